What follows belongs to an exercise in optimizing a design on an open flow for small area, a short achievable clock period and few clock cycles per item; a production flow would make more cautious choices.
RTL that was checked went through simulation tests only; none was proved equivalent to the original.
The runs stand in the order in which they began. Some may have run side by side, so a run need not build on the results above it, and the first need not be the original design.
The series may have gaps, and a smaller design here may also do less where the tests do not look.
Function not checked in runs 2 to 6: the RTL went through the layout flow alone.
The clock port is modelled as an ideal driver; clocking choices that lean on that would not hold on a real chip.
No activity file was given, so power comes from the tool's default toggle rates.

`design.v`:
```
module storage(input pclk, input we, input [6:0] addr, input [31:0] wdata,
               input [3:0] strb, output [31:0] rdata);
  reg [31:0] memory [0:127];
  wire [3:0] be = (strb == 4'b0) ? 4'b1111 : strb;
  always @(posedge pclk) begin
    if (we) begin
      if (be[0]) memory[addr][7:0]   <= wdata[7:0];
      if (be[1]) memory[addr][15:8]  <= wdata[15:8];
      if (be[2]) memory[addr][23:16] <= wdata[23:16];
      if (be[3]) memory[addr][31:24] <= wdata[31:24];
    end
  end
  assign rdata = memory[addr];
endmodule
module apb_master(
  input pclk,
  input preset,
  input [31:0]paddr,
  input pwrite,
  input [2:0]pprot,
  input [31:0]pwdata,
  input [3:0]pstrb,
  output reg [31:0]prdata,
  output pslverr,
  output reg penable,
  output reg [3:0]psel,
  output reg pready
);
  wire req = |paddr;
  wire [31:0] rdata;
  storage m1(pclk, preset & req & pwrite, {paddr[31:30], paddr[4:0]}, pwdata, pstrb, rdata);
  assign pslverr = 1'b0;
  always @(*) begin
    pready  = req;
    penable = req;
    psel    = 4'b0001 << paddr[31:30];
    prdata  = rdata;
  end
endmodule
```
`run.sh`:
```
#!/bin/bash
# synth_recipe.tcl (not shown) runs the flow's synth.tcl, then flattens the netlist and writes it again
# the make line also repeats each setting of config.mk as NAME=value (left out here)
make -C /OpenROAD-flow-scripts/flow DESIGN_CONFIG=/design/flow/config.mk WORK_HOME=/design/flow/orfs CLKGATE_MAP_FILE= SYNTH_SCRIPT=/design/flow/synth_recipe.tcl finish
```
`config.mk`:
```
export PLATFORM = sky130hd
export DESIGN_NAME = apb_master
export DESIGN_NICKNAME = apb_master
export VERILOG_FILES = /design/flow/design.v
export SDC_FILE = /design/flow/constraint.sdc
export NUM_CORES = 4
export LEC_CHECK = 0
export CAP_MARGIN = 20
export CORE_MARGIN = 2
export CORE_UTILIZATION = 45
export PLACE_DENSITY = 0.6
export SLEW_MARGIN = 20
```
`constraint.sdc`:
```
create_clock -name core_clock -period 8.0 [get_ports {pclk}]
set_input_delay 1.6000 -clock core_clock [delete_from_list [all_inputs] [get_ports {pclk}]]
set_output_delay 1.6000 -clock core_clock [all_outputs]
set_load 0.01 [all_outputs]
```
==> out/qor.csv, run 1 <==
stage,metric,value,unit
outcome,status,timing/DRC/antenna clean,
layout,nFillCells,28927,
sta,maxSlewHeadroom,5.197,%
placement,port_buffers,108,
yosys,yosysSeqAreaShare,76.04,%
sta,layout_setup_ws,382.4,ps
critical_path,crit_arrival,6020,ps
yosys,synth_edf_count,4096,
route,drt-pass1-iter-count,10,
yosys,synth.avg_cell_area,16.69,sq um
layout,design_area,183300,sq um
route,drt-wirelength-per-cell,39.57,um
route,drt-initial-drc-count,18132,
global_routing,grt_overflow,0,
floorplanning,initial_utilization,45.13,%
global_routing,antenna_found_initial,94,
global_routing,grt_pass1_vias,95057,
critical_path,cp_data_required_time,6400,ps
critical_path,critical_path_class,input port to output port,
placement,dp_hpwl,369.0,mm
critical_path,start_kind,input port,
yosys,syn-cell-area,161800,sq um
clocking,cts_root_buf,clkbuf_16,
yosys,synth_mux_area_share,4.281,%
clocking,clock_sinks,4096,
route,avgViaCountPerCell,6.823,
floorplanning,die_area,364300,sq um
clocking,cts_tree,yes,
route,drcViolationCount,0,
placement,gp_congestion,0.9427,
power_and_ir_drop,vdd_drop_max,196.2,uV
yosys,yosys.area.top_type_share,76.04,%
floorplanning,core,358400,sq um
yosys,synth_simple_gate_area_share,4.435,%
floorplanning,dieHeight,603.5,um
clocking,clk_path_buf_depth,4,
yosys,yosys_warnings,2,
floorplanning,rows,220,
yosys,synthesis.instances,9692,
sta,slew_violations,0,
yosys,ys_top_cells_by_area,"edfxtp_1, a22oi_1, mux2_2",
clocking,post_cts_resized,0,
yosys,synth_flop_cell,edfxtp_1,
route,drt_wl_total,596.3,mm
floorplanning,die_w,603.5,um
layout,top_regs,m1.memory: 4096 flops,
yosys,synth_top_family_by_area,compound AO/OA/AOI/OAI gates,
flow_run,drv_cap,0,
yosys,synth_cell_type_count,81,
clocking,postCtsHoldBufs,0,
layout,fin_nets,9912,
global_routing,grt_max_degree,107,
power_and_ir_drop,leakage,57.18,nW
route,ant_nets,0,
clocking,htreeDepth,5,
critical_path,crit_fanout,52,
placement,pre_cts_slack,661.4,ps
sta,max_slew.worst_pin.slew,1419,ps
hold_path,hold_path.class,input port to flop,
clocking,cts_setup_buffers,0,
placement,placed_cell_area,169500,sq um
yosys,yosysTopAreaCell,edfxtp_1,
floorplanning,ios,113,
yosys,synth_compound_area_share,12.64,%
yosys,synthAdderAreaFrac,0,%
critical_path,cp-end-kind,output port,
clocking,numCtsBuffers,414,
sta,hold_violations,0,
yosys,synth.ff_latch_count,4096,
layout,area_delta_synth_final,13.32,%
layout,final_cell_mix,"edfxtp_1, nor2_1, a22oi_1, nand2_1, clkbuf_16",
layout,drive_gt1_share,16.06,%
sta,fin_tns_setup,0,ps
yosys,syn_nets,9766,
global_routing,grt_use_total,31.91,%
yosys,synth-async-reset-ratio,0,%
layout,top_register,m1.memory,
global_routing,grt_pass1_wl,799.0,mm
sta,finalCritPeriodShare,95.22,%
route,dr_total_vias,102795,
sta,rsz0062_at_grt,false,
sta,fmaxAchievable,131.3,MHz
yosys,synthXorXnorAreaFrac,0,%
power_and_ir_drop,p_per_area,251.6,nW/um^2
sta,setup_viol,0,
clocking,clk_pin_slew,60,ps
layout,largest_reg_flops,4096,
layout,final_common_cell,edfxtp_1,
sta,fin_crit,7618,ps
[kinds of logic after synthesis]
kind of cell / count (synthesis)
and+or+nand+nor: 1562
DFF: 4096
buffers and inverters: 846
other: 1
muxes: 568
AOI/OAI and AO/OA: 2619
[per-layer routing]
layer	vias up	routed length, um	GRT usage [%]
met4	58	44450	21.28
met1	52782	213700	41.32
li1	40187	-	-
met3	1572	79870	10.12
met2	8196	257700	46.06
met5	-	493	0.7003
[report_power, final]
part	total (W)	internal, W	switching, W
clock	0.0194	0.0111	0.00833
combinational	0.00307	0.000868	0.00221
sequential	0.0236	0.0236	0.00000636
[through the flow]
step / hold slack [ps] / total power [W] / cells / utilization (%)
3_5_place_dp: 2037 / 0.02707 / 14193 / 47.30
6_report: 1030 / 0.04612 / 15067 / 51.14
2_1_floorplan: 1699 / 0.02542 / 9692 / -
4_1_cts: 1009 / 0.04601 / 14954 / 51.04
5_1_grt: 1044 / 0.04691 / 14975 / 51.08
3_3_place_gp: 2025 / 0.02702 / 14191 / 47.27
[final timing paths]
path,startpoint,endpoint,cells past startpoint
worst min-delay path,pwdata[3],m1.memory[23][3]$_DFFE_PP_,1
worst max-delay path,paddr[0],prdata[7],9
[synthesized netlist by cell type, drive strengths merged (22+ instances only)]
cell,instances
a222oi,215
buf,484
o211ai,34
nand4,34
nand2b,42
mux4,71
a221o,139
a211o,23
a21bo,105
o2bb2ai,78
clkbuf,331
nand3,33
o221ai,108
mux2i,216
o22a,22
nand3b,62
o21ai,212
or3b,27
a221oi,252
nand2,494
mux2,281
nor2,624
a22o,112
nor3,32
edfxtp,4096
nor3b,27
a21oi,347
and3b,22
o22ai,136
and3,27
o32ai,58
a22oi,540
nor4,29
inv,31
a2111oi,23
nor2b,80
[final cells by class]
class / count / area (sq um) / share of cell area (%)
sequential: 4096 / 123000 / 67.10
multi-input combinational: 4750 / 34940 / 19.06
clock buffer: 497 / 10880 / 5.938
tap: 4773 / 5972 / 3.258
timing repair buffer: 545 / 5563 / 3.035
clock inverter: 264 / 2522 / 1.376
antenna: 111 / 277.8 / 0.1515
inverter: 31 / 133.9 / 0.07304
[worst max-delay path, stage by stage]
cell             delay [ps]
buf_8                   440
nor2b_4                 340
buf_12                  350
buf_4                   500
a221oi_1                180
o21ai_0                 730
o221ai_1                480
o32ai_1                 580
clkdlybuf4s50_1         690
Testbench counts, summed over its fixed seeds: cycles 12,000, items 12,000.
==> run 2, diff against run 1 <==
--- a/design.v
+++ b/design.v
@@ -1,16 +1,24 @@
 module storage(input pclk, input we, input [6:0] addr, input [31:0] wdata,
-               input [3:0] strb, output [31:0] rdata);
+               input [3:0] strb, output reg [31:0] rdata);
   reg [31:0] memory [0:127];
   wire [3:0] be = (strb == 4'b0) ? 4'b1111 : strb;
+  wire [127:0] wl = 128'b1 << addr;
+  integer i;
   always @(posedge pclk) begin
-    if (we) begin
-      if (be[0]) memory[addr][7:0]   <= wdata[7:0];
-      if (be[1]) memory[addr][15:8]  <= wdata[15:8];
-      if (be[2]) memory[addr][23:16] <= wdata[23:16];
-      if (be[3]) memory[addr][31:24] <= wdata[31:24];
+    for (i = 0; i < 128; i = i + 1) begin
+      if (we & wl[i]) begin
+        if (be[0]) memory[i][7:0]   <= wdata[7:0];
+        if (be[1]) memory[i][15:8]  <= wdata[15:8];
+        if (be[2]) memory[i][23:16] <= wdata[23:16];
+        if (be[3]) memory[i][31:24] <= wdata[31:24];
+      end
     end
   end
-  assign rdata = memory[addr];
+  always @(*) begin
+    rdata = 32'b0;
+    for (i = 0; i < 128; i = i + 1)
+      rdata = rdata | (memory[i] & {32{wl[i]}});
+  end
 endmodule
 module apb_master(
   input pclk,
--- a/config.mk
+++ b/config.mk
@@ -7,6 +7,7 @@
 export LEC_CHECK = 0
 export CAP_MARGIN = 20
 export CORE_MARGIN = 2
-export CORE_UTILIZATION = 45
-export PLACE_DENSITY = 0.6
+export CORE_UTILIZATION = 60
+export PLACE_DENSITY = 0.7
+export SETUP_SLACK_MARGIN = 2.5
 export SLEW_MARGIN = 20
==> run 2 against run 1 <==
  * The flow now stops in global routing (5_1_grt)
  * Synthesized area is 5.1% lower
  * Synthesized cell count is 7.7% lower
==> out/qor.csv, run 2 <==
stage,metric,value,unit,change
global_routing,grt_max_degree,118,,
yosys,synth_edf_count,4096,,unchanged
outcome,stop_error,[ERROR GRT-0232] Routing congestion too high. Check the congestion heatmap in the GUI.,,
global_routing,grt_overflow,2,,
clocking,htreeDepth,5,,unchanged
floorplanning,ios,113,,unchanged
yosys,synth-async-reset-ratio,0,%,unchanged
floorplanning,rows,185,,-16%
clocking,clock_sinks,4096,,unchanged
yosys,syn_nets,9017,,-7.7%
floorplanning,initial_utilization,60.37,%,+15 points
global_routing,grt_use_total,77.13,%,
yosys,synthesis.instances,8943,,-7.7%
yosys,synth_flop_cell,edfxtp_1,,
yosys,ys_top_cells_by_count,"edfxtp_1, a22oi_1, nor2_1",,
floorplanning,dieHeight,509.7,um,-16%
placement,place_inst,13185,,-7.1%
yosys,syn-cell-area,153400,sq um,-5.1%
yosys,synth.avg_cell_area,17.16,sq um,+2.8%
placement,port_buffers,108,,unchanged
yosys,yosys.area.top_type_share,80.16,%,+4.1 points
clocking,numCtsBuffers,414,,unchanged
yosys,synth.most_common_cell,edfxtp_1,,
placement,dp_hpwl,624.1,mm,+69%
outcome,haltStage,global routing (5_1_grt),,
clocking,clk_path_buf_depth,4,,unchanged
yosys,yosysTopAreaCell,edfxtp_1,,
yosys,synth_cell_type_count,89,,+9.9%
yosys,yosysSeqAreaShare,80.16,%,+4.1 points
outcome,status,aborted with a tool error,,
yosys,ys_top_cells_by_area,"edfxtp_1, a22oi_1, nor2_1",,
yosys,synth.ff_latch_count,4096,,unchanged
placement,pre_cts_slack,128.1,ps,-533.3 ps
placement,placed_cell_area,168800,sq um,-0.42%
floorplanning,die_w,509.7,um,-16%
placement,gp_congestion,1.271,,+35%
clocking,cts_root_buf,clkbuf_16,,
yosys,yosys_warnings,3,,+1
==> run 2: cell types whose count changed after synthesis, sizes merged, moves of 136 or more <==
cell	previous run	this run
a22oi	540	1349
mux2	281	69
a21oi	347	161
nand4	34	190
a221oi	252	104
nand2	494	347
a222oi	215	78
o21ai	212	76
==> run 2: repair_timing <==
item / 4_1_cts
setup endpoints to repair: 3759
buffers inserted: 395
hold buffers: 0
gates cloned: 23
pin swaps: 251
resized for setup: 829
==> run 2: how the worst max path moves through the flow <==
stage	from	endpoint	cells past startpoint
detailed placement	paddr[4]	prdata[1]	13
floorplan	paddr[30]	prdata[5]	9
CTS	paddr[2]	prdata[21]	13
global placement	paddr[4]	prdata[12]	13
==> run 2: kinds of logic after synthesis <==
logic type / after synthesis / synth area share (%)
buf+inv: 579 / 1.778
flops: 4096 / 80.16
compound gates: 2258 / 11.08
other cells: 1 / 0.002444
simple gates: 1818 / 5.653
mux: 191 / 1.327
==> run 2: per-layer routing <==
metal / global-route usage (%) / overflow
met4: 73.19 / 0
met3: 68.33 / 0
met1: 78.68 / 0
met2: 86.73 / 0
met5: 50.27 / 2
==> run 2: stage by stage <==
step / power, W / hold slack (ps)
2_1_floorplan: 0.02463 / 1699
3_3_place_gp: 0.02601 / 1874
3_5_place_dp: 0.02604 / 1883
4_1_cts: 0.04481 / 805.7
==> run 2: power groups by stage <==
stage / Clock (W) / Sequential [W] / Combinational [W]
floorplan: 0 / 0.0241 / 0.000531
global placement: 0 / 0.0241 / 0.00192
detailed placement: 0 / 0.0241 / 0.00194
CTS: 0.0189 / 0.0236 / 0.00222
==> run 3, diff against run 2 <==
==> design.v (replaced) <==
module rd_aoi3(input [31:0] d0, input [31:0] d1, input [31:0] d2,
               input s0, input s1, input s2, output [31:0] y);
  assign y = ~((d0 & {32{s0}}) | (d1 & {32{s1}}) | (d2 & {32{s2}}));
endmodule
module rd_aoi2(input [31:0] d0, input [31:0] d1, input s0, input s1,
               output [31:0] y);
  assign y = ~((d0 & {32{s0}}) | (d1 & {32{s1}}));
endmodule
module rd_nand4(input [31:0] a, input [31:0] b, input [31:0] c, input [31:0] d,
                output [31:0] y);
  assign y = ~(a & b & c & d);
endmodule
module rd_nand3(input [31:0] a, input [31:0] b, input [31:0] c, output [31:0] y);
  assign y = ~(a & b & c);
endmodule
module rd_nor4(input [31:0] a, input [31:0] b, input [31:0] c, input [31:0] d,
               output [31:0] y);
  assign y = ~(a | b | c | d);
endmodule
module rd_nor3(input [31:0] a, input [31:0] b, input [31:0] c, output [31:0] y);
  assign y = ~(a | b | c);
endmodule
module apb_master(
  input pclk,
  input preset,
  input [31:0]paddr,
  input pwrite,
  input [2:0]pprot,
  input [31:0]pwdata,
  input [3:0]pstrb,
  output reg [31:0]prdata,
  output pslverr,
  output reg penable,
  output reg [3:0]psel,
  output reg pready
);
  wire req = |paddr;
  wire [6:0] addr = {paddr[31:30], paddr[4:0]};
  wire [127:0] wl = 128'b1 << addr;
  wire [3:0] be = (pstrb == 4'b0) ? 4'b1111 : pstrb;
  wire [3:0] wen = {4{preset & req & pwrite}} & be;
  reg [31:0] memory [0:127];
  integer i;
  always @(posedge pclk) begin
    for (i = 0; i < 128; i = i + 1) begin
      if (wl[i] & wen[0]) memory[i][7:0]   <= pwdata[7:0];
      if (wl[i] & wen[1]) memory[i][15:8]  <= pwdata[15:8];
      if (wl[i] & wen[2]) memory[i][23:16] <= pwdata[23:16];
      if (wl[i] & wen[3]) memory[i][31:24] <= pwdata[31:24];
    end
  end
  wire [31:0] g [0:42];
  genvar k;
  generate
    for (k = 0; k < 42; k = k + 1) begin : l1
      rd_aoi3 u(memory[3*k], memory[3*k+1], memory[3*k+2],
                wl[3*k], wl[3*k+1], wl[3*k+2], g[k]);
    end
  endgenerate
  rd_aoi2 l1_last(memory[126], memory[127], wl[126], wl[127], g[42]);
  wire [31:0] h [0:10];
  generate
    for (k = 0; k < 10; k = k + 1) begin : l2
      rd_nand4 u(g[4*k], g[4*k+1], g[4*k+2], g[4*k+3], h[k]);
    end
  endgenerate
  rd_nand3 l2_last(g[40], g[41], g[42], h[10]);
  wire [31:0] k0, k1, k2, rdata;
  rd_nor4 l3_0(h[0], h[1], h[2], h[3], k0);
  rd_nor4 l3_1(h[4], h[5], h[6], h[7], k1);
  rd_nor3 l3_2(h[8], h[9], h[10], k2);
  rd_nand3 l4(k0, k1, k2, rdata);
  assign pslverr = 1'b0;
  always @(*) begin
    pready  = req;
    penable = req;
    psel    = 4'b0001 << paddr[31:30];
    prdata  = rdata;
  end
endmodule
--- a/config.mk
+++ b/config.mk
@@ -7,7 +7,9 @@
 export LEC_CHECK = 0
 export CAP_MARGIN = 20
 export CORE_MARGIN = 2
-export CORE_UTILIZATION = 60
-export PLACE_DENSITY = 0.7
-export SETUP_SLACK_MARGIN = 2.5
+export CORE_UTILIZATION = 45
+export PLACE_DENSITY = 0.6
+export SETUP_SLACK_MARGIN = 2.0
 export SLEW_MARGIN = 20
+export SYNTH_HIERARCHICAL = 1
+export SYNTH_MINIMUM_KEEP_SIZE = 0
==> run 3 against run 2 <==
  * The run now finishes clean
  * Synthesized area down 3.1%
  * Synthesized cell count down 19%
==> out/qor.csv, run 3 <==
stage,metric,value,unit,change
yosys,synth_flop_cell,edfxtp_1,,
clocking,clock_sinks,4096,,unchanged
placement,dp_hpwl,273.1,mm,-56%
critical_path,cp_data_required_time,6400,ps,
sta,fin_crit,6532,ps,
route,drt_wl_total,428.7,mm,
layout,largest_reg_flops,4096,,
floorplanning,core,329700,sq um,
power_and_ir_drop,leakage,53.61,nW,
sta,max_slew.worst_pin.slew,1181,ps,
yosys,syn-cell-area,148700,sq um,-3.1%
critical_path,cp-end-kind,output port,,
sta,slew_violations,0,,
yosys,synth.avg_cell_area,20.53,sq um,+20%
clocking,postCtsHoldBufs,0,,unchanged
power_and_ir_drop,p_int,0.03476,W,
yosys,synth_cell_type_count,39,,-56%
yosys,ys_top_cells_by_area,"edfxtp_1, a222oi_1, buf_6",,
yosys,yosysSeqAreaShare,82.71,%,+2.5 points
power_and_ir_drop,p_clk_share,42.7,%,
clocking,cts_tree,yes,,
critical_path,crit_arrival,4930,ps,
floorplanning,die_area,335100,sq um,
yosys,syn_nets,7317,,-19%
sta,setup_viol,0,,
layout,drive_gt1_share,19.77,%,
route,avgViaCountPerCell,6.504,,
power_and_ir_drop,p_per_area,255.1,nW/um^2,
global_routing,grt_use_total,24.88,%,
global_routing,grt_pass1_vias,78774,,
power_and_ir_drop,vdd_drop_max,195.1,uV,
sta,fmaxAchievable,153.1,MHz,
clocking,htreeDepth,5,,unchanged
clocking,clk_path_buf_depth,4,,unchanged
power_and_ir_drop,finalPower,0.04391,W,
power_and_ir_drop,pwr-share-seq,53.9,%,
yosys,yosysTopAreaCell,edfxtp_1,,
route,drt-initial-drc-count,16932,,
route,dr_total_vias,82278,,
hold_path,hold_path.class,input port to flop,,
placement,gp_congestion,0.8804,,-31%
yosys,yosys.area.top_type_share,82.71,%,+2.5 points
floorplanning,dieHeight,578.9,um,+14%
critical_path,path_cells,"buf_8, nor2b_4, buf_12, buf_16, nand3_4, clkinvlp_4, buf_6, buf_12, a222oi_1, nand4_1, nor4_4, nand3_4, buf_6",,
placement,port_buffers,108,,unchanged
layout,final_cell_mix,"edfxtp_1, a222oi_1, buf_4, nor2_1, clkbuf_16",,
critical_path,critPathMaxStageDelay,610,ps,
yosys,synthesis.instances,7243,,-19%
yosys,synth.ff_latch_count,4096,,unchanged
layout,fin_nets,8020,,
global_routing,grt_overflow,0,,
yosys,synth_edf_count,4096,,unchanged
layout,top_regs,memory: 4096 flops,,
global_routing,grt_pass1_wl,590.8,mm,
clocking,numCtsBuffers,401,,-3.1%
sta,hold_violations,0,,
layout,area_delta_synth_final,15.73,%,
yosys,ys_top_cells_by_count,"edfxtp_1, a222oi_1, nor2_1",,
floorplanning,initial_utilization,45.10,%,-15 points
sta,maxSlewHeadroom,21.27,%,
route,ant_nets,0,,
power_and_ir_drop,switchingPower,0.009155,W,
layout,final_common_cell,edfxtp_1,,
layout,top_register,memory,,
route,wl_met2,200.3,mm,
clocking,cts_root_buf,clkbuf_16,,
critical_path,crit_fanout,7,,
global_routing,antenna_found_initial,12,,
sta,fin_tns_setup,0,ps,
power_and_ir_drop,p_sw_share,20.85,%,
route,routed.top_layer,met5,,
floorplanning,rows,211,,+14%
clocking,clk_pin_slew,60,ps,
yosys,yosys_warnings,9,,+6
sta,rsz0062_at_grt,true,,
global_routing,grt_max_degree,129,,
route,drcViolationCount,0,,
yosys,synth.most_common_cell,edfxtp_1,,
yosys,synth-async-reset-ratio,0,%,unchanged
route,route.met3.wl,48.15,mm,
critical_path,crit_slowest_cell,nor4_4,,
route,drt-pass1-iter-count,13,,
flow_run,drv_cap,0,,
route,wl_met1,161.1,mm,
critical_path,start_kind,input port,,
sta,finalCritPeriodShare,81.65,%,
outcome,status,timing/DRC/antenna clean,,
critical_path,critical_path_class,input port to output port,,
floorplanning,die_w,578.9,um,+14%
power_and_ir_drop,p_comb_share,3.4,%,
route,drt-wirelength-per-cell,33.89,um,
floorplanning,ios,113,,unchanged
[run 3: changes by cell type after synthesis, sizes merged, moves of 161 or more]
cell and change:
clkbuf -216, a21oi -161, nor2 -247, nand2 -347, a22oi -1317, a222oi +1266
[run 3: kinds of logic after synthesis]
| logic type | Yosys count | share of synthesized area (%) |
|---|---|---|
| other cells | 1 | 0.002522 |
| flops | 4096 | 82.71 |
| simple gates | 1147 | 4.876 |
| buf+inv | 615 | 3.173 |
| compound gates | 1384 | 9.241 |
[run 3: area by class of cell]
type                            instances  area (sq um)
Timing Repair inverter                  6         42.54
Sequential cell                      4096        123000
Clock inverter                        265          2716
Fill cell                           25377        157600
Multi-Input combinational cell       2533         22010
Antenna cell                            7         17.52
Inverter                              130         744.5
Timing Repair Buffer                  778          7741
Tap cell                             4366          5463
Clock buffer                          469         10380
[run 3: power groups by stage]
stage          Clock [W]  Sequential [W]  Combinational, W
3_3_place_gp           0          0.0241           0.00128
2_1_floorplan          0          0.0241          0.000334
6_report          0.0188          0.0236           0.00150
5_1_grt           0.0198          0.0236           0.00152
3_5_place_dp           0          0.0241           0.00131
4_1_cts           0.0190          0.0236           0.00143
[run 3: repair_timing]
action,in CTS,in global routing
endpoints found under the setup margin,32,32
gates resized for setup,459,114
buffers inserted,187,85
hold endpoints to repair,0,0
pin swaps,282,173
gates cloned,13,4
[run 3: path summary, 6_finish.rpt]
path	start	end	slack, ps	cells after the start
worst max-delay path	paddr[4]	prdata[28]	1470	13
worst min-delay path	pwdata[19]	memory[20][19]$_DFFE_PP_	1090	1
[run 3: critical path, delay by kind of cell]
family          cells  cell delay [ps]
compound gates      1              510
buf+inv             7             1070
simple gates        5             1670
[run 3: stage by stage]
stage          hold slack, ps  std cells  utilization, %  cell area, sq um  worst slack [ps]
2_1_floorplan            1699       7243               -            148700              2984
3_3_place_gp             2065      11617           46.82            154400            -258.3
3_5_place_dp             2073      11619           46.83            154400            -290.6
4_1_cts                  1045      12553           51.80            170800              1609
5_1_grt                  1084      12644           52.19            172100              1537
6_report                 1090      12650           52.20            172100              1468
[run 3: Yosys stat by module (local to each module, per instance)]
module	copies in the design	cells	flip-flops and latches	area (sq um)
apb_master	1	5003	4096	128100
rd_nand4	10	32	0	200.2
rd_nor4	2	32	0	400.4
rd_nor3	1	32	0	320.3
rd_aoi3	42	41	0	402.9
rd_nand3	2	32	0	160.2
rd_aoi2	1	38	0	289.0
[run 3: layer usage]
| layer | GRT usage [%] | up-vias |
|---|---|---|
| met5 | 0 | - |
| met4 | 9.769 | 4 |
| met3 | 4.512 | 682 |
| met2 | 39.28 | 5264 |
| met1 | 34.45 | 42569 |
| li1 | - | 33759 |
==> run 4, diff against run 3 <==
--- a/config.mk
+++ b/config.mk
@@ -7,8 +7,10 @@
 export LEC_CHECK = 0
 export CAP_MARGIN = 20
 export CORE_MARGIN = 2
-export CORE_UTILIZATION = 45
-export PLACE_DENSITY = 0.6
+export CORE_UTILIZATION = 60
+export CTS_CLUSTER_DIAMETER = 100
+export CTS_CLUSTER_SIZE = 30
+export PLACE_DENSITY = 0.7
 export SETUP_SLACK_MARGIN = 2.0
 export SLEW_MARGIN = 20
 export SYNTH_HIERARCHICAL = 1
==> run 4 against run 3 <==
  * Die area shrank 25%
  * Non-clock buffer count grew 52
  * Utilization up 14 points
  * Critical endpoint is now prdata[7]
  * Via count shrank 0.66%
  * Still clean
==> out/qor.csv, run 4 <==
stage,metric,value,unit,change
outcome,status,timing/DRC/antenna clean,,
yosys,synth.ff_latch_count,4096,,unchanged
clocking,cts_root_buf,clkbuf_16,,
power_and_ir_drop,p_clk_share,28.1,%,-15 points
critical_path,critical_path_class,input port to output port,,
global_routing,grt_max_degree,129,,unchanged
layout,nFillCells,15655,,-38%
critical_path,crit_arrival,4830,ps,-100 ps
route,drt_wl_total,408.0,mm,-4.8%
layout,top_regs,memory: 4096 flops,,
critical_path,cp-end-kind,output port,,
global_routing,grt_pass1_wl,565.3,mm,-4.3%
power_and_ir_drop,p_comb_share,4.2,%,+0.8 points
sta,slew_violations,0,,unchanged
sta,setup_viol,0,,unchanged
floorplanning,dieHeight,501.9,um,-13%
power_and_ir_drop,p_int,0.02772,W,-20%
yosys,ys_top_cells_by_area,"edfxtp_1, a222oi_1, buf_6",,
critical_path,crit_fanout,8,,+1
hold_path,hold_path_end,memory[1][25]$_DFFE_PP_,,
layout,drive_gt1_share,16.55,%,-3.2 points
yosys,yosys.area.top_type_share,82.71,%,unchanged
layout,top_register,memory,,
layout,final_cell_mix,"edfxtp_1, a222oi_1, buf_4, nor2_1, nand4_1",,
clocking,htreeDepth,4,,-1
floorplanning,rows,182,,-14%
power_and_ir_drop,pwr-share-seq,67.7,%,+14 points
route,avgViaCountPerCell,7.375,,+13%
floorplanning,ios,113,,unchanged
floorplanning,core,246200,sq um,-25%
yosys,synth.avg_cell_area,20.53,sq um,unchanged
hold_path,holdPathStages,1,,unchanged
sta,fmaxAchievable,155.6,MHz,+1.6%
clocking,postCtsHoldBufs,0,,unchanged
yosys,synth_edf_count,4096,,unchanged
power_and_ir_drop,vdd_drop_max,243.7,uV,+25%
clocking,cts_tree,yes,,
route,drt-initial-drc-count,19768,,+17%
global_routing,grt_use_total,31.79,%,+6.9 points
route,dr_total_vias,81732,,-0.66%
placement,dp_hpwl,260.6,mm,-4.6%
yosys,yosysSeqAreaShare,82.71,%,unchanged
route,drt-wirelength-per-cell,36.82,um,+8.6%
route,ant_nets,0,,unchanged
critical_path,start_kind,input port,,
global_routing,grt_overflow,0,,unchanged
power_and_ir_drop,finalPower,0.03488,W,-21%
power_and_ir_drop,leakage,49.65,nW,-7.4%
yosys,yosysTopAreaCell,edfxtp_1,,
placement,port_buffers,108,,unchanged
clocking,clock_sinks,4096,,unchanged
flow_run,drv_cap,0,,unchanged
layout,fin_nets,7822,,-2.5%
sta,fin_crit,6428,ps,-104.0 ps
yosys,syn_nets,7317,,unchanged
yosys,synth.most_common_cell,edfxtp_1,,
power_and_ir_drop,p_sw_share,20.54,%,-0.31 points
yosys,syn-cell-area,148700,sq um,unchanged
floorplanning,initial_utilization,60.41,%,+15 points
layout,post-route-util,65.96,%,+14 points
hold_path,hold_path.class,input port to flop,,
critical_path,cp_data_required_time,6400,ps,about the same
route,drt-pass1-iter-count,13,,unchanged
clocking,clk_path_buf_depth,3,,-1
yosys,yosys_warnings,9,,unchanged
power_and_ir_drop,p_per_area,214.8,nW/um^2,-16%
layout,largest_reg_flops,4096,,unchanged
floorplanning,die_w,501.9,um,-13%
sta,finalCritPeriodShare,80.35,%,-1.3 points
yosys,synth_cell_type_count,39,,unchanged
sta,maxSlewHeadroom,25.23,%,+4.0 points
route,drcViolationCount,0,,unchanged
clocking,numCtsBuffers,155,,-61%
sta,hold_violations,0,,unchanged
global_routing,grt_pass1_vias,77171,,-2.0%
sta,rsz0062_at_grt,true,,
floorplanning,die_area,251900,sq um,-25%
sta,max_slew.worst_pin.slew,1122,ps,-59.42 ps
sta,fin_tns_setup,0,ps,unchanged
power_and_ir_drop,switchingPower,0.007163,W,-22%
yosys,ys_top_cells_by_count,"edfxtp_1, a222oi_1, nor2_1",,
yosys,synth_flop_cell,edfxtp_1,,
yosys,synthesis.instances,7243,,unchanged
layout,area_delta_synth_final,9.181,%,
yosys,synth-async-reset-ratio,0,%,unchanged
placement,gp_congestion,0.9169,,+4.1%
clocking,clk_pin_slew,100,ps,+40 ps
layout,final_common_cell,edfxtp_1,,
global_routing,antenna_found_initial,14,,+2
hold_path,hp-start,pwdata[25],,
==> run 4: cell counts after synthesis <==
Identical to the previous run, type by type.
==> run 4: per-layer routing <==
metal / vias up / track usage (%) / wire length, um
met2: 6463 / 49.72 / 191600
met3: 740 / 6.500 / 56580
met5: - / 0 / 25
li1: 32934 / - / -
met1: 41591 / 44.18 / 139200
met4: 4 / 13.22 / 20620
==> run 4: worst max-delay path, stage by stage <==
cell,delay (ps)
buf_6,140
and2_4,230
buf_12,150
buf_6,140
nand3_4,110
clkinvlp_4,190
buf_12,180
buf_4,160
a222oi_1,470
nand4_1,540
nor4_4,520
nand3_1,180
buf_2,180
==> run 4: through the flow <==
step	cells	hold slack, ps	setup slack (ps)	area, sq um
2_1_floorplan	7243	1699	2984	148700
3_3_place_gp	10619	2071	-4.362	153400
3_5_place_dp	10619	2081	-50.17	153400
4_1_cts	11012	1130	1718	161500
5_1_grt	11081	1157	1620	162400
6_report	11083	1172	1572	162400
==> run 4: how the worst max path moves through the flow <==
| stage | from | endpoint | slack (ps) |
|---|---|---|---|
| finish | paddr[3] | prdata[7] | 1570 |
| global route | paddr[1] | prdata[28] | 1620 |
| CTS | paddr[1] | prdata[28] | 1720 |
| detailed placement | paddr[0] | prdata[25] | -50 |
| global placement | paddr[2] | prdata[25] | -4 |
| floorplan | paddr[1] | prdata[10] | 2980 |
==> run 4: logic make-up (layout without fill, tap and decap cells) <==
group / after synthesis / count (layout) / share of synthesized area (%)
AO/OA/AOI/OAI: 1384 / 1384 / 9.241
buffers and inverters: 615 / 1136 / 3.173
flip-flops: 4096 / 4096 / 82.71
other: 1 / 6 / 0.002522
AND/OR/NAND/NOR: 1147 / 1149 / 4.876
==> run 4: per-module statistics from Yosys, one instance, submodules excluded <==
module	area (sq um)	flops+latches
rd_aoi2	289.0	0
rd_aoi3	402.9	0
rd_nor3	320.3	0
rd_nand4	200.2	0
rd_nand3	160.2	0
rd_nor4	400.4	0
apb_master	128100	4096
==> run 4: area by class of cell <==
cell class | instances | area [sq um] | area share [%]
sequential | 4096 | 123000 | 75.75
multi-input combinational | 2534 | 21930 | 13.51
timing repair buffer | 830 | 8269 | 5.093
tap | 3312 | 4144 | 2.552
clock buffer | 160 | 4004 | 2.466
inverter | 130 | 725.7 | 0.4469
clock inverter | 15 | 279.0 | 0.1718
antenna | 5 | 12.51 | 0.007706
timing repair inverter | 1 | 5.005 | 0.003082
==> run 4: power groups by stage <==
stage          combinational (W)  sequential [W]  clock [W]
5_1_grt                  0.00147          0.0236     0.0105
6_report                 0.00146          0.0236    0.00980
4_1_cts                  0.00140          0.0236    0.00981
3_3_place_gp             0.00123          0.0241          0
3_5_place_dp             0.00126          0.0241          0
2_1_floorplan           0.000334          0.0241          0
==> run 4: timing repair <==
action	CTS	global route
gates cloned	12	4
pin swaps	323	142
resized for setup	527	65
hold endpoints to repair	0	0
buffers inserted	206	62
endpoints found under the setup margin	34	32
==> run 5, diff against run 4 <==
==> flow/run.sh (new file) <==
#!/bin/bash
# Layout: the standard flow, with the resizer allowed to change a cell's
# footprint (drive strength) while repairing timing.
set -euo pipefail
bash standard.sh MATCH_CELL_FOOTPRINT=0 finish > standard_flow.log 2>&1
==> standard.sh (new file) <==
#!/bin/bash
# synth_recipe.tcl (not shown) runs the flow's synth.tcl, then flattens the netlist and writes it again
# the make line also repeats each setting of config.mk as NAME=value (left out here)
make -C /OpenROAD-flow-scripts/flow DESIGN_CONFIG=/design/flow/config.mk WORK_HOME=/design/flow/orfs CLKGATE_MAP_FILE= SYNTH_SCRIPT=/design/flow/synth_recipe.tcl "${@:-finish}"
--- a/config.mk
+++ b/config.mk
@@ -7,10 +7,8 @@
 export LEC_CHECK = 0
 export CAP_MARGIN = 20
 export CORE_MARGIN = 2
-export CORE_UTILIZATION = 60
-export CTS_CLUSTER_DIAMETER = 100
-export CTS_CLUSTER_SIZE = 30
-export PLACE_DENSITY = 0.7
+export CORE_UTILIZATION = 45
+export PLACE_DENSITY = 0.6
 export SETUP_SLACK_MARGIN = 2.0
 export SLEW_MARGIN = 20
 export SYNTH_HIERARCHICAL = 1
removed: run.sh
==> run 5 against run 4 <==
  * Critical endpoint is now prdata[26]
  * Routed wire length up 4.8%
  * Synthesized area unchanged
  * Global-route usage down 6.9 points
  * Utilization down 14 points
  * Cell area up 5.4%
  * Via count up 0.74%
  * Setup slack worse by 130 ps
  * Critical path type unchanged
==> out/qor.csv, run 5 <==
stage,metric,value,unit,change
yosys,synth_cell_type_count,39,,unchanged
yosys,ys_top_cells_by_count,"edfxtp_1, a222oi_1, nor2_1",,
power_and_ir_drop,p_comb_share,3.3,%,-0.9 points
clocking,cts_tree,yes,,
route,dr_total_vias,82334,,+0.74%
yosys,syn_nets,7317,,unchanged
sta,hold_violations,0,,unchanged
floorplanning,ios,113,,unchanged
route,drt-pass1-iter-count,14,,+1
floorplanning,dieHeight,578.9,um,+15%
sta,rsz0062_at_grt,true,,
clocking,clk_path_buf_depth,4,,+1
layout,area_delta_synth_final,15.09,%,
floorplanning,core,329700,sq um,+34%
hold_path,hold_path.class,input port to flop,,
critical_path,critical_path_class,input port to output port,,
sta,fmaxAchievable,152.4,MHz,-2.0%
sta,finalCritPeriodShare,82.00,%,+1.6 points
clocking,cts_root_buf,clkbuf_16,,
clocking,htreeDepth,5,,+1
placement,gp_congestion,0.8804,,-4.0%
yosys,yosysSeqAreaShare,82.71,%,unchanged
sta,setup_viol,0,,unchanged
yosys,synth.ff_latch_count,4096,,unchanged
critical_path,crit_arrival,4960,ps,+130 ps
yosys,synth.most_common_cell,edfxtp_1,,
power_and_ir_drop,p_per_area,256.3,nW/um^2,+19%
global_routing,antenna_found_initial,14,,unchanged
layout,design_area,171200,sq um,+5.4%
flow_run,drv_cap,0,,unchanged
placement,port_buffers,108,,unchanged
route,ant_nets,0,,unchanged
critical_path,cp-end-kind,output port,,
power_and_ir_drop,pwr-share-seq,53.9,%,-14 points
sta,max_slew.worst_pin.slew,1209,ps,+87.75 ps
route,drt_wl_total,427.8,mm,+4.8%
hold_path,holdPathStages,1,,unchanged
layout,fin_nets,7956,,+1.7%
layout,post-route-util,51.91,%,-14 points
power_and_ir_drop,finalPower,0.04387,W,+26%
critical_path,cp_data_required_time,6400,ps,about the same
placement,placed_cell_area,154400,sq um,+0.63%
yosys,yosys_warnings,9,,unchanged
floorplanning,rows,211,,+16%
clocking,clk_pin_slew,60,ps,-40 ps
sta,slew_violations,0,,unchanged
outcome,status,timing/DRC/antenna clean,,
placement,dp_hpwl,273.1,mm,+4.8%
yosys,synth_flop_cell,edfxtp_1,,
route,avgViaCountPerCell,6.541,,-11%
sta,hold_slack,1081,ps,-90.63 ps
floorplanning,die_w,578.9,um,+15%
route,drt-wirelength-per-cell,33.98,um,-7.7%
yosys,ys_top_cells_by_area,"edfxtp_1, a222oi_1, buf_6",,
clocking,clock_sinks,4096,,unchanged
yosys,yosysTopAreaCell,edfxtp_1,,
clocking,numCtsBuffers,401,,+160%
layout,top_register,memory,,
yosys,yosys.area.top_type_share,82.71,%,unchanged
hold_path,hp-start,pwdata[19],,
sta,maxSlewHeadroom,19.38,%,-5.8 points
yosys,synth.avg_cell_area,20.53,sq um,unchanged
global_routing,grt_max_degree,129,,unchanged
power_and_ir_drop,p_clk_share,42.8,%,+15 points
layout,final_cell_mix,"edfxtp_1, a222oi_1, nor2_1, buf_4, clkbuf_16",,
layout,final_common_cell,edfxtp_1,,
yosys,syn-cell-area,148700,sq um,unchanged
power_and_ir_drop,p_int,0.03473,W,+25%
layout,top_regs,memory: 4096 flops,,
global_routing,grt_pass1_wl,590.9,mm,+4.5%
floorplanning,die_area,335100,sq um,+33%
yosys,synth_edf_count,4096,,unchanged
floorplanning,initial_utilization,45.10,%,-15 points
global_routing,grt_overflow,0,,unchanged
power_and_ir_drop,leakage,53.31,nW,+7.4%
sta,fin_crit,6560,ps,+131.6 ps
sta,fin_tns_setup,0,ps,unchanged
power_and_ir_drop,vdd_drop_max,198.0,uV,-19%
route,drt-initial-drc-count,16974,,-14%
global_routing,grt_pass1_vias,78759,,+2.1%
critical_path,crit_fanout,6,,-2
power_and_ir_drop,p_sw_share,20.83,%,+0.30 points
yosys,synthesis.instances,7243,,unchanged
hold_path,hold_path_end,memory[20][19]$_DFFE_PP_,,
power_and_ir_drop,switchingPower,0.009141,W,+28%
critical_path,start_kind,input port,,
layout,largest_reg_flops,4096,,unchanged
global_routing,grt_use_total,24.90,%,-6.9 points
yosys,synth-async-reset-ratio,0,%,unchanged
layout,drive_gt1_share,18.91,%,+2.4 points
route,drcViolationCount,0,,unchanged
-- run 5: logic make-up (layout without fill, tap and decap cells) --
logic type	after synthesis	in the layout	synth area share (%)
flops	4096	4096	82.71
compound gates	1384	1384	9.241
simple gates	1147	1148	4.876
buf+inv	615	1584	3.173
other cells	1	9	0.002522
-- run 5: worst max path at each step --
stage | to | startpoint | cells after the start | slack, ps
6_report | prdata[26] | paddr[2] | 15 | 1440
5_1_grt | prdata[13] | paddr[2] | 14 | 1480
4_1_cts | prdata[19] | paddr[2] | 15 | 1570
3_5_place_dp | prdata[28] | paddr[0] | 10 | -290
3_3_place_gp | prdata[28] | paddr[0] | 10 | -260
2_1_floorplan | prdata[10] | paddr[1] | 11 | 2980
-- run 5: modules after synthesis (local to each module, per instance) --
module / area, sq um / cells inside / copies in the design / flip-flops and latches
apb_master: 128100 / 5003 / 1 / 4096
rd_nand3: 160.2 / 32 / 2 / 0
rd_nor3: 320.3 / 32 / 1 / 0
rd_aoi3: 402.9 / 41 / 42 / 0
rd_nor4: 400.4 / 32 / 2 / 0
rd_aoi2: 289.0 / 38 / 1 / 0
rd_nand4: 200.2 / 32 / 10 / 0
-- run 5: power groups by stage --
stage / clock network, W / registers, W / logic (W)
after CTS: 0.0190 / 0.0236 / 0.00143
after global routing: 0.0198 / 0.0236 / 0.00148
after floorplan: 0 / 0.0241 / 0.000334
final: 0.0188 / 0.0236 / 0.00146
after global placement: 0 / 0.0241 / 0.00128
after detailed placement: 0 / 0.0241 / 0.00131
-- run 5: timing repair --
action	CTS	global route
hold buffers	0	0
pin swaps	257	97
setup buffers	179	30
endpoints found under the setup margin	32	32
cloned	13	4
gates resized for setup	419	41
-- run 5: metal layers --
metal  global-route usage (%)  part of all wire (%)  vias to the layer above
met5                        0                0.0061                        -
met4                    9.895                   4.4                        4
met3                    4.527                    11                      669
met2                    39.30                    47                     5367
met1                    34.43                    38                    42655
li1                         -                     -                    33639
-- run 5: through the flow --
step                worst slack [ps]  cells
global placement              -258.3  11617
global route                    1478  12581
CTS                             1567  12545
finish                          1440  12587
detailed placement            -290.6  11619
floorplan                       2984   7243
-- run 5: layout make-up --
| type | count | area (sq um) |
|---|---|---|
| Timing Repair inverter | 5 | 37.54 |
| Clock buffer | 469 | 10380 |
| Sequential cell | 4096 | 123000 |
| Clock inverter | 265 | 2716 |
| Tap cell | 4366 | 5463 |
| Fill cell | 25490 | 158600 |
| Inverter | 130 | 686.9 |
| Multi-Input combinational cell | 2533 | 21900 |
| Timing Repair Buffer | 715 | 6960 |
| Antenna cell | 8 | 20.02 |
-- run 5: worst max-delay path, stage by stage --
cell and delay, ps:
buf_12 110, buf_8 120, nor3b_4 150, buf_12 150
buf_8 130, nand3_4 90, clkinvlp_4 190, buf_4 190
buf_6 120, clkbuf_16 160, a222oi_1 420, nand4_1 480
nor4_4 520, nand3_4 290, buf_6 210
==> run 6, diff against run 5 <==
==> flow/run.sh (replaced) <==
#!/bin/bash
# Layout: the standard flow, with longer timing repair after CTS
# (flow/post_cts.tcl, sourced at the end of ORFS's CTS step).
set -euo pipefail
here=$(pwd)
bash standard.sh POST_CTS_TCL=$here/flow/post_cts.tcl finish > standard_flow.log 2>&1
==> flow/post_cts.tcl (new file) <==
# Extra setup repair after CTS: the standard call stops after a fixed number of
# passes while the in-to-out paths are still improving.
estimate_parasitics -placement
for {set i 0} {$i < 4} {incr i} {
  log_cmd repair_timing -setup -setup_margin 3.0 -repair_tns 100 \
    -max_passes 5000 -verbose
  detailed_placement
  estimate_parasitics -placement
}
check_placement -verbose
report_worst_slack -max
--- a/config.mk
+++ b/config.mk
@@ -7,8 +7,10 @@
 export LEC_CHECK = 0
 export CAP_MARGIN = 20
 export CORE_MARGIN = 2
-export CORE_UTILIZATION = 45
-export PLACE_DENSITY = 0.6
+export CORE_UTILIZATION = 60
+export CTS_CLUSTER_DIAMETER = 100
+export CTS_CLUSTER_SIZE = 30
+export PLACE_DENSITY = 0.7
 export SETUP_SLACK_MARGIN = 2.0
 export SLEW_MARGIN = 20
 export SYNTH_HIERARCHICAL = 1
==> run 6 against run 5 <==
  * Synthesized area unchanged
  * Non-clock buffer count increased by 175
  * Setup slack improved by 110 ps
  * Sequential cell count unchanged
  * Largest cell class unchanged
  * First-iteration DRC count increased by 11%
  * Critical path type unchanged
  * Still clean
  * Critical endpoint is now prdata[22]
  * Largest power group unchanged
==> out/qor.csv, run 6 <==
stage,metric,value,unit,change
layout,final_cell_mix,"edfxtp_1, a222oi_1, buf_4, nor2_1, nand4_1",,
hold_path,holdPathStages,1,,unchanged
yosys,syn-cell-area,148700,sq um,unchanged
critical_path,cp.buffers_inverters,8,,-1
critical_path,crit_fanout,6,,unchanged
critical_path,crit_slowest_cell,nor4_4,,
yosys,yosysSeqAreaShare,82.71,%,unchanged
layout,drive_gt1_share,17.26,%,-1.6 points
floorplanning,dieHeight,501.9,um,-13%
sta,finalCritPeriodShare,80.63,%,-1.4 points
sta,setup_viol,0,,unchanged
clocking,clock_sinks,4096,,unchanged
yosys,synth.most_common_cell,edfxtp_1,,
power_and_ir_drop,p_per_area,213.8,nW/um^2,-17%
route,drt-wirelength-per-cell,36.83,um,+8.4%
critical_path,cpMostUsedCell,buf_6,,
critical_path,cp_top_family,simple AND/OR/NAND/NOR gates,,
yosys,ys_top_cells_by_count,"edfxtp_1, a222oi_1, nor2_1",,
hold_path,hold_path_end,memory[9][25]$_DFFE_PP_,,
yosys,yosysTopAreaCell,edfxtp_1,,
yosys,synth_cell_type_count,39,,unchanged
yosys,yosys_warnings,9,,unchanged
yosys,syn_nets,7317,,unchanged
sta,maxSlewHeadroom,25.72,%,+6.3 points
floorplanning,die_w,501.9,um,-13%
global_routing,grt_use_total,32.06,%,+7.2 points
power_and_ir_drop,leakage,50.09,nW,-6.0%
floorplanning,die_area,251900,sq um,-25%
sta,hold_violations,0,,unchanged
global_routing,antenna_found_initial,9,,-5
power_and_ir_drop,vdd_drop_max,241.9,uV,+22%
yosys,synth_flop_cell,edfxtp_1,,
floorplanning,core,246200,sq um,-25%
sta,rsz0062_at_grt,true,,
sta,fmaxAchievable,155.0,MHz,+1.7%
route,dr_total_vias,81994,,-0.41%
critical_path,critical_path_class,input port to output port,,
route,drt_wl_total,410.3,mm,-4.1%
global_routing,grt_overflow,0,,unchanged
layout,nFillCells,15549,,-39%
clocking,cts_tree,yes,,
placement,pre_cts_slack,-50.17,ps,+240.4 ps
critical_path,start_kind,input port,,
critical_path,critPathMaxStageDelay,740,ps,+220 ps
sta,layout_setup_ws,1550,ps,+109.3 ps
critical_path,crit_arrival,4850,ps,-110 ps
global_routing,grt_pass1_vias,77842,,-1.2%
sta,slew_violations,0,,unchanged
layout,final-seq-area,123000,sq um,unchanged
hold_path,hold_path.class,input port to flop,,
yosys,synth.ff_latch_count,4096,,unchanged
layout,top_regs,memory: 4096 flops,,
critical_path,cp-end-kind,output port,,
critical_path,cp_data_required_time,6400,ps,about the same
sta,fin_crit,6450,ps,-109.3 ps
layout,largest_reg_flops,4096,,unchanged
layout,top_register,memory,,
route,drt-initial-drc-count,18900,,+11%
layout,final_common_cell,edfxtp_1,,
yosys,ys_top_cells_by_area,"edfxtp_1, a222oi_1, buf_6",,
global_routing,grt_max_degree,129,,unchanged
yosys,yosys.area.top_type_share,82.71,%,unchanged
critical_path,path_cells,"buf_12, buf_8, nor3b_4, buf_6, buf_12, nand3_4, inv_2, buf_6, buf_4, a222oi_1, nand4_1, nor4_4, nand3_2, buf_6",,
clocking,clk_pin_slew,110,ps,+50 ps
route,avgViaCountPerCell,7.360,,+13%
outcome,status,timing/DRC/antenna clean,,
placement,dp_hpwl,260.6,mm,-4.6%
placement,gp_congestion,0.9169,,+4.1%
layout,fin_nets,7882,,-0.93%
flow_run,drv_cap,0,,unchanged
layout,area_delta_synth_final,9.832,%,
floorplanning,initial_utilization,60.41,%,+15 points
floorplanning,ios,113,,unchanged
yosys,synth_edf_count,4096,,unchanged
yosys,synthesis.instances,7243,,unchanged
hold_path,hp-start,pwdata[25],,
route,drt-pass1-iter-count,13,,-1
route,ant_nets,0,,unchanged
global_routing,grt_pass1_wl,570.5,mm,-3.5%
placement,port_buffers,108,,unchanged
yosys,synth.avg_cell_area,20.53,sq um,unchanged
layout,multi_input_area,21990,sq um,+0.41%
route,drcViolationCount,0,,unchanged
sta,max_slew.worst_pin.slew,1114,ps,-95.06 ps
floorplanning,rows,182,,-14%
sta,fin_tns_setup,0,ps,unchanged
yosys,synth-async-reset-ratio,0,%,unchanged
[run 6: cell counts after synthesis]
Identical to the previous run, type by type.
[run 6: area by class of cell]
type                    instances  area share [%]
diodes                          2        0.003064
repair buffers                890           5.621
flip-flops and latches       4096           75.30
repair inverters                1        0.003064
clock inverters                15          0.1708
multi-input cells            2534           13.46
well taps                    3312           2.537
clock buffers                 160           2.451
inverters                     130          0.4458
[run 6: cells by family (layout without fill, tap and decap cells)]
kind of cell | Yosys count | in the layout | share of synthesized area [%]
AO/OA/AOI/OAI | 1384 | 1384 | 9.241
flip-flops | 4096 | 4096 | 82.71
buffers and inverters | 615 | 1196 | 3.173
other | 1 | 3 | 0.002522
AND/OR/NAND/NOR | 1147 | 1149 | 4.876
[run 6: per-stage QoR]
stage          hold slack (ps)  utilization [%]  total power (W)  cells  instance area, sq um
3_5_place_dp              2081            62.33          0.02536  10619                153400
2_1_floorplan             1699                -          0.02443   7243                148700
5_1_grt                   1148            66.35          0.03557  11139                163300
6_report                  1170            66.35          0.03492  11140                163300
3_3_place_gp              2071            62.33          0.02533  10619                153400
[run 6: worst max-delay path by stage]
stage | start | end | slack, ps | cells after the start
after floorplan | paddr[1] | prdata[10] | 2980 | 11
after global placement | paddr[2] | prdata[25] | -4 | 12
after detailed placement | paddr[0] | prdata[25] | -50 | 12
after global routing | paddr[0] | prdata[28] | 1610 | 10
final | paddr[1] | prdata[22] | 1550 | 14
[run 6: layer usage]
metal	up-vias	track usage (%)	wire length [um]
li1	33054	-	-
met1	41746	44.44	140100
met2	6402	49.90	191300
met3	786	6.694	57310
met4	6	13.95	21560
met5	-	0	35
[run 6: report_power, final]
part / leakage (nW) / switching, W / internal (W) / total (W)
logic: 11.2 / 0.00109 / 0.000397 / 0.00149
clock network: 2.10 / 0.00608 / 0.00373 / 0.00981
registers: 36.8 / 0.00000732 / 0.0236 / 0.0236
total: 50.1 / 0.00718 / 0.0277 / 0.0349
[run 6: Yosys stat by module (local to each module, per instance)]
| module | cell area (sq um) | times used |
|---|---|---|
| apb_master | 128100 | 1 |
| rd_nor3 | 320.3 | 1 |
| rd_aoi3 | 402.9 | 42 |
| rd_nand3 | 160.2 | 2 |
| rd_nor4 | 400.4 | 2 |
| rd_aoi2 | 289.0 | 1 |
| rd_nand4 | 200.2 | 10 |
==> run 7, diff against run 6 <==
==> design.v (replaced) <==
module rd_aoi2(input [31:0] d0, input [31:0] d1, input s0, input s1, output [31:0] y);
  assign y = ~((d0 & {32{s0}}) | (d1 & {32{s1}}));
endmodule
module rd_nand4(input [31:0] a0, input [31:0] a1, input [31:0] a2, input [31:0] a3, output [31:0] y);
  assign y = ~(a0 & a1 & a2 & a3);
endmodule
module rd_nor4(input [31:0] a0, input [31:0] a1, input [31:0] a2, input [31:0] a3, output [31:0] y);
  assign y = ~(a0 | a1 | a2 | a3);
endmodule
module apb_master(
  input pclk,
  input preset,
  input [31:0]paddr,
  input pwrite,
  input [2:0]pprot,
  input [31:0]pwdata,
  input [3:0]pstrb,
  output reg [31:0]prdata,
  output pslverr,
  output reg penable,
  output reg [3:0]psel,
  output reg pready
);
  wire req = |paddr;
  wire [6:0] addr = {paddr[31:30], paddr[4:0]};
  wire [127:0] wl = 128'b1 << addr;
  wire [3:0] be = (pstrb == 4'b0) ? 4'b1111 : pstrb;
  wire [3:0] wen = {4{preset & req & pwrite}} & be;
  reg [31:0] memory [0:127];
  integer i;
  always @(posedge pclk) begin
    for (i = 0; i < 128; i = i + 1) begin
      if (wl[i] & wen[0]) memory[i][7:0]   <= pwdata[7:0];
      if (wl[i] & wen[1]) memory[i][15:8]  <= pwdata[15:8];
      if (wl[i] & wen[2]) memory[i][23:16] <= pwdata[23:16];
      if (wl[i] & wen[3]) memory[i][31:24] <= pwdata[31:24];
    end
  end
  wire [31:0] t1 [0:63];
  rd_aoi2 l1_0(memory[0], memory[1], wl[0], wl[1], t1[0]);
  rd_aoi2 l1_1(memory[2], memory[3], wl[2], wl[3], t1[1]);
  rd_aoi2 l1_2(memory[4], memory[5], wl[4], wl[5], t1[2]);
  rd_aoi2 l1_3(memory[6], memory[7], wl[6], wl[7], t1[3]);
  rd_aoi2 l1_4(memory[8], memory[9], wl[8], wl[9], t1[4]);
  rd_aoi2 l1_5(memory[10], memory[11], wl[10], wl[11], t1[5]);
  rd_aoi2 l1_6(memory[12], memory[13], wl[12], wl[13], t1[6]);
  rd_aoi2 l1_7(memory[14], memory[15], wl[14], wl[15], t1[7]);
  rd_aoi2 l1_8(memory[16], memory[17], wl[16], wl[17], t1[8]);
  rd_aoi2 l1_9(memory[18], memory[19], wl[18], wl[19], t1[9]);
  rd_aoi2 l1_10(memory[20], memory[21], wl[20], wl[21], t1[10]);
  rd_aoi2 l1_11(memory[22], memory[23], wl[22], wl[23], t1[11]);
  rd_aoi2 l1_12(memory[24], memory[25], wl[24], wl[25], t1[12]);
  rd_aoi2 l1_13(memory[26], memory[27], wl[26], wl[27], t1[13]);
  rd_aoi2 l1_14(memory[28], memory[29], wl[28], wl[29], t1[14]);
  rd_aoi2 l1_15(memory[30], memory[31], wl[30], wl[31], t1[15]);
  rd_aoi2 l1_16(memory[32], memory[33], wl[32], wl[33], t1[16]);
  rd_aoi2 l1_17(memory[34], memory[35], wl[34], wl[35], t1[17]);
  rd_aoi2 l1_18(memory[36], memory[37], wl[36], wl[37], t1[18]);
  rd_aoi2 l1_19(memory[38], memory[39], wl[38], wl[39], t1[19]);
  rd_aoi2 l1_20(memory[40], memory[41], wl[40], wl[41], t1[20]);
  rd_aoi2 l1_21(memory[42], memory[43], wl[42], wl[43], t1[21]);
  rd_aoi2 l1_22(memory[44], memory[45], wl[44], wl[45], t1[22]);
  rd_aoi2 l1_23(memory[46], memory[47], wl[46], wl[47], t1[23]);
  rd_aoi2 l1_24(memory[48], memory[49], wl[48], wl[49], t1[24]);
  rd_aoi2 l1_25(memory[50], memory[51], wl[50], wl[51], t1[25]);
  rd_aoi2 l1_26(memory[52], memory[53], wl[52], wl[53], t1[26]);
  rd_aoi2 l1_27(memory[54], memory[55], wl[54], wl[55], t1[27]);
  rd_aoi2 l1_28(memory[56], memory[57], wl[56], wl[57], t1[28]);
  rd_aoi2 l1_29(memory[58], memory[59], wl[58], wl[59], t1[29]);
  rd_aoi2 l1_30(memory[60], memory[61], wl[60], wl[61], t1[30]);
  rd_aoi2 l1_31(memory[62], memory[63], wl[62], wl[63], t1[31]);
  rd_aoi2 l1_32(memory[64], memory[65], wl[64], wl[65], t1[32]);
  rd_aoi2 l1_33(memory[66], memory[67], wl[66], wl[67], t1[33]);
  rd_aoi2 l1_34(memory[68], memory[69], wl[68], wl[69], t1[34]);
  rd_aoi2 l1_35(memory[70], memory[71], wl[70], wl[71], t1[35]);
  rd_aoi2 l1_36(memory[72], memory[73], wl[72], wl[73], t1[36]);
  rd_aoi2 l1_37(memory[74], memory[75], wl[74], wl[75], t1[37]);
  rd_aoi2 l1_38(memory[76], memory[77], wl[76], wl[77], t1[38]);
  rd_aoi2 l1_39(memory[78], memory[79], wl[78], wl[79], t1[39]);
  rd_aoi2 l1_40(memory[80], memory[81], wl[80], wl[81], t1[40]);
  rd_aoi2 l1_41(memory[82], memory[83], wl[82], wl[83], t1[41]);
  rd_aoi2 l1_42(memory[84], memory[85], wl[84], wl[85], t1[42]);
  rd_aoi2 l1_43(memory[86], memory[87], wl[86], wl[87], t1[43]);
  rd_aoi2 l1_44(memory[88], memory[89], wl[88], wl[89], t1[44]);
  rd_aoi2 l1_45(memory[90], memory[91], wl[90], wl[91], t1[45]);
  rd_aoi2 l1_46(memory[92], memory[93], wl[92], wl[93], t1[46]);
  rd_aoi2 l1_47(memory[94], memory[95], wl[94], wl[95], t1[47]);
  rd_aoi2 l1_48(memory[96], memory[97], wl[96], wl[97], t1[48]);
  rd_aoi2 l1_49(memory[98], memory[99], wl[98], wl[99], t1[49]);
  rd_aoi2 l1_50(memory[100], memory[101], wl[100], wl[101], t1[50]);
  rd_aoi2 l1_51(memory[102], memory[103], wl[102], wl[103], t1[51]);
  rd_aoi2 l1_52(memory[104], memory[105], wl[104], wl[105], t1[52]);
  rd_aoi2 l1_53(memory[106], memory[107], wl[106], wl[107], t1[53]);
  rd_aoi2 l1_54(memory[108], memory[109], wl[108], wl[109], t1[54]);
  rd_aoi2 l1_55(memory[110], memory[111], wl[110], wl[111], t1[55]);
  rd_aoi2 l1_56(memory[112], memory[113], wl[112], wl[113], t1[56]);
  rd_aoi2 l1_57(memory[114], memory[115], wl[114], wl[115], t1[57]);
  rd_aoi2 l1_58(memory[116], memory[117], wl[116], wl[117], t1[58]);
  rd_aoi2 l1_59(memory[118], memory[119], wl[118], wl[119], t1[59]);
  rd_aoi2 l1_60(memory[120], memory[121], wl[120], wl[121], t1[60]);
  rd_aoi2 l1_61(memory[122], memory[123], wl[122], wl[123], t1[61]);
  rd_aoi2 l1_62(memory[124], memory[125], wl[124], wl[125], t1[62]);
  rd_aoi2 l1_63(memory[126], memory[127], wl[126], wl[127], t1[63]);
  wire [31:0] t2 [0:15];
  rd_nand4 l2_0(t1[0], t1[1], t1[2], t1[3], t2[0]);
  rd_nand4 l2_1(t1[4], t1[5], t1[6], t1[7], t2[1]);
  rd_nand4 l2_2(t1[8], t1[9], t1[10], t1[11], t2[2]);
  rd_nand4 l2_3(t1[12], t1[13], t1[14], t1[15], t2[3]);
  rd_nand4 l2_4(t1[16], t1[17], t1[18], t1[19], t2[4]);
  rd_nand4 l2_5(t1[20], t1[21], t1[22], t1[23], t2[5]);
  rd_nand4 l2_6(t1[24], t1[25], t1[26], t1[27], t2[6]);
  rd_nand4 l2_7(t1[28], t1[29], t1[30], t1[31], t2[7]);
  rd_nand4 l2_8(t1[32], t1[33], t1[34], t1[35], t2[8]);
  rd_nand4 l2_9(t1[36], t1[37], t1[38], t1[39], t2[9]);
  rd_nand4 l2_10(t1[40], t1[41], t1[42], t1[43], t2[10]);
  rd_nand4 l2_11(t1[44], t1[45], t1[46], t1[47], t2[11]);
  rd_nand4 l2_12(t1[48], t1[49], t1[50], t1[51], t2[12]);
  rd_nand4 l2_13(t1[52], t1[53], t1[54], t1[55], t2[13]);
  rd_nand4 l2_14(t1[56], t1[57], t1[58], t1[59], t2[14]);
  rd_nand4 l2_15(t1[60], t1[61], t1[62], t1[63], t2[15]);
  wire [31:0] t3 [0:3];
  rd_nor4 l3_0(t2[0], t2[1], t2[2], t2[3], t3[0]);
  rd_nor4 l3_1(t2[4], t2[5], t2[6], t2[7], t3[1]);
  rd_nor4 l3_2(t2[8], t2[9], t2[10], t2[11], t3[2]);
  rd_nor4 l3_3(t2[12], t2[13], t2[14], t2[15], t3[3]);
  wire [31:0] t4 [0:0];
  rd_nand4 l4_0(t3[0], t3[1], t3[2], t3[3], t4[0]);
  wire [31:0] rdata = t4[0];
  assign pslverr = 1'b0;
  always @(*) begin
    pready  = req;
    penable = req;
    psel    = 4'b0001 << paddr[31:30];
    prdata  = rdata;
  end
endmodule
==> run.sh (new file) <==
#!/bin/bash
# synth_recipe.tcl (not shown) runs the flow's synth.tcl, then flattens the netlist and writes it again
# the make line also repeats each setting of config.mk as NAME=value (left out here)
make -C /OpenROAD-flow-scripts/flow DESIGN_CONFIG=/design/flow/config.mk WORK_HOME=/design/flow/orfs CLKGATE_MAP_FILE= SYNTH_SCRIPT=/design/flow/synth_recipe.tcl finish
--- a/config.mk
+++ b/config.mk
@@ -7,10 +7,10 @@
 export LEC_CHECK = 0
 export CAP_MARGIN = 20
 export CORE_MARGIN = 2
-export CORE_UTILIZATION = 60
+export CORE_UTILIZATION = 70
 export CTS_CLUSTER_DIAMETER = 100
-export CTS_CLUSTER_SIZE = 30
-export PLACE_DENSITY = 0.7
+export CTS_CLUSTER_SIZE = 25
+export PLACE_DENSITY = 0.8
 export SETUP_SLACK_MARGIN = 2.0
 export SLEW_MARGIN = 20
 export SYNTH_HIERARCHICAL = 1
removed: flow/run.sh
removed: flow/post_cts.tcl
removed: standard.sh
==> run 7 against run 6 <==
  * Cell area is 0.16% higher
  * Power is 0.67% higher
  * Still clean on timing, DRC and antenna
  * Largest cell class unchanged
  * Sequential cell count stayed put
  * Routed wire length is 7.3% lower
  * Sequential power hardly changed
  * Clock power is 5% higher
  * Sequential share of layout area is 0.12 points lower
  * Global-route usage is 1.8 points higher
==> out/qor.csv, run 7 <==
stage,metric,value,unit,change
outcome,status,timing/DRC/antenna clean,,
flow_run,drv_cap,0,,unchanged
global_routing,grt_max_degree,101,,-22%
layout,final_common_cell,edfxtp_1,,
clocking,clk_path_buf_depth,3,,
yosys,yosys.area.top_type_share,81.15,%,-1.6 points
power_and_ir_drop,p_comb_share,3.6,%,-0.7 points
layout,largest_reg_flops,4096,,unchanged
yosys,synthesis.instances,8107,,+12%
route,drt-initial-drc-count,11426,,-40%
hold_path,hold_path.class,input port to flop,,
floorplanning,ios,113,,unchanged
hold_path,hp-start,pwdata[19],,
global_routing,grt_use_total,33.83,%,+1.8 points
layout,fin_nets,8536,,+8.3%
clocking,postCtsHoldBufs,0,,
critical_path,crit_arrival,4780,ps,-70 ps
sta,finalCritPeriodShare,79.76,%,-0.87 points
power_and_ir_drop,p_clk_share,29.2,%,+1.1 points
sta,rsz0062_at_grt,true,,
global_routing,antenna_found_initial,20,,+11
power_and_ir_drop,p_per_area,214.8,nW/um^2,+0.50%
yosys,yosysSeqAreaShare,81.15,%,-1.6 points
power_and_ir_drop,p_int,0.02812,W,+1.4%
sta,max_slew.worst_pin.slew,1098,ps,-16.40 ps
placement,gp_congestion,0.8979,,-2.1%
critical_path,cp_data_required_time,6400,ps,about the same
layout,final-seq-area,123000,sq um,unchanged
layout,top_register,memory,,
power_and_ir_drop,pwr-share-seq,67.2,%,-0.4 points
global_routing,grt_pass1_wl,541.0,mm,-5.2%
sta,maxSlewHeadroom,26.81,%,+1.1 points
yosys,ys_top_cells_by_area,"edfxtp_1, a22oi_1, nand4_1",,
critical_path,cp-end-kind,output port,,
clocking,cts_root_buf,clkbuf_16,,
sta,slew_violations,0,,unchanged
clocking,clk_pin_slew,90,ps,-20 ps
critical_path,critical_path_class,input port to output port,,
sta,fmaxAchievable,156.7,MHz,+1.1%
layout,drive_gt1_share,14.42,%,-2.8 points
floorplanning,die_w,469.3,um,-6.5%
floorplanning,initial_utilization,70.55,%,+10 points
floorplanning,core,214800,sq um,-13%
hold_path,holdPathStages,1,,unchanged
placement,dp_hpwl,255.0,mm,-2.1%
critical_path,start_kind,input port,,
yosys,synth_flop_cell,edfxtp_1,,
power_and_ir_drop,leakage,49.06,nW,-2.0%
layout,final_cell_mix,"edfxtp_1, a22oi_1, nand4_1, nor2_1, buf_4",,
sta,setup_viol,0,,unchanged
layout,area_delta_synth_final,7.944,%,
placement,port_buffers,108,,unchanged
route,dr_total_vias,83165,,+1.4%
floorplanning,rows,170,,-6.6%
route,ant_nets,0,,unchanged
clocking,clock_sinks,4096,,unchanged
clocking,cts_tree,yes,,
layout,nFillCells,10911,,-30%
layout,multi_input_area,25590,sq um,+16%
power_and_ir_drop,vdd_drop_max,278.1,uV,+15%
power_and_ir_drop,p_sw_share,19.99,%,-0.57 points
yosys,ys_top_cells_by_count,"edfxtp_1, a22oi_1, nand4_1",,
global_routing,grt_overflow,0,,unchanged
layout,design_area,163600,sq um,+0.16%
yosys,syn-cell-area,151600,sq um,+1.9%
route,drcViolationCount,0,,unchanged
hold_path,hold_path_end,memory[28][19]$_DFFE_PP_,,
yosys,syn_nets,8181,,+12%
global_routing,grt_pass1_vias,79397,,+2.0%
yosys,yosys_warnings,9,,unchanged
route,avgViaCountPerCell,7.342,,-0.26%
placement,placed_cell_area,155100,sq um,+1.1%
layout,top_regs,memory: 4096 flops,,
power_and_ir_drop,switchingPower,0.007027,W,-2.1%
yosys,synth.avg_cell_area,18.70,sq um,-8.9%
yosys,synth_cell_type_count,37,,-5.1%
yosys,synth.most_common_cell,edfxtp_1,,
route,drt-wirelength-per-cell,33.59,um,-8.8%
floorplanning,die_area,220300,sq um,-13%
yosys,synth_edf_count,4096,,unchanged
sta,fin_tns_setup,0,ps,unchanged
yosys,synth.ff_latch_count,4096,,unchanged
route,drt_wl_total,380.5,mm,-7.3%
sta,hold_violations,0,,unchanged
clocking,htreeDepth,4,,
floorplanning,dieHeight,469.3,um,-6.5%
clocking,numCtsBuffers,181,,
yosys,yosysTopAreaCell,edfxtp_1,,
critical_path,crit_fanout,8,,+2
sta,fin_crit,6381,ps,-69.30 ps
route,drt-pass1-iter-count,6,,-7
yosys,synth-async-reset-ratio,0,%,unchanged
==> run 7: cell types whose count changed in the layout (fill, tap and decap cells not counted), sizes merged, moves of 13 or more <==
cell,before,now
a222oi,1344,0
buf,844,605
nand3,192,128
a22oi,32,2048
inv,85,99
nor3,38,6
clkbuf,167,190
nor4,69,133
nand4,320,544
clkinvlp,53,40
==> run 7: per-layer routing <==
layer	share of wire, %	global-route usage, %	routed length, um	up-vias
li1	-	-	-	34351
met1	34	46.10	128900	42322
met2	48	53.78	181800	5749
met3	13	7.454	49840	731
met4	5.2	14.43	19890	12
met5	0.021	0	80	-
==> run 7: worst max-delay path, cell delays in order <==
cell and delay, ps:
buf_4 180, nor2b_4 160, buf_8 170, buf_4 180, nand3_1 130, inv_1 90
a22oi_1 300, nand4_1 300, nor4_4 800, nand4_1 540, buf_2 310
==> run 7: stage by stage <==
step | util, % | instances | total power [W] | setup slack, ps | hold slack [ps]
detailed placement | 72.21 | 10925 | 0.02524 | 225.3 | 2021
CTS | 75.67 | 11275 | 0.03504 | 1847 | 1077
floorplan | - | 8107 | 0.02443 | 3127 | 1699
global placement | 72.20 | 10924 | 0.02518 | 333.3 | 2007
global route | 76.14 | 11318 | 0.03584 | 1719 | 1103
finish | 76.15 | 11328 | 0.03515 | 1619 | 1119
==> run 7: worst max path at each step <==
stage	depth (start not counted)	slack (ps)	start	to
after floorplan	11	3130	paddr[0]	prdata[10]
after CTS	12	1850	paddr[1]	prdata[17]
final	11	1620	paddr[3]	prdata[17]
after global routing	11	1720	paddr[3]	prdata[17]
after detailed placement	11	230	paddr[31]	prdata[17]
after global placement	9	330	paddr[30]	prdata[17]
==> run 7: power groups by stage <==
| stage | Clock (W) | Combinational (W) | Sequential, W |
|---|---|---|---|
| finish | 0.0103 | 0.00126 | 0.0236 |
| global route | 0.0110 | 0.00128 | 0.0236 |
| CTS | 0.0102 | 0.00119 | 0.0236 |
| detailed placement | 0 | 0.00114 | 0.0241 |
| global placement | 0 | 0.00108 | 0.0241 |
| floorplan | 0 | 0.000329 | 0.0241 |
==> run 7: per-module statistics from Yosys (local to each module, per instance) <==
module      flip-flops and latches  cells inside  copies in the design
apb_master                    4096          5003                     1
rd_aoi2                          0            38                    64
rd_nand4                         0            32                    17
rd_nor4                          0            32                     4
==> run 7: kinds of logic (layout without fill, tap and decap cells) <==
| logic type | Yosys count | count (layout) | synth area share, % |
|---|---|---|---|
| DFF | 4096 | 4096 | 81.15 |
| AOI/OAI and AO/OA | 2056 | 2056 | 10.18 |
| and+or+nand+nor | 1339 | 1342 | 5.815 |
| other | 1 | 15 | 0.002474 |
| buffers and inverters | 615 | 981 | 2.853 |
==> run 7: area by class of cell <==
class	count	area share, %
Tap cell	2838	2.170
Multi-Input combinational cell	3399	15.64
Clock buffer	187	2.860
Clock inverter	10	0.08489
Antenna cell	14	0.02141
Inverter	130	0.3900
Sequential cell	4096	75.18
Timing Repair Buffer	649	3.633
Timing Repair inverter	5	0.02141
==> run 7: what timing repair did <==
item                                    CTS  global route
pin swaps                               157           128
cloned                                   12             2
setup buffers                           141            35
endpoints found under the setup margin   34            32
resized for setup                       403           136
Testbench counts for the RTL of run 7, summed over its fixed seeds: cycles 12,000, items 12,000.
==> run 8, diff against run 7 <==
--- a/design.v
+++ b/design.v
@@ -1,11 +1,14 @@
 module rd_aoi2(input [31:0] d0, input [31:0] d1, input s0, input s1, output [31:0] y);
   assign y = ~((d0 & {32{s0}}) | (d1 & {32{s1}}));
+endmodule
+module rd_nand2(input [31:0] a0, input [31:0] a1, output [31:0] y);
+  assign y = ~(a0 & a1);
 endmodule
 module rd_nand4(input [31:0] a0, input [31:0] a1, input [31:0] a2, input [31:0] a3, output [31:0] y);
   assign y = ~(a0 & a1 & a2 & a3);
 endmodule
-module rd_nor4(input [31:0] a0, input [31:0] a1, input [31:0] a2, input [31:0] a3, output [31:0] y);
-  assign y = ~(a0 | a1 | a2 | a3);
+module rd_nor2(input [31:0] a0, input [31:0] a1, output [31:0] y);
+  assign y = ~(a0 | a1);
 endmodule
 module apb_master(
   input pclk,
@@ -118,14 +121,26 @@
   rd_nand4 l2_13(t1[52], t1[53], t1[54], t1[55], t2[13]);
   rd_nand4 l2_14(t1[56], t1[57], t1[58], t1[59], t2[14]);
   rd_nand4 l2_15(t1[60], t1[61], t1[62], t1[63], t2[15]);
-  wire [31:0] t3 [0:3];
-  rd_nor4 l3_0(t2[0], t2[1], t2[2], t2[3], t3[0]);
-  rd_nor4 l3_1(t2[4], t2[5], t2[6], t2[7], t3[1]);
-  rd_nor4 l3_2(t2[8], t2[9], t2[10], t2[11], t3[2]);
-  rd_nor4 l3_3(t2[12], t2[13], t2[14], t2[15], t3[3]);
-  wire [31:0] t4 [0:0];
-  rd_nand4 l4_0(t3[0], t3[1], t3[2], t3[3], t4[0]);
-  wire [31:0] rdata = t4[0];
+  wire [31:0] t3 [0:7];
+  rd_nor2 l3_0(t2[0], t2[1], t3[0]);
+  rd_nor2 l3_1(t2[2], t2[3], t3[1]);
+  rd_nor2 l3_2(t2[4], t2[5], t3[2]);
+  rd_nor2 l3_3(t2[6], t2[7], t3[3]);
+  rd_nor2 l3_4(t2[8], t2[9], t3[4]);
+  rd_nor2 l3_5(t2[10], t2[11], t3[5]);
+  rd_nor2 l3_6(t2[12], t2[13], t3[6]);
+  rd_nor2 l3_7(t2[14], t2[15], t3[7]);
+  wire [31:0] t4 [0:3];
+  rd_nand2 l4_0(t3[0], t3[1], t4[0]);
+  rd_nand2 l4_1(t3[2], t3[3], t4[1]);
+  rd_nand2 l4_2(t3[4], t3[5], t4[2]);
+  rd_nand2 l4_3(t3[6], t3[7], t4[3]);
+  wire [31:0] t5 [0:1];
+  rd_nor2 l5_0(t4[0], t4[1], t5[0]);
+  rd_nor2 l5_1(t4[2], t4[3], t5[1]);
+  wire [31:0] t6 [0:0];
+  rd_nand2 l6_0(t5[0], t5[1], t6[0]);
+  wire [31:0] rdata = t6[0];
   assign pslverr = 1'b0;
   always @(*) begin
     pready  = req;
==> run 8 against run 7 <==
  * Combinational power rose by 7%
  * Fmax rose by 3.3%
  * Largest cell class unchanged
  * Largest power group unchanged
  * Highest routed layer is now met4
  * Die area did not move
==> out/qor.csv, run 8 <==
stage,metric,value,unit,change
clocking,clk_path_buf_depth,3,,unchanged
layout,final_cells,11695,,+3.2%
floorplanning,initial_utilization,70.55,%,unchanged
flow_run,drv_cap,0,,unchanged
power_and_ir_drop,p_per_area,212.8,nW/um^2,-0.97%
yosys,ys_top_cells_by_area,"edfxtp_1, a22oi_1, nand4_1",,
clocking,numCtsBuffers,181,,unchanged
global_routing,grt_max_degree,108,,+6.9%
floorplanning,rows,170,,unchanged
sta,fin_tns_setup,0,ps,unchanged
clocking,postCtsHoldBufs,0,,unchanged
sta,finalCritPeriodShare,77.23,%,-2.5 points
placement,port_buffers,108,,unchanged
global_routing,grt_pass1_wl,540.8,mm,about the same
yosys,yosysTopAreaCell,edfxtp_1,,
layout,top_register,memory,,
yosys,syn-cell-area,151600,sq um,unchanged
layout,fin_nets,8912,,+4.4%
yosys,yosysSeqAreaShare,81.15,%,unchanged
sta,slew_violations,0,,unchanged
layout,drive_gt1_share,16.00,%,+1.6 points
sta,hold_violations,0,,unchanged
sta,max_slew.worst_pin.slew,1112,ps,+13.73 ps
global_routing,grt_pass1_vias,81553,,+2.7%
clocking,htreeDepth,4,,unchanged
sta,hold_slack,1255,ps,+135.9 ps
power_and_ir_drop,vdd_drop_max,263.0,uV,-5.4%
layout,largest_reg_flops,4096,,unchanged
placement,pre_cts_slack,377.2,ps,+151.9 ps
route,drt_wl_total,380.1,mm,about the same
critical_path,path_cells,"clkdlybuf4s15_2, buf_6, nor3b_4, buf_12, buf_4, nand3_4, clkinvlp_4, buf_4, a22oi_1, nand4_1, nor2_2, nand2_4, nor2_4, nand2_2, dlygate4sd2_1",,
power_and_ir_drop,leakage,50.25,nW,+2.4%
hold_path,holdPathStages,1,,unchanged
layout,area_delta_synth_final,9.135,%,
layout,nFillCells,10787,,-1.1%
layout,final-seq-area,123000,sq um,unchanged
global_routing,grt_use_total,33.84,%,about the same
hold_path,hp-start,pwdata[28],,
sta,rsz0062_at_grt,true,,
floorplanning,die_w,469.3,um,unchanged
route,drt-pass1-iter-count,8,,+2
power_and_ir_drop,finalPower,0.03519,W,+0.13%
yosys,synth_flop_cell,edfxtp_1,,
yosys,yosys.area.top_type_share,81.15,%,unchanged
layout,multi_input_area,26470,sq um,+3.4%
critical_path,start_kind,input port,,
critical_path,crit_fanout,7,,-1
sta,maxSlewHeadroom,25.89,%,-0.92 points
layout,top_regs,memory: 4096 flops,,
critical_path,cp_data_required_time,6400,ps,about the same
placement,place_inst,11267,,+3.1%
sta,fin_crit,6179,ps,-202.5 ps
clocking,cts_root_buf,clkbuf_16,,
critical_path,cp_top_family,buffers and inverters,,
critical_path,cp.depth,15,,+4
critical_path,crit_arrival,4580,ps,-200 ps
critical_path,critical_path_class,input port to output port,,
yosys,synth.ff_latch_count,4096,,unchanged
yosys,yosys_warnings,9,,unchanged
floorplanning,ios,113,,unchanged
route,dr_total_vias,85162,,+2.4%
clocking,clock_sinks,4096,,unchanged
placement,dp_hpwl,247.9,mm,-2.8%
outcome,status,timing/DRC/antenna clean,,
yosys,synth_edf_count,4096,,unchanged
critical_path,cp-end-kind,output port,,
yosys,syn_nets,8501,,+3.9%
yosys,synthesis.instances,8427,,+3.9%
placement,gp_congestion,0.9457,,+5.3%
critical_path,cpMostUsedCell,buf_4,,
floorplanning,core,214800,sq um,unchanged
layout,final_common_cell,edfxtp_1,,
yosys,synth-async-reset-ratio,0,%,unchanged
critical_path,critPathMaxStageDelay,320,ps,-480 ps
yosys,synth.most_common_cell,edfxtp_1,,
critical_path,crit_slowest_cell,dlygate4sd2_1,,
route,drcViolationCount,0,,unchanged
clocking,cts_tree,yes,,
floorplanning,dieHeight,469.3,um,unchanged
yosys,synth_cell_type_count,37,,unchanged
clocking,clk_pin_slew,90,ps,about the same
route,ant_nets,0,,unchanged
route,drt-initial-drc-count,13652,,+19%
route,drt-wirelength-per-cell,32.50,um,-3.2%
hold_path,hold_path_end,memory[83][28]$_DFFE_PP_,,
floorplanning,die_area,220300,sq um,unchanged
global_routing,grt_overflow,0,,unchanged
sta,fmaxAchievable,161.8,MHz,+3.3%
critical_path,cp.buffers_inverters,7,,+2
sta,layout_setup_ws,1821,ps,+202.5 ps
yosys,synth.avg_cell_area,17.99,sq um,-3.8%
route,avgViaCountPerCell,7.282,,-0.81%
hold_path,hold_path.class,input port to flop,,
layout,final_cell_mix,"edfxtp_1, a22oi_1, nor2_1, nand4_1, buf_4",,
global_routing,antenna_found_initial,5,,-75%
yosys,ys_top_cells_by_count,"edfxtp_1, a22oi_1, nor2_1",,
sta,setup_viol,0,,unchanged
-- run 8: Yosys stat by module (local to each module, per instance) --
module	flops+latches	times used	area [sq um]
rd_nand2	0	5	120.1
rd_nor2	0	10	120.1
rd_aoi2	0	64	289.0
rd_nand4	0	16	200.2
apb_master	4096	1	128100
-- run 8: layer usage --
metal  global-route usage [%]  vias to the layer above  part of all wire [%]
li1                         -                    35128                     -
met1                    46.08                    42698                    33
met2                    54.48                     6444                    48
met3                    5.927                      892                    13
met4                    15.62                        0                   5.8
met5                        0                        -                     0
-- run 8: what timing repair did --
item,CTS,global route
gates resized for setup,649,194
pin swaps,178,169
gates cloned,9,3
endpoints found under the setup margin,32,32
buffers inserted,171,43
-- run 8: power by group --
| group | internal (W) | total [W] | switching (W) |
|---|---|---|---|
| clock network | 0.00424 | 0.0102 | 0.00599 |
| registers | 0.0236 | 0.0236 | 0.00000799 |
| logic | 0.000298 | 0.00135 | 0.00105 |
| total | 0.0281 | 0.0352 | 0.00705 |
-- run 8: worst max path at each step --
stage,endpoint,startpoint
after floorplan,prdata[21],paddr[1]
after global placement,prdata[9],paddr[1]
after detailed placement,prdata[0],paddr[0]
after CTS,prdata[26],paddr[4]
after global routing,prdata[29],paddr[2]
final,prdata[25],paddr[2]
-- run 8: logic make-up (layout without fill, tap and decap cells) --
| kind of cell | after synthesis | count (layout) | share of synthesized area (%) |
|---|---|---|---|
| DFF | 4096 | 4096 | 81.15 |
| AOI/OAI and AO/OA | 2056 | 2056 | 10.18 |
| and+or+nand+nor | 1659 | 1660 | 5.815 |
| buffers and inverters | 615 | 1039 | 2.853 |
| other | 1 | 6 | 0.002474 |
-- run 8: layout make-up --
type	instances	share of cell area (%)
Antenna cell	5	0.007564
Clock buffer	188	2.844
Clock inverter	9	0.08094
Inverter	130	0.4145
Multi-Input combinational cell	3717	16.00
Sequential cell	4096	74.36
Tap cell	2838	2.147
Timing Repair Buffer	707	4.126
Timing Repair inverter	5	0.02118
-- run 8: per-stage QoR --
stage	util, %	area (sq um)
after floorplan	-	151600
after global placement	72.50	155700
after detailed placement	72.50	155700
after CTS	76.47	164300
after global routing	76.99	165400
final	77.00	165400
Testbench counts for the RTL of run 8, summed over its fixed seeds: cycles 12,000, items 12,000.
==> run 9, diff against run 8 <==
==> flow/run.sh (new file) <==
#!/bin/bash
# Layout: the standard flow. Synthesis runs unchanged; the later steps
# buffer the ports with plain buffers (which the resizer can size) and keep
# the resizer off the low-power clock inverters and delay cells
# (flow/dont_use.txt: the platform's own list plus those).
set -euo pipefail
bash standard.sh synth > synth.log 2>&1
du="$(cat flow/dont_use.txt)"
bash standard.sh "BUFFER_PORTS_ARGS=-buffer_cell sky130_fd_sc_hd__buf_4" \
  "DONT_USE_CELLS=$du" finish > layout.log 2>&1
==> flow/dont_use.txt (new file) <==
sky130_fd_sc_hd__probe_p_8 sky130_fd_sc_hd__probec_p_8 sky130_fd_sc_hd__lpflow_bleeder_1 sky130_fd_sc_hd__lpflow_clkbufkapwr_1 sky130_fd_sc_hd__lpflow_clkbufkapwr_16 sky130_fd_sc_hd__lpflow_clkbufkapwr_2 sky130_fd_sc_hd__lpflow_clkbufkapwr_4 sky130_fd_sc_hd__lpflow_clkbufkapwr_8 sky130_fd_sc_hd__lpflow_clkinvkapwr_1 sky130_fd_sc_hd__lpflow_clkinvkapwr_16 sky130_fd_sc_hd__lpflow_clkinvkapwr_2 sky130_fd_sc_hd__lpflow_clkinvkapwr_4 sky130_fd_sc_hd__lpflow_clkinvkapwr_8 sky130_fd_sc_hd__lpflow_decapkapwr_12 sky130_fd_sc_hd__lpflow_decapkapwr_3 sky130_fd_sc_hd__lpflow_decapkapwr_4 sky130_fd_sc_hd__lpflow_decapkapwr_6 sky130_fd_sc_hd__lpflow_decapkapwr_8 sky130_fd_sc_hd__lpflow_inputiso0n_1 sky130_fd_sc_hd__lpflow_inputiso0p_1 sky130_fd_sc_hd__lpflow_inputiso1n_1 sky130_fd_sc_hd__lpflow_inputiso1p_1 sky130_fd_sc_hd__lpflow_inputisolatch_1 sky130_fd_sc_hd__lpflow_isobufsrc_1 sky130_fd_sc_hd__lpflow_isobufsrc_16 sky130_fd_sc_hd__lpflow_isobufsrc_2 sky130_fd_sc_hd__lpflow_isobufsrc_4 sky130_fd_sc_hd__lpflow_isobufsrc_8 sky130_fd_sc_hd__lpflow_isobufsrckapwr_16 sky130_fd_sc_hd__lpflow_lsbuf_lh_hl_isowell_tap_1 sky130_fd_sc_hd__lpflow_lsbuf_lh_hl_isowell_tap_2 sky130_fd_sc_hd__lpflow_lsbuf_lh_hl_isowell_tap_4 sky130_fd_sc_hd__lpflow_lsbuf_lh_isowell_4 sky130_fd_sc_hd__lpflow_lsbuf_lh_isowell_tap_1 sky130_fd_sc_hd__lpflow_lsbuf_lh_isowell_tap_2 sky130_fd_sc_hd__lpflow_lsbuf_lh_isowell_tap_4 sky130_fd_sc_hd__fill_1 sky130_fd_sc_hd__fill_2 sky130_fd_sc_hd__fill_4 sky130_fd_sc_hd__fill_8  sky130_fd_sc_hd__clkdlybuf4s15_1 sky130_fd_sc_hd__clkdlybuf4s15_2 sky130_fd_sc_hd__clkdlybuf4s18_1 sky130_fd_sc_hd__clkdlybuf4s18_2 sky130_fd_sc_hd__clkdlybuf4s25_1 sky130_fd_sc_hd__clkdlybuf4s25_2 sky130_fd_sc_hd__clkdlybuf4s50_1 sky130_fd_sc_hd__clkdlybuf4s50_2 sky130_fd_sc_hd__clkinvlp_2 sky130_fd_sc_hd__clkinvlp_4 sky130_fd_sc_hd__dlygate4sd1_1 sky130_fd_sc_hd__dlygate4sd2_1 sky130_fd_sc_hd__dlygate4sd3_1 sky130_fd_sc_hd__dlymetal6s2s_1 sky130_fd_sc_hd__dlymetal6s4s_1 sky130_fd_sc_hd__dlymetal6s6s_1 
==> standard.sh (new file) <==
#!/bin/bash
# synth_recipe.tcl (not shown) runs the flow's synth.tcl, then flattens the netlist and writes it again
# the make line also repeats each setting of config.mk as NAME=value (left out here)
make -C /OpenROAD-flow-scripts/flow DESIGN_CONFIG=/design/flow/config.mk WORK_HOME=/design/flow/orfs CLKGATE_MAP_FILE= SYNTH_SCRIPT=/design/flow/synth_recipe.tcl "${@:-finish}"
removed: run.sh
==> run 9 against run 8 <==
  * Critical path type unchanged
  * Sequential cell count stayed put
  * Hold slack better by 18 ps
  * Sequential share of layout area is 2.4 points higher
  * Combinational power is about 10% lower
  * Routed wire length is 5.9% lower
  * Critical endpoint is now prdata[3]
==> out/qor.csv, run 9 <==
stage,metric,value,unit,change
critical_path,crit_fanout,24,,+17
layout,final_cell_mix,"edfxtp_1, a22oi_1, nor2_1, nand4_1, clkbuf_16",,
placement,placed_cell_area,153700,sq um,-1.3%
layout,design_area,160300,sq um,-3.1%
yosys,synth_edf_count,4096,,unchanged
global_routing,grt_pass1_vias,79095,,-3.0%
yosys,synth_flop_cell,edfxtp_1,,
layout,largest_reg_flops,4096,,unchanged
route,dr_total_vias,82152,,-3.5%
route,drt-wirelength-per-cell,31.23,um,-3.9%
yosys,synthesis.instances,8427,,unchanged
critical_path,cp-end-kind,output port,,
yosys,ys_top_cells_by_area,"edfxtp_1, a22oi_1, nand4_1",,
layout,top_register,memory,,
global_routing,antenna_found_initial,4,,-1
power_and_ir_drop,leakage,48.20,nW,-4.1%
global_routing,grt_overflow,0,,unchanged
placement,dp_hpwl,241.5,mm,-2.6%
yosys,syn_nets,8501,,unchanged
critical_path,start_kind,input port,,
global_routing,grt_max_degree,100,,-7.4%
route,drt_wl_total,357.8,mm,-5.9%
route,drt-initial-drc-count,12106,,-11%
clocking,clk_pin_slew,90,ps,about the same
yosys,ys_top_cells_by_count,"edfxtp_1, a22oi_1, nor2_1",,
yosys,synth-async-reset-ratio,0,%,unchanged
route,drcViolationCount,0,,unchanged
floorplanning,core,214800,sq um,unchanged
floorplanning,rows,170,,unchanged
sta,max_slew.worst_pin.slew,1197,ps,+85.63 ps
clocking,cts_tree,yes,,
clocking,clk_path_buf_depth,3,,unchanged
sta,finalCritPeriodShare,76.31,%,-0.93 points
yosys,syn-cell-area,151600,sq um,unchanged
critical_path,cp_data_required_time,6400,ps,about the same
sta,fin_crit,6104,ps,-74.15 ps
yosys,synth.ff_latch_count,4096,,unchanged
route,avgViaCountPerCell,7.171,,-1.5%
critical_path,critical_path_class,input port to output port,,
route,drt-pass1-iter-count,8,,unchanged
yosys,synth_cell_type_count,37,,unchanged
layout,drive_gt1_share,10.96,%,-5.0 points
layout,top_regs,memory: 4096 flops,,
sta,fmaxAchievable,163.8,MHz,+1.2%
clocking,cts_root_buf,clkbuf_16,,
sta,hold_violations,0,,unchanged
floorplanning,ios,113,,unchanged
flow_run,drv_cap,0,,unchanged
floorplanning,dieHeight,469.3,um,unchanged
yosys,synth.avg_cell_area,17.99,sq um,unchanged
clocking,htreeDepth,4,,unchanged
power_and_ir_drop,p_per_area,218.4,nW/um^2,+2.6%
critical_path,crit_arrival,4500,ps,-80 ps
layout,fin_nets,8675,,-2.7%
floorplanning,initial_utilization,70.55,%,unchanged
clocking,numCtsBuffers,181,,unchanged
placement,port_buffers,108,,unchanged
sta,fin_tns_setup,0,ps,unchanged
yosys,yosysSeqAreaShare,81.15,%,unchanged
power_and_ir_drop,vdd_drop_max,240.1,uV,-8.7%
clocking,clock_sinks,4096,,unchanged
floorplanning,die_area,220300,sq um,unchanged
placement,gp_congestion,0.9380,,-0.81%
sta,setup_viol,0,,unchanged
layout,nFillCells,11682,,+8.3%
floorplanning,die_w,469.3,um,unchanged
layout,area_delta_synth_final,5.763,%,
outcome,status,timing/DRC/antenna clean,,
sta,maxSlewHeadroom,20.19,%,-5.7 points
layout,final_common_cell,edfxtp_1,,
yosys,yosysTopAreaCell,edfxtp_1,,
sta,slew_violations,0,,unchanged
yosys,yosys.area.top_type_share,81.15,%,unchanged
hold_path,hold_path.class,input port to flop,,
yosys,synth.most_common_cell,edfxtp_1,,
sta,rsz0062_at_grt,true,,
global_routing,grt_use_total,32.20,%,-1.6 points
power_and_ir_drop,finalPower,0.03500,W,-0.54%
route,ant_nets,0,,unchanged
global_routing,grt_pass1_wl,517.2,mm,-4.4%
yosys,yosys_warnings,9,,unchanged
[run 9: cell counts after synthesis]
No cell type changed its count.
[run 9: Yosys stat by module (local to each module, per instance)]
module	flops+latches	cell area, sq um	cells	times used
rd_nand4	0	200.2	32	16
rd_nor2	0	120.1	32	10
rd_aoi2	0	289.0	38	64
rd_nand2	0	120.1	32	5
apb_master	4096	128100	5003	1
[run 9: cells by family (layout without fill, tap and decap cells)]
kind of cell	after synthesis	after routing	share of synthesized area [%]
DFF	4096	4096	81.15
AOI/OAI and AO/OA	2056	2056	10.18
and+or+nand+nor	1659	1662	5.815
buffers and inverters	615	796	2.853
other	1	8	0.002474
[run 9: metal layers]
layer | GRT usage, % | share of wire [%] | routed length (um)
met5 | 0 | 0.0034 | 12
met3 | 5.707 | 12 | 43170
met4 | 13.96 | 5.1 | 18210
met2 | 51.27 | 48 | 171600
met1 | 44.72 | 35 | 124800
[run 9: repair_timing]
item | 4_1_cts | 5_1_grt
pin swaps | 9 | 19
cloned | 3 | 0
endpoints found under the setup margin | 32 | 32
hold buffers | 0 | 0
setup buffers | 57 | 5
resized for setup | 355 | 137
[run 9: cell type report]
| cell class | count | area (sq um) | area share (%) |
|---|---|---|---|
| Antenna cell | 7 | 17.52 | 0.01093 |
| Clock inverter | 2 | 38.79 | 0.02420 |
| Multi-Input combinational cell | 3719 | 25010 | 15.60 |
| Tap cell | 2838 | 3551 | 2.215 |
| Inverter | 130 | 661.9 | 0.4129 |
| Timing Repair Buffer | 473 | 3243 | 2.023 |
| Sequential cell | 4096 | 123000 | 76.73 |
| Clock buffer | 191 | 4780 | 2.982 |
[run 9: final timing paths]
path,from,to,slack (ps),depth (start not counted)
max,paddr[30],prdata[3],1900,14
min,pwdata[0],memory[2][0]$_DFFE_PP_,1270,1
[run 9: through the flow]
step | cells | setup slack [ps] | hold WS [ps] | util, %
floorplan | 8427 | 3245 | 1699 | -
global placement | 11188 | 1016 | 2148 | 71.55
detailed placement | 11189 | 895.9 | 2183 | 71.56
CTS | 11442 | 1984 | 1243 | 74.37
global route | 11452 | 1933 | 1273 | 74.61
finish | 11456 | 1896 | 1272 | 74.62
[run 9: critical path, stage by stage]
cell      delay, ps
buf_6           180
nand2b_1        140
bufinv_8        250
buf_6           200
nand3_4         140
inv_4           120
buf_2           220
a22oi_1         280
nand4_1         190
nor2_1          340
nand2_2         270
nor2_1          230
nand2_1         110
buf_4           160
[run 9: power by group]
group          internal [W]  switching, W
clock network       0.00428       0.00591
registers            0.0236    0.00000751
logic              0.000236      0.000971
total                0.0281       0.00688
==> run 10, diff against run 9 <==
==> design.v (replaced) <==
module rd_aoi2(input [31:0] d0, input [31:0] d1, input s0, input s1, output [31:0] y);
  assign y = ~((d0 & {32{s0}}) | (d1 & {32{s1}}));
endmodule
module rd_aoi3(input [31:0] d0, input [31:0] d1, input [31:0] d2, input s0, input s1, input s2, output [31:0] y);
  assign y = ~((d0 & {32{s0}}) | (d1 & {32{s1}}) | (d2 & {32{s2}}));
endmodule
module rd_inv(input [31:0] a, output [31:0] y);
  assign y = ~a;
endmodule
module rd_nand2(input [31:0] a0, input [31:0] a1, output [31:0] y);
  assign y = ~(a0 & a1);
endmodule
module rd_nand3(input [31:0] a0, input [31:0] a1, input [31:0] a2, output [31:0] y);
  assign y = ~(a0 & a1 & a2);
endmodule
module rd_nand4(input [31:0] a0, input [31:0] a1, input [31:0] a2, input [31:0] a3, output [31:0] y);
  assign y = ~(a0 & a1 & a2 & a3);
endmodule
module rd_nor2(input [31:0] a0, input [31:0] a1, output [31:0] y);
  assign y = ~(a0 | a1);
endmodule
module apb_master(
  input pclk,
  input preset,
  input [31:0]paddr,
  input pwrite,
  input [2:0]pprot,
  input [31:0]pwdata,
  input [3:0]pstrb,
  output reg [31:0]prdata,
  output pslverr,
  output reg penable,
  output reg [3:0]psel,
  output reg pready
);
  wire req = |paddr;
  wire [6:0] addr = {paddr[31:30], paddr[4:0]};
  wire [127:0] wl = 128'b1 << addr;
  wire [3:0] be = (pstrb == 4'b0) ? 4'b1111 : pstrb;
  wire [3:0] wen = {4{preset & req & pwrite}} & be;
  reg [31:0] memory [0:127];
  integer i;
  always @(posedge pclk) begin
    for (i = 0; i < 128; i = i + 1) begin
      if (wl[i] & wen[0]) memory[i][7:0]   <= pwdata[7:0];
      if (wl[i] & wen[1]) memory[i][15:8]  <= pwdata[15:8];
      if (wl[i] & wen[2]) memory[i][23:16] <= pwdata[23:16];
      if (wl[i] & wen[3]) memory[i][31:24] <= pwdata[31:24];
    end
  end
  wire [31:0] t1 [0:42];
  rd_aoi3 l1_0(memory[0], memory[1], memory[2], wl[0], wl[1], wl[2], t1[0]);
  rd_aoi3 l1_1(memory[3], memory[4], memory[5], wl[3], wl[4], wl[5], t1[1]);
  rd_aoi3 l1_2(memory[6], memory[7], memory[8], wl[6], wl[7], wl[8], t1[2]);
  rd_aoi3 l1_3(memory[9], memory[10], memory[11], wl[9], wl[10], wl[11], t1[3]);
  rd_aoi3 l1_4(memory[12], memory[13], memory[14], wl[12], wl[13], wl[14], t1[4]);
  rd_aoi3 l1_5(memory[15], memory[16], memory[17], wl[15], wl[16], wl[17], t1[5]);
  rd_aoi3 l1_6(memory[18], memory[19], memory[20], wl[18], wl[19], wl[20], t1[6]);
  rd_aoi3 l1_7(memory[21], memory[22], memory[23], wl[21], wl[22], wl[23], t1[7]);
  rd_aoi3 l1_8(memory[24], memory[25], memory[26], wl[24], wl[25], wl[26], t1[8]);
  rd_aoi3 l1_9(memory[27], memory[28], memory[29], wl[27], wl[28], wl[29], t1[9]);
  rd_aoi3 l1_10(memory[30], memory[31], memory[32], wl[30], wl[31], wl[32], t1[10]);
  rd_aoi3 l1_11(memory[33], memory[34], memory[35], wl[33], wl[34], wl[35], t1[11]);
  rd_aoi3 l1_12(memory[36], memory[37], memory[38], wl[36], wl[37], wl[38], t1[12]);
  rd_aoi3 l1_13(memory[39], memory[40], memory[41], wl[39], wl[40], wl[41], t1[13]);
  rd_aoi3 l1_14(memory[42], memory[43], memory[44], wl[42], wl[43], wl[44], t1[14]);
  rd_aoi3 l1_15(memory[45], memory[46], memory[47], wl[45], wl[46], wl[47], t1[15]);
  rd_aoi3 l1_16(memory[48], memory[49], memory[50], wl[48], wl[49], wl[50], t1[16]);
  rd_aoi3 l1_17(memory[51], memory[52], memory[53], wl[51], wl[52], wl[53], t1[17]);
  rd_aoi3 l1_18(memory[54], memory[55], memory[56], wl[54], wl[55], wl[56], t1[18]);
  rd_aoi3 l1_19(memory[57], memory[58], memory[59], wl[57], wl[58], wl[59], t1[19]);
  rd_aoi3 l1_20(memory[60], memory[61], memory[62], wl[60], wl[61], wl[62], t1[20]);
  rd_aoi3 l1_21(memory[63], memory[64], memory[65], wl[63], wl[64], wl[65], t1[21]);
  rd_aoi3 l1_22(memory[66], memory[67], memory[68], wl[66], wl[67], wl[68], t1[22]);
  rd_aoi3 l1_23(memory[69], memory[70], memory[71], wl[69], wl[70], wl[71], t1[23]);
  rd_aoi3 l1_24(memory[72], memory[73], memory[74], wl[72], wl[73], wl[74], t1[24]);
  rd_aoi3 l1_25(memory[75], memory[76], memory[77], wl[75], wl[76], wl[77], t1[25]);
  rd_aoi3 l1_26(memory[78], memory[79], memory[80], wl[78], wl[79], wl[80], t1[26]);
  rd_aoi3 l1_27(memory[81], memory[82], memory[83], wl[81], wl[82], wl[83], t1[27]);
  rd_aoi3 l1_28(memory[84], memory[85], memory[86], wl[84], wl[85], wl[86], t1[28]);
  rd_aoi3 l1_29(memory[87], memory[88], memory[89], wl[87], wl[88], wl[89], t1[29]);
  rd_aoi3 l1_30(memory[90], memory[91], memory[92], wl[90], wl[91], wl[92], t1[30]);
  rd_aoi3 l1_31(memory[93], memory[94], memory[95], wl[93], wl[94], wl[95], t1[31]);
  rd_aoi3 l1_32(memory[96], memory[97], memory[98], wl[96], wl[97], wl[98], t1[32]);
  rd_aoi3 l1_33(memory[99], memory[100], memory[101], wl[99], wl[100], wl[101], t1[33]);
  rd_aoi3 l1_34(memory[102], memory[103], memory[104], wl[102], wl[103], wl[104], t1[34]);
  rd_aoi3 l1_35(memory[105], memory[106], memory[107], wl[105], wl[106], wl[107], t1[35]);
  rd_aoi3 l1_36(memory[108], memory[109], memory[110], wl[108], wl[109], wl[110], t1[36]);
  rd_aoi3 l1_37(memory[111], memory[112], memory[113], wl[111], wl[112], wl[113], t1[37]);
  rd_aoi3 l1_38(memory[114], memory[115], memory[116], wl[114], wl[115], wl[116], t1[38]);
  rd_aoi3 l1_39(memory[117], memory[118], memory[119], wl[117], wl[118], wl[119], t1[39]);
  rd_aoi3 l1_40(memory[120], memory[121], memory[122], wl[120], wl[121], wl[122], t1[40]);
  rd_aoi3 l1_41(memory[123], memory[124], memory[125], wl[123], wl[124], wl[125], t1[41]);
  rd_aoi2 l1_42(memory[126], memory[127], wl[126], wl[127], t1[42]);
  wire [31:0] t2 [0:10];
  rd_nand4 l2_0(t1[0], t1[1], t1[2], t1[3], t2[0]);
  rd_nand4 l2_1(t1[4], t1[5], t1[6], t1[7], t2[1]);
  rd_nand4 l2_2(t1[8], t1[9], t1[10], t1[11], t2[2]);
  rd_nand4 l2_3(t1[12], t1[13], t1[14], t1[15], t2[3]);
  rd_nand4 l2_4(t1[16], t1[17], t1[18], t1[19], t2[4]);
  rd_nand4 l2_5(t1[20], t1[21], t1[22], t1[23], t2[5]);
  rd_nand4 l2_6(t1[24], t1[25], t1[26], t1[27], t2[6]);
  rd_nand4 l2_7(t1[28], t1[29], t1[30], t1[31], t2[7]);
  rd_nand4 l2_8(t1[32], t1[33], t1[34], t1[35], t2[8]);
  rd_nand4 l2_9(t1[36], t1[37], t1[38], t1[39], t2[9]);
  rd_nand3 l2_10(t1[40], t1[41], t1[42], t2[10]);
  wire [31:0] t3 [0:5];
  rd_nor2 l3_0(t2[0], t2[1], t3[0]);
  rd_nor2 l3_1(t2[2], t2[3], t3[1]);
  rd_nor2 l3_2(t2[4], t2[5], t3[2]);
  rd_nor2 l3_3(t2[6], t2[7], t3[3]);
  rd_nor2 l3_4(t2[8], t2[9], t3[4]);
  rd_inv l3_5(t2[10], t3[5]);
  wire [31:0] t4 [0:2];
  rd_nand2 l4_0(t3[0], t3[1], t4[0]);
  rd_nand2 l4_1(t3[2], t3[3], t4[1]);
  rd_nand2 l4_2(t3[4], t3[5], t4[2]);
  wire [31:0] t5 [0:1];
  rd_nor2 l5_0(t4[0], t4[1], t5[0]);
  rd_inv l5_1(t4[2], t5[1]);
  wire [31:0] t6 [0:0];
  rd_nand2 l6_0(t5[0], t5[1], t6[0]);
  wire [31:0] rdata = t6[0];
  assign pslverr = 1'b0;
  always @(*) begin
    pready  = req;
    penable = req;
    psel    = 4'b0001 << paddr[31:30];
    prdata  = rdata;
  end
endmodule
--- a/config.mk
+++ b/config.mk
@@ -7,10 +7,10 @@
 export LEC_CHECK = 0
 export CAP_MARGIN = 20
 export CORE_MARGIN = 2
-export CORE_UTILIZATION = 70
+export CORE_UTILIZATION = 75
 export CTS_CLUSTER_DIAMETER = 100
-export CTS_CLUSTER_SIZE = 25
-export PLACE_DENSITY = 0.8
+export CTS_CLUSTER_SIZE = 30
+export PLACE_DENSITY = 0.85
 export SETUP_SLACK_MARGIN = 2.0
 export SLEW_MARGIN = 20
 export SYNTH_HIERARCHICAL = 1
==> run 10 against run 9 <==
  * Power decreased by 0.94%
  * Largest cell class unchanged
  * Critical path type unchanged
  * Still clean on timing, DRC and antenna
  * Final cell count down 9.3%
  * Setup slack got worse by 170 ps
  * Die area fell by 8.3%
==> out/qor.csv, run 10 <==
stage,metric,value,unit,change
outcome,status,timing/DRC/antenna clean,,
sta,fin_tns_setup,0,ps,unchanged
global_routing,grt_util_met2,61.07,%,+9.8 points
yosys,synth.most_common_cell,edfxtp_1,,
layout,largest_reg_flops,4096,,unchanged
global_routing,grt_pass1_wl,567.5,mm,+9.7%
floorplanning,core,197200,sq um,-8.2%
yosys,syn_nets,7573,,-11%
yosys,synth_edf_count,4096,,unchanged
route,dr_total_vias,86019,,+4.7%
sta,maxSlewHeadroom,16.83,%,-3.4 points
global_routing,grt_use_total,39.60,%,+7.4 points
layout,top_register,memory,,
clocking,cts_tree,yes,,
yosys,ys_top_cells_by_count,"edfxtp_1, a222oi_1, nor2_1",,
global_routing,grt_overflow,0,,unchanged
yosys,synthesis.instances,7499,,-11%
sta,layout_setup_ws,1722,ps,-173.1 ps
route,ant_nets,0,,unchanged
yosys,syn-cell-area,148900,sq um,-1.8%
placement,port_buffers,108,,unchanged
critical_path,crit_arrival,4680,ps,+180 ps
layout,fin_nets,7810,,-10%
yosys,yosysSeqAreaShare,82.62,%,+1.5 points
layout,area_delta_synth_final,6.427,%,
yosys,synth-async-reset-ratio,0,%,unchanged
critical_path,crit_fanout,8,,-67%
sta,hold_slack,1228,ps,-44.56 ps
clocking,postCtsHoldBufs,0,,unchanged
route,drcViolationCount,0,,unchanged
critical_path,path_cells,"buf_12, and3b_4, buf_12, nand3_4, inv_4, buf_2, clkbuf_16, buf_2, a222oi_1, nand4_1, nor2_1, nand2_2, nor2_2, nand2_4, buf_4",,
global_routing,grt_max_degree,90,,-10%
floorplanning,rows,163,,-4.1%
clocking,numCtsBuffers,154,,-15%
power_and_ir_drop,p_per_area,218.8,nW/um^2,+0.22%
placement,dp_hpwl,245.0,mm,+1.5%
clocking,clock_sinks,4096,,unchanged
flow_run,drv_cap,0,,unchanged
sta,hold_violations,0,,unchanged
floorplanning,die_w,449.5,um,-4.2%
sta,fin_crit,6278,ps,+173.1 ps
sta,fmaxAchievable,159.3,MHz,-2.8%
sta,slew_violations,0,,unchanged
power_and_ir_drop,vdd_drop_max,295.1,uV,+23%
layout,final_cell_mix,"edfxtp_1, a222oi_1, nor2_1, nand4_1, buf_4",,
route,drt-initial-drc-count,22714,,+88%
floorplanning,initial_utilization,75.49,%,+4.9 points
global_routing,grt.busiest_layer,met2,,
critical_path,cp_data_required_time,6400,ps,about the same
yosys,synth.ff_latch_count,4096,,unchanged
critical_path,critical_path_class,input port to output port,,
layout,nFillCells,8666,,-26%
route,drt_wl_total,414.3,mm,+16%
placement,pre_cts_slack,634.4,ps,-261.4 ps
hold_path,hold_path.class,input port to flop,,
global_routing,grt_pass1_vias,79973,,+1.1%
route,drt-wirelength-per-cell,39.86,um,+28%
clocking,clk_path_buf_depth,3,,unchanged
clocking,cts_root_buf,clkbuf_16,,
clocking,htreeDepth,4,,unchanged
yosys,yosys_warnings,9,,unchanged
critical_path,cp-end-kind,output port,,
global_routing,antenna_found_initial,7,,+3
yosys,yosys.area.top_type_share,82.62,%,+1.5 points
sta,setup_viol,0,,unchanged
global_routing,grt_use_met1,51.92,%,+7.2 points
floorplanning,ios,113,,unchanged
critical_path,critPathMaxStageDelay,560,ps,+220 ps
power_and_ir_drop,finalPower,0.03467,W,-0.94%
route,avgViaCountPerCell,8.276,,+15%
route,drt-pass1-iter-count,14,,+6
layout,final_common_cell,edfxtp_1,,
critical_path,start_kind,input port,,
clocking,clk_pin_slew,110,ps,+20 ps
placement,place_inst,10025,,-10%
placement,gp_congestion,0.9428,,+0.51%
critical_path,crit_slowest_cell,a222oi_1,,
global_routing,met3_usage,9.603,%,+3.9 points
sta,rsz0062_at_grt,true,,
yosys,yosysTopAreaCell,edfxtp_1,,
layout,multi_input_area,22460,sq um,-10%
yosys,ys_top_cells_by_area,"edfxtp_1, a222oi_1, buf_6",,
floorplanning,dieHeight,449.5,um,-4.2%
floorplanning,die_area,202100,sq um,-8.3%
yosys,synth_cell_type_count,38,,+2.7%
layout,top_regs,memory: 4096 flops,,
sta,finalCritPeriodShare,78.47,%,+2.2 points
yosys,synth.avg_cell_area,19.85,sq um,+10%
yosys,synth_flop_cell,edfxtp_1,,
layout,drive_gt1_share,13.99,%,+3.0 points
layout,final_cells,10394,,-9.3%
sta,max_slew.worst_pin.slew,1247,ps,+50.28 ps
layout,final-seq-area,123000,sq um,unchanged
power_and_ir_drop,leakage,48.30,nW,+0.21%
[run 10: cell type report]
type,instances,share of cell area (%)
Clock buffer,160,2.527
Antenna cell,4,0.006317
Multi-Input combinational cell,2728,14.17
Inverter,194,0.6641
Clock inverter,10,0.06002
Timing Repair inverter,5,0.02922
Sequential cell,4096,77.63
Tap cell,2640,2.085
Timing Repair Buffer,557,2.825
[run 10: final timing paths]
check                 depth (start not counted)       from                  endpoint  slack, ps
worst max-delay path                         15   paddr[0]                prdata[10]       1720
worst min-delay path                          1  pwdata[2]  memory[117][2]$_DFFE_PP_       1230
[run 10: per-layer routing]
metal | vias to the layer above | routed length (um)
li1 | 32945 | -
met5 | - | 0
met1 | 41830 | 117800
met2 | 9613 | 188200
met3 | 1631 | 71480
met4 | 0 | 36790
[run 10: worst max-delay path: cells and delay by family]
| kind | cells | cell delay, ps |
|---|---|---|
| simple gates | 7 | 1510 |
| buf+inv | 7 | 970 |
| compound gates | 1 | 560 |
[run 10: logic make-up (layout without fill, tap and decap cells)]
group / count (synthesis) / in the layout / synth area share [%]
AOI/OAI and AO/OA: 1384 / 1384 / 9.231
buffers and inverters: 679 / 926 / 3.331
other: 1 / 5 / 0.002519
and+or+nand+nor: 1339 / 1343 / 4.817
DFF: 4096 / 4096 / 82.62
[run 10: timing repair]
action / CTS / global route
setup buffers: 59 / 120
cloned: 5 / 9
setup endpoints to repair: 32 / 32
resized for setup: 669 / 248
pin swaps: 312 / 239
[run 10: per-module statistics from Yosys, one instance, submodules excluded, excerpt]
module / times used / flip-flops and latches / cell area [sq um] / cells
rd_nand4: 10 / 0 / 200.2 / 32
rd_aoi2: 1 / 0 / 289.0 / 38
rd_nand3: 1 / 0 / 160.2 / 32
rd_nor2: 6 / 0 / 120.1 / 32
rd_aoi3: 42 / 0 / 402.9 / 41
rd_inv: 2 / 0 / 120.1 / 32
rd_nand2: 4 / 0 / 120.1 / 32
[run 10: through the flow]
step                area (sq um)  util (%)
global placement          150200     76.17
detailed placement        150300     76.22
floorplan                 148900         -
finish                    158400     80.34
global route              158400     80.34
CTS                       156800     79.51
[run 10: report_power, final]
| part | total (W) | switching [W] | internal, W |
|---|---|---|---|
| Clock | 0.00961 | 0.00598 | 0.00363 |
| Combinational | 0.00145 | 0.00116 | 0.000291 |
| Sequential | 0.0236 | 0.00000867 | 0.0236 |
Testbench counts for the RTL of run 10, summed over its fixed seeds: cycles 12,000, items 12,000.
==> run 11, diff against run 10 <==
==> design.v: back to that of run 8 <==
==> flow/run.sh (replaced) <==
#!/bin/bash
# Layout: the standard flow. Synthesis runs unchanged; the later steps
# buffer the ports with plain buffers (which the resizer can size), keep the
# resizer off the low-power clock inverters and delay cells
# (flow/dont_use.txt: the platform's own list plus those), and weight the
# timing-critical nets more in global placement.
set -euo pipefail
bash standard.sh synth > synth.log 2>&1
du="$(cat flow/dont_use.txt)"
bash standard.sh "BUFFER_PORTS_ARGS=-buffer_cell sky130_fd_sc_hd__buf_4" \
  "DONT_USE_CELLS=$du" \
  "GLOBAL_PLACEMENT_ARGS=-timing_driven_net_weight_max 5 -timing_driven_nets_percentage 30" \
  finish > layout.log 2>&1
--- a/config.mk
+++ b/config.mk
@@ -7,10 +7,10 @@
 export LEC_CHECK = 0
 export CAP_MARGIN = 20
 export CORE_MARGIN = 2
-export CORE_UTILIZATION = 75
+export CORE_UTILIZATION = 70
 export CTS_CLUSTER_DIAMETER = 100
 export CTS_CLUSTER_SIZE = 30
-export PLACE_DENSITY = 0.85
+export PLACE_DENSITY = 0.8
 export SETUP_SLACK_MARGIN = 2.0
 export SLEW_MARGIN = 20
 export SYNTH_HIERARCHICAL = 1
==> run 11 against run 10 <==
  * Synthesized area grew 1.8%
  * Routed wire length shrank 14%
  * Sequential cell count is the same
  * First-iteration DRC count is 45% lower
  * Largest cell class unchanged
  * Fmax increased by 2.3%
  * Largest power group unchanged
==> out/qor.csv, run 11 <==
stage,metric,value,unit,change
layout,drive_gt1_share,10.92,%,-3.1 points
sta,maxSlewHeadroom,22.57,%,+5.7 points
route,drt_wl_total,357.0,mm,-14%
sta,hold_slack,1217,ps,-10.34 ps
placement,port_buffers,108,,unchanged
layout,area_delta_synth_final,5.225,%,
sta,fmaxAchievable,162.9,MHz,+2.3%
critical_path,crit_slowest_cell,nor2_1,,
clocking,htreeDepth,4,,unchanged
clocking,clk_path_buf_depth,3,,unchanged
yosys,synthesis.instances,8427,,+12%
route,drcViolationCount,0,,unchanged
critical_path,cp.depth,14,,-1
layout,nFillCells,11895,,+37%
global_routing,grt_max_degree,105,,+17%
layout,fin_nets,8641,,+11%
yosys,yosys.area.top_type_share,81.15,%,-1.5 points
layout,final_common_cell,edfxtp_1,,
critical_path,crit_arrival,4540,ps,-140 ps
critical_path,path_cells,"buf_4, nor3b_4, buf_8, buf_4, nand3_4, inv_1, clkbuf_8, a22oi_1, nand4_1, nor2_1, nand2_2, nor2_2, nand2_1, buf_4",,
layout,top_register,memory,,
floorplanning,die_area,220300,sq um,+9.0%
sta,layout_setup_ws,1862,ps,+139.3 ps
critical_path,cp_top_family,simple AND/OR/NAND/NOR gates,,
yosys,syn_nets,8501,,+12%
clocking,cts_tree,yes,,
yosys,yosys_warnings,9,,unchanged
sta,hold_violations,0,,unchanged
clocking,clock_sinks,4096,,unchanged
yosys,ys_top_cells_by_area,"edfxtp_1, a22oi_1, nand4_1",,
critical_path,start_kind,input port,,
placement,dp_hpwl,239.3,mm,-2.3%
floorplanning,rows,170,,+4.3%
global_routing,grt_pass1_vias,78228,,-2.2%
sta,fin_crit,6138,ps,-139.3 ps
critical_path,critical_path_class,input port to output port,,
flow_run,drv_cap,0,,unchanged
critical_path,cp.buffers_inverters,6,,-1
power_and_ir_drop,leakage,47.85,nW,-0.95%
yosys,syn-cell-area,151600,sq um,+1.8%
outcome,status,timing/DRC/antenna clean,,
route,avgViaCountPerCell,7.181,,-13%
placement,gp_congestion,0.9791,,+3.9%
floorplanning,ios,113,,unchanged
global_routing,grt_use_total,32.11,%,-7.5 points
sta,setup_viol,0,,unchanged
placement,pre_cts_slack,945.8,ps,+311.4 ps
critical_path,cp-end-kind,output port,,
global_routing,grt_overflow,0,,unchanged
yosys,synth_cell_type_count,37,,-2.6%
sta,max_slew.worst_pin.slew,1157,ps,-90.31 ps
sta,slew_violations,0,,unchanged
yosys,synth_edf_count,4096,,unchanged
floorplanning,die_w,469.3,um,+4.4%
route,dr_total_vias,82002,,-4.7%
hold_path,holdPathStages,1,,unchanged
clocking,numCtsBuffers,154,,unchanged
layout,top_regs,memory: 4096 flops,,
yosys,synth.ff_latch_count,4096,,unchanged
floorplanning,initial_utilization,70.55,%,-4.9 points
global_routing,antenna_found_initial,10,,+3
sta,finalCritPeriodShare,76.73,%,-1.7 points
sta,rsz0062_at_grt,true,,
global_routing,grt_pass1_wl,515.7,mm,-9.1%
critical_path,cp_data_required_time,6400,ps,about the same
critical_path,critPathMaxStageDelay,310,ps,-250 ps
route,drt-initial-drc-count,12437,,-45%
route,ant_nets,0,,unchanged
critical_path,crit_fanout,32,,+24
clocking,clk_pin_slew,110,ps,about the same
yosys,yosysTopAreaCell,edfxtp_1,,
power_and_ir_drop,p_per_area,214.5,nW/um^2,-2.0%
route,drt-pass1-iter-count,6,,-8
floorplanning,dieHeight,469.3,um,+4.4%
sta,fin_tns_setup,0,ps,unchanged
route,drt-wirelength-per-cell,31.26,um,-22%
yosys,synth-async-reset-ratio,0,%,unchanged
yosys,synth_flop_cell,edfxtp_1,,
power_and_ir_drop,vdd_drop_max,263.2,uV,-11%
yosys,ys_top_cells_by_count,"edfxtp_1, a22oi_1, nor2_1",,
layout,multi_input_area,25090,sq um,+12%
critical_path,cpMostUsedCell,buf_4,,
yosys,yosysSeqAreaShare,81.15,%,-1.5 points
layout,final_cell_mix,"edfxtp_1, a22oi_1, nor2_1, nand4_1, buf_4",,
layout,final-seq-area,123000,sq um,unchanged
hold_path,hold_path.class,input port to flop,,
floorplanning,core,214800,sq um,+8.9%
clocking,cts_root_buf,clkbuf_16,,
yosys,synth.avg_cell_area,17.99,sq um,-9.4%
layout,largest_reg_flops,4096,,unchanged
yosys,synth.most_common_cell,edfxtp_1,,
## run 11: cell count changes after synthesis, sizes merged
cell,change
a222oi,-1344
nor2,+128
a22oi,+2016
inv,-64
nand4,+192
nand2,+32
nand3,-32
## run 11: metal layers
layer	up-vias	part of all wire [%]	GRT usage (%)
met1	41457	35	45.01
met4	10	4.5	12.28
li1	34571	-	-
met3	572	13	6.113
met2	5392	48	51.14
met5	-	0.018	0
## run 11: power breakdown
group          total (W)  switching, W  leakage (nW)  internal (W)
logic            0.00122      0.000979          9.07      0.000240
registers         0.0236    0.00000752          36.8        0.0236
clock network    0.00938       0.00578          1.97       0.00359
total             0.0342       0.00677          47.8        0.0274
## run 11: final timing paths
path	slack, ps	from	endpoint
worst max-delay path	1860	paddr[0]	prdata[28]
worst min-delay path	1220	pwdata[1]	memory[5][1]$_DFFE_PP_
## run 11: final cells by class
cell class	count	share of cell area [%]
multi-input cells	3719	15.73
diodes	10	0.01569
well taps	2838	2.226
repair buffers	466	2.003
clock buffers	159	2.495
clock inverters	2	0.01569
flip-flops and latches	4096	77.12
inverters	130	0.3876
## run 11: Yosys stat by module (local to each module, per instance)
module      copies in the design  cell area [sq um]
rd_nand4                      16              200.2
rd_nor2                       10              120.1
apb_master                     1             128100
rd_aoi2                       64              289.0
rd_nand2                       5              120.1
## run 11: metrics by stage
step	total power, W	utilization (%)	instances	area [sq um]
floorplan	0.02443	-	8427	151600
global placement	0.02512	71.52	11171	153700
detailed placement	0.02517	71.52	11171	153700
CTS	0.03410	74.00	11405	159000
global route	0.03486	74.23	11414	159500
finish	0.03421	74.24	11420	159500
## run 11: cells by family (layout without fill, tap and decap cells)
family	after synthesis	after routing	synth area share (%)
flip-flops	4096	4096	81.15
AO/OA/AOI/OAI	2056	2056	10.18
AND/OR/NAND/NOR	1659	1662	5.815
buffers and inverters	615	757	2.853
other	1	11	0.002474
## run 11: repair_timing
action | CTS | global route
hold buffers | 0 | 0
setup buffers | 70 | 3
pin swaps | 15 | 30
gates resized for setup | 336 | 136
cloned | 3 | 0
setup endpoints to repair | 32 | 32
Testbench counts for the RTL of run 11, summed over its fixed seeds: cycles 12,000, items 12,000.
==> run 12, diff against run 11 <==
==> design.v (replaced) <==
module rd_oai2(input [31:0] q0, input [31:0] q1, input ns0, input ns1, output [31:0] y);
  assign y = ~((q0 | {32{ns0}}) & (q1 | {32{ns1}}));
endmodule
module rd_nand2(input [31:0] a0, input [31:0] a1, output [31:0] y);
  assign y = ~(a0 & a1);
endmodule
module rd_nor2(input [31:0] a0, input [31:0] a1, output [31:0] y);
  assign y = ~(a0 | a1);
endmodule
module apb_master(
  input pclk,
  input preset,
  input [31:0]paddr,
  input pwrite,
  input [2:0]pprot,
  input [31:0]pwdata,
  input [3:0]pstrb,
  output reg [31:0]prdata,
  output pslverr,
  output reg penable,
  output reg [3:0]psel,
  output reg pready
);
  wire req = |paddr;
  wire [6:0] addr = {paddr[31:30], paddr[4:0]};
  wire [127:0] nwl = ~(128'b1 << addr);
  wire [31:0] nwdata = ~pwdata;
  wire [3:0] be = (pstrb == 4'b0) ? 4'b1111 : pstrb;
  wire [3:0] wen = {4{preset & req & pwrite}} & be;
  reg [31:0] memory [0:127];
  integer i;
  always @(posedge pclk) begin
    for (i = 0; i < 128; i = i + 1) begin
      if (~nwl[i] & wen[0]) memory[i][7:0]   <= nwdata[7:0];
      if (~nwl[i] & wen[1]) memory[i][15:8]  <= nwdata[15:8];
      if (~nwl[i] & wen[2]) memory[i][23:16] <= nwdata[23:16];
      if (~nwl[i] & wen[3]) memory[i][31:24] <= nwdata[31:24];
    end
  end
  wire [31:0] t1 [0:63];
  rd_oai2 l1_0(memory[0], memory[1], nwl[0], nwl[1], t1[0]);
  rd_oai2 l1_1(memory[2], memory[3], nwl[2], nwl[3], t1[1]);
  rd_oai2 l1_2(memory[4], memory[5], nwl[4], nwl[5], t1[2]);
  rd_oai2 l1_3(memory[6], memory[7], nwl[6], nwl[7], t1[3]);
  rd_oai2 l1_4(memory[8], memory[9], nwl[8], nwl[9], t1[4]);
  rd_oai2 l1_5(memory[10], memory[11], nwl[10], nwl[11], t1[5]);
  rd_oai2 l1_6(memory[12], memory[13], nwl[12], nwl[13], t1[6]);
  rd_oai2 l1_7(memory[14], memory[15], nwl[14], nwl[15], t1[7]);
  rd_oai2 l1_8(memory[16], memory[17], nwl[16], nwl[17], t1[8]);
  rd_oai2 l1_9(memory[18], memory[19], nwl[18], nwl[19], t1[9]);
  rd_oai2 l1_10(memory[20], memory[21], nwl[20], nwl[21], t1[10]);
  rd_oai2 l1_11(memory[22], memory[23], nwl[22], nwl[23], t1[11]);
  rd_oai2 l1_12(memory[24], memory[25], nwl[24], nwl[25], t1[12]);
  rd_oai2 l1_13(memory[26], memory[27], nwl[26], nwl[27], t1[13]);
  rd_oai2 l1_14(memory[28], memory[29], nwl[28], nwl[29], t1[14]);
  rd_oai2 l1_15(memory[30], memory[31], nwl[30], nwl[31], t1[15]);
  rd_oai2 l1_16(memory[32], memory[33], nwl[32], nwl[33], t1[16]);
  rd_oai2 l1_17(memory[34], memory[35], nwl[34], nwl[35], t1[17]);
  rd_oai2 l1_18(memory[36], memory[37], nwl[36], nwl[37], t1[18]);
  rd_oai2 l1_19(memory[38], memory[39], nwl[38], nwl[39], t1[19]);
  rd_oai2 l1_20(memory[40], memory[41], nwl[40], nwl[41], t1[20]);
  rd_oai2 l1_21(memory[42], memory[43], nwl[42], nwl[43], t1[21]);
  rd_oai2 l1_22(memory[44], memory[45], nwl[44], nwl[45], t1[22]);
  rd_oai2 l1_23(memory[46], memory[47], nwl[46], nwl[47], t1[23]);
  rd_oai2 l1_24(memory[48], memory[49], nwl[48], nwl[49], t1[24]);
  rd_oai2 l1_25(memory[50], memory[51], nwl[50], nwl[51], t1[25]);
  rd_oai2 l1_26(memory[52], memory[53], nwl[52], nwl[53], t1[26]);
  rd_oai2 l1_27(memory[54], memory[55], nwl[54], nwl[55], t1[27]);
  rd_oai2 l1_28(memory[56], memory[57], nwl[56], nwl[57], t1[28]);
  rd_oai2 l1_29(memory[58], memory[59], nwl[58], nwl[59], t1[29]);
  rd_oai2 l1_30(memory[60], memory[61], nwl[60], nwl[61], t1[30]);
  rd_oai2 l1_31(memory[62], memory[63], nwl[62], nwl[63], t1[31]);
  rd_oai2 l1_32(memory[64], memory[65], nwl[64], nwl[65], t1[32]);
  rd_oai2 l1_33(memory[66], memory[67], nwl[66], nwl[67], t1[33]);
  rd_oai2 l1_34(memory[68], memory[69], nwl[68], nwl[69], t1[34]);
  rd_oai2 l1_35(memory[70], memory[71], nwl[70], nwl[71], t1[35]);
  rd_oai2 l1_36(memory[72], memory[73], nwl[72], nwl[73], t1[36]);
  rd_oai2 l1_37(memory[74], memory[75], nwl[74], nwl[75], t1[37]);
  rd_oai2 l1_38(memory[76], memory[77], nwl[76], nwl[77], t1[38]);
  rd_oai2 l1_39(memory[78], memory[79], nwl[78], nwl[79], t1[39]);
  rd_oai2 l1_40(memory[80], memory[81], nwl[80], nwl[81], t1[40]);
  rd_oai2 l1_41(memory[82], memory[83], nwl[82], nwl[83], t1[41]);
  rd_oai2 l1_42(memory[84], memory[85], nwl[84], nwl[85], t1[42]);
  rd_oai2 l1_43(memory[86], memory[87], nwl[86], nwl[87], t1[43]);
  rd_oai2 l1_44(memory[88], memory[89], nwl[88], nwl[89], t1[44]);
  rd_oai2 l1_45(memory[90], memory[91], nwl[90], nwl[91], t1[45]);
  rd_oai2 l1_46(memory[92], memory[93], nwl[92], nwl[93], t1[46]);
  rd_oai2 l1_47(memory[94], memory[95], nwl[94], nwl[95], t1[47]);
  rd_oai2 l1_48(memory[96], memory[97], nwl[96], nwl[97], t1[48]);
  rd_oai2 l1_49(memory[98], memory[99], nwl[98], nwl[99], t1[49]);
  rd_oai2 l1_50(memory[100], memory[101], nwl[100], nwl[101], t1[50]);
  rd_oai2 l1_51(memory[102], memory[103], nwl[102], nwl[103], t1[51]);
  rd_oai2 l1_52(memory[104], memory[105], nwl[104], nwl[105], t1[52]);
  rd_oai2 l1_53(memory[106], memory[107], nwl[106], nwl[107], t1[53]);
  rd_oai2 l1_54(memory[108], memory[109], nwl[108], nwl[109], t1[54]);
  rd_oai2 l1_55(memory[110], memory[111], nwl[110], nwl[111], t1[55]);
  rd_oai2 l1_56(memory[112], memory[113], nwl[112], nwl[113], t1[56]);
  rd_oai2 l1_57(memory[114], memory[115], nwl[114], nwl[115], t1[57]);
  rd_oai2 l1_58(memory[116], memory[117], nwl[116], nwl[117], t1[58]);
  rd_oai2 l1_59(memory[118], memory[119], nwl[118], nwl[119], t1[59]);
  rd_oai2 l1_60(memory[120], memory[121], nwl[120], nwl[121], t1[60]);
  rd_oai2 l1_61(memory[122], memory[123], nwl[122], nwl[123], t1[61]);
  rd_oai2 l1_62(memory[124], memory[125], nwl[124], nwl[125], t1[62]);
  rd_oai2 l1_63(memory[126], memory[127], nwl[126], nwl[127], t1[63]);
  wire [31:0] t2 [0:31];
  rd_nor2 l2_0(t1[0], t1[1], t2[0]);
  rd_nor2 l2_1(t1[2], t1[3], t2[1]);
  rd_nor2 l2_2(t1[4], t1[5], t2[2]);
  rd_nor2 l2_3(t1[6], t1[7], t2[3]);
  rd_nor2 l2_4(t1[8], t1[9], t2[4]);
  rd_nor2 l2_5(t1[10], t1[11], t2[5]);
  rd_nor2 l2_6(t1[12], t1[13], t2[6]);
  rd_nor2 l2_7(t1[14], t1[15], t2[7]);
  rd_nor2 l2_8(t1[16], t1[17], t2[8]);
  rd_nor2 l2_9(t1[18], t1[19], t2[9]);
  rd_nor2 l2_10(t1[20], t1[21], t2[10]);
  rd_nor2 l2_11(t1[22], t1[23], t2[11]);
  rd_nor2 l2_12(t1[24], t1[25], t2[12]);
  rd_nor2 l2_13(t1[26], t1[27], t2[13]);
  rd_nor2 l2_14(t1[28], t1[29], t2[14]);
  rd_nor2 l2_15(t1[30], t1[31], t2[15]);
  rd_nor2 l2_16(t1[32], t1[33], t2[16]);
  rd_nor2 l2_17(t1[34], t1[35], t2[17]);
  rd_nor2 l2_18(t1[36], t1[37], t2[18]);
  rd_nor2 l2_19(t1[38], t1[39], t2[19]);
  rd_nor2 l2_20(t1[40], t1[41], t2[20]);
  rd_nor2 l2_21(t1[42], t1[43], t2[21]);
  rd_nor2 l2_22(t1[44], t1[45], t2[22]);
  rd_nor2 l2_23(t1[46], t1[47], t2[23]);
  rd_nor2 l2_24(t1[48], t1[49], t2[24]);
  rd_nor2 l2_25(t1[50], t1[51], t2[25]);
  rd_nor2 l2_26(t1[52], t1[53], t2[26]);
  rd_nor2 l2_27(t1[54], t1[55], t2[27]);
  rd_nor2 l2_28(t1[56], t1[57], t2[28]);
  rd_nor2 l2_29(t1[58], t1[59], t2[29]);
  rd_nor2 l2_30(t1[60], t1[61], t2[30]);
  rd_nor2 l2_31(t1[62], t1[63], t2[31]);
  wire [31:0] t3 [0:15];
  rd_nand2 l3_0(t2[0], t2[1], t3[0]);
  rd_nand2 l3_1(t2[2], t2[3], t3[1]);
  rd_nand2 l3_2(t2[4], t2[5], t3[2]);
  rd_nand2 l3_3(t2[6], t2[7], t3[3]);
  rd_nand2 l3_4(t2[8], t2[9], t3[4]);
  rd_nand2 l3_5(t2[10], t2[11], t3[5]);
  rd_nand2 l3_6(t2[12], t2[13], t3[6]);
  rd_nand2 l3_7(t2[14], t2[15], t3[7]);
  rd_nand2 l3_8(t2[16], t2[17], t3[8]);
  rd_nand2 l3_9(t2[18], t2[19], t3[9]);
  rd_nand2 l3_10(t2[20], t2[21], t3[10]);
  rd_nand2 l3_11(t2[22], t2[23], t3[11]);
  rd_nand2 l3_12(t2[24], t2[25], t3[12]);
  rd_nand2 l3_13(t2[26], t2[27], t3[13]);
  rd_nand2 l3_14(t2[28], t2[29], t3[14]);
  rd_nand2 l3_15(t2[30], t2[31], t3[15]);
  wire [31:0] t4 [0:7];
  rd_nor2 l4_0(t3[0], t3[1], t4[0]);
  rd_nor2 l4_1(t3[2], t3[3], t4[1]);
  rd_nor2 l4_2(t3[4], t3[5], t4[2]);
  rd_nor2 l4_3(t3[6], t3[7], t4[3]);
  rd_nor2 l4_4(t3[8], t3[9], t4[4]);
  rd_nor2 l4_5(t3[10], t3[11], t4[5]);
  rd_nor2 l4_6(t3[12], t3[13], t4[6]);
  rd_nor2 l4_7(t3[14], t3[15], t4[7]);
  wire [31:0] t5 [0:3];
  rd_nand2 l5_0(t4[0], t4[1], t5[0]);
  rd_nand2 l5_1(t4[2], t4[3], t5[1]);
  rd_nand2 l5_2(t4[4], t4[5], t5[2]);
  rd_nand2 l5_3(t4[6], t4[7], t5[3]);
  wire [31:0] t6 [0:1];
  rd_nor2 l6_0(t5[0], t5[1], t6[0]);
  rd_nor2 l6_1(t5[2], t5[3], t6[1]);
  wire [31:0] t7 [0:0];
  rd_nand2 l7_0(t6[0], t6[1], t7[0]);
  wire [31:0] rdata = t7[0];
  assign pslverr = 1'b0;
  always @(*) begin
    pready  = req;
    penable = req;
    psel    = 4'b0001 << paddr[31:30];
    prdata  = rdata;
  end
endmodule
==> run 12 against run 11 <==
  * Still clean on timing, DRC and antenna
  * First-iteration DRC count up 1.7%
  * Clock power increased by 0.5%
  * Via count grew 2.8%
  * Routed wire length is 2.2% lower
  * Critical path depth is the same
  * Combinational power about the same
  * Sequential cell count did not move
  * Non-clock buffer count decreased by 107
  * Synthesized area decreased by 0.39%
  * Largest power group unchanged
==> out/qor.csv, run 12 <==
stage,metric,value,unit,change
layout,drive_gt1_share,8.005,%,-2.9 points
layout,largest_reg_flops,4096,,unchanged
critical_path,crit_arrival,4530,ps,about the same
hold_path,hp-start,pwdata[24],,
sta,fin_tns_setup,0,ps,unchanged
route,routed.top_layer,met5,,
floorplanning,rows,170,,unchanged
global_routing,grt_use_total,31.28,%,-0.83 points
yosys,synth.most_common_cell,edfxtp_1,,
layout,area_delta_synth_final,4.787,%,
sta,fin_crit,6128,ps,-10.12 ps
layout,design_area,158200,sq um,-0.81%
route,dr_total_vias,84330,,+2.8%
floorplanning,core,214400,sq um,-0.20%
yosys,syn_nets,9428,,+11%
clocking,clock_sinks,4096,,unchanged
sta,max_slew.worst_pin.slew,1184,ps,+26.83 ps
sta,setup_viol,0,,unchanged
hold_path,hold_path.class,input port to flop,,
route,route.met3.wl,42.51,mm,-5.0%
floorplanning,ios,113,,unchanged
sta,slew_violations,0,,unchanged
route,drt-initial-drc-count,12645,,+1.7%
critical_path,cp_top_family,simple AND/OR/NAND/NOR gates,,
floorplanning,die_w,468.4,um,-0.19%
layout,final_cell_mix,"edfxtp_1, o22ai_1, nor2_1, nand2_1, buf_4",,
route,avgViaCountPerCell,6.881,,-4.2%
critical_path,crit_fanout,36,,+13%
global_routing,grt_pass1_vias,80170,,+2.5%
layout,top_regs,memory: 4096 flops,,
yosys,yosys.area.top_type_share,81.47,%,+0.32 points
global_routing,antenna_found_initial,13,,+3
placement,placed_cell_area,152700,sq um,-0.63%
yosys,synth-async-reset-ratio,0,%,unchanged
sta,hold_violations,0,,unchanged
placement,port_buffers,108,,unchanged
power_and_ir_drop,finalPower,0.03424,W,+0.11%
power_and_ir_drop,leakage,49.91,nW,+4.3%
critical_path,critical_path_class,input port to output port,,
floorplanning,die_area,219400,sq um,-0.39%
critical_path,cp.buffers_inverters,5,,-1
yosys,syn-cell-area,151000,sq um,-0.39%
critical_path,critPathMaxStageDelay,310,ps,about the same
placement,pre_cts_slack,1225,ps,+278.7 ps
route,drt-wirelength-per-cell,28.49,um,-8.8%
flow_run,drv_cap,0,,unchanged
critical_path,crit_slowest_cell,buf_6,,
outcome,status,timing/DRC/antenna clean,,
floorplanning,initial_utilization,70.41,%,-0.14 points
yosys,ys_top_cells_by_area,"edfxtp_1, o22ai_1, nor2_1",,
yosys,yosysSeqAreaShare,81.47,%,+0.32 points
global_routing,grt_max_degree,106,,+0.95%
critical_path,start_kind,input port,,
clocking,cts_tree,yes,,
clocking,htreeDepth,4,,unchanged
route,drcViolationCount,0,,unchanged
clocking,cts_root_buf,clkbuf_16,,
global_routing,grt_pass1_wl,502.4,mm,-2.6%
route,ant_nets,0,,unchanged
layout,top_register,memory,,
layout,fin_nets,9468,,+9.6%
power_and_ir_drop,vdd_drop_max,240.7,uV,-8.6%
global_routing,grt_overflow,0,,unchanged
placement,gp_congestion,0.9800,,about the same
clocking,postCtsHoldBufs,0,,unchanged
sta,finalCritPeriodShare,76.60,%,-0.13 points
clocking,clk_pin_slew,110,ps,about the same
route,wl_met1,120.7,mm,-3.7%
floorplanning,dieHeight,468.4,um,-0.19%
yosys,synthesis.instances,9354,,+11%
yosys,synth_cell_type_count,29,,-22%
clocking,clk_path_buf_depth,3,,unchanged
sta,layout_setup_ws,1872,ps,+10.12 ps
yosys,synth.avg_cell_area,16.14,sq um,-10%
layout,post-route-util,73.78,%,-0.45 points
critical_path,cp-end-kind,output port,,
route,drt_wl_total,349.2,mm,-2.2%
hold_path,holdPathStages,2,,+1
placement,dp_hpwl,218.5,mm,-8.7%
critical_path,path_cells,"buf_4, nor2b_4, buf_8, buf_2, nand3_1, buf_6, o22ai_1, nor2_1, nand2_1, nor2_1, nand2_2, nor2_2, nand2_1, buf_4",,
yosys,yosys_warnings,9,,unchanged
power_and_ir_drop,p_per_area,216.5,nW/um^2,+0.93%
clocking,numCtsBuffers,154,,unchanged
yosys,synth.ff_latch_count,4096,,unchanged
yosys,ys_top_cells_by_count,"edfxtp_1, o22ai_1, nor2_1",,
sta,maxSlewHeadroom,21.07,%,-1.5 points
route,wl_met2,168.7,mm,-1.2%
yosys,synth_flop_cell,edfxtp_1,,
yosys,yosysTopAreaCell,edfxtp_1,,
sta,fmaxAchievable,163.2,MHz,+0.17%
hold_path,hold_path_end,memory[103][24]$_DFFE_PP_,,
layout,final_common_cell,edfxtp_1,,
sta,rsz0062_at_grt,true,,
critical_path,cp_data_required_time,6400,ps,about the same
yosys,synth_edf_count,4096,,unchanged
route,drt-pass1-iter-count,7,,+1
[run 12: kinds of logic (layout without fill, tap and decap cells)]
kind of cell / Yosys count / after routing / synth area share, %
and+or+nand+nor: 2683 / 2694 / 7.344
AOI/OAI and AO/OA: 2056 / 2056 / 8.520
other: 1 / 11 / 0.002484
buffers and inverters: 518 / 560 / 2.660
DFF: 4096 / 4096 / 81.47
[run 12: per-module statistics from Yosys (local to each module, per instance)]
module,times used,cells
apb_master,1,4906
rd_oai2,64,38
rd_nand2,21,32
rd_nor2,42,32
[run 12: area by class of cell]
type | instances | area (sq um)
flip-flops and latches | 4096 | 123000
clock inverters | 10 | 106.4
diodes | 10 | 25.02
clock buffers | 159 | 3979
repair buffers | 359 | 2570
inverters | 32 | 245.2
multi-input cells | 4751 | 24720
well taps | 2838 | 3551
fillers | 11924 | 56210
[run 12: how the worst max path moves through the flow]
stage            endpoint  slack, ps  cells after the start      start
2_1_floorplan  prdata[10]       3240                     13   paddr[2]
3_3_place_gp   prdata[16]       1370                     13   paddr[1]
3_5_place_dp   prdata[12]       1220                     13  paddr[30]
4_1_cts         prdata[6]       1940                     14   paddr[1]
5_1_grt        prdata[19]       1930                     13   paddr[4]
6_report        prdata[3]       1870                     14   paddr[3]
[run 12: timing repair]
| item | CTS | global route |
|---|---|---|
| buffers inserted | 42 | 12 |
| cloned | 3 | 8 |
| endpoints found under the setup margin | 32 | 32 |
| pin swaps | 7 | 6 |
| resized for setup | 168 | 95 |
[run 12: metrics by stage]
stage               hold slack (ps)  instances
finish                         1261      12255
global route                   1305      12249
CTS                            1307      12224
detailed placement             2230      12010
global placement               2205      12010
floorplan                      2073       9354
[run 12: per-layer routing]
metal / up-vias / track usage, %
met5: - / 0
met4: 4 / 13.63
met3: 585 / 4.724
met2: 5545 / 50.18
met1: 41939 / 43.72
li1: 36257 / -
[run 12: power breakdown]
part           switching, W  total (W)  internal (W)
registers        0.00000731     0.0236        0.0236
logic              0.000992    0.00120      0.000213
clock network       0.00582    0.00943       0.00361
total               0.00682     0.0342        0.0274
Testbench counts for the RTL of run 12, summed over its fixed seeds: cycles 12,000, items 12,000.
==> run 13, diff against run 12 <==
==> design.v: back to that of run 10 <==
==> run 13 against run 12 <==
  * Setup slack worse by 250 ps
  * Sequential cell count unchanged
  * Synthesized area down 1.4%
  * Clock power up 1%
  * Critical path depth down 1
  * Power up 0.96%
  * Combinational power up 18%
  * Critical endpoint is now prdata[8]
  * Highest routed layer unchanged
==> out/qor.csv, run 13 <==
stage,metric,value,unit,change
clocking,htreeDepth,4,,unchanged
critical_path,critPathMaxStageDelay,570,ps,+260 ps
sta,slew_violations,0,,unchanged
yosys,synth.most_common_cell,edfxtp_1,,
global_routing,grt_pass1_wl,561.0,mm,+12%
layout,post-route-util,74.72,%,+0.93 points
critical_path,cp.buffers_inverters,5,,unchanged
layout,final_common_cell,edfxtp_1,,
yosys,yosysTopAreaCell,edfxtp_1,,
yosys,synth_flop_cell,edfxtp_1,,
sta,finalCritPeriodShare,79.75,%,+3.1 points
sta,setup_viol,0,,unchanged
critical_path,crit_arrival,4780,ps,+250 ps
critical_path,start_kind,input port,,
placement,gp_congestion,0.9116,,-7.0%
layout,nFillCells,10922,,-8.4%
layout,top_regs,memory: 4096 flops,,
floorplanning,die_area,216400,sq um,-1.4%
layout,fin_nets,7771,,-18%
route,avgViaCountPerCell,7.951,,+16%
layout,top_register,memory,,
sta,fin_crit,6380,ps,+251.5 ps
critical_path,path_cells,"buf_4, nor2b_4, buf_12, nand3_4, inv_4, buf_6, a222oi_1, nand4_1, nor2_2, nand2_2, nor2_4, nand2_4, buf_4",,
sta,rsz0062_at_grt,true,,
clocking,cts_tree,yes,,
yosys,yosys_warnings,9,,unchanged
floorplanning,core,211700,sq um,-1.3%
floorplanning,rows,169,,-0.59%
clocking,numCtsBuffers,154,,unchanged
placement,placed_cell_area,150800,sq um,-1.2%
yosys,syn-cell-area,148900,sq um,-1.4%
route,drcViolationCount,0,,unchanged
clocking,postCtsHoldBufs,0,,unchanged
power_and_ir_drop,finalPower,0.03457,W,+0.96%
yosys,synth_edf_count,4096,,unchanged
clocking,cts_root_buf,clkbuf_16,,
hold_path,hold_path.class,input port to flop,,
critical_path,cp_top_family,simple AND/OR/NAND/NOR gates,,
route,ant_nets,0,,unchanged
global_routing,grt_use_total,36.67,%,+5.4 points
placement,port_buffers,108,,unchanged
power_and_ir_drop,leakage,48.10,nW,-3.6%
clocking,clk_pin_slew,110,ps,about the same
global_routing,grt_overflow,0,,unchanged
global_routing,grt_max_degree,117,,+10%
flow_run,drv_cap,0,,unchanged
critical_path,cp_data_required_time,6400,ps,about the same
route,drt-pass1-iter-count,14,,+7
floorplanning,initial_utilization,70.34,%,-0.076 points
yosys,synth-async-reset-ratio,0,%,unchanged
yosys,yosys.area.top_type_share,82.62,%,+1.1 points
route,drt_wl_total,402.6,mm,+15%
sta,hold_violations,0,,unchanged
global_routing,grt_pass1_vias,78865,,-1.6%
layout,drive_gt1_share,13.63,%,+5.6 points
sta,maxSlewHeadroom,18.86,%,-2.2 points
floorplanning,ios,113,,unchanged
critical_path,crit_slowest_cell,a222oi_1,,
layout,largest_reg_flops,4096,,unchanged
clocking,clock_sinks,4096,,unchanged
yosys,ys_top_cells_by_area,"edfxtp_1, a222oi_1, buf_6",,
route,drt-initial-drc-count,20919,,+65%
global_routing,antenna_found_initial,13,,unchanged
critical_path,critical_path_class,input port to output port,,
yosys,synth.avg_cell_area,19.85,sq um,+23%
layout,design_area,158100,sq um,about the same
yosys,synth_cell_type_count,38,,+31%
yosys,synth.ff_latch_count,4096,,unchanged
floorplanning,dieHeight,465.2,um,-0.69%
yosys,syn_nets,7573,,-20%
sta,max_slew.worst_pin.slew,1217,ps,+33.09 ps
layout,final_cell_mix,"edfxtp_1, a222oi_1, nor2_1, nand4_1, buf_4",,
yosys,synthesis.instances,7499,,-20%
outcome,status,timing/DRC/antenna clean,,
power_and_ir_drop,vdd_drop_max,281.6,uV,+17%
yosys,yosysSeqAreaShare,82.62,%,+1.1 points
critical_path,crit_fanout,15,,-58%
critical_path,cpMostUsedCell,buf_4,,
route,dr_total_vias,83794,,-0.64%
power_and_ir_drop,p_per_area,218.6,nW/um^2,+0.99%
sta,fin_tns_setup,0,ps,unchanged
route,drt-wirelength-per-cell,38.20,um,+34%
floorplanning,die_w,465.2,um,-0.69%
placement,dp_hpwl,250.5,mm,+15%
critical_path,cp-end-kind,output port,,
sta,fmaxAchievable,156.7,MHz,-3.9%
clocking,clk_path_buf_depth,3,,unchanged
yosys,ys_top_cells_by_count,"edfxtp_1, a222oi_1, nor2_1",,
layout,area_delta_synth_final,6.229,%,
-- run 13: cell types whose count changed in the layout (fill, tap and decap cells not counted), moves of 32 or more --
cell,change
o22ai_1,-2048
a222oi_1,+1344
nor2_1,-1211
nand2_1,-577
nand4_1,+320
inv_1,+78
nor2_4,+75
buf_1,+57
inv_4,+42
inv_2,+37
buf_2,+34
nand3_4,+33
a22oi_1,+32
-- run 13: Yosys stat by module, one instance, submodules excluded --
module	area (sq um)	copies in the design
apb_master	128100	1
rd_aoi3	402.9	42
rd_aoi2	289.0	1
rd_nand4	200.2	10
rd_nand3	160.2	1
rd_inv	120.1	2
rd_nand2	120.1	4
rd_nor2	120.1	6
-- run 13: final timing paths --
kind	from	end	cells after the start
setup / recovery	paddr[4]	prdata[8]	13
hold / removal	pwdata[7]	memory[80][7]$_DFFE_PP_	1
-- run 13: power by group --
group | total (W) | switching (W) | internal [W]
Combinational | 0.00141 | 0.00113 | 0.000288
Sequential | 0.0236 | 0.00000790 | 0.0236
Clock | 0.00955 | 0.00590 | 0.00365
-- run 13: area by class of cell --
type	instances	area, sq um	area share (%)
flip-flops and latches	4096	123000	77.77
multi-input cells	2729	22460	14.20
clock buffers	161	4029	2.548
repair buffers	521	4005	2.532
well taps	2821	3530	2.232
inverters	194	1012	0.6400
clock inverters	9	93.84	0.05934
diodes	7	17.52	0.01108
repair inverters	1	8.758	0.005538
-- run 13: repair_timing --
action / 4_1_cts / 5_1_grt
setup endpoints to repair: 32 / 32
resized for setup: 639 / 194
gates cloned: 8 / 0
setup buffers: 72 / 27
pin swaps: 244 / 210
-- run 13: cell families after synthesis --
| logic type | count (synthesis) | synth area share (%) |
|---|---|---|
| flops | 4096 | 82.62 |
| compound gates | 1384 | 9.231 |
| simple gates | 1339 | 4.817 |
| buf+inv | 679 | 3.331 |
| other cells | 1 | 0.002519 |
-- run 13: stage by stage --
| step | cells | setup WS [ps] | hold slack, ps |
|---|---|---|---|
| final | 10539 | 1620 | 1184 |
| after global placement | 10248 | 763.6 | 2077 |
| after global routing | 10535 | 1922 | 1169 |
| after detailed placement | 10251 | 730.5 | 2090 |
| after CTS | 10501 | 1973 | 1142 |
| after floorplan | 7499 | 3081 | 1699 |
-- run 13: metal layers --
metal / share of wire, % / vias up / GRT usage (%)
li1: - / 32887 / -
met1: 30 / 41507 / 49.13
met2: 46 / 8167 / 56.02
met3: 17 / 1227 / 9.272
met4: 7.2 / 6 / 20.61
met5: 0.0075 / - / 0
Testbench counts for the RTL of run 13, summed over its fixed seeds: cycles 12,000, items 12,000.

-- re-timing with driven ports --
The results above use ideal ports. As a check the final layouts listed here were re-extracted and re-timed, cells and wires unchanged.
Step 1 assumes that a clkbuf_16 drives the clock port and a buf_2 every other input.
Step 2 also shifts input and output timing later by t, the mid clock arrival at the registers, as if the neighbouring blocks saw the same clock.
Slacks: ideal ports / drivers / drivers and shift; pairs: ideal ports / drivers.
| run | t (ns) | setup slack, ns | worst setup path after step 2 | pins driven straight from the clock port |
|---|---|---|---|---|
| run 1 | 1.112 | 0.382 / 0.329 / 0.329 | input to output | 1 |
| run 3 | 1.055 | 1.468 / 1.264 / 1.264 | input to output | 1 |
| run 4 | 0.966 | 1.572 / 1.513 / 1.513 | input to output | 1 |
| run 5 | 1.060 | 1.440 / 1.275 / 1.275 | input to output | 1 |
| run 6 | 0.972 | 1.550 / 1.493 / 1.493 | input to output | 1 |
| run 7 | 0.997 | 1.619 / 1.391 / 1.391 | input to output | 1 |
| run 8 | 0.964 | 1.821 / 1.800 / 1.800 | input to output | 1 |
| run 9 | 0.956 | 1.896 / 1.842 / 1.842 | input to output | 1 |
| run 10 | 0.951 | 1.722 / 1.618 / 1.618 | input to output | 1 |
| run 11 | 0.948 | 1.862 / 1.814 / 1.814 | input to output | 1 |
| run 12 | 0.932 | 1.872 / 1.780 / 1.780 | input to output | 1 |
| run 13 | 0.976 | 1.620 / 1.540 / 1.540 | input to output | 1 |
After both steps every run listed still meets setup and hold. For run 7, which loses most, drivers alone change the setup slack by -0.228 ns; drivers and shift together by -0.228 ns.
